Context: an optimization exercise on an open-source flow, tuned for small area. The choices shown serve that exercise and are no tape-out recipe. RTL that was checked went through simulation tests only; none was proved equivalent to the original. The runs stand in the order in which they began. Some may have run side by side, so a run need not build on the results above it, and the first need not be the original design. The series may have gaps, and a smaller design here may also do less where the tests do not look. For runs 1 to 4 and 9, only the layout was checked, not whether the RTL still works.

--- design/flow/run.sh ---
#!/bin/bash
# synth_recipe.tcl (not shown) runs the flow's synth.tcl, then flattens the netlist and writes it again
# the make line also repeats each setting of config.mk as NAME=value (left out here)
make -C /OpenROAD-flow-scripts/flow DESIGN_CONFIG=/design/flow/config.mk WORK_HOME=/design/flow/orfs CLKGATE_MAP_FILE= SYNTH_SCRIPT=/design/flow/synth_recipe.tcl finish
--- design/flow/config.mk ---
export PLATFORM = sky130hd
export DESIGN_NAME = systolic_array_8x8
export DESIGN_NICKNAME = systolic_array_8x8
export VERILOG_FILES = /design/flow/design.v
export SDC_FILE = /design/flow/constraint.sdc
export NUM_CORES = 4
export LEC_CHECK = 0
export CAP_MARGIN = 20
export CORE_MARGIN = 2
export CORE_UTILIZATION = 40
export SLEW_MARGIN = 20
--- design/flow/constraint.sdc ---
create_clock -name core_clock -period 10.0 [get_ports {clk}]
set_input_delay 2.0000 -clock core_clock [delete_from_list [all_inputs] [get_ports {clk}]]
set_output_delay 2.0000 -clock core_clock [all_outputs]
set_load 0.01 [all_outputs]
--- design/flow/design.v ---
`timescale 1ns / 1ps
module integer_mac_pe #(parameter DATA_WIDTH=8)
(
    input clk, rstn,
    input signed [DATA_WIDTH-1:0] in_row,
    input signed [DATA_WIDTH-1:0] in_col,
    output reg signed [DATA_WIDTH-1:0] out_row,
    output reg signed [DATA_WIDTH-1:0] out_col,
    output reg signed [DATA_WIDTH-1:0] out_data
);
    always @ (posedge clk) begin
        if (! rstn) begin
            out_data <= 0;
            out_row <= 0;
            out_col <= 0;
        end
        else
            out_data <= out_data + (in_row * in_col);
            out_row <= in_row;
            out_col <= in_col;
    end
endmodule
`timescale 1ns / 1ps
module fifo #(parameter DEPTH=8, DATA_WIDTH=8) 
(
    input clk, rstn,
    input w_en, r_en,
    input signed [DATA_WIDTH-1:0] in_data,
    output reg signed [DATA_WIDTH-1:0] out_data,
    output full, empty
);
    reg [$clog2(DEPTH)-1:0] w_ptr, r_ptr;
    reg signed [DATA_WIDTH-1:0] fifo[DEPTH-1:0];
    always @ (posedge clk) begin
        if (! rstn) begin
            w_ptr <= 0;
        end
        else if (w_en & ! full) begin
            fifo[w_ptr] <= in_data;
            w_ptr <= w_ptr + 1;
        end
    end
    always @ (posedge clk) begin
        if (! rstn) begin
            out_data <= 0;
            r_ptr <= 0;
        end
        else if (r_en & ! empty) begin
            out_data <= fifo[r_ptr];
            r_ptr <= r_ptr + 1;
        end
    end
    assign full = ((w_ptr + 1'b1) == r_ptr);
    assign empty = (w_ptr == r_ptr);
endmodule
`timescale 1ns / 1ps
module demux_1_to_8 #(parameter SELECT_WIDTH=3, DATA_WIDTH=8) 
(
  input [SELECT_WIDTH-1:0] select,
	input signed [DATA_WIDTH-1:0] in_data,
	output reg signed [DATA_WIDTH-1:0] out_data_0,
	output reg signed [DATA_WIDTH-1:0] out_data_1,
	output reg signed [DATA_WIDTH-1:0] out_data_2,
	output reg signed [DATA_WIDTH-1:0] out_data_3,
	output reg signed [DATA_WIDTH-1:0] out_data_4,
	output reg signed [DATA_WIDTH-1:0] out_data_5,
	output reg signed [DATA_WIDTH-1:0] out_data_6,
	output reg signed [DATA_WIDTH-1:0] out_data_7
);
  always @* begin
    {out_data_0, out_data_1, out_data_2, out_data_3,
     out_data_4, out_data_5, out_data_6, out_data_7} = 0;
    case (select)
			3'b000 : out_data_0 = in_data;
			3'b001 : out_data_1 = in_data;
			3'b010 : out_data_2 = in_data;
			3'b011 : out_data_3 = in_data;
			3'b100 : out_data_4 = in_data;
			3'b101 : out_data_5 = in_data;
			3'b110 : out_data_6 = in_data;
			3'b111 : out_data_7 = in_data;
  endcase
end
endmodule
`timescale 1ns / 1ps
module mux_64_to_1 #(parameter SELECT_WIDTH=6, DATA_WIDTH=8) 
(
  input [SELECT_WIDTH-1:0] select,
	input signed [DATA_WIDTH-1:0] in_data_0_0,
	input signed [DATA_WIDTH-1:0] in_data_0_1,
	input signed [DATA_WIDTH-1:0] in_data_0_2,
	input signed [DATA_WIDTH-1:0] in_data_0_3,
	input signed [DATA_WIDTH-1:0] in_data_0_4,
	input signed [DATA_WIDTH-1:0] in_data_0_5,
	input signed [DATA_WIDTH-1:0] in_data_0_6,
	input signed [DATA_WIDTH-1:0] in_data_0_7,
	input signed [DATA_WIDTH-1:0] in_data_1_0,
	input signed [DATA_WIDTH-1:0] in_data_1_1,
	input signed [DATA_WIDTH-1:0] in_data_1_2,
	input signed [DATA_WIDTH-1:0] in_data_1_3,
	input signed [DATA_WIDTH-1:0] in_data_1_4,
	input signed [DATA_WIDTH-1:0] in_data_1_5,
	input signed [DATA_WIDTH-1:0] in_data_1_6,
	input signed [DATA_WIDTH-1:0] in_data_1_7,
	input signed [DATA_WIDTH-1:0] in_data_2_0,
	input signed [DATA_WIDTH-1:0] in_data_2_1,
	input signed [DATA_WIDTH-1:0] in_data_2_2,
	input signed [DATA_WIDTH-1:0] in_data_2_3,
	input signed [DATA_WIDTH-1:0] in_data_2_4,
	input signed [DATA_WIDTH-1:0] in_data_2_5,
	input signed [DATA_WIDTH-1:0] in_data_2_6,
	input signed [DATA_WIDTH-1:0] in_data_2_7,
	input signed [DATA_WIDTH-1:0] in_data_3_0,
	input signed [DATA_WIDTH-1:0] in_data_3_1,
	input signed [DATA_WIDTH-1:0] in_data_3_2,
	input signed [DATA_WIDTH-1:0] in_data_3_3,
	input signed [DATA_WIDTH-1:0] in_data_3_4,
	input signed [DATA_WIDTH-1:0] in_data_3_5,
	input signed [DATA_WIDTH-1:0] in_data_3_6,
	input signed [DATA_WIDTH-1:0] in_data_3_7,
	input signed [DATA_WIDTH-1:0] in_data_4_0,
	input signed [DATA_WIDTH-1:0] in_data_4_1,
	input signed [DATA_WIDTH-1:0] in_data_4_2,
	input signed [DATA_WIDTH-1:0] in_data_4_3,
	input signed [DATA_WIDTH-1:0] in_data_4_4,
	input signed [DATA_WIDTH-1:0] in_data_4_5,
	input signed [DATA_WIDTH-1:0] in_data_4_6,
	input signed [DATA_WIDTH-1:0] in_data_4_7,
	input signed [DATA_WIDTH-1:0] in_data_5_0,
	input signed [DATA_WIDTH-1:0] in_data_5_1,
	input signed [DATA_WIDTH-1:0] in_data_5_2,
	input signed [DATA_WIDTH-1:0] in_data_5_3,
	input signed [DATA_WIDTH-1:0] in_data_5_4,
	input signed [DATA_WIDTH-1:0] in_data_5_5,
	input signed [DATA_WIDTH-1:0] in_data_5_6,
	input signed [DATA_WIDTH-1:0] in_data_5_7,
	input signed [DATA_WIDTH-1:0] in_data_6_0,
	input signed [DATA_WIDTH-1:0] in_data_6_1,
	input signed [DATA_WIDTH-1:0] in_data_6_2,
	input signed [DATA_WIDTH-1:0] in_data_6_3,
	input signed [DATA_WIDTH-1:0] in_data_6_4,
	input signed [DATA_WIDTH-1:0] in_data_6_5,
	input signed [DATA_WIDTH-1:0] in_data_6_6,
	input signed [DATA_WIDTH-1:0] in_data_6_7,
	input signed [DATA_WIDTH-1:0] in_data_7_0,
	input signed [DATA_WIDTH-1:0] in_data_7_1,
	input signed [DATA_WIDTH-1:0] in_data_7_2,
	input signed [DATA_WIDTH-1:0] in_data_7_3,
	input signed [DATA_WIDTH-1:0] in_data_7_4,
	input signed [DATA_WIDTH-1:0] in_data_7_5,
	input signed [DATA_WIDTH-1:0] in_data_7_6,
	input signed [DATA_WIDTH-1:0] in_data_7_7,
	output reg signed [DATA_WIDTH-1:0] out_data
);
  always @* begin
    case (select)
			6'b000000 : out_data <= in_data_0_0;
			6'b000001 : out_data <= in_data_0_1;
			6'b000010 : out_data <= in_data_0_2;
			6'b000011 : out_data <= in_data_0_3;
			6'b000100 : out_data <= in_data_0_4;
			6'b000101 : out_data <= in_data_0_5;
			6'b000110 : out_data <= in_data_0_6;
			6'b000111 : out_data <= in_data_0_7;
			6'b001000 : out_data <= in_data_1_0;
			6'b001001 : out_data <= in_data_1_1;
			6'b001010 : out_data <= in_data_1_2;
			6'b001011 : out_data <= in_data_1_3;
			6'b001100 : out_data <= in_data_1_4;
			6'b001101 : out_data <= in_data_1_5;
			6'b001110 : out_data <= in_data_1_6;
			6'b001111 : out_data <= in_data_1_7;
			6'b010000 : out_data <= in_data_2_0;
			6'b010001 : out_data <= in_data_2_1;
			6'b010010 : out_data <= in_data_2_2;
			6'b010011 : out_data <= in_data_2_3;
			6'b010100 : out_data <= in_data_2_4;
			6'b010101 : out_data <= in_data_2_5;
			6'b010110 : out_data <= in_data_2_6;
			6'b010111 : out_data <= in_data_2_7;
			6'b011000 : out_data <= in_data_3_0;
			6'b011001 : out_data <= in_data_3_1;
			6'b011010 : out_data <= in_data_3_2;
			6'b011011 : out_data <= in_data_3_3;
			6'b011100 : out_data <= in_data_3_4;
			6'b011101 : out_data <= in_data_3_5;
			6'b011110 : out_data <= in_data_3_6;
			6'b011111 : out_data <= in_data_3_7;
			6'b100000 : out_data <= in_data_4_0;
			6'b100001 : out_data <= in_data_4_1;
			6'b100010 : out_data <= in_data_4_2;
			6'b100011 : out_data <= in_data_4_3;
			6'b100100 : out_data <= in_data_4_4;
			6'b100101 : out_data <= in_data_4_5;
			6'b100110 : out_data <= in_data_4_6;
			6'b100111 : out_data <= in_data_4_7;
			6'b101000 : out_data <= in_data_5_0;
			6'b101001 : out_data <= in_data_5_1;
			6'b101010 : out_data <= in_data_5_2;
			6'b101011 : out_data <= in_data_5_3;
			6'b101100 : out_data <= in_data_5_4;
			6'b101101 : out_data <= in_data_5_5;
			6'b101110 : out_data <= in_data_5_6;
			6'b101111 : out_data <= in_data_5_7;
			6'b110000 : out_data <= in_data_6_0;
			6'b110001 : out_data <= in_data_6_1;
			6'b110010 : out_data <= in_data_6_2;
			6'b110011 : out_data <= in_data_6_3;
			6'b110100 : out_data <= in_data_6_4;
			6'b110101 : out_data <= in_data_6_5;
			6'b110110 : out_data <= in_data_6_6;
			6'b110111 : out_data <= in_data_6_7;
			6'b111000 : out_data <= in_data_7_0;
			6'b111001 : out_data <= in_data_7_1;
			6'b111010 : out_data <= in_data_7_2;
			6'b111011 : out_data <= in_data_7_3;
			6'b111100 : out_data <= in_data_7_4;
			6'b111101 : out_data <= in_data_7_5;
			6'b111110 : out_data <= in_data_7_6;
			6'b111111 : out_data <= in_data_7_7;
  endcase
end
endmodule
`timescale 1ns / 1ps
module systolic_array_8x8 #(parameter DEPTH=8, DATA_WIDTH=8, OUT_SELECT_WIDTH=6) (
	input clk, rstn,
	input r_en, w_en,
	input [2:0] row_select,
	input [2:0] col_select,
	input [OUT_SELECT_WIDTH-1:0] out_select,
	input signed [DATA_WIDTH-1:0] in_row,
	input signed [DATA_WIDTH-1:0] in_col,
	output signed [DATA_WIDTH-1:0] mux_data_out,
	output row_fifo_0_full,
	output row_fifo_0_empty,
	output row_fifo_1_full,
	output row_fifo_1_empty,
	output row_fifo_2_full,
	output row_fifo_2_empty,
	output row_fifo_3_full,
	output row_fifo_3_empty,
	output row_fifo_4_full,
	output row_fifo_4_empty,
	output row_fifo_5_full,
	output row_fifo_5_empty,
	output row_fifo_6_full,
	output row_fifo_6_empty,
	output row_fifo_7_full,
	output row_fifo_7_empty,
	output col_fifo_0_full,
	output col_fifo_0_empty,
	output col_fifo_1_full,
	output col_fifo_1_empty,
	output col_fifo_2_full,
	output col_fifo_2_empty,
	output col_fifo_3_full,
	output col_fifo_3_empty,
	output col_fifo_4_full,
	output col_fifo_4_empty,
	output col_fifo_5_full,
	output col_fifo_5_empty,
	output col_fifo_6_full,
	output col_fifo_6_empty,
	output col_fifo_7_full,
	output col_fifo_7_empty
);
	wire [DATA_WIDTH-1:0] row_demux_out_data_0;
	wire [DATA_WIDTH-1:0] row_demux_out_data_1;
	wire [DATA_WIDTH-1:0] row_demux_out_data_2;
	wire [DATA_WIDTH-1:0] row_demux_out_data_3;
	wire [DATA_WIDTH-1:0] row_demux_out_data_4;
	wire [DATA_WIDTH-1:0] row_demux_out_data_5;
	wire [DATA_WIDTH-1:0] row_demux_out_data_6;
	wire [DATA_WIDTH-1:0] row_demux_out_data_7;
	demux_1_to_8  row_demux (
		.select (row_select),
		.in_data (in_row),
		.out_data_0 (row_demux_out_data_0),
		.out_data_1 (row_demux_out_data_1),
		.out_data_2 (row_demux_out_data_2),
		.out_data_3 (row_demux_out_data_3),
		.out_data_4 (row_demux_out_data_4),
		.out_data_5 (row_demux_out_data_5),
		.out_data_6 (row_demux_out_data_6),
		.out_data_7 (row_demux_out_data_7)
	);
	wire [DATA_WIDTH-1:0] col_demux_out_data_0;
	wire [DATA_WIDTH-1:0] col_demux_out_data_1;
	wire [DATA_WIDTH-1:0] col_demux_out_data_2;
	wire [DATA_WIDTH-1:0] col_demux_out_data_3;
	wire [DATA_WIDTH-1:0] col_demux_out_data_4;
	wire [DATA_WIDTH-1:0] col_demux_out_data_5;
	wire [DATA_WIDTH-1:0] col_demux_out_data_6;
	wire [DATA_WIDTH-1:0] col_demux_out_data_7;
	demux_1_to_8  col_demux (
		.select (col_select),
		.in_data (in_col),
		.out_data_0 (col_demux_out_data_0),
		.out_data_1 (col_demux_out_data_1),
		.out_data_2 (col_demux_out_data_2),
		.out_data_3 (col_demux_out_data_3),
		.out_data_4 (col_demux_out_data_4),
		.out_data_5 (col_demux_out_data_5),
		.out_data_6 (col_demux_out_data_6),
		.out_data_7 (col_demux_out_data_7)
	);
	wire signed [DATA_WIDTH-1:0] row_fifo_0_out;
	fifo  row_fifo_0 (
		.clk (clk),
		.rstn (rstn),
		.w_en (w_en & (row_select == 3'd0)),
		.r_en (r_en),
		.in_data (row_demux_out_data_0),
		.out_data (row_fifo_0_out),
		.full (row_fifo_0_full),
		.empty(row_fifo_0_empty)
	);
	wire signed [DATA_WIDTH-1:0] row_fifo_1_out;
	fifo  row_fifo_1 (
		.clk (clk),
		.rstn (rstn),
		.w_en (w_en & (row_select == 3'd1)),
		.r_en (r_en),
		.in_data (row_demux_out_data_1),
		.out_data (row_fifo_1_out),
		.full (row_fifo_1_full),
		.empty(row_fifo_1_empty)
	);
	wire signed [DATA_WIDTH-1:0] row_fifo_2_out;
	fifo  row_fifo_2 (
		.clk (clk),
		.rstn (rstn),
		.w_en (w_en & (row_select == 3'd2)),
		.r_en (r_en),
		.in_data (row_demux_out_data_2),
		.out_data (row_fifo_2_out),
		.full (row_fifo_2_full),
		.empty(row_fifo_2_empty)
	);
	wire signed [DATA_WIDTH-1:0] row_fifo_3_out;
	fifo  row_fifo_3 (
		.clk (clk),
		.rstn (rstn),
		.w_en (w_en & (row_select == 3'd3)),
		.r_en (r_en),
		.in_data (row_demux_out_data_3),
		.out_data (row_fifo_3_out),
		.full (row_fifo_3_full),
		.empty(row_fifo_3_empty)
	);
	wire signed [DATA_WIDTH-1:0] row_fifo_4_out;
	fifo  row_fifo_4 (
		.clk (clk),
		.rstn (rstn),
		.w_en (w_en & (row_select == 3'd4)),
		.r_en (r_en),
		.in_data (row_demux_out_data_4),
		.out_data (row_fifo_4_out),
		.full (row_fifo_4_full),
		.empty(row_fifo_4_empty)
	);
	wire signed [DATA_WIDTH-1:0] row_fifo_5_out;
	fifo  row_fifo_5 (
		.clk (clk),
		.rstn (rstn),
		.w_en (w_en & (row_select == 3'd5)),
		.r_en (r_en),
		.in_data (row_demux_out_data_5),
		.out_data (row_fifo_5_out),
		.full (row_fifo_5_full),
		.empty(row_fifo_5_empty)
	);
	wire signed [DATA_WIDTH-1:0] row_fifo_6_out;
	fifo  row_fifo_6 (
		.clk (clk),
		.rstn (rstn),
		.w_en (w_en & (row_select == 3'd6)),
		.r_en (r_en),
		.in_data (row_demux_out_data_6),
		.out_data (row_fifo_6_out),
		.full (row_fifo_6_full),
		.empty(row_fifo_6_empty)
	);
	wire signed [DATA_WIDTH-1:0] row_fifo_7_out;
	fifo  row_fifo_7 (
		.clk (clk),
		.rstn (rstn),
		.w_en (w_en & (row_select == 3'd7)),
		.r_en (r_en),
		.in_data (row_demux_out_data_7),
		.out_data (row_fifo_7_out),
		.full (row_fifo_7_full),
		.empty(row_fifo_7_empty)
	);
	wire signed [DATA_WIDTH-1:0] col_fifo_0_out;
	fifo  col_fifo_0 (
		.clk (clk),
		.rstn (rstn),
		.w_en (w_en & (col_select == 3'd0)),
		.r_en (r_en),
		.in_data (col_demux_out_data_0),
		.out_data (col_fifo_0_out),
		.full (col_fifo_0_full),
		.empty(col_fifo_0_empty)
	);
	wire signed [DATA_WIDTH-1:0] col_fifo_1_out;
	fifo  col_fifo_1 (
		.clk (clk),
		.rstn (rstn),
		.w_en (w_en & (col_select == 3'd1)),
		.r_en (r_en),
		.in_data (col_demux_out_data_1),
		.out_data (col_fifo_1_out),
		.full (col_fifo_1_full),
		.empty(col_fifo_1_empty)
	);
	wire signed [DATA_WIDTH-1:0] col_fifo_2_out;
	fifo  col_fifo_2 (
		.clk (clk),
		.rstn (rstn),
		.w_en (w_en & (col_select == 3'd2)),
		.r_en (r_en),
		.in_data (col_demux_out_data_2),
		.out_data (col_fifo_2_out),
		.full (col_fifo_2_full),
		.empty(col_fifo_2_empty)
	);
	wire signed [DATA_WIDTH-1:0] col_fifo_3_out;
	fifo  col_fifo_3 (
		.clk (clk),
		.rstn (rstn),
		.w_en (w_en & (col_select == 3'd3)),
		.r_en (r_en),
		.in_data (col_demux_out_data_3),
		.out_data (col_fifo_3_out),
		.full (col_fifo_3_full),
		.empty(col_fifo_3_empty)
	);
	wire signed [DATA_WIDTH-1:0] col_fifo_4_out;
	fifo  col_fifo_4 (
		.clk (clk),
		.rstn (rstn),
		.w_en (w_en & (col_select == 3'd4)),
		.r_en (r_en),
		.in_data (col_demux_out_data_4),
		.out_data (col_fifo_4_out),
		.full (col_fifo_4_full),
		.empty(col_fifo_4_empty)
	);
	wire signed [DATA_WIDTH-1:0] col_fifo_5_out;
	fifo  col_fifo_5 (
		.clk (clk),
		.rstn (rstn),
		.w_en (w_en & (col_select == 3'd5)),
		.r_en (r_en),
		.in_data (col_demux_out_data_5),
		.out_data (col_fifo_5_out),
		.full (col_fifo_5_full),
		.empty(col_fifo_5_empty)
	);
	wire signed [DATA_WIDTH-1:0] col_fifo_6_out;
	fifo  col_fifo_6 (
		.clk (clk),
		.rstn (rstn),
		.w_en (w_en & (col_select == 3'd6)),
		.r_en (r_en),
		.in_data (col_demux_out_data_6),
		.out_data (col_fifo_6_out),
		.full (col_fifo_6_full),
		.empty(col_fifo_6_empty)
	);
	wire signed [DATA_WIDTH-1:0] col_fifo_7_out;
	fifo  col_fifo_7 (
		.clk (clk),
		.rstn (rstn),
		.w_en (w_en & (col_select == 3'd7)),
		.r_en (r_en),
		.in_data (col_demux_out_data_7),
		.out_data (col_fifo_7_out),
		.full (col_fifo_7_full),
		.empty(col_fifo_7_empty)
	);
	wire signed [DATA_WIDTH-1:0] out_row_0_0;
	wire signed [DATA_WIDTH-1:0] out_col_0_0;
	wire signed [DATA_WIDTH-1:0] out_data_0_0;
	integer_mac_pe mac_pe_0_0 (
		.clk (clk),
		.rstn (rstn),
		.in_row (row_fifo_0_out),
		.in_col (col_fifo_0_out),
		.out_row (out_row_0_0),
		.out_col (out_col_0_0),
		.out_data (out_data_0_0)
	);
	wire signed [DATA_WIDTH-1:0] out_row_0_1;
	wire signed [DATA_WIDTH-1:0] out_col_0_1;
	wire signed [DATA_WIDTH-1:0] out_data_0_1;
	integer_mac_pe mac_pe_0_1 (
		.clk (clk),
		.rstn (rstn),
		.in_row (out_row_0_0),
		.in_col (col_fifo_1_out),
		.out_row (out_row_0_1),
		.out_col (out_col_0_1),
		.out_data (out_data_0_1)
	);
	wire signed [DATA_WIDTH-1:0] out_row_0_2;
	wire signed [DATA_WIDTH-1:0] out_col_0_2;
	wire signed [DATA_WIDTH-1:0] out_data_0_2;
	integer_mac_pe mac_pe_0_2 (
		.clk (clk),
		.rstn (rstn),
		.in_row (out_row_0_1),
		.in_col (col_fifo_2_out),
		.out_row (out_row_0_2),
		.out_col (out_col_0_2),
		.out_data (out_data_0_2)
	);
	wire signed [DATA_WIDTH-1:0] out_row_0_3;
	wire signed [DATA_WIDTH-1:0] out_col_0_3;
	wire signed [DATA_WIDTH-1:0] out_data_0_3;
	integer_mac_pe mac_pe_0_3 (
		.clk (clk),
		.rstn (rstn),
		.in_row (out_row_0_2),
		.in_col (col_fifo_3_out),
		.out_row (out_row_0_3),
		.out_col (out_col_0_3),
		.out_data (out_data_0_3)
	);
	wire signed [DATA_WIDTH-1:0] out_row_0_4;
	wire signed [DATA_WIDTH-1:0] out_col_0_4;
	wire signed [DATA_WIDTH-1:0] out_data_0_4;
	integer_mac_pe mac_pe_0_4 (
		.clk (clk),
		.rstn (rstn),
		.in_row (out_row_0_3),
		.in_col (col_fifo_4_out),
		.out_row (out_row_0_4),
		.out_col (out_col_0_4),
		.out_data (out_data_0_4)
	);
	wire signed [DATA_WIDTH-1:0] out_row_0_5;
	wire signed [DATA_WIDTH-1:0] out_col_0_5;
	wire signed [DATA_WIDTH-1:0] out_data_0_5;
	integer_mac_pe mac_pe_0_5 (
		.clk (clk),
		.rstn (rstn),
		.in_row (out_row_0_4),
		.in_col (col_fifo_5_out),
		.out_row (out_row_0_5),
		.out_col (out_col_0_5),
		.out_data (out_data_0_5)
	);
	wire signed [DATA_WIDTH-1:0] out_row_0_6;
	wire signed [DATA_WIDTH-1:0] out_col_0_6;
	wire signed [DATA_WIDTH-1:0] out_data_0_6;
	integer_mac_pe mac_pe_0_6 (
		.clk (clk),
		.rstn (rstn),
		.in_row (out_row_0_5),
		.in_col (col_fifo_6_out),
		.out_row (out_row_0_6),
		.out_col (out_col_0_6),
		.out_data (out_data_0_6)
	);
	wire signed [DATA_WIDTH-1:0] out_row_0_7;
	wire signed [DATA_WIDTH-1:0] out_col_0_7;
	wire signed [DATA_WIDTH-1:0] out_data_0_7;
	integer_mac_pe mac_pe_0_7 (
		.clk (clk),
		.rstn (rstn),
		.in_row (out_row_0_6),
		.in_col (col_fifo_7_out),
		.out_row (out_row_0_7),
		.out_col (out_col_0_7),
		.out_data (out_data_0_7)
	);
	wire signed [DATA_WIDTH-1:0] out_row_1_0;
	wire signed [DATA_WIDTH-1:0] out_col_1_0;
	wire signed [DATA_WIDTH-1:0] out_data_1_0;
	integer_mac_pe mac_pe_1_0 (
		.clk (clk),
		.rstn (rstn),
		.in_row (row_fifo_1_out),
		.in_col (out_col_0_0),
		.out_row (out_row_1_0),
		.out_col (out_col_1_0),
		.out_data (out_data_1_0)
	);
	wire signed [DATA_WIDTH-1:0] out_row_1_1;
	wire signed [DATA_WIDTH-1:0] out_col_1_1;
	wire signed [DATA_WIDTH-1:0] out_data_1_1;
	integer_mac_pe mac_pe_1_1 (
		.clk (clk),
		.rstn (rstn),
		.in_row (out_row_1_0),
		.in_col (out_col_0_1),
		.out_row (out_row_1_1),
		.out_col (out_col_1_1),
		.out_data (out_data_1_1)
	);
	wire signed [DATA_WIDTH-1:0] out_row_1_2;
	wire signed [DATA_WIDTH-1:0] out_col_1_2;
	wire signed [DATA_WIDTH-1:0] out_data_1_2;
	integer_mac_pe mac_pe_1_2 (
		.clk (clk),
		.rstn (rstn),
		.in_row (out_row_1_1),
		.in_col (out_col_0_2),
		.out_row (out_row_1_2),
		.out_col (out_col_1_2),
		.out_data (out_data_1_2)
	);
	wire signed [DATA_WIDTH-1:0] out_row_1_3;
	wire signed [DATA_WIDTH-1:0] out_col_1_3;
	wire signed [DATA_WIDTH-1:0] out_data_1_3;
	integer_mac_pe mac_pe_1_3 (
		.clk (clk),
		.rstn (rstn),
		.in_row (out_row_1_2),
		.in_col (out_col_0_3),
		.out_row (out_row_1_3),
		.out_col (out_col_1_3),
		.out_data (out_data_1_3)
	);
	wire signed [DATA_WIDTH-1:0] out_row_1_4;
	wire signed [DATA_WIDTH-1:0] out_col_1_4;
	wire signed [DATA_WIDTH-1:0] out_data_1_4;
	integer_mac_pe mac_pe_1_4 (
		.clk (clk),
		.rstn (rstn),
		.in_row (out_row_1_3),
		.in_col (out_col_0_4),
		.out_row (out_row_1_4),
		.out_col (out_col_1_4),
		.out_data (out_data_1_4)
	);
	wire signed [DATA_WIDTH-1:0] out_row_1_5;
	wire signed [DATA_WIDTH-1:0] out_col_1_5;
	wire signed [DATA_WIDTH-1:0] out_data_1_5;
	integer_mac_pe mac_pe_1_5 (
		.clk (clk),
		.rstn (rstn),
		.in_row (out_row_1_4),
		.in_col (out_col_0_5),
		.out_row (out_row_1_5),
		.out_col (out_col_1_5),
		.out_data (out_data_1_5)
	);
	wire signed [DATA_WIDTH-1:0] out_row_1_6;
	wire signed [DATA_WIDTH-1:0] out_col_1_6;
	wire signed [DATA_WIDTH-1:0] out_data_1_6;
	integer_mac_pe mac_pe_1_6 (
		.clk (clk),
		.rstn (rstn),
		.in_row (out_row_1_5),
		.in_col (out_col_0_6),
		.out_row (out_row_1_6),
		.out_col (out_col_1_6),
		.out_data (out_data_1_6)
	);
	wire signed [DATA_WIDTH-1:0] out_row_1_7;
	wire signed [DATA_WIDTH-1:0] out_col_1_7;
	wire signed [DATA_WIDTH-1:0] out_data_1_7;
	integer_mac_pe mac_pe_1_7 (
		.clk (clk),
		.rstn (rstn),
		.in_row (out_row_1_6),
		.in_col (out_col_0_7),
		.out_row (out_row_1_7),
		.out_col (out_col_1_7),
		.out_data (out_data_1_7)
	);
	wire signed [DATA_WIDTH-1:0] out_row_2_0;
	wire signed [DATA_WIDTH-1:0] out_col_2_0;
	wire signed [DATA_WIDTH-1:0] out_data_2_0;
	integer_mac_pe mac_pe_2_0 (
		.clk (clk),
		.rstn (rstn),
		.in_row (row_fifo_2_out),
		.in_col (out_col_1_0),
		.out_row (out_row_2_0),
		.out_col (out_col_2_0),
		.out_data (out_data_2_0)
	);
	wire signed [DATA_WIDTH-1:0] out_row_2_1;
	wire signed [DATA_WIDTH-1:0] out_col_2_1;
	wire signed [DATA_WIDTH-1:0] out_data_2_1;
	integer_mac_pe mac_pe_2_1 (
		.clk (clk),
		.rstn (rstn),
		.in_row (out_row_2_0),
		.in_col (out_col_1_1),
		.out_row (out_row_2_1),
		.out_col (out_col_2_1),
		.out_data (out_data_2_1)
	);
	wire signed [DATA_WIDTH-1:0] out_row_2_2;
	wire signed [DATA_WIDTH-1:0] out_col_2_2;
	wire signed [DATA_WIDTH-1:0] out_data_2_2;
	integer_mac_pe mac_pe_2_2 (
		.clk (clk),
		.rstn (rstn),
		.in_row (out_row_2_1),
		.in_col (out_col_1_2),
		.out_row (out_row_2_2),
		.out_col (out_col_2_2),
		.out_data (out_data_2_2)
	);
	wire signed [DATA_WIDTH-1:0] out_row_2_3;
	wire signed [DATA_WIDTH-1:0] out_col_2_3;
	wire signed [DATA_WIDTH-1:0] out_data_2_3;
	integer_mac_pe mac_pe_2_3 (
		.clk (clk),
		.rstn (rstn),
		.in_row (out_row_2_2),
		.in_col (out_col_1_3),
		.out_row (out_row_2_3),
		.out_col (out_col_2_3),
		.out_data (out_data_2_3)
	);
	wire signed [DATA_WIDTH-1:0] out_row_2_4;
	wire signed [DATA_WIDTH-1:0] out_col_2_4;
	wire signed [DATA_WIDTH-1:0] out_data_2_4;
	integer_mac_pe mac_pe_2_4 (
		.clk (clk),
		.rstn (rstn),
		.in_row (out_row_2_3),
		.in_col (out_col_1_4),
		.out_row (out_row_2_4),
		.out_col (out_col_2_4),
		.out_data (out_data_2_4)
	);
	wire signed [DATA_WIDTH-1:0] out_row_2_5;
	wire signed [DATA_WIDTH-1:0] out_col_2_5;
	wire signed [DATA_WIDTH-1:0] out_data_2_5;
	integer_mac_pe mac_pe_2_5 (
		.clk (clk),
		.rstn (rstn),
		.in_row (out_row_2_4),
		.in_col (out_col_1_5),
		.out_row (out_row_2_5),
		.out_col (out_col_2_5),
		.out_data (out_data_2_5)
	);
	wire signed [DATA_WIDTH-1:0] out_row_2_6;
	wire signed [DATA_WIDTH-1:0] out_col_2_6;
	wire signed [DATA_WIDTH-1:0] out_data_2_6;
	integer_mac_pe mac_pe_2_6 (
		.clk (clk),
		.rstn (rstn),
		.in_row (out_row_2_5),
		.in_col (out_col_1_6),
		.out_row (out_row_2_6),
		.out_col (out_col_2_6),
		.out_data (out_data_2_6)
	);
	wire signed [DATA_WIDTH-1:0] out_row_2_7;
	wire signed [DATA_WIDTH-1:0] out_col_2_7;
	wire signed [DATA_WIDTH-1:0] out_data_2_7;
	integer_mac_pe mac_pe_2_7 (
		.clk (clk),
		.rstn (rstn),
		.in_row (out_row_2_6),
		.in_col (out_col_1_7),
		.out_row (out_row_2_7),
		.out_col (out_col_2_7),
		.out_data (out_data_2_7)
	);
	wire signed [DATA_WIDTH-1:0] out_row_3_0;
	wire signed [DATA_WIDTH-1:0] out_col_3_0;
	wire signed [DATA_WIDTH-1:0] out_data_3_0;
	integer_mac_pe mac_pe_3_0 (
		.clk (clk),
		.rstn (rstn),
		.in_row (row_fifo_3_out),
		.in_col (out_col_2_0),
		.out_row (out_row_3_0),
		.out_col (out_col_3_0),
		.out_data (out_data_3_0)
	);
	wire signed [DATA_WIDTH-1:0] out_row_3_1;
	wire signed [DATA_WIDTH-1:0] out_col_3_1;
	wire signed [DATA_WIDTH-1:0] out_data_3_1;
	integer_mac_pe mac_pe_3_1 (
		.clk (clk),
		.rstn (rstn),
		.in_row (out_row_3_0),
		.in_col (out_col_2_1),
		.out_row (out_row_3_1),
		.out_col (out_col_3_1),
		.out_data (out_data_3_1)
	);
	wire signed [DATA_WIDTH-1:0] out_row_3_2;
	wire signed [DATA_WIDTH-1:0] out_col_3_2;
	wire signed [DATA_WIDTH-1:0] out_data_3_2;
	integer_mac_pe mac_pe_3_2 (
		.clk (clk),
		.rstn (rstn),
		.in_row (out_row_3_1),
		.in_col (out_col_2_2),
		.out_row (out_row_3_2),
		.out_col (out_col_3_2),
		.out_data (out_data_3_2)
	);
	wire signed [DATA_WIDTH-1:0] out_row_3_3;
	wire signed [DATA_WIDTH-1:0] out_col_3_3;
	wire signed [DATA_WIDTH-1:0] out_data_3_3;
	integer_mac_pe mac_pe_3_3 (
		.clk (clk),
		.rstn (rstn),
		.in_row (out_row_3_2),
		.in_col (out_col_2_3),
		.out_row (out_row_3_3),
		.out_col (out_col_3_3),
		.out_data (out_data_3_3)
	);
	wire signed [DATA_WIDTH-1:0] out_row_3_4;
	wire signed [DATA_WIDTH-1:0] out_col_3_4;
	wire signed [DATA_WIDTH-1:0] out_data_3_4;
	integer_mac_pe mac_pe_3_4 (
		.clk (clk),
		.rstn (rstn),
		.in_row (out_row_3_3),
		.in_col (out_col_2_4),
		.out_row (out_row_3_4),
		.out_col (out_col_3_4),
		.out_data (out_data_3_4)
	);
	wire signed [DATA_WIDTH-1:0] out_row_3_5;
	wire signed [DATA_WIDTH-1:0] out_col_3_5;
	wire signed [DATA_WIDTH-1:0] out_data_3_5;
	integer_mac_pe mac_pe_3_5 (
		.clk (clk),
		.rstn (rstn),
		.in_row (out_row_3_4),
		.in_col (out_col_2_5),
		.out_row (out_row_3_5),
		.out_col (out_col_3_5),
		.out_data (out_data_3_5)
	);
	wire signed [DATA_WIDTH-1:0] out_row_3_6;
	wire signed [DATA_WIDTH-1:0] out_col_3_6;
	wire signed [DATA_WIDTH-1:0] out_data_3_6;
	integer_mac_pe mac_pe_3_6 (
		.clk (clk),
		.rstn (rstn),
		.in_row (out_row_3_5),
		.in_col (out_col_2_6),
		.out_row (out_row_3_6),
		.out_col (out_col_3_6),
		.out_data (out_data_3_6)
	);
	wire signed [DATA_WIDTH-1:0] out_row_3_7;
	wire signed [DATA_WIDTH-1:0] out_col_3_7;
	wire signed [DATA_WIDTH-1:0] out_data_3_7;
	integer_mac_pe mac_pe_3_7 (
		.clk (clk),
		.rstn (rstn),
		.in_row (out_row_3_6),
		.in_col (out_col_2_7),
		.out_row (out_row_3_7),
		.out_col (out_col_3_7),
		.out_data (out_data_3_7)
	);
	wire signed [DATA_WIDTH-1:0] out_row_4_0;
	wire signed [DATA_WIDTH-1:0] out_col_4_0;
	wire signed [DATA_WIDTH-1:0] out_data_4_0;
	integer_mac_pe mac_pe_4_0 (
		.clk (clk),
		.rstn (rstn),
		.in_row (row_fifo_4_out),
		.in_col (out_col_3_0),
		.out_row (out_row_4_0),
		.out_col (out_col_4_0),
		.out_data (out_data_4_0)
	);
	wire signed [DATA_WIDTH-1:0] out_row_4_1;
	wire signed [DATA_WIDTH-1:0] out_col_4_1;
	wire signed [DATA_WIDTH-1:0] out_data_4_1;
	integer_mac_pe mac_pe_4_1 (
		.clk (clk),
		.rstn (rstn),
		.in_row (out_row_4_0),
		.in_col (out_col_3_1),
		.out_row (out_row_4_1),
		.out_col (out_col_4_1),
		.out_data (out_data_4_1)
	);
	wire signed [DATA_WIDTH-1:0] out_row_4_2;
	wire signed [DATA_WIDTH-1:0] out_col_4_2;
	wire signed [DATA_WIDTH-1:0] out_data_4_2;
	integer_mac_pe mac_pe_4_2 (
		.clk (clk),
		.rstn (rstn),
		.in_row (out_row_4_1),
		.in_col (out_col_3_2),
		.out_row (out_row_4_2),
		.out_col (out_col_4_2),
		.out_data (out_data_4_2)
	);
	wire signed [DATA_WIDTH-1:0] out_row_4_3;
	wire signed [DATA_WIDTH-1:0] out_col_4_3;
	wire signed [DATA_WIDTH-1:0] out_data_4_3;
	integer_mac_pe mac_pe_4_3 (
		.clk (clk),
		.rstn (rstn),
		.in_row (out_row_4_2),
		.in_col (out_col_3_3),
		.out_row (out_row_4_3),
		.out_col (out_col_4_3),
		.out_data (out_data_4_3)
	);
	wire signed [DATA_WIDTH-1:0] out_row_4_4;
	wire signed [DATA_WIDTH-1:0] out_col_4_4;
	wire signed [DATA_WIDTH-1:0] out_data_4_4;
	integer_mac_pe mac_pe_4_4 (
		.clk (clk),
		.rstn (rstn),
		.in_row (out_row_4_3),
		.in_col (out_col_3_4),
		.out_row (out_row_4_4),
		.out_col (out_col_4_4),
		.out_data (out_data_4_4)
	);
	wire signed [DATA_WIDTH-1:0] out_row_4_5;
	wire signed [DATA_WIDTH-1:0] out_col_4_5;
	wire signed [DATA_WIDTH-1:0] out_data_4_5;
	integer_mac_pe mac_pe_4_5 (
		.clk (clk),
		.rstn (rstn),
		.in_row (out_row_4_4),
		.in_col (out_col_3_5),
		.out_row (out_row_4_5),
		.out_col (out_col_4_5),
		.out_data (out_data_4_5)
	);
	wire signed [DATA_WIDTH-1:0] out_row_4_6;
	wire signed [DATA_WIDTH-1:0] out_col_4_6;
	wire signed [DATA_WIDTH-1:0] out_data_4_6;
	integer_mac_pe mac_pe_4_6 (
		.clk (clk),
		.rstn (rstn),
		.in_row (out_row_4_5),
		.in_col (out_col_3_6),
		.out_row (out_row_4_6),
		.out_col (out_col_4_6),
		.out_data (out_data_4_6)
	);
	wire signed [DATA_WIDTH-1:0] out_row_4_7;
	wire signed [DATA_WIDTH-1:0] out_col_4_7;
	wire signed [DATA_WIDTH-1:0] out_data_4_7;
	integer_mac_pe mac_pe_4_7 (
		.clk (clk),
		.rstn (rstn),
		.in_row (out_row_4_6),
		.in_col (out_col_3_7),
		.out_row (out_row_4_7),
		.out_col (out_col_4_7),
		.out_data (out_data_4_7)
	);
	wire signed [DATA_WIDTH-1:0] out_row_5_0;
	wire signed [DATA_WIDTH-1:0] out_col_5_0;
	wire signed [DATA_WIDTH-1:0] out_data_5_0;
	integer_mac_pe mac_pe_5_0 (
		.clk (clk),
		.rstn (rstn),
		.in_row (row_fifo_5_out),
		.in_col (out_col_4_0),
		.out_row (out_row_5_0),
		.out_col (out_col_5_0),
		.out_data (out_data_5_0)
	);
	wire signed [DATA_WIDTH-1:0] out_row_5_1;
	wire signed [DATA_WIDTH-1:0] out_col_5_1;
	wire signed [DATA_WIDTH-1:0] out_data_5_1;
	integer_mac_pe mac_pe_5_1 (
		.clk (clk),
		.rstn (rstn),
		.in_row (out_row_5_0),
		.in_col (out_col_4_1),
		.out_row (out_row_5_1),
		.out_col (out_col_5_1),
		.out_data (out_data_5_1)
	);
	wire signed [DATA_WIDTH-1:0] out_row_5_2;
	wire signed [DATA_WIDTH-1:0] out_col_5_2;
	wire signed [DATA_WIDTH-1:0] out_data_5_2;
	integer_mac_pe mac_pe_5_2 (
		.clk (clk),
		.rstn (rstn),
		.in_row (out_row_5_1),
		.in_col (out_col_4_2),
		.out_row (out_row_5_2),
		.out_col (out_col_5_2),
		.out_data (out_data_5_2)
	);
	wire signed [DATA_WIDTH-1:0] out_row_5_3;
	wire signed [DATA_WIDTH-1:0] out_col_5_3;
	wire signed [DATA_WIDTH-1:0] out_data_5_3;
	integer_mac_pe mac_pe_5_3 (
		.clk (clk),
		.rstn (rstn),
		.in_row (out_row_5_2),
		.in_col (out_col_4_3),
		.out_row (out_row_5_3),
		.out_col (out_col_5_3),
		.out_data (out_data_5_3)
	);
	wire signed [DATA_WIDTH-1:0] out_row_5_4;
	wire signed [DATA_WIDTH-1:0] out_col_5_4;
	wire signed [DATA_WIDTH-1:0] out_data_5_4;
	integer_mac_pe mac_pe_5_4 (
		.clk (clk),
		.rstn (rstn),
		.in_row (out_row_5_3),
		.in_col (out_col_4_4),
		.out_row (out_row_5_4),
		.out_col (out_col_5_4),
		.out_data (out_data_5_4)
	);
	wire signed [DATA_WIDTH-1:0] out_row_5_5;
	wire signed [DATA_WIDTH-1:0] out_col_5_5;
	wire signed [DATA_WIDTH-1:0] out_data_5_5;
	integer_mac_pe mac_pe_5_5 (
		.clk (clk),
		.rstn (rstn),
		.in_row (out_row_5_4),
		.in_col (out_col_4_5),
		.out_row (out_row_5_5),
		.out_col (out_col_5_5),
		.out_data (out_data_5_5)
	);
	wire signed [DATA_WIDTH-1:0] out_row_5_6;
	wire signed [DATA_WIDTH-1:0] out_col_5_6;
	wire signed [DATA_WIDTH-1:0] out_data_5_6;
	integer_mac_pe mac_pe_5_6 (
		.clk (clk),
		.rstn (rstn),
		.in_row (out_row_5_5),
		.in_col (out_col_4_6),
		.out_row (out_row_5_6),
		.out_col (out_col_5_6),
		.out_data (out_data_5_6)
	);
	wire signed [DATA_WIDTH-1:0] out_row_5_7;
	wire signed [DATA_WIDTH-1:0] out_col_5_7;
	wire signed [DATA_WIDTH-1:0] out_data_5_7;
	integer_mac_pe mac_pe_5_7 (
		.clk (clk),
		.rstn (rstn),
		.in_row (out_row_5_6),
		.in_col (out_col_4_7),
		.out_row (out_row_5_7),
		.out_col (out_col_5_7),
		.out_data (out_data_5_7)
	);
	wire signed [DATA_WIDTH-1:0] out_row_6_0;
	wire signed [DATA_WIDTH-1:0] out_col_6_0;
	wire signed [DATA_WIDTH-1:0] out_data_6_0;
	integer_mac_pe mac_pe_6_0 (
		.clk (clk),
		.rstn (rstn),
		.in_row (row_fifo_6_out),
		.in_col (out_col_5_0),
		.out_row (out_row_6_0),
		.out_col (out_col_6_0),
		.out_data (out_data_6_0)
	);
	wire signed [DATA_WIDTH-1:0] out_row_6_1;
	wire signed [DATA_WIDTH-1:0] out_col_6_1;
	wire signed [DATA_WIDTH-1:0] out_data_6_1;
	integer_mac_pe mac_pe_6_1 (
		.clk (clk),
		.rstn (rstn),
		.in_row (out_row_6_0),
		.in_col (out_col_5_1),
		.out_row (out_row_6_1),
		.out_col (out_col_6_1),
		.out_data (out_data_6_1)
	);
	wire signed [DATA_WIDTH-1:0] out_row_6_2;
	wire signed [DATA_WIDTH-1:0] out_col_6_2;
	wire signed [DATA_WIDTH-1:0] out_data_6_2;
	integer_mac_pe mac_pe_6_2 (
		.clk (clk),
		.rstn (rstn),
		.in_row (out_row_6_1),
		.in_col (out_col_5_2),
		.out_row (out_row_6_2),
		.out_col (out_col_6_2),
		.out_data (out_data_6_2)
	);
	wire signed [DATA_WIDTH-1:0] out_row_6_3;
	wire signed [DATA_WIDTH-1:0] out_col_6_3;
	wire signed [DATA_WIDTH-1:0] out_data_6_3;
	integer_mac_pe mac_pe_6_3 (
		.clk (clk),
		.rstn (rstn),
		.in_row (out_row_6_2),
		.in_col (out_col_5_3),
		.out_row (out_row_6_3),
		.out_col (out_col_6_3),
		.out_data (out_data_6_3)
	);
	wire signed [DATA_WIDTH-1:0] out_row_6_4;
	wire signed [DATA_WIDTH-1:0] out_col_6_4;
	wire signed [DATA_WIDTH-1:0] out_data_6_4;
	integer_mac_pe mac_pe_6_4 (
		.clk (clk),
		.rstn (rstn),
		.in_row (out_row_6_3),
		.in_col (out_col_5_4),
		.out_row (out_row_6_4),
		.out_col (out_col_6_4),
		.out_data (out_data_6_4)
	);
	wire signed [DATA_WIDTH-1:0] out_row_6_5;
	wire signed [DATA_WIDTH-1:0] out_col_6_5;
	wire signed [DATA_WIDTH-1:0] out_data_6_5;
	integer_mac_pe mac_pe_6_5 (
		.clk (clk),
		.rstn (rstn),
		.in_row (out_row_6_4),
		.in_col (out_col_5_5),
		.out_row (out_row_6_5),
		.out_col (out_col_6_5),
		.out_data (out_data_6_5)
	);
	wire signed [DATA_WIDTH-1:0] out_row_6_6;
	wire signed [DATA_WIDTH-1:0] out_col_6_6;
	wire signed [DATA_WIDTH-1:0] out_data_6_6;
	integer_mac_pe mac_pe_6_6 (
		.clk (clk),
		.rstn (rstn),
		.in_row (out_row_6_5),
		.in_col (out_col_5_6),
		.out_row (out_row_6_6),
		.out_col (out_col_6_6),
		.out_data (out_data_6_6)
	);
	wire signed [DATA_WIDTH-1:0] out_row_6_7;
	wire signed [DATA_WIDTH-1:0] out_col_6_7;
	wire signed [DATA_WIDTH-1:0] out_data_6_7;
	integer_mac_pe mac_pe_6_7 (
		.clk (clk),
		.rstn (rstn),
		.in_row (out_row_6_6),
		.in_col (out_col_5_7),
		.out_row (out_row_6_7),
		.out_col (out_col_6_7),
		.out_data (out_data_6_7)
	);
	wire signed [DATA_WIDTH-1:0] out_row_7_0;
	wire signed [DATA_WIDTH-1:0] out_col_7_0;
	wire signed [DATA_WIDTH-1:0] out_data_7_0;
	integer_mac_pe mac_pe_7_0 (
		.clk (clk),
		.rstn (rstn),
		.in_row (row_fifo_7_out),
		.in_col (out_col_6_0),
		.out_row (out_row_7_0),
		.out_col (out_col_7_0),
		.out_data (out_data_7_0)
	);
	wire signed [DATA_WIDTH-1:0] out_row_7_1;
	wire signed [DATA_WIDTH-1:0] out_col_7_1;
	wire signed [DATA_WIDTH-1:0] out_data_7_1;
	integer_mac_pe mac_pe_7_1 (
		.clk (clk),
		.rstn (rstn),
		.in_row (out_row_7_0),
		.in_col (out_col_6_1),
		.out_row (out_row_7_1),
		.out_col (out_col_7_1),
		.out_data (out_data_7_1)
	);
	wire signed [DATA_WIDTH-1:0] out_row_7_2;
	wire signed [DATA_WIDTH-1:0] out_col_7_2;
	wire signed [DATA_WIDTH-1:0] out_data_7_2;
	integer_mac_pe mac_pe_7_2 (
		.clk (clk),
		.rstn (rstn),
		.in_row (out_row_7_1),
		.in_col (out_col_6_2),
		.out_row (out_row_7_2),
		.out_col (out_col_7_2),
		.out_data (out_data_7_2)
	);
	wire signed [DATA_WIDTH-1:0] out_row_7_3;
	wire signed [DATA_WIDTH-1:0] out_col_7_3;
	wire signed [DATA_WIDTH-1:0] out_data_7_3;
	integer_mac_pe mac_pe_7_3 (
		.clk (clk),
		.rstn (rstn),
		.in_row (out_row_7_2),
		.in_col (out_col_6_3),
		.out_row (out_row_7_3),
		.out_col (out_col_7_3),
		.out_data (out_data_7_3)
	);
	wire signed [DATA_WIDTH-1:0] out_row_7_4;
	wire signed [DATA_WIDTH-1:0] out_col_7_4;
	wire signed [DATA_WIDTH-1:0] out_data_7_4;
	integer_mac_pe mac_pe_7_4 (
		.clk (clk),
		.rstn (rstn),
		.in_row (out_row_7_3),
		.in_col (out_col_6_4),
		.out_row (out_row_7_4),
		.out_col (out_col_7_4),
		.out_data (out_data_7_4)
	);
	wire signed [DATA_WIDTH-1:0] out_row_7_5;
	wire signed [DATA_WIDTH-1:0] out_col_7_5;
	wire signed [DATA_WIDTH-1:0] out_data_7_5;
	integer_mac_pe mac_pe_7_5 (
		.clk (clk),
		.rstn (rstn),
		.in_row (out_row_7_4),
		.in_col (out_col_6_5),
		.out_row (out_row_7_5),
		.out_col (out_col_7_5),
		.out_data (out_data_7_5)
	);
	wire signed [DATA_WIDTH-1:0] out_row_7_6;
	wire signed [DATA_WIDTH-1:0] out_col_7_6;
	wire signed [DATA_WIDTH-1:0] out_data_7_6;
	integer_mac_pe mac_pe_7_6 (
		.clk (clk),
		.rstn (rstn),
		.in_row (out_row_7_5),
		.in_col (out_col_6_6),
		.out_row (out_row_7_6),
		.out_col (out_col_7_6),
		.out_data (out_data_7_6)
	);
	wire signed [DATA_WIDTH-1:0] out_row_7_7;
	wire signed [DATA_WIDTH-1:0] out_col_7_7;
	wire signed [DATA_WIDTH-1:0] out_data_7_7;
	integer_mac_pe mac_pe_7_7 (
		.clk (clk),
		.rstn (rstn),
		.in_row (out_row_7_6),
		.in_col (out_col_6_7),
		.out_row (out_row_7_7),
		.out_col (out_col_7_7),
		.out_data (out_data_7_7)
	);
	mux_64_to_1  mux (
		.select (out_select),
		.in_data_0_0 (out_data_0_0),
		.in_data_0_1 (out_data_0_1),
		.in_data_0_2 (out_data_0_2),
		.in_data_0_3 (out_data_0_3),
		.in_data_0_4 (out_data_0_4),
		.in_data_0_5 (out_data_0_5),
		.in_data_0_6 (out_data_0_6),
		.in_data_0_7 (out_data_0_7),
		.in_data_1_0 (out_data_1_0),
		.in_data_1_1 (out_data_1_1),
		.in_data_1_2 (out_data_1_2),
		.in_data_1_3 (out_data_1_3),
		.in_data_1_4 (out_data_1_4),
		.in_data_1_5 (out_data_1_5),
		.in_data_1_6 (out_data_1_6),
		.in_data_1_7 (out_data_1_7),
		.in_data_2_0 (out_data_2_0),
		.in_data_2_1 (out_data_2_1),
		.in_data_2_2 (out_data_2_2),
		.in_data_2_3 (out_data_2_3),
		.in_data_2_4 (out_data_2_4),
		.in_data_2_5 (out_data_2_5),
		.in_data_2_6 (out_data_2_6),
		.in_data_2_7 (out_data_2_7),
		.in_data_3_0 (out_data_3_0),
		.in_data_3_1 (out_data_3_1),
		.in_data_3_2 (out_data_3_2),
		.in_data_3_3 (out_data_3_3),
		.in_data_3_4 (out_data_3_4),
		.in_data_3_5 (out_data_3_5),
		.in_data_3_6 (out_data_3_6),
		.in_data_3_7 (out_data_3_7),
		.in_data_4_0 (out_data_4_0),
		.in_data_4_1 (out_data_4_1),
		.in_data_4_2 (out_data_4_2),
		.in_data_4_3 (out_data_4_3),
		.in_data_4_4 (out_data_4_4),
		.in_data_4_5 (out_data_4_5),
		.in_data_4_6 (out_data_4_6),
		.in_data_4_7 (out_data_4_7),
		.in_data_5_0 (out_data_5_0),
		.in_data_5_1 (out_data_5_1),
		.in_data_5_2 (out_data_5_2),
		.in_data_5_3 (out_data_5_3),
		.in_data_5_4 (out_data_5_4),
		.in_data_5_5 (out_data_5_5),
		.in_data_5_6 (out_data_5_6),
		.in_data_5_7 (out_data_5_7),
		.in_data_6_0 (out_data_6_0),
		.in_data_6_1 (out_data_6_1),
		.in_data_6_2 (out_data_6_2),
		.in_data_6_3 (out_data_6_3),
		.in_data_6_4 (out_data_6_4),
		.in_data_6_5 (out_data_6_5),
		.in_data_6_6 (out_data_6_6),
		.in_data_6_7 (out_data_6_7),
		.in_data_7_0 (out_data_7_0),
		.in_data_7_1 (out_data_7_1),
		.in_data_7_2 (out_data_7_2),
		.in_data_7_3 (out_data_7_3),
		.in_data_7_4 (out_data_7_4),
		.in_data_7_5 (out_data_7_5),
		.in_data_7_6 (out_data_7_6),
		.in_data_7_7 (out_data_7_7),
		.out_data (mux_data_out)
	);
endmodule
==> flow_metrics.py, run 1 <==
metrics = {
    "timing": {
        "finalHoldViolations": 0,
        "max_freq_ghz": 0.1160,
        "setup_viol": 0,
        "rsz0062_at_grt": "no",
        "drv_slew": 0,
        "fin_setup_tns_ns": 0,
        "worst_pin_slew_ns": 1.208,
        "fin_skew_ns": 0.05867,
        "slew_headroom_pct": 19.38,
        "finalCritPeriodShare_pct": 86.22,
        "holdWs_ns": 0.3517,
        "min_period_ns": 8.622,
    },
    "min_path": {
        "hp-class": "reg2reg",
    },
    "cells_and_area": {
        "fin_area_sq_mm": 0.1710,
        "finalNonFillerCells": 18890,
        "drive_gt1_share_pct": 6.797,
        "syn2layout_area_growth_pct": 11.14,
        "mostFrequentLayoutCell": "inv_1",
        "nFillCells": 35210,
        "final_cell_mix": "1,924 x inv_1, 1,632 x dfxtp_1, 1,629 x nand2_1",
        "nNetsFinal": 16080,
    },
    "yosys": {
        "synth_ff_type": "dfxtp_1",
        "synth_nets": 15870,
        "synth_edf_count": 1024,
        "synth.avg_cell_area_sq_um": 11.50,
        "synth_top_cell_area_share_pct": 21.23,
        "yosys-top-cells-area": "dfxtp_1 21%, edfxtp_1 20%, fa_1 15%",
        "netlist_area_sq_mm": 0.1539,
        "synth_cell_type_count": 68,
        "netlist.top_cell.by_area": "dfxtp_1",
        "synth-seq-cells": 2656,
        "ys_seq_area_share_pct": 41.22,
        "yosysWarnings": 4,
        "async_flop_share_pct": 0,
        "synthCells": 13380,
    },
    "floorplan": {
        "die_x_um": 624.2,
        "die_area_sq_mm": 0.3896,
        "start_util_pct": 40.22,
        "die-height_um": 624.2,
        "num_rows": 227,
        "coreArea_sq_mm": 0.3826,
        "io-pin-count": 72,
    },
    "place": {
        "place_inst": 18320,
        "dpl_cell_area_sq_mm": 0.1609,
        "numPortBuffers": 71,
        "place_hpwl_um": 347900,
        "gp_congestion": 1.012,
    },
    "global_routing": {
        "grt_overflow_total": 0,
        "grt_pass1_wl_um": 663100,
        "grt_use_total_pct": 22.97,
        "antenna_found_initial": 48,
        "first_global_vias": 97030,
        "grt_max_degree": 127,
    },
    "critical_path": {
        "cp-start-kind": "input port",
        "critPathBufInv": 4,
        "cp_slowest_cell": "a32oi_1",
        "required_ns": 8.00,
        "path_class": "in2out",
        "endpoint_kind": "output port",
        "crit_path_max_fanout": 21,
        "cpPeakStageDelay_ns": 0.86,
        "arrival_ns": 6.62,
        "path_delay_family": "buffers and inverters",
        "path_cells": "buf_2 > buf_4 > nor2b_2 > buf_4 > and2_1 > a32oi_1 > nand4_1 > nor4_1 > a32oi_1 > clkdlybuf4s50_1",
    },
    "clock_network": {
        "clkTransAtPathRegs_ns": 0.06,
        "cts_tree": "done",
        "cts_resized": 0,
        "cts_max_level": 5,
        "cts_hold_buf": 0,
        "cts.sinks": 2656,
        "post_cts_buffers": 0,
        "clock_path_buffers": 4,
        "clockRootBuffer": "clkbuf_16",
        "clk_latency_ns": 0.93,
        "numCtsBuffers": 300,
    },
    "detailed_routing": {
        "drt-total-wl_um": 443700,
        "drtIter0Drc": 6145,
        "route.detailed.drc": 0,
        "dr_total_vias": 94650,
        "ant_nets": 0,
        "dr.pass1.iters": 5,
        "wl_per_cell_um": 23.49,
        "vias_per_cell": 5.011,
    },
    "flow_run": {
        "maxCapViolCount": 0,
    },
    "run_status": {
        "status": "no timing/DRC/antenna violations",
    },
}
[final timing paths]
check | from | end | slack (ns) | cells past startpoint
worst min register to register | mac_pe_0_1.out_row[7] | mac_pe_0_2.out_row[7] | 0.35 | 0
worst max register to register | mac_pe_0_7.out_data[6] | mac_pe_0_7.out_data[7] | 5.42 | 15
worst max-delay path | out_select[2] | mux_data_out[1] | 1.38 | 10
worst min-delay path | mac_pe_0_1.out_row[7] | mac_pe_0_2.out_row[7] | 0.35 | 0
[cells by family (layout without fill, tap and decap cells)]
| group | Yosys count | count (layout) | share of synthesized area (%) |
|---|---|---|---|
| buf+inv | 2251 | 2703 | 5.583 |
| xor+xnor | 1308 | 1308 | 7.455 |
| flops | 2656 | 2656 | 41.22 |
| simple gates | 3747 | 3747 | 12.39 |
| other cells | 0 | 20 | 0 |
| mux | 446 | 446 | 4.991 |
| fa+ha+maj | 2464 | 2464 | 25.66 |
| compound gates | 506 | 506 | 2.706 |
[cell usage after synthesis, drive strengths merged, types with 4 or more instances]
cell,n
nor4,15
a21o,64
ha,1312
nand3,94
clkbuf,221
xnor2,978
or4,6
a22o,11
a2111oi,7
and4b,4
a221oi,14
a32o,19
o22ai,11
mux2,9
and2,1565
o311a,15
or3,4
nand3b,10
nor2,99
edfxtp,1024
nor3,84
xor2,329
nand2,1629
o211a,128
nor4b,23
mux4,256
fa,1152
o32a,7
o21ai,10
nor3b,6
a32oi,81
and4,5
nand4,42
a31oi,12
nor4bb,7
buf,106
nor2b,95
nand2b,30
mux2i,181
a21oi,74
and3,20
a22oi,40
dfxtp,1632
inv,1924
[through the flow]
stage | worst slack, ns | util, %
3_5_place_dp | 1.545 | 42.05
6_report | 1.378 | 44.70
3_3_place_gp | 1.565 | 42.04
2_1_floorplan | 3.956 | -
5_1_grt | 1.489 | 44.69
4_1_cts | 1.553 | 44.68
[per-layer routing]
layer  global-route usage [%]  vias to the layer above  wire [um]
met5                        0                        -         89
met4                    9.728                       12      22290
met3                    4.197                      699      26130
met2                    36.33                     2216     199700
met1                    30.94                    48040     195600
li1                         -                    43690          -
[final cells by class]
cell class                 instances  area [sq um]  share of cell area [%]
antenna                           20         50.05                 0.02927
clock buffer                     387          8212                   4.802
clock inverter                   162          1879                   1.099
inverter                        1924          7222                   4.223
multi-input combinational       8471         82020                   47.97
sequential                      2656         63420                   37.09
tap                             5038          6304                   3.686
timing repair buffer             230          1894                   1.108
Power of run 1 is not shown: the default activity estimate is doubtful for this run.
==> run 2, diff against run 1 <==
==> design/flow/design.v (replaced) <==
module integer_mac_pe #(parameter DATA_WIDTH=8)
(
    input clk, rstn,
    input signed [DATA_WIDTH-1:0] in_row,
    input signed [DATA_WIDTH-1:0] in_col,
    output reg signed [DATA_WIDTH-1:0] out_row,
    output reg signed [DATA_WIDTH-1:0] out_col,
    output reg signed [DATA_WIDTH-1:0] out_data
);
  wire p1, p2, p3, p4, p5, p6, p7, p8, p9, p10, p11, p12, p13, p14, p15, p16, p17, p18, p19, p20, p21, p22, p23, p24, p25, p26, p27, p28, p29, p30, p31, p32, p33, p34, p35, p36, s37, c38, s39, c40, s41, c42, s43, c44, s45, c46, s47, c48, s49, c50, s51, c52, s53, c54, s55, c56, s57, c58, s59, c60, s61, c62, s63, c64, s65, c66, s67, c68, s69, c70, s71, c72, s73, c74, s75, c76, s77, c78, s79, c80, s81, c82, s83, c84, s85, c86, s87, c88, s89, c90, s91, c92, s93, s94, s95, s96, s97, s98, s99, s100;
  wire [7:0] sum;
  assign p1 = ~(in_row[0] & in_col[0]);
  assign p2 = ~(in_row[0] & in_col[1]);
  assign p3 = ~(in_row[0] & in_col[2]);
  assign p4 = ~(in_row[0] & in_col[3]);
  assign p5 = ~(in_row[0] & in_col[4]);
  assign p6 = ~(in_row[0] & in_col[5]);
  assign p7 = ~(in_row[0] & in_col[6]);
  assign p8 = ~(in_row[0] & in_col[7]);
  assign p9 = ~(in_row[1] & in_col[0]);
  assign p10 = ~(in_row[1] & in_col[1]);
  assign p11 = ~(in_row[1] & in_col[2]);
  assign p12 = ~(in_row[1] & in_col[3]);
  assign p13 = ~(in_row[1] & in_col[4]);
  assign p14 = ~(in_row[1] & in_col[5]);
  assign p15 = ~(in_row[1] & in_col[6]);
  assign p16 = ~(in_row[2] & in_col[0]);
  assign p17 = ~(in_row[2] & in_col[1]);
  assign p18 = ~(in_row[2] & in_col[2]);
  assign p19 = ~(in_row[2] & in_col[3]);
  assign p20 = ~(in_row[2] & in_col[4]);
  assign p21 = ~(in_row[2] & in_col[5]);
  assign p22 = ~(in_row[3] & in_col[0]);
  assign p23 = ~(in_row[3] & in_col[1]);
  assign p24 = ~(in_row[3] & in_col[2]);
  assign p25 = ~(in_row[3] & in_col[3]);
  assign p26 = ~(in_row[3] & in_col[4]);
  assign p27 = ~(in_row[4] & in_col[0]);
  assign p28 = ~(in_row[4] & in_col[1]);
  assign p29 = ~(in_row[4] & in_col[2]);
  assign p30 = ~(in_row[4] & in_col[3]);
  assign p31 = ~(in_row[5] & in_col[0]);
  assign p32 = ~(in_row[5] & in_col[1]);
  assign p33 = ~(in_row[5] & in_col[2]);
  assign p34 = ~(in_row[6] & in_col[0]);
  assign p35 = ~(in_row[6] & in_col[1]);
  assign p36 = ~(in_row[7] & in_col[0]);
  assign s37 = ~(p1 ^ out_data[0]);
  assign c38 = p1 | out_data[0];
  mac_fa u40 (.a(p2), .b(p9), .c(out_data[1]), .s(s39), .co(c40));
  assign s41 = ~(c38 ^ s39);
  assign c42 = c38 | s39;
  mac_fa u44 (.a(p3), .b(p10), .c(p16), .s(s43), .co(c44));
  mac_fa u46 (.a(out_data[2]), .b(c40), .c(s43), .s(s45), .co(c46));
  assign s47 = ~(c42 ^ s45);
  assign c48 = c42 | s45;
  mac_fa u50 (.a(p4), .b(p11), .c(p17), .s(s49), .co(c50));
  mac_fa u52 (.a(p22), .b(out_data[3]), .c(c44), .s(s51), .co(c52));
  mac_fa u54 (.a(s49), .b(c46), .c(s51), .s(s53), .co(c54));
  assign s55 = ~(c48 ^ s53);
  assign c56 = c48 | s53;
  mac_fa u58 (.a(p5), .b(p12), .c(p18), .s(s57), .co(c58));
  mac_fa u60 (.a(p23), .b(p27), .c(out_data[4]), .s(s59), .co(c60));
  mac_fa u62 (.a(c50), .b(s57), .c(s59), .s(s61), .co(c62));
  mac_fa u64 (.a(c52), .b(s61), .c(c54), .s(s63), .co(c64));
  assign s65 = ~(c56 ^ s63);
  assign c66 = c56 | s63;
  mac_fa u68 (.a(p6), .b(p13), .c(p19), .s(s67), .co(c68));
  mac_fa u70 (.a(p24), .b(p28), .c(p31), .s(s69), .co(c70));
  mac_fa u72 (.a(out_data[5]), .b(c58), .c(c60), .s(s71), .co(c72));
  mac_fa u74 (.a(s67), .b(s69), .c(c62), .s(s73), .co(c74));
  mac_fa u76 (.a(s71), .b(s73), .c(c64), .s(s75), .co(c76));
  assign s77 = ~(c66 ^ s75);
  assign c78 = c66 | s75;
  mac_fa u80 (.a(p7), .b(p14), .c(p20), .s(s79), .co(c80));
  mac_fa u82 (.a(p25), .b(p29), .c(p32), .s(s81), .co(c82));
  mac_fa u84 (.a(p34), .b(out_data[6]), .c(c68), .s(s83), .co(c84));
  mac_fa u86 (.a(c70), .b(s79), .c(s81), .s(s85), .co(c86));
  mac_fa u88 (.a(c72), .b(s83), .c(s85), .s(s87), .co(c88));
  mac_fa u90 (.a(c74), .b(s87), .c(c76), .s(s89), .co(c90));
  assign s91 = ~(c78 ^ s89);
  assign c92 = c78 | s89;
  assign s93 = p8 ^ p15 ^ p21;
  assign s94 = p26 ^ p30 ^ p33;
  assign s95 = p35 ^ p36 ^ out_data[7];
  assign s96 = c80 ^ c82 ^ s93;
  assign s97 = s94 ^ s95 ^ c84;
  assign s98 = c86 ^ s96 ^ c88;
  assign s99 = s97 ^ s98 ^ c90;
  assign s100 = ~(c92 ^ s99);
  assign sum = {s100, s91, s77, s65, s55, s47, s41, s37};
  always @(posedge clk) begin
    out_row <= in_row;
    out_col <= in_col;
    if (!rstn) out_data <= 8'hff;
    else out_data <= sum;
  end
endmodule
module mac_fa (input a, b, c, output s, co);
  assign s = a ^ b ^ c;
  assign co = (a & b) | (c & (a ^ b));
endmodule
module fifo (
    input clk, rstn,
    input w_en, r_en,
    input [7:0] in_data,
    input [7:0] in_data_z,
    output [7:0] out_data,
    output full, empty
);
    reg [2:0] wq, rq;
    reg [7:0] mem [0:7];
    wire [2:0] wn = {wq[1:0], wq[2] ^ (wq[1] | ~wq[0])};
    wire [2:0] rn = {rq[1:0], rq[2] ^ (rq[1] | ~rq[0])};
    assign full  = (wn == rq);
    assign empty = (wq == rq);
    assign out_data = mem[rq];
    wire wr = w_en & !full;
    always @(posedge clk) begin
        if (!rstn) begin
            wq <= 3'd7;
            rq <= 3'd7;
        end else begin
            if (wr) wq <= wn;
            if (r_en & !empty) rq <= rn;
        end
    end
    genvar k;
    generate
        for (k = 0; k < 7; k = k + 1) begin : slot
            always @(posedge clk)
                if (wr & (wn == k)) mem[k] <= in_data;
        end
    endgenerate
    always @(posedge clk)
        if (!rstn | (wr & (wn == 3'd7))) mem[7] <= in_data_z;
endmodule
`timescale 1ns / 1ps
module demux_1_to_8 #(parameter SELECT_WIDTH=3, DATA_WIDTH=8) 
(
  input [SELECT_WIDTH-1:0] select,
	input signed [DATA_WIDTH-1:0] in_data,
	output reg signed [DATA_WIDTH-1:0] out_data_0,
	output reg signed [DATA_WIDTH-1:0] out_data_1,
	output reg signed [DATA_WIDTH-1:0] out_data_2,
	output reg signed [DATA_WIDTH-1:0] out_data_3,
	output reg signed [DATA_WIDTH-1:0] out_data_4,
	output reg signed [DATA_WIDTH-1:0] out_data_5,
	output reg signed [DATA_WIDTH-1:0] out_data_6,
	output reg signed [DATA_WIDTH-1:0] out_data_7
);
  always @* begin
    {out_data_0, out_data_1, out_data_2, out_data_3,
     out_data_4, out_data_5, out_data_6, out_data_7} = 0;
    case (select)
			3'b000 : out_data_0 = in_data;
			3'b001 : out_data_1 = in_data;
			3'b010 : out_data_2 = in_data;
			3'b011 : out_data_3 = in_data;
			3'b100 : out_data_4 = in_data;
			3'b101 : out_data_5 = in_data;
			3'b110 : out_data_6 = in_data;
			3'b111 : out_data_7 = in_data;
  endcase
end
endmodule
module mux_64_to_1 #(parameter SELECT_WIDTH=6, DATA_WIDTH=8)
(
    input [SELECT_WIDTH-1:0] select,
    input [64*DATA_WIDTH-1:0] in_data,
    output [DATA_WIDTH-1:0] out_data
);
    assign out_data = ~in_data[select*DATA_WIDTH +: DATA_WIDTH];
endmodule
module systolic_array_8x8 #(parameter DEPTH=8, DATA_WIDTH=8, OUT_SELECT_WIDTH=6) (
	input clk, rstn,
	input r_en, w_en,
	input [2:0] row_select,
	input [2:0] col_select,
	input [OUT_SELECT_WIDTH-1:0] out_select,
	input signed [DATA_WIDTH-1:0] in_row,
	input signed [DATA_WIDTH-1:0] in_col,
	output signed [DATA_WIDTH-1:0] mux_data_out,
	output row_fifo_0_full,
	output row_fifo_0_empty,
	output row_fifo_1_full,
	output row_fifo_1_empty,
	output row_fifo_2_full,
	output row_fifo_2_empty,
	output row_fifo_3_full,
	output row_fifo_3_empty,
	output row_fifo_4_full,
	output row_fifo_4_empty,
	output row_fifo_5_full,
	output row_fifo_5_empty,
	output row_fifo_6_full,
	output row_fifo_6_empty,
	output row_fifo_7_full,
	output row_fifo_7_empty,
	output col_fifo_0_full,
	output col_fifo_0_empty,
	output col_fifo_1_full,
	output col_fifo_1_empty,
	output col_fifo_2_full,
	output col_fifo_2_empty,
	output col_fifo_3_full,
	output col_fifo_3_empty,
	output col_fifo_4_full,
	output col_fifo_4_empty,
	output col_fifo_5_full,
	output col_fifo_5_empty,
	output col_fifo_6_full,
	output col_fifo_6_empty,
	output col_fifo_7_full,
	output col_fifo_7_empty
);
	wire [7:0] row_full, row_empty, col_full, col_empty;
	assign row_fifo_0_full = row_full[0];
	assign row_fifo_0_empty = row_empty[0];
	assign row_fifo_1_full = row_full[1];
	assign row_fifo_1_empty = row_empty[1];
	assign row_fifo_2_full = row_full[2];
	assign row_fifo_2_empty = row_empty[2];
	assign row_fifo_3_full = row_full[3];
	assign row_fifo_3_empty = row_empty[3];
	assign row_fifo_4_full = row_full[4];
	assign row_fifo_4_empty = row_empty[4];
	assign row_fifo_5_full = row_full[5];
	assign row_fifo_5_empty = row_empty[5];
	assign row_fifo_6_full = row_full[6];
	assign row_fifo_6_empty = row_empty[6];
	assign row_fifo_7_full = row_full[7];
	assign row_fifo_7_empty = row_empty[7];
	assign col_fifo_0_full = col_full[0];
	assign col_fifo_0_empty = col_empty[0];
	assign col_fifo_1_full = col_full[1];
	assign col_fifo_1_empty = col_empty[1];
	assign col_fifo_2_full = col_full[2];
	assign col_fifo_2_empty = col_empty[2];
	assign col_fifo_3_full = col_full[3];
	assign col_fifo_3_empty = col_empty[3];
	assign col_fifo_4_full = col_full[4];
	assign col_fifo_4_empty = col_empty[4];
	assign col_fifo_5_full = col_full[5];
	assign col_fifo_5_empty = col_empty[5];
	assign col_fifo_6_full = col_full[6];
	assign col_fifo_6_empty = col_empty[6];
	assign col_fifo_7_full = col_full[7];
	assign col_fifo_7_empty = col_empty[7];
	wire [8*9*8-1:0] x;
	wire [9*8*8-1:0] y;
	wire [511:0] acc;
	wire [7:0] in_row_z = in_row & {8{rstn}};
	wire [7:0] in_col_z = in_col & {8{rstn}};
	genvar i, j;
	generate
		for (i = 0; i < 8; i = i + 1) begin : rf
			fifo row_fifo (
				.clk (clk), .rstn (rstn),
				.w_en (w_en & (row_select == i)), .r_en (r_en),
				.in_data (in_row), .in_data_z (in_row_z), .out_data (x[(i*9)*8 +: 8]),
				.full (row_full[i]), .empty (row_empty[i])
			);
		end
		for (j = 0; j < 8; j = j + 1) begin : cf
			fifo col_fifo (
				.clk (clk), .rstn (rstn),
				.w_en (w_en & (col_select == j)), .r_en (r_en),
				.in_data (in_col), .in_data_z (in_col_z), .out_data (y[j*8 +: 8]),
				.full (col_full[j]), .empty (col_empty[j])
			);
		end
		for (i = 0; i < 8; i = i + 1) begin : r
			for (j = 0; j < 8; j = j + 1) begin : c
				integer_mac_pe pe (
					.clk (clk), .rstn (rstn),
					.in_row (x[(i*9+j)*8 +: 8]), .in_col (y[(i*8+j)*8 +: 8]),
					.out_row (x[(i*9+j+1)*8 +: 8]), .out_col (y[((i+1)*8+j)*8 +: 8]),
					.out_data (acc[(8*i+j)*8 +: 8])
				);
			end
		end
	endgenerate
	mux_64_to_1 mux (.select (out_select), .in_data (acc), .out_data (mux_data_out));
endmodule
--- a/design/flow/config.mk
+++ b/design/flow/config.mk
@@ -11 +11,3 @@
 export SLEW_MARGIN = 20
+export SYNTH_HIERARCHICAL = 1
+export SYNTH_MINIMUM_KEEP_SIZE = 0
==> run 2 against run 1 <==
Core utilization is 0.24 points lower. Critical path type unchanged. Register-to-register slack worse by 2.3 ns. Sequential share of layout area is 3.6 points higher. Critical path depth down 2. Via count decreased by 14%. First-iteration DRC count is 6.4% higher. Worst setup slack better by 0.95 ns. Fmax is 12% higher. Flip-flop and latch count fell by 128. Still clean. Clock skew down 0.011 ns.
==> flow_metrics.py, run 2 <==
metrics = {
    "timing": {
        "setup_viol": 0,
        "fin_ws_ns": 2.331,
        "drv_slew": 0,
        "min_period_ns": 7.669,
        "rsz0062_at_grt": "no",
        "fin_setup_tns_ns": 0,
        "slew_headroom_pct": 24.00,
        "worst_pin_slew_ns": 1.125,
        "fin_skew_ns": 0.04772,
        "finalCritPeriodShare_pct": 76.69,
        "max_freq_ghz": 0.1304,
        "finalHoldViolations": 0,
    },
    "cells_and_area": {
        "drive_gt1_share_pct": 10.11,
        "syn2layout_area_growth_pct": 10.51,
        "nNetsFinal": 12830,
        "mostFrequentLayoutCell": "nand2_1",
        "reg_top3": "cf.col_fifo.mem x512, r.c.pe.out_data x512, rf.row_fifo.mem x512",
        "final_cell_mix": "2,915 x nand2_1, 1,504 x dfxtp_1, 1,344 x fa_1",
    },
    "run_status": {
        "status": "no timing/DRC/antenna violations",
    },
    "detailed_routing": {
        "route.detailed.drc": 0,
        "ant_nets": 0,
        "drt-total-wl_um": 333000,
        "wl_per_cell_um": 21.19,
        "drtIter0Drc": 6540,
        "vias_per_cell": 5.184,
        "dr.pass1.iters": 10,
        "dr_total_vias": 81460,
    },
    "critical_path": {
        "worstSetupStartpoint": "out_select[0]",
        "required_ns": 8.00,
        "arrival_ns": 5.67,
        "path_delay_family": "buffers and inverters",
        "reg2reg_from": "cf[7].col_fifo.rq[2]",
        "crit_path_max_fanout": 79,
        "path_cells": "clkbuf_8 > buf_12 > mux4_2 > mux2i_1 > o22ai_1 > o21a_1 > o21ai_1 > clkdlybuf4s50_1",
        "endpoint_kind": "output port",
        "reg2reg_slack_ns": 3.15,
        "worstReg2RegEnd": "r[0].c[7].pe.out_data[7]",
        "worst-path-stages": 8,
        "critPathBufInv": 3,
        "reg2reg_depth": 18,
        "cp-start-kind": "input port",
        "cp_slowest_cell": "clkdlybuf4s50_1",
        "cp-endpoint": "mux_data_out[7]",
        "cpPeakStageDelay_ns": 0.67,
        "path_class": "in2out",
    },
    "clock_network": {
        "cts_tree": "done",
        "clk_latency_ns": 0.91,
        "clkTransAtPathRegs_ns": 0.06,
        "clock_path_buffers": 4,
        "cts_hold_buf": 0,
        "post_cts_buffers": 0,
        "numCtsBuffers": 281,
        "cts.sinks": 2528,
        "clockRootBuffer": "clkbuf_16",
        "cts_resized": 0,
        "cts_max_level": 5,
    },
    "floorplan": {
        "io-pin-count": 72,
        "start_util_pct": 40.23,
        "num_rows": 213,
        "coreArea_sq_mm": 0.3369,
        "die-height_um": 586.0,
        "die_area_sq_mm": 0.3434,
        "die_x_um": 586.0,
    },
    "global_routing": {
        "antenna_found_initial": 9,
        "first_global_vias": 86580,
        "grt_overflow_total": 0,
        "grt_max_degree": 159,
        "grt_use_total_pct": 19.61,
        "grt_pass1_wl_um": 520700,
    },
    "yosys": {
        "yosysWarnings": 9,
        "synth.avg_cell_area_sq_um": 12.47,
        "netlist_area_sq_mm": 0.1355,
        "synth_nets": 12720,
        "synthCells": 10870,
    },
    "flow_run": {
        "maxCapViolCount": 0,
    },
    "place": {
        "gp_congestion": 0.9065,
        "place_hpwl_um": 249600,
        "pre_cts_ws_ns": 2.394,
        "numPortBuffers": 71,
    },
    "min_path": {
        "hp-class": "reg2reg",
    },
}
==> run 2: cell count changes in the layout (fill, tap and decap cells not counted), sizes merged, moves of 78 or more <==
cell	change
o21ai	+104
a222oi	+127
dfxtp	-128
a32oi	-81
a31oi	+180
fa	+192
ha	-832
o211a	-128
xnor2	-306
and2	-1485
inv	-1426
nor2	+110
nand2	+1350
nand3	-78
==> run 2: how the worst min path moves through the flow <==
stage / start / to / slack (ns) / cells after the start
after floorplan: r[0].c[0].pe.out_col[7] / r[1].c[0].pe.out_col[7] / 0.33 / 0
after detailed placement: r[5].c[7].pe.out_col[7] / r[6].c[7].pe.out_col[7] / 0.35 / 0
final: r[5].c[1].pe.out_row[7] / r[5].c[2].pe.out_row[7] / 0.35 / 0
after global routing: r[5].c[1].pe.out_row[7] / r[5].c[2].pe.out_row[7] / 0.36 / 0
after CTS: r[5].c[1].pe.out_row[7] / r[5].c[2].pe.out_row[7] / 0.35 / 0
after global placement: r[5].c[2].pe.out_col[7] / r[6].c[2].pe.out_col[7] / 0.34 / 0
==> run 2: layer usage <==
layer  global-route usage (%)  vias to the layer above  share of wire, %
met1                    24.66                    41650                40
li1                         -                    36680                 -
met4                    8.666                        2               4.9
met5                        0                        -            0.0054
met2                    34.01                     2513                50
met3                    2.241                      618               5.1
==> run 2: area by class of cell <==
type	count	area (sq um)
timing repair buffer	187	1553
inverter	496	1862
sequential	2528	60860
tap	4515	5649
clock buffer	367	7834
multi-input combinational	7475	70270
clock inverter	140	1715
antenna	5	12.51
fill	30490	187100
==> run 2: metrics by stage <==
stage,std cells,util [%],instance area [sq um],hold slack [ns]
after global placement,15200,41.49,139800,0.3414
after CTS,15710,44.38,149500,0.3486
after floorplan,10870,-,135500,0.3311
after detailed placement,15200,41.55,140000,0.3537
final,15710,44.46,149800,0.3461
after global routing,15710,44.45,149700,0.3644
Power of run 2 is not shown: the default activity estimate is doubtful for this run.
==> run 3, diff against run 2 <==
--- a/design/flow/design.v
+++ b/design/flow/design.v
@@ -116,4 +116,15 @@
     assign empty = (wq == rq);
-    assign out_data = mem[rq];
     wire wr = w_en & !full;
+    wire [7:0] rs = 8'd1 << rq;
+    wire [7:0] ws = 8'd1 << wn;
+    genvar b;
+    generate
+        for (b = 0; b < 8; b = b + 1) begin : rd
+            wire g0, g1, g2;
+            aoi222 u0 (.a0(mem[0][b]), .s0(rs[0]), .a1(mem[1][b]), .s1(rs[1]), .a2(mem[2][b]), .s2(rs[2]), .y(g0));
+            aoi222 u1 (.a0(mem[3][b]), .s0(rs[3]), .a1(mem[4][b]), .s1(rs[4]), .a2(mem[5][b]), .s2(rs[5]), .y(g1));
+            assign g2 = ~((mem[6][b] & rs[6]) | (mem[7][b] & rs[7]));
+            assign out_data[b] = ~(g0 & g1 & g2);
+        end
+    endgenerate
     always @(posedge clk) begin
@@ -131,3 +142,3 @@
             always @(posedge clk)
-                if (wr & (wn == k)) mem[k] <= in_data;
+                if (wr & ws[k]) mem[k] <= in_data;
         end
@@ -135,3 +146,3 @@
     always @(posedge clk)
-        if (!rstn | (wr & (wn == 3'd7))) mem[7] <= in_data_z;
+        if (!rstn | (wr & ws[7])) mem[7] <= in_data_z;
 endmodule
@@ -172,3 +183,24 @@
 );
-    assign out_data = ~in_data[select*DATA_WIDTH +: DATA_WIDTH];
+    wire [7:0] hi = 8'd1 << select[5:3];
+    wire [7:0] lo = 8'd1 << select[2:0];
+    wire [63:0] oh;
+    genvar k, b;
+    generate
+        for (k = 0; k < 64; k = k + 1) begin : dec
+            assign oh[k] = hi[k/8] & lo[k%8];
+        end
+        for (b = 0; b < 8; b = b + 1) begin : bit_
+            wire [21:0] g;
+            for (k = 0; k < 21; k = k + 1) begin : grp
+                aoi222 u (.a0(in_data[(3*k)*8+b]), .s0(oh[3*k]),
+                              .a1(in_data[(3*k+1)*8+b]), .s1(oh[3*k+1]),
+                              .a2(in_data[(3*k+2)*8+b]), .s2(oh[3*k+2]), .y(g[k]));
+            end
+            assign g[21] = ~(in_data[63*8+b] & oh[63]);
+            assign out_data[b] = &g;
+        end
+    endgenerate
+endmodule
+module aoi222 (input a0, s0, a1, s1, a2, s2, output y);
+    assign y = ~((a0 & s0) | (a1 & s1) | (a2 & s2));
 endmodule
--- a/design/flow/config.mk
+++ b/design/flow/config.mk
@@ -9,3 +9,6 @@
 export CORE_MARGIN = 2
-export CORE_UTILIZATION = 40
+export CORE_UTILIZATION = 60
+export CTS_BUF_LIST = sky130_fd_sc_hd__clkbuf_16
+export CTS_CLUSTER_DIAMETER = 100
+export CTS_CLUSTER_SIZE = 30
 export SLEW_MARGIN = 20
==> run 3 against run 2 <==
Still clean on timing, DRC and antenna. Hold slack better by 0.0018 ns. Routed wire length rose by 7.3%. Fmax is 5.7% lower. Largest cell class unchanged.
==> flow_metrics.py, run 3 <==
metrics = {
    "run_status": {
        "status": "no timing/DRC/antenna violations",
    },
    "cells_and_area": {
        "nNetsFinal": 12550,
        "syn2layout_area_growth_pct": 5.620,
        "drive_gt1_share_pct": 5.225,
        "mostFrequentLayoutCell": "nand2_1",
        "finalNonFillerCells": 13640,
        "final_cell_mix": "2,826 x nand2_1, 1,504 x dfxtp_1, 1,344 x fa_1",
        "reg_top3": "cf.col_fifo.mem x512, r.c.pe.out_data x512, rf.row_fifo.mem x512",
        "fin_area_sq_mm": 0.1390,
        "fin_util_pct": 63.89,
        "nFillCells": 16820,
    },
    "critical_path": {
        "cpPeakStageDelay_ns": 0.70,
        "worstSetupStartpoint": "out_select[1]",
        "reg2reg_from": "rf[3].row_fifo.rq[0]",
        "arrival_ns": 6.13,
        "critPathBufInv": 2,
        "path_common_cell": "clkdlybuf4s50_1",
        "endpoint_kind": "output port",
        "path_class": "in2out",
        "path_delay_family": "simple AND/OR/NAND/NOR gates",
        "worstReg2RegEnd": "r[3].c[0].pe.out_data[7]",
        "required_ns": 8.00,
        "cp_slowest_cell": "a2111oi_2",
        "cp-start-kind": "input port",
        "path_cells": "clkdlybuf4s50_1 > or3b_1 > nor2_1 > a222oi_1 > nand4_1 > or4_1 > a2111oi_2 > clkdlybuf4s50_1",
        "crit_path_max_fanout": 8,
        "reg2reg_depth": 18,
        "reg2reg_slack_ns": 3.36,
    },
    "clock_network": {
        "clockRootBuffer": "clkbuf_16",
        "cts_tree": "done",
        "cts_hold_buf": 0,
        "numCtsBuffers": 108,
        "cts.sinks": 2528,
        "cts_resized": 0,
        "cts_max_level": 3,
        "clk_latency_ns": 0.84,
        "post_cts_buffers": 0,
        "clkTransAtPathRegs_ns": 0.11,
        "clock_path_buffers": 3,
    },
    "yosys": {
        "synth.avg_cell_area_sq_um": 12.38,
        "yosysWarnings": 10,
        "synthCells": 10630,
        "netlist_area_sq_mm": 0.1316,
        "synth_nets": 12490,
    },
    "detailed_routing": {
        "wl_per_cell_um": 26.21,
        "drt-total-wl_um": 357400,
        "routed-wl-met3_um": 24220,
        "wl_met1_um": 143400,
        "vias_per_cell": 6.068,
        "dr_total_vias": 82770,
        "drtIter0Drc": 9652,
        "dr.max_layer_used": "met5",
        "route.detailed.drc": 0,
        "dr.pass1.iters": 15,
        "ant_nets": 0,
        "wl_met2_um": 170600,
    },
    "place": {
        "place_hpwl_um": 277700,
        "numPortBuffers": 71,
        "gp_congestion": 0.9648,
        "place_inst": 13440,
        "dpl_cell_area_sq_mm": 0.1353,
    },
    "timing": {
        "slew_headroom_pct": 19.76,
        "drv_slew": 0,
        "setup_viol": 0,
        "fin_setup_tns_ns": 0,
        "max_freq_ghz": 0.1229,
        "min_period_ns": 8.134,
        "finalCritPeriodShare_pct": 81.34,
        "finalHoldViolations": 0,
        "worst_pin_slew_ns": 1.194,
        "rsz0062_at_grt": "no",
        "fin_skew_ns": 0.03705,
    },
    "floorplan": {
        "num_rows": 171,
        "die_x_um": 472.4,
        "die_area_sq_mm": 0.2231,
        "start_util_pct": 60.49,
        "coreArea_sq_mm": 0.2176,
        "die-height_um": 472.4,
        "io-pin-count": 72,
    },
    "global_routing": {
        "grt_overflow_total": 0,
        "grt_pass1_wl_um": 544400,
        "grt_max_degree": 159,
        "first_global_vias": 85320,
        "grt_use_total_pct": 32.59,
        "antenna_found_initial": 12,
    },
    "min_path": {
        "hold_end": "r[1].c[6].pe.out_row[7]",
        "hp-class": "reg2reg",
        "hold_depth": 0,
        "worstHoldStart": "r[1].c[5].pe.out_row[7]",
    },
    "flow_run": {
        "maxCapViolCount": 0,
    },
}
run 3: cell count changes in the layout (fill, tap and decap cells not counted), sizes merged, moves of 73 or more:
cell    before   now
a222oi     128   424
a31oi      192    16
clkbuf     368   110
mux4       210     0
nand2     2979  2906
o211ai      32   128
o221ai       5    80
run 3: layer usage:
layer	track usage [%]	vias to the layer above
li1	-	36300
met1	43.52	42600
met2	53.21	3249
met3	4.713	614
met4	14.71	10
met5	0	-
run 3: how the worst max path moves through the flow:
stage / endpoint / slack (ns) / cells past startpoint
final: mux_data_out[2] / 1.87 / 8
after floorplan: mux_data_out[1] / 3.93 / 8
after CTS: mux_data_out[5] / 1.98 / 8
after detailed placement: mux_data_out[5] / 2.00 / 8
after global placement: mux_data_out[2] / 2.11 / 8
after global routing: mux_data_out[1] / 1.80 / 8
run 3: area by class of cell:
class | instances | area [sq um] | area share, %
multi-input cells | 7354 | 67540 | 48.58
flip-flops and latches | 2528 | 60860 | 43.78
well taps | 2854 | 3571 | 2.569
clock buffers | 109 | 2728 | 1.962
inverters | 528 | 1982 | 1.426
repair buffers | 175 | 1426 | 1.026
clock inverters | 81 | 884.6 | 0.6364
diodes | 10 | 25.02 | 0.01800
run 3: worst register-to-register path: cells and delay by family, from the launching register on:
family / cells / cell delay, ns
flip-flops: 1 / 1.03
buffers and inverters: 2 / 0.20
AO/OA/AOI/OAI: 2 / 0.85
XOR/XNOR: 4 / 0.74
adder cells (fa/ha/maj): 7 / 2.84
AND/OR/NAND/NOR: 3 / 0.88
run 3: through the flow:
step / worst slack [ns] / hold WS, ns
final: 1.866 / 0.3479
after global routing: 1.797 / 0.3653
after CTS: 1.978 / 0.3608
after floorplan: 3.935 / 0.3311
after global placement: 2.109 / 0.3433
after detailed placement: 1.996 / 0.3447
Power of run 3 is not shown: the default activity estimate is doubtful for this run.
==> run 4, diff against run 3 <==
--- a/design/flow/config.mk
+++ b/design/flow/config.mk
@@ -10,5 +10,5 @@
 export CORE_UTILIZATION = 60
-export CTS_BUF_LIST = sky130_fd_sc_hd__clkbuf_16
-export CTS_CLUSTER_DIAMETER = 100
-export CTS_CLUSTER_SIZE = 30
+export CTS_BUF_LIST = sky130_fd_sc_hd__clkbuf_8
+export CTS_CLUSTER_DIAMETER = 60
+export CTS_CLUSTER_SIZE = 16
 export SLEW_MARGIN = 20
==> run 4 against run 3 <==
Hold slack gained 0.013 ns. Flip-flop and latch count is the same. Cell area grew 0.38%. Fmax shrank 0.30%. Critical path depth is the same. Sequential share of layout area shrank 0.17 points. Routed wire length grew 0.49%. Final cell count grew 1.3%. Register-to-register slack gained 0.05 ns. Synthesized cell count is the same. Clock-buffer cell count grew 103.
==> flow_metrics.py, run 4 <==
metrics = {
    "place": {
        "dpl_cell_area_sq_mm": 0.1353,
        "place_hpwl_um": 277700,
        "gp_congestion": 0.9648,
        "numPortBuffers": 71,
        "place_inst": 13440,
    },
    "timing": {
        "fin_setup_tns_ns": 0,
        "setup_viol": 0,
        "drv_slew": 0,
        "max_freq_ghz": 0.1226,
        "finalHoldViolations": 0,
        "finalCritPeriodShare_pct": 81.58,
        "fin_skew_ns": 0.04501,
        "worst_pin_slew_ns": 1.144,
        "min_period_ns": 8.158,
        "slew_headroom_pct": 23.12,
        "rsz0062_at_grt": "no",
    },
    "detailed_routing": {
        "route.detailed.drc": 0,
        "dr_total_vias": 83170,
        "drtIter0Drc": 9091,
        "ant_nets": 0,
        "drt-total-wl_um": 359200,
        "dr.pass1.iters": 17,
        "vias_per_cell": 6.020,
        "wl_per_cell_um": 26.00,
    },
    "flow_run": {
        "maxCapViolCount": 0,
    },
    "clock_network": {
        "cts_max_level": 4,
        "clkTransAtPathRegs_ns": 0.09,
        "cts.sinks": 2528,
        "clock_path_buffers": 3,
        "clk_latency_ns": 1.03,
        "cts_resized": 0,
        "numCtsBuffers": 205,
        "cts_tree": "done",
        "clockRootBuffer": "clkbuf_8",
        "cts_hold_buf": 0,
        "post_cts_buffers": 0,
    },
    "global_routing": {
        "antenna_found_initial": 13,
        "grt_overflow_total": 0,
        "first_global_vias": 86210,
        "grt_max_degree": 159,
        "grt_pass1_wl_um": 547200,
        "grt_use_total_pct": 32.79,
    },
    "floorplan": {
        "coreArea_sq_mm": 0.2176,
        "die-height_um": 472.4,
        "start_util_pct": 60.49,
        "io-pin-count": 72,
        "die_area_sq_mm": 0.2231,
        "num_rows": 171,
        "die_x_um": 472.4,
    },
    "cells_and_area": {
        "drive_gt1_share_pct": 6.458,
        "nNetsFinal": 12650,
        "mostFrequentLayoutCell": "nand2_1",
        "fin_area_sq_mm": 0.1395,
        "nFillCells": 16840,
        "finalNonFillerCells": 13820,
        "fin_util_pct": 64.13,
        "final_cell_mix": "2,826 x nand2_1, 1,504 x dfxtp_1, 1,344 x fa_1",
        "reg_top3": "cf.col_fifo.mem x512, r.c.pe.out_data x512, rf.row_fifo.mem x512",
        "syn2layout_area_growth_pct": 6.025,
    },
    "yosys": {
        "synth.avg_cell_area_sq_um": 12.38,
        "synth_nets": 12490,
        "synthCells": 10630,
        "yosysWarnings": 10,
        "netlist_area_sq_mm": 0.1316,
    },
    "critical_path": {
        "arrival_ns": 6.16,
        "reg2reg_slack_ns": 3.41,
        "required_ns": 8.00,
        "path_cells": "clkdlybuf4s50_1 > or3b_1 > nor2_1 > a222oi_1 > nand3_1 > or4_1 > a2111oi_2 > clkdlybuf4s50_1",
        "path_delay_family": "simple AND/OR/NAND/NOR gates",
        "cp-start-kind": "input port",
        "endpoint_kind": "output port",
        "path_class": "in2out",
        "crit_path_max_fanout": 8,
        "cpPeakStageDelay_ns": 0.70,
        "path_common_cell": "clkdlybuf4s50_1",
        "cp_slowest_cell": "a2111oi_2",
        "critPathBufInv": 2,
    },
    "run_status": {
        "status": "no timing/DRC/antenna violations",
    },
    "min_path": {
        "hp-class": "reg2reg",
    },
}
run 4: final timing paths:
check	from	end	cells past startpoint
worst max register to register	rf[3].row_fifo.rq[0]	r[3].c[0].pe.out_data[7]	18
worst min-delay path	r[3].c[0].pe.out_col[7]	r[4].c[0].pe.out_col[7]	0
worst min register to register	r[3].c[0].pe.out_col[7]	r[4].c[0].pe.out_col[7]	0
worst max-delay path	out_select[1]	mux_data_out[7]	8
run 4: area by class of cell:
cell class	instances	area [sq um]	area share, %
Inverter	528	1982	1.420
Timing Repair Buffer	176	1431	1.026
Clock inverter	150	1220	0.8742
Sequential cell	2528	60860	43.61
Clock buffer	212	2918	2.091
Antenna cell	13	32.53	0.02331
Multi-Input combinational cell	7354	67530	48.39
Tap cell	2854	3571	2.559
run 4: stage by stage:
stage | setup slack [ns] | hold WS, ns
final | 1.842 | 0.3611
after global routing | 1.798 | 0.3628
after CTS | 1.978 | 0.3615
after detailed placement | 1.996 | 0.3447
after global placement | 2.109 | 0.3433
after floorplan | 3.935 | 0.3311
run 4: metal layers:
layer / wire length [um] / track usage [%] / vias up
li1: - / - / 36550
met5: 52 / 0 / -
met3: 25530 / 5.044 / 698
met1: 143400 / 43.65 / 42620
met4: 20300 / 15.79 / 8
met2: 169900 / 53.00 / 3292
Power of run 4 is not shown: the default activity estimate is doubtful for this run.
==> run 5, diff against run 4 <==
--- a/design/flow/design.v
+++ b/design/flow/design.v
@@ -105,4 +105,5 @@
     input w_en, r_en,
+    input z,                         
     input [7:0] in_data,
-    input [7:0] in_data_z,
+    input [7:0] last_out,            
     output [7:0] out_data,
@@ -111,8 +112,12 @@
     reg [2:0] wq, rq;
-    reg [7:0] mem [0:7];
-    wire [2:0] wn = {wq[1:0], wq[2] ^ (wq[1] | ~wq[0])};
-    wire [2:0] rn = {rq[1:0], rq[2] ^ (rq[1] | ~rq[0])};
-    assign full  = (wn == rq);
-    assign empty = (wq == rq);
+    reg wx, rx;
+    reg popped;
+    reg [7:0] mem [1:7];
+    wire [2:0] wn = {wq[1:0], wq[2] ^ wq[1]};
+    wire [2:0] rn = {rq[1:0], rq[2] ^ rq[1]};
+    wire same = (wq == rq);
+    assign empty = same & (wx == rx);
+    assign full  = same & (wx != rx);
     wire wr = w_en & !full;
+    wire rd = r_en & !empty;
     wire [7:0] rs = 8'd1 << rq;
@@ -121,8 +126,8 @@
     generate
-        for (b = 0; b < 8; b = b + 1) begin : rd
+        for (b = 0; b < 8; b = b + 1) begin : rdm
             wire g0, g1, g2;
-            aoi222 u0 (.a0(mem[0][b]), .s0(rs[0]), .a1(mem[1][b]), .s1(rs[1]), .a2(mem[2][b]), .s2(rs[2]), .y(g0));
-            aoi222 u1 (.a0(mem[3][b]), .s0(rs[3]), .a1(mem[4][b]), .s1(rs[4]), .a2(mem[5][b]), .s2(rs[5]), .y(g1));
-            assign g2 = ~((mem[6][b] & rs[6]) | (mem[7][b] & rs[7]));
-            assign out_data[b] = ~(g0 & g1 & g2);
+            aoi222 u0 (.a0(mem[1][b]), .s0(rs[1]), .a1(mem[2][b]), .s1(rs[2]), .a2(mem[3][b]), .s2(rs[3]), .y(g0));
+            aoi222 u1 (.a0(mem[4][b]), .s0(rs[4]), .a1(mem[5][b]), .s1(rs[5]), .a2(mem[6][b]), .s2(rs[6]), .y(g1));
+            assign g2 = ~(mem[7][b] & rs[7]);
+            assign out_data[b] = popped ? ~(g0 & g1 & g2) : (last_out[b] & ~z);
         end
@@ -131,7 +136,9 @@
         if (!rstn) begin
-            wq <= 3'd7;
-            rq <= 3'd7;
+            wq <= 3'd1; rq <= 3'd1;
+            wx <= 1'b0; rx <= 1'b0;
+            popped <= 1'b0;
         end else begin
-            if (wr) wq <= wn;
-            if (r_en & !empty) rq <= rn;
+            if (wr) begin wq <= wn; if (wq == 3'd4) wx <= ~wx; end
+            if (rd) begin rq <= rn; if (rq == 3'd4) rx <= ~rx; end
+            popped <= rd;
         end
@@ -140,3 +147,3 @@
     generate
-        for (k = 0; k < 7; k = k + 1) begin : slot
+        for (k = 1; k < 8; k = k + 1) begin : slot
             always @(posedge clk)
@@ -145,4 +152,2 @@
     endgenerate
-    always @(posedge clk)
-        if (!rstn | (wr & ws[7])) mem[7] <= in_data_z;
 endmodule
@@ -284,4 +289,4 @@
 	wire [511:0] acc;
-	wire [7:0] in_row_z = in_row & {8{rstn}};
-	wire [7:0] in_col_z = in_col & {8{rstn}};
+	reg z;
+	always @(posedge clk) z <= !rstn;
 	genvar i, j;
@@ -292,3 +297,3 @@
 				.w_en (w_en & (row_select == i)), .r_en (r_en),
-				.in_data (in_row), .in_data_z (in_row_z), .out_data (x[(i*9)*8 +: 8]),
+				.z (z), .in_data (in_row), .last_out (x[(i*9+1)*8 +: 8]), .out_data (x[(i*9)*8 +: 8]),
 				.full (row_full[i]), .empty (row_empty[i])
@@ -300,3 +305,3 @@
 				.w_en (w_en & (col_select == j)), .r_en (r_en),
-				.in_data (in_col), .in_data_z (in_col_z), .out_data (y[j*8 +: 8]),
+				.z (z), .in_data (in_col), .last_out (y[(8+j)*8 +: 8]), .out_data (y[j*8 +: 8]),
 				.full (col_full[j]), .empty (col_empty[j])
==> design/flow/flow/run.sh (new file) <==
#!/bin/bash
# The standard layout, with power recovery (downsizing of gates off the
# critical paths) after global routing. ORFS's logs stay under orfs/logs.
set -euo pipefail
bash standard.sh RECOVER_POWER=100 finish > standard.log 2>&1
==> design/flow/standard.sh (new file) <==
#!/bin/bash
# synth_recipe.tcl (not shown) runs the flow's synth.tcl, then flattens the netlist and writes it again
# the make line also repeats each setting of config.mk as NAME=value (left out here)
make -C /OpenROAD-flow-scripts/flow DESIGN_CONFIG=/design/flow/config.mk WORK_HOME=/design/flow/orfs CLKGATE_MAP_FILE= SYNTH_SCRIPT=/design/flow/synth_recipe.tcl "${@:-finish}"
--- a/design/flow/config.mk
+++ b/design/flow/config.mk
@@ -10,5 +10,5 @@
 export CORE_UTILIZATION = 60
-export CTS_BUF_LIST = sky130_fd_sc_hd__clkbuf_8
-export CTS_CLUSTER_DIAMETER = 60
-export CTS_CLUSTER_SIZE = 16
+export CTS_BUF_LIST = sky130_fd_sc_hd__clkbuf_16
+export CTS_CLUSTER_DIAMETER = 80
+export CTS_CLUSTER_SIZE = 24
 export SLEW_MARGIN = 20
removed: design/flow/run.sh
==> run 5 against run 4 <==
Now fails the layout checks on max-capacitance violations, max-slew violations. Worst setup slack worse by 1.2 ns. Flip-flop and latch count shrank 79. Routed wire length decreased by 5.6%. Non-clock buffer count is 28 higher. Critical endpoint unchanged.
==> flow_metrics.py, run 5 <==
metrics = {
    "critical_path": {
        "path_class": "in2out",
        "endpoint_kind": "output port",
        "required_ns": 8.00,
        "arrival_ns": 7.39,
        "cpPeakStageDelay_ns": 1.60,
        "path_cells": "clkdlybuf4s50_1 > nand3b_1 > nor2_1 > a222oi_1 > nand4_1 > or4_1 > a2111oi_1 > clkdlybuf4s50_1",
        "cp-start-kind": "input port",
        "cp_slowest_cell": "a2111oi_1",
        "path_common_cell": "clkdlybuf4s50_1",
        "crit_path_max_fanout": 8,
    },
    "timing": {
        "setup_viol": 0,
        "max_freq_ghz": 0.1065,
        "fin_setup_tns_ns": 0,
        "drv_slew": 1586,
        "fin_ws_ns": 0.6063,
        "worst_pin_slew_ns": 4.318,
        "rsz0062_at_grt": "no",
        "finalHoldViolations": 0,
        "min_period_ns": 9.394,
        "holdWs_ns": 0.3528,
        "finalCritPeriodShare_pct": 93.94,
        "fin_skew_ns": 0.02435,
        "slew_headroom_pct": -187.8,
    },
    "place": {
        "pre_cts_ws_ns": 1.392,
        "gp_congestion": 0.9735,
        "place_hpwl_um": 265400,
        "numPortBuffers": 71,
    },
    "clock_network": {
        "clock_path_buffers": 3,
        "clockRootBuffer": "clkbuf_16",
        "cts_resized": 0,
        "numCtsBuffers": 141,
        "clk_latency_ns": 0.83,
        "clkTransAtPathRegs_ns": 0.09,
        "cts.sinks": 2449,
        "cts_hold_buf": 0,
        "cts_max_level": 4,
        "cts_tree": "done",
        "post_cts_buffers": 0,
    },
    "detailed_routing": {
        "ant_nets": 0,
        "route.detailed.drc": 0,
        "wl_per_cell_um": 24.72,
        "dr.pass1.iters": 17,
        "vias_per_cell": 5.958,
        "dr_total_vias": 81750,
        "drt-total-wl_um": 339200,
        "drtIter0Drc": 8634,
    },
    "cells_and_area": {
        "multiInputGateArea_sq_mm": 0.06888,
        "fin_util_pct": 63.70,
        "final_cell_mix": "2,858 x nand2_1, 1,552 x dfxtp_1, 1,344 x fa_1",
        "largest_reg_flops": 512,
        "mostFrequentLayoutCell": "nand2_1",
        "syn2layout_area_growth_pct": 5.643,
        "nNetsFinal": 12570,
        "register_area_sq_mm": 0.05800,
        "regMostFlops": "r.c.pe.out_data",
        "drive_gt1_share_pct": 4.845,
        "nFillCells": 16910,
    },
    "yosys": {
        "netlist_area_sq_mm": 0.1308,
        "yosysWarnings": 11,
        "synth.avg_cell_area_sq_um": 12.27,
        "synth_nets": 12490,
        "synthCells": 10670,
    },
    "global_routing": {
        "grt_max_degree": 158,
        "first_global_vias": 84760,
        "grt_overflow_total": 0,
        "grt_use_total_pct": 31.11,
        "grt_pass1_wl_um": 522600,
        "antenna_found_initial": 19,
    },
    "run_status": {
        "so.violations": "max-capacitance violations, max-slew violations",
        "status": "complete, but fails checks",
    },
    "floorplan": {
        "die_area_sq_mm": 0.2218,
        "num_rows": 171,
        "coreArea_sq_mm": 0.2170,
        "io-pin-count": 72,
        "die-height_um": 470.9,
        "start_util_pct": 60.29,
        "die_x_um": 470.9,
    },
    "flow_run": {
        "maxCapViolCount": 28,
    },
    "min_path": {
        "hp-class": "reg2reg",
    },
}
## run 5: worst max-delay path: cells and delay by family
kind | cells | cell delay [ns]
and+or+nand+nor | 4 | 1.84
buffers and inverters | 2 | 1.37
AOI/OAI and AO/OA | 2 | 2.16
## run 5: metrics by stage
step / cell area, sq um / cells
after floorplan: 130800 / 10670
after global placement: 134500 / 13450
after detailed placement: 134500 / 13450
after CTS: 139200 / 13710
after global routing: 138200 / 13720
final: 138200 / 13720
## run 5: worst paths after layout
check	start	to	slack, ns	cells past startpoint
max	out_select[2]	mux_data_out[7]	0.61	8
min	r[1].c[5].pe.out_col[7]	r[2].c[5].pe.out_col[7]	0.35	0
max reg2reg	cf[5].col_fifo.rq[0]	r[0].c[5].pe.out_data[7]	3.18	17
min reg2reg	r[1].c[5].pe.out_col[7]	r[2].c[5].pe.out_col[7]	0.35	0
## run 5: routing by layer
layer / global-route usage [%] / wire length, um
met1: 40.16 / 132700
met2: 51.58 / 166500
met3: 3.835 / 18950
met4: 16.68 / 20920
met5: 0 / 87
## run 5: area by class of cell
cell class	instances	area share [%]
antenna	12	0.02173
tap	2854	2.584
clock inverter	111	0.7859
clock buffer	145	2.626
timing repair buffer	204	0.8610
multi-input combinational	7466	49.85
inverter	481	1.307
sequential	2449	41.97
Power of run 5 is not shown: the default activity estimate is doubtful for this run.
==> run 6, diff against run 5 <==
==> design/flow/run.sh (new file) <==
#!/bin/bash
# synth_recipe.tcl (not shown) runs the flow's synth.tcl, then flattens the netlist and writes it again
# the make line also repeats each setting of config.mk as NAME=value (left out here)
make -C /OpenROAD-flow-scripts/flow DESIGN_CONFIG=/design/flow/config.mk WORK_HOME=/design/flow/orfs CLKGATE_MAP_FILE= SYNTH_SCRIPT=/design/flow/synth_recipe.tcl finish
removed: design/flow/flow/run.sh
removed: design/flow/standard.sh
==> run 6 against run 5 <==
Now clean on timing, DRC and antenna. Critical path depth unchanged. Die area stayed put. Hold slack about the same. Flip-flop and latch count stayed put. Critical endpoint unchanged.
==> flow_metrics.py, run 6 <==
metrics = {
    "global_routing": {
        "antenna_found_initial": 18,
        "grt_overflow_total": 0,
        "grt_use_total_pct": 31.11,
        "grt_pass1_wl_um": 522600,
        "first_global_vias": 84760,
        "grt_max_degree": 158,
    },
    "detailed_routing": {
        "dr.pass1.iters": 15,
        "drtIter0Drc": 8734,
        "drt-total-wl_um": 338800,
        "route.detailed.drc": 0,
        "wl_per_cell_um": 24.70,
        "dr_total_vias": 81540,
        "ant_nets": 0,
        "vias_per_cell": 5.944,
    },
    "critical_path": {
        "worst-path-stages": 8,
        "path_class": "in2out",
        "cpPeakStageDelay_ns": 1.03,
        "path_delay_family": "simple AND/OR/NAND/NOR gates",
        "reg2reg_from": "cf[5].col_fifo.rq[0]",
        "endpoint_kind": "output port",
        "cp_slowest_cell": "a2111oi_2",
        "required_ns": 8.00,
        "path_common_cell": "clkdlybuf4s50_1",
        "cp-start-kind": "input port",
        "worstSetupStartpoint": "out_select[2]",
        "path_cells": "clkdlybuf4s50_1 > nand3b_1 > nor2_1 > a222oi_1 > nand4_1 > or4_1 > a2111oi_2 > clkdlybuf4s50_1",
        "reg2reg_depth": 17,
        "arrival_ns": 6.69,
        "reg2reg_slack_ns": 3.29,
        "critPathBufInv": 2,
        "crit_path_max_fanout": 8,
    },
    "run_status": {
        "status": "no timing/DRC/antenna violations",
    },
    "clock_network": {
        "numCtsBuffers": 141,
        "clockRootBuffer": "clkbuf_16",
        "clk_latency_ns": 0.82,
        "cts.sinks": 2449,
        "cts_tree": "done",
        "cts_resized": 0,
        "clkTransAtPathRegs_ns": 0.09,
        "cts_max_level": 4,
        "cts_hold_buf": 0,
        "post_cts_buffers": 0,
        "clock_path_buffers": 3,
    },
    "floorplan": {
        "die-height_um": 470.9,
        "coreArea_sq_mm": 0.2170,
        "io-pin-count": 72,
        "die_area_sq_mm": 0.2218,
        "start_util_pct": 60.29,
        "die_x_um": 470.9,
        "num_rows": 171,
    },
    "cells_and_area": {
        "final_cell_mix": "2,858 x nand2_1, 1,552 x dfxtp_1, 1,344 x fa_1",
        "regMostFlops": "r.c.pe.out_data",
        "mostFrequentLayoutCell": "nand2_1",
        "syn2layout_area_growth_pct": 6.444,
        "nNetsFinal": 12570,
        "largest_reg_flops": 512,
        "nFillCells": 16710,
        "drive_gt1_share_pct": 6.402,
    },
    "flow_run": {
        "maxCapViolCount": 0,
    },
    "timing": {
        "max_freq_ghz": 0.1151,
        "worst_pin_slew_ns": 1.214,
        "fin_skew_ns": 0.02159,
        "setup_viol": 0,
        "finalHoldViolations": 0,
        "fin_setup_tns_ns": 0,
        "rsz0062_at_grt": "no",
        "slew_headroom_pct": 18.91,
        "min_period_ns": 8.690,
        "drv_slew": 0,
        "finalCritPeriodShare_pct": 86.90,
    },
    "yosys": {
        "synth_nets": 12490,
        "synth.avg_cell_area_sq_um": 12.27,
        "netlist_area_sq_mm": 0.1308,
        "synthCells": 10670,
        "yosysWarnings": 11,
    },
    "place": {
        "place_hpwl_um": 265400,
        "gp_congestion": 0.9735,
        "numPortBuffers": 71,
    },
    "min_path": {
        "hold_depth": 0,
        "hp-class": "reg2reg",
        "worstHoldStart": "r[1].c[5].pe.out_col[7]",
    },
}
-- run 6: final cells by class --
type | instances | area, sq um | share of cell area, %
diodes | 9 | 22.52 | 0.01617
multi-input cells | 7466 | 69450 | 49.88
repair buffers | 204 | 1677 | 1.204
inverters | 481 | 1805 | 1.297
clock buffers | 145 | 3628 | 2.606
flip-flops and latches | 2449 | 58000 | 41.65
well taps | 2854 | 3571 | 2.565
clock inverters | 111 | 1086 | 0.7800
-- run 6: final timing paths --
check,to
worst max-delay path,mux_data_out[7]
worst min-delay path,r[2].c[5].pe.out_col[7]
worst max register to register,r[0].c[5].pe.out_data[7]
worst min register to register,r[2].c[5].pe.out_col[7]
-- run 6: per-stage QoR --
stage	hold slack (ns)	setup slack (ns)	utilization (%)	area (sq um)	cells
6_report	0.3530	1.310	64.18	139200	13720
5_1_grt	0.3680	1.367	64.18	139200	13720
4_1_cts	0.3554	1.384	64.16	139200	13710
3_5_place_dp	0.3377	1.392	61.98	134500	13450
3_3_place_gp	0.3382	1.362	61.98	134500	13450
2_1_floorplan	0.3311	3.935	-	130800	10670
-- run 6: per-layer routing --
metal,part of all wire [%],global-route usage [%],vias up
li1,-,-,36600
met1,39,40.16,41620
met2,49,51.58,2647
met3,5.3,3.835,661
met4,6.2,16.68,14
met5,0.030,0,-
Power of run 6 is not shown: the default activity estimate is doubtful for this run.
==> run 7, diff against run 6 <==
==> design/flow/flow/run.sh (new file) <==
#!/bin/bash
# The standard layout, except that synthesis maps the logic with
# flow/abc.script: synth_recipe.tcl with an abc wrapper (flow/abc_proc.tcl)
# inserted after its first line. Everything else, registers included, is
# the standard synthesis and layout. make's output goes to standard.log,
# each ORFS step's log to orfs/logs/.
set -euo pipefail
export FLOW_ABC_SCRIPT="$PWD/flow/abc.script"
{ head -n 1 synth_recipe.tcl; cat flow/abc_proc.tcl; tail -n +2 synth_recipe.tcl; } > synth_abc.tcl
bash standard.sh SYNTH_SCRIPT="$PWD/synth_abc.tcl" finish > standard.log 2>&1
==> design/flow/flow/abc.script (new file) <==
&get -n
&st
&dch
&nf -R 1000
&st
&syn2
&if -g -K 6
&synch2
&nf -R 1000
&st
&syn2
&if -g -K 6
&synch2
&nf -R 1000
&st
&syn2
&if -g -K 6
&synch2
&nf -R 1000
&st
&syn2
&if -g -K 6
&synch2
&nf -R 1000
&st
&syn2
&if -g -K 6
&synch2
&nf -R 1000
&put
==> design/flow/flow/abc_proc.tcl (new file) <==
# Use this flow's ABC script (ORFS's speed script without its final buffering
# and gate upsizing, with more area recovery) for the technology mapping.
proc abc {args} {
  set i [lsearch -exact $args -script]
  if { $i >= 0 } {
    set args [lreplace $args [expr {$i + 1}] [expr {$i + 1}] $::env(FLOW_ABC_SCRIPT)]
  }
  yosys abc {*}$args
}
==> design/flow/standard.sh (new file) <==
#!/bin/bash
# synth_recipe.tcl (not shown) runs the flow's synth.tcl, then flattens the netlist and writes it again
# the make line also repeats each setting of config.mk as NAME=value (left out here)
make -C /OpenROAD-flow-scripts/flow DESIGN_CONFIG=/design/flow/config.mk WORK_HOME=/design/flow/orfs CLKGATE_MAP_FILE= SYNTH_SCRIPT=/design/flow/synth_recipe.tcl "${@:-finish}"
removed: design/flow/run.sh
==> run 7 against run 6 <==
Still clean. Non-clock buffer count shrank 45. Synthesized area is 5.0% lower. Routed wire length decreased by 2.4%. Synthesized cell count fell by 2.3%. Die area decreased by 4.9%. Register-to-register slack gained 0.38 ns. Fmax rose by 2.3%. Critical path type unchanged. Largest cell class unchanged. Highest routed layer unchanged.
==> flow_metrics.py, run 7 <==
metrics = {
    "place": {
        "place_hpwl_um": 260500,
        "numPortBuffers": 71,
        "gp_congestion": 0.9872,
    },
    "clock_network": {
        "cts_max_level": 4,
        "cts_resized": 0,
        "cts_hold_buf": 0,
        "numCtsBuffers": 142,
        "post_cts_buffers": 0,
        "clock_path_buffers": 3,
        "clkTransAtPathRegs_ns": 0.09,
        "clockRootBuffer": "clkbuf_16",
        "clk_latency_ns": 0.84,
        "cts_tree": "done",
        "cts.sinks": 2449,
    },
    "critical_path": {
        "path_cells": "clkdlybuf4s50_1 > nand3b_1 > nor2_1 > a222oi_1 > nand4_1 > or4_1 > a2111oi_2 > clkdlybuf4s50_1",
        "arrival_ns": 6.49,
        "path_common_cell": "clkdlybuf4s50_1",
        "cpPeakStageDelay_ns": 0.88,
        "crit_path_max_fanout": 8,
        "path_delay_family": "simple AND/OR/NAND/NOR gates",
        "worstReg2RegEnd": "r[0].c[3].pe.out_data[7]",
        "reg2reg_depth": 17,
        "required_ns": 8.00,
        "cp-start-kind": "input port",
        "cp_slowest_cell": "a2111oi_2",
        "endpoint_kind": "output port",
        "reg2reg_from": "cf[3].col_fifo.rq[0]",
        "reg2reg_slack_ns": 3.67,
        "path_class": "in2out",
        "critPathBufInv": 2,
    },
    "timing": {
        "finalHoldViolations": 0,
        "setup_viol": 0,
        "min_period_ns": 8.492,
        "max_freq_ghz": 0.1178,
        "rsz0062_at_grt": "no",
        "worst_pin_slew_ns": 1.086,
        "drv_slew": 0,
        "fin_skew_ns": 0.02792,
        "fin_setup_tns_ns": 0,
        "finalCritPeriodShare_pct": 84.92,
        "slew_headroom_pct": 27.49,
    },
    "cells_and_area": {
        "regMostFlops": "r.c.pe.out_data",
        "nFillCells": 15840,
        "final_cell_mix": "3,070 x nand2_1, 1,552 x dfxtp_1, 1,344 x fa_1",
        "fin_util_pct": 64.95,
        "syn2layout_area_growth_pct": 7.848,
        "largest_reg_flops": 512,
        "register_area_sq_mm": 0.05800,
        "mostFrequentLayoutCell": "nand2_1",
        "nNetsFinal": 12550,
        "drive_gt1_share_pct": 3.339,
        "multiInputGateArea_sq_mm": 0.06468,
    },
    "global_routing": {
        "grt_overflow_total": 0,
        "grt_max_degree": 163,
        "grt_use_total_pct": 32.01,
        "antenna_found_initial": 13,
        "grt_pass1_wl_um": 507600,
        "first_global_vias": 82240,
    },
    "detailed_routing": {
        "dr.pass1.iters": 15,
        "dr_total_vias": 80040,
        "wl_per_cell_um": 24.41,
        "drt-total-wl_um": 330800,
        "drtIter0Drc": 8621,
        "route.detailed.drc": 0,
        "vias_per_cell": 5.906,
        "ant_nets": 0,
    },
    "yosys": {
        "synthCells": 10420,
        "synth.avg_cell_area_sq_um": 11.93,
        "synth_nets": 12250,
        "netlist_area_sq_mm": 0.1243,
        "yosysWarnings": 11,
    },
    "floorplan": {
        "die-height_um": 459.2,
        "coreArea_sq_mm": 0.2064,
        "io-pin-count": 72,
        "die_x_um": 459.2,
        "start_util_pct": 60.22,
        "num_rows": 167,
        "die_area_sq_mm": 0.2109,
    },
    "flow_run": {
        "maxCapViolCount": 0,
    },
    "min_path": {
        "hold_end": "r[5].c[2].pe.out_row[7]",
        "hold_depth": 0,
        "hp-class": "reg2reg",
        "worstHoldStart": "r[5].c[1].pe.out_row[7]",
    },
    "run_status": {
        "status": "no timing/DRC/antenna violations",
    },
}
==> run 7: changes by cell type in the layout (fill, tap and decap cells not counted), moves of 80 or more <==
cell and delta:
and2_0 +80, clkinv_1 +478, nand4_1 -105, inv_1 -480
xnor2_2 -80, xnor2_1 +256, nand2_1 +212
==> run 7: worst max-delay path by stage <==
stage | cells past startpoint | to | startpoint
2_1_floorplan | 6 | mux_data_out[1] | out_select[1]
3_3_place_gp | 8 | mux_data_out[1] | out_select[2]
3_5_place_dp | 8 | mux_data_out[5] | out_select[2]
4_1_cts | 8 | mux_data_out[5] | out_select[2]
5_1_grt | 8 | mux_data_out[1] | out_select[2]
6_report | 8 | mux_data_out[5] | out_select[2]
==> run 7: metal layers <==
metal	share of wire (%)	vias up	wire length (um)	track usage, %
li1	-	35910	-	-
met1	39	40500	127800	40.92
met2	48	2981	160400	52.63
met3	6.3	641	20680	4.367
met4	6.6	6	21990	18.44
met5	0.012	-	39	0
==> run 7: area by class of cell <==
type | instances | area share (%)
Timing Repair Buffer | 159 | 1.000
Multi-Input combinational cell | 7492 | 48.24
Clock buffer | 145 | 2.706
Tap cell | 2704 | 2.523
Inverter | 481 | 1.347
Clock inverter | 116 | 0.9117
Sequential cell | 2449 | 43.26
Antenna cell | 6 | 0.01120
==> run 7: stage by stage <==
stage	setup WS (ns)	instances	area [sq um]	hold WS (ns)
after global routing	1.556	13550	134100	0.3640
after global placement	1.713	13280	129100	0.3369
after CTS	1.666	13550	134000	0.3518
after detailed placement	1.674	13290	129100	0.3356
after floorplan	3.998	10420	124300	0.3311
final	1.508	13550	134100	0.3472
Power of run 7 is not shown: the default activity estimate is doubtful for this run.
==> run 8, diff against run 7 <==
==> design/flow/flow/run.sh (replaced) <==
#!/bin/bash
# The standard layout (standard.sh) with three changes:
# - synthesis maps the logic with flow/abc.script: synth_recipe.tcl with an
#   abc wrapper (flow/abc_proc.tcl) inserted after its first line; the rest,
#   registers included, is the standard synthesis;
# - port buffers are buf_1 cells;
# - clock tree synthesis without dummy loads (same clustering as config.mk).
# make's output goes to standard.log, each ORFS step's log to orfs/logs/.
set -euo pipefail
export FLOW_ABC_SCRIPT="$PWD/flow/abc.script"
{ head -n 1 synth_recipe.tcl; cat flow/abc_proc.tcl; tail -n +2 synth_recipe.tcl; } > synth_abc.tcl
bash standard.sh SYNTH_SCRIPT="$PWD/synth_abc.tcl" \
  BUFFER_PORTS_ARGS="-buffer_cell sky130_fd_sc_hd__buf_1" \
  CTS_ARGS="-sink_clustering_enable -repair_clock_nets -sink_clustering_size 24 -sink_clustering_max_diameter 100 -buf_list sky130_fd_sc_hd__clkbuf_16 -dont_use_dummy_load" \
  finish > standard.log 2>&1
--- a/design/flow/config.mk
+++ b/design/flow/config.mk
@@ -9,5 +9,5 @@
 export CORE_MARGIN = 2
-export CORE_UTILIZATION = 60
+export CORE_UTILIZATION = 70
 export CTS_BUF_LIST = sky130_fd_sc_hd__clkbuf_16
-export CTS_CLUSTER_DIAMETER = 80
+export CTS_CLUSTER_DIAMETER = 100
 export CTS_CLUSTER_SIZE = 24
==> run 8 against run 7 <==
Hold slack lost 0.018 ns. Clock skew up 0.037 ns. Final cell count shrank 3.7%. Clock-buffer cell count decreased by 33. Register-to-register slack worse by 0.05 ns. Worst setup slack improved by 0.80 ns. Core utilization increased by 9.5 points. Via count grew 1.1%. First-iteration DRC count is 1.5% lower. Non-clock buffer count grew 8. Still clean. Routed wire length decreased by 3.4%. Flip-flop and latch count unchanged.
==> flow_metrics.py, run 8 <==
metrics = {
    "min_path": {
        "hp-class": "reg2reg",
    },
    "floorplan": {
        "coreArea_sq_mm": 0.1763,
        "start_util_pct": 70.51,
        "num_rows": 154,
        "die_area_sq_mm": 0.1810,
        "die_x_um": 425.4,
        "io-pin-count": 72,
        "die-height_um": 425.4,
    },
    "critical_path": {
        "path_delay_family": "simple AND/OR/NAND/NOR gates",
        "required_ns": 8.00,
        "cpPeakStageDelay_ns": 0.96,
        "path_common_cell": "buf_1",
        "arrival_ns": 5.69,
        "cp_slowest_cell": "a2111oi_2",
        "path_class": "in2out",
        "path_cells": "buf_1 > or3_1 > nor2_1 > a222oi_1 > nand4_1 > or4_1 > a2111oi_2 > buf_1",
        "crit_path_max_fanout": 8,
        "cp-start-kind": "input port",
        "critPathBufInv": 2,
        "endpoint_kind": "output port",
    },
    "global_routing": {
        "grt_overflow_total": 0,
        "grt_max_degree": 137,
        "antenna_found_initial": 21,
        "grt_pass1_wl_um": 493300,
        "first_global_vias": 83380,
        "grt_use_total_pct": 36.17,
    },
    "yosys": {
        "synthCells": 10420,
        "synth_nets": 12250,
        "netlist_area_sq_mm": 0.1243,
        "yosysWarnings": 11,
        "synth.avg_cell_area_sq_um": 11.93,
    },
    "timing": {
        "fin_skew_ns": 0.06518,
        "finalHoldViolations": 0,
        "fin_setup_tns_ns": 0,
        "worst_pin_slew_ns": 1.091,
        "slew_headroom_pct": 26.69,
        "rsz0062_at_grt": "no",
        "drv_slew": 0,
        "finalCritPeriodShare_pct": 76.94,
        "min_period_ns": 7.694,
        "max_freq_ghz": 0.1300,
        "setup_viol": 0,
    },
    "clock_network": {
        "cts_tree": "done",
        "clk_latency_ns": 0.80,
        "cts_max_level": 3,
        "clockRootBuffer": "clkbuf_16",
        "cts_hold_buf": 0,
        "numCtsBuffers": 112,
        "cts.sinks": 2449,
        "post_cts_buffers": 0,
        "clock_path_buffers": 3,
        "cts_resized": 0,
        "clkTransAtPathRegs_ns": 0.09,
    },
    "run_status": {
        "status": "no timing/DRC/antenna violations",
    },
    "detailed_routing": {
        "drt-total-wl_um": 319700,
        "dr_total_vias": 80880,
        "drtIter0Drc": 8492,
        "route.detailed.drc": 0,
        "vias_per_cell": 6.198,
        "wl_per_cell_um": 24.50,
        "ant_nets": 0,
        "dr.pass1.iters": 14,
    },
    "cells_and_area": {
        "nNetsFinal": 12530,
        "largest_reg_flops": 512,
        "regMostFlops": "r.c.pe.out_data",
        "syn2layout_area_growth_pct": 5.565,
        "drive_gt1_share_pct": 2.355,
        "mostFrequentLayoutCell": "nand2_1",
        "final_cell_mix": "3,070 x nand2_1, 1,552 x dfxtp_1, 1,344 x fa_1",
    },
    "place": {
        "place_hpwl_um": 249900,
        "numPortBuffers": 71,
        "gp_congestion": 1.026,
    },
    "flow_run": {
        "maxCapViolCount": 0,
    },
}
==> run 8: cell count changes in the layout (fill, tap and decap cells not counted), sizes merged <==
cell,previous run,this run
inv,72,0
clkbuf,145,130
clkdlybuf4s50,53,0
diode,6,10
clkinv,511,481
bufinv,10,0
clkinvlp,4,0
buf,106,149
==> run 8: final timing paths <==
| check | from | end | slack (ns) | depth (start not counted) |
|---|---|---|---|---|
| max | out_select[2] | mux_data_out[1] | 2.31 | 8 |
| min | r[1].c[5].pe.out_row[7] | r[1].c[6].pe.out_row[7] | 0.33 | 0 |
| max reg2reg | cf[6].col_fifo.rq[1] | r[0].c[6].pe.out_data[7] | 3.62 | 17 |
| min reg2reg | r[1].c[5].pe.out_row[7] | r[1].c[6].pe.out_row[7] | 0.33 | 0 |
==> run 8: metal layers <==
layer / wire, um / vias up / track usage (%)
li1: - / 35720 / -
met1: 116100 / 40450 / 45.38
met2: 153200 / 3808 / 58.45
met3: 23140 / 897 / 5.170
met4: 27260 / 4 / 25.19
met5: 24 / - / 0
==> run 8: final cells by class <==
cell class / count / area [sq um]
well taps: 2340 / 2928
clock buffers: 112 / 2803
flip-flops and latches: 2449 / 58000
diodes: 10 / 25.02
fillers: 11620 / 45070
repair buffers: 167 / 1032
inverters: 481 / 1805
multi-input cells: 7492 / 64650
==> run 8: worst reg2reg max path: stages, from the launching register on <==
cell,delay [ns]
dfxtp_1,0.57
nor3b_1,0.86
a222oi_1,0.25
a41oi_1,0.83
nand2_1,0.17
fa_1,0.45
fa_1,0.44
fa_1,0.42
fa_1,0.38
fa_1,0.38
fa_1,0.49
clkinv_1,0.06
ha_1,0.19
xnor2_1,0.21
xnor2_1,0.17
xnor2_1,0.16
xnor2_1,0.14
nand2_1,0.06
==> run 8: metrics by stage <==
| stage | instances | cell area, sq um | util, % | setup slack [ns] | hold slack [ns] |
|---|---|---|---|---|---|
| final | 13050 | 131200 | 74.44 | 2.306 | 0.3288 |
| after global routing | 13050 | 131200 | 74.43 | 2.457 | 0.3430 |
| after CTS | 13040 | 131100 | 74.37 | 2.543 | 0.3249 |
| after detailed placement | 12930 | 128300 | 72.78 | 2.555 | 0.3382 |
| after global placement | 12930 | 128300 | 72.76 | 2.556 | 0.3394 |
| after floorplan | 10420 | 124300 | - | 3.998 | 0.3311 |
Power of run 8 is not shown: the default activity estimate is doubtful for this run.
==> run 9, diff against run 8 <==
--- a/design/flow/design.v
+++ b/design/flow/design.v
@@ -122,3 +122,4 @@
     wire rd = r_en & !empty;
-    wire [7:0] rs = 8'd1 << rq;
+    wire [7:0] rs = popped ? (8'd1 << rq) : 8'd0;
+    wire keep = ~popped & ~z;
     wire [7:0] ws = 8'd1 << wn;
@@ -130,4 +131,4 @@
             aoi222 u1 (.a0(mem[4][b]), .s0(rs[4]), .a1(mem[5][b]), .s1(rs[5]), .a2(mem[6][b]), .s2(rs[6]), .y(g1));
-            assign g2 = ~(mem[7][b] & rs[7]);
-            assign out_data[b] = popped ? ~(g0 & g1 & g2) : (last_out[b] & ~z);
+            assign g2 = ~((mem[7][b] & rs[7]) | (last_out[b] & keep));
+            assign out_data[b] = ~(g0 & g1 & g2);
         end
==> run 9 against run 8 <==
First-iteration DRC count increased by 6.3%. Highest routed layer unchanged. Clock-buffer cell count increased by 1. Final cell count decreased by 0.64%. Synthesized cell count decreased by 0.15%. Still clean.
==> flow_metrics.py, run 9 <==
metrics = {
    "run_status": {
        "status": "no timing/DRC/antenna violations",
    },
    "min_path": {
        "worstHoldStart": "r[4].c[5].pe.out_row[7]",
        "hp-class": "reg2reg",
    },
    "floorplan": {
        "die_x_um": 424.6,
        "die_area_sq_mm": 0.1803,
        "die-height_um": 424.6,
        "start_util_pct": 70.38,
        "coreArea_sq_mm": 0.1759,
        "io-pin-count": 72,
        "num_rows": 154,
    },
    "clock_network": {
        "cts.sinks": 2449,
        "cts_resized": 0,
        "cts_hold_buf": 0,
        "clockRootBuffer": "clkbuf_16",
        "cts_tree": "done",
        "cts_max_level": 3,
        "clk_latency_ns": 0.80,
        "post_cts_buffers": 0,
        "clkTransAtPathRegs_ns": 0.09,
        "numCtsBuffers": 113,
        "clock_path_buffers": 3,
    },
    "timing": {
        "fin_setup_tns_ns": 0,
        "drv_slew": 0,
        "finalHoldViolations": 0,
        "rsz0062_at_grt": "no",
        "slew_headroom_pct": 26.11,
        "min_period_ns": 7.583,
        "fin_skew_ns": 0.05708,
        "finalCritPeriodShare_pct": 75.83,
        "setup_viol": 0,
        "worst_pin_slew_ns": 1.108,
        "max_freq_ghz": 0.1319,
    },
    "critical_path": {
        "path_cells": "buf_1 > nand3b_1 > nor2_1 > a222oi_1 > nand3_1 > or4_1 > a2111oi_2 > buf_1",
        "endpoint_kind": "output port",
        "cp-start-kind": "input port",
        "reg2reg_from": "rf[4].row_fifo.rq[2]",
        "path_class": "in2out",
        "path_common_cell": "buf_1",
        "arrival_ns": 5.58,
        "worstSetupStartpoint": "out_select[0]",
        "required_ns": 8.00,
        "cpPeakStageDelay_ns": 0.91,
        "cp_slowest_cell": "a2111oi_2",
        "crit_path_max_fanout": 8,
    },
    "place": {
        "place_hpwl_um": 249700,
        "numPortBuffers": 71,
        "gp_congestion": 0.9843,
    },
    "detailed_routing": {
        "drtIter0Drc": 9027,
        "dr_total_vias": 80340,
        "route.detailed.drc": 0,
        "drt-total-wl_um": 320000,
        "ant_nets": 0,
        "wl_per_cell_um": 24.68,
        "vias_per_cell": 6.196,
        "dr.pass1.iters": 15,
    },
    "cells_and_area": {
        "final_cell_mix": "3,102 x nand2_1, 1,553 x dfxtp_1, 1,344 x fa_1",
        "mostFrequentLayoutCell": "nand2_1",
        "drive_gt1_share_pct": 1.799,
        "nNetsFinal": 12440,
        "largest_reg_flops": 512,
        "nFillCells": 11600,
        "syn2layout_area_growth_pct": 5.232,
        "regMostFlops": "r.c.pe.out_data",
    },
    "flow_run": {
        "maxCapViolCount": 0,
    },
    "global_routing": {
        "grt_pass1_wl_um": 494600,
        "first_global_vias": 83830,
        "grt_max_degree": 200,
        "grt_overflow_total": 0,
        "grt_use_total_pct": 36.41,
        "antenna_found_initial": 18,
    },
    "yosys": {
        "synthCells": 10410,
        "synth.avg_cell_area_sq_um": 11.90,
        "yosysWarnings": 11,
        "netlist_area_sq_mm": 0.1238,
        "synth_nets": 12230,
    },
}
## run 9: final timing paths
kind                         endpoint  slack (ns)  depth (start not counted)
max reg2reg  r[4].c[0].pe.out_data[7]        3.85                         19
min reg2reg   r[4].c[6].pe.out_row[7]        0.35                          0
max                   mux_data_out[3]        2.42                          8
min           r[4].c[6].pe.out_row[7]        0.35                          0
## run 9: cell type report
| cell class | instances | area, sq um | share of cell area [%] |
|---|---|---|---|
| Clock buffer | 113 | 2828 | 2.170 |
| Tap cell | 2340 | 2928 | 2.247 |
| Timing Repair Buffer | 99 | 536.8 | 0.4120 |
| Antenna cell | 9 | 22.52 | 0.01728 |
| Inverter | 497 | 1866 | 1.432 |
| Multi-Input combinational cell | 7460 | 64120 | 49.21 |
| Sequential cell | 2449 | 58000 | 44.51 |
## run 9: critical path: cells and delay by family
kind	cells	cell delay [ns]
buffers and inverters	2	0.43
AOI/OAI and AO/OA	2	1.32
and+or+nand+nor	4	1.81
## run 9: through the flow
step | area (sq um) | util (%) | setup slack, ns | hold slack [ns] | std cells
final | 130300 | 74.07 | 2.417 | 0.3507 | 12970
after global routing | 130300 | 74.06 | 2.447 | 0.3593 | 12960
after CTS | 130200 | 73.99 | 2.521 | 0.3569 | 12960
after detailed placement | 127300 | 72.38 | 2.547 | 0.3397 | 12850
after global placement | 127300 | 72.35 | 2.606 | 0.3396 | 12840
after floorplan | 123800 | - | 3.998 | 0.3311 | 10410
## run 9: per-layer routing
metal  share of wire [%]  GRT usage (%)  up-vias
li1                    -              -    35440
met1                  36          44.96    40300
met2                  49          60.04     3728
met3                 7.6          5.469      864
met4                 8.1          24.16       14
met5               0.032              0        -
Power of run 9 is not shown: the default activity estimate is doubtful for this run.
==> run 10, diff against run 9 <==
--- a/design/flow/design.v
+++ b/design/flow/design.v
@@ -149,4 +149,6 @@
         for (k = 1; k < 8; k = k + 1) begin : slot
-            always @(posedge clk)
-                if (wr & ws[k]) mem[k] <= in_data;
+            wire load = wr & ws[k];
+            wire [7:0] d;
+            hold_mux8 hm (.a(in_data), .sa(load), .b(mem[k]), .sb(~load), .y(d));
+            always @(posedge clk) mem[k] <= d;
         end
@@ -154,2 +156,5 @@
 endmodule
+module hold_mux8 (input [7:0] a, input sa, input [7:0] b, input sb, output [7:0] y);
+    assign y = (a & {8{sa}}) | (b & {8{sb}});
+endmodule
 `timescale 1ns / 1ps
==> design/flow/flow/abc.script (replaced) <==
&get -n
&st
&dch
&nf -R 1000
&st
&syn2
&dch
&nf -R 1000
&st
&synch2
&nf -R 1000
&put
==> design/flow/flow/abc_proc.tcl (replaced) <==
# Use this flow's ABC script (area-recovering mapping rounds, without the final
# buffering and gate upsizing of ORFS's speed script) for the technology mapping.
proc abc {args} {
  set i [lsearch -exact $args -script]
  if { $i >= 0 } {
    set args [lreplace $args [expr {$i + 1}] [expr {$i + 1}] $::env(FLOW_ABC_SCRIPT)]
  }
  yosys abc {*}$args
}
==> run 10 against run 9 <==
Clock skew up 0.019 ns. Critical endpoint is now mux_data_out[2]. Final cell count is 6.8% higher. Via count increased by 9.1%. Routed wire length grew 3.7%. Highest routed layer unchanged. Largest cell class unchanged. Sequential share of layout area shrank 6.6 points. Global-route usage increased by 0.97 points.
==> flow_metrics.py, run 10 <==
metrics = {
    "run_status": {
        "status": "no timing/DRC/antenna violations",
    },
    "floorplan": {
        "start_util_pct": 70.48,
        "die_area_sq_mm": 0.1786,
        "die_x_um": 422.6,
        "coreArea_sq_mm": 0.1740,
        "die-height_um": 422.6,
        "io-pin-count": 72,
        "num_rows": 153,
    },
    "timing": {
        "fin_setup_tns_ns": 0,
        "fin_skew_ns": 0.07632,
        "worst_pin_slew_ns": 1.131,
        "slew_headroom_pct": 23.59,
        "setup_viol": 0,
        "finalHoldViolations": 0,
        "rsz0062_at_grt": "no",
        "drv_slew": 0,
        "max_freq_ghz": 0.1276,
        "min_period_ns": 7.839,
        "finalCritPeriodShare_pct": 78.39,
        "holdWs_ns": 0.3072,
    },
    "flow_run": {
        "maxCapViolCount": 0,
    },
    "detailed_routing": {
        "routed-wl-met3_um": 25370,
        "drt-total-wl_um": 331900,
        "route.detailed.drc": 0,
        "wl_met2_um": 156400,
        "wl_per_cell_um": 23.96,
        "wl_met1_um": 125500,
        "dr.pass1.iters": 15,
        "dr_total_vias": 87630,
        "drtIter0Drc": 9577,
        "ant_nets": 0,
        "vias_per_cell": 6.326,
        "dr.max_layer_used": "met5",
    },
    "global_routing": {
        "grt_use_total_pct": 37.39,
        "antenna_found_initial": 13,
        "first_global_vias": 89300,
        "grt_overflow_total": 0,
        "grt_max_degree": 188,
        "grt_pass1_wl_um": 518000,
    },
    "place": {
        "place_inst": 13730,
        "place_hpwl_um": 257800,
        "numPortBuffers": 71,
        "dpl_cell_area_sq_mm": 0.1263,
        "gp_congestion": 1.001,
    },
    "min_path": {
        "hp-class": "reg2reg",
    },
    "cells_and_area": {
        "regMostFlops": "r.c.pe.out_data",
        "drive_gt1_share_pct": 1.667,
        "register_area_sq_mm": 0.04903,
        "finalNonFillerCells": 13850,
        "multiInputGateArea_sq_mm": 0.07134,
        "final_cell_mix": "3,086 x nand2_1, 2,449 x dfxtp_1, 1,344 x fa_1",
        "largest_reg_flops": 512,
        "nFillCells": 11930,
        "fin_area_sq_mm": 0.1292,
        "nNetsFinal": 13350,
        "syn2layout_area_growth_pct": 5.318,
        "mostFrequentLayoutCell": "nand2_1",
    },
    "clock_network": {
        "cts.sinks": 2449,
        "cts_resized": 0,
        "clockRootBuffer": "clkbuf_16",
        "clk_latency_ns": 0.80,
        "post_cts_buffers": 0,
        "cts_hold_buf": 0,
        "cts_tree": "done",
        "clkTransAtPathRegs_ns": 0.10,
        "clock_path_buffers": 3,
        "cts_max_level": 3,
        "numCtsBuffers": 113,
    },
    "yosys": {
        "synth.avg_cell_area_sq_um": 10.87,
        "synth_nets": 13110,
        "synthCells": 11290,
        "yosysWarnings": 11,
        "netlist_area_sq_mm": 0.1226,
    },
    "critical_path": {
        "cp-start-kind": "input port",
        "path_class": "in2out",
        "arrival_ns": 5.84,
        "endpoint_kind": "output port",
        "crit_path_max_fanout": 8,
        "required_ns": 8.00,
    },
}
-- run 10: path summary, 6_finish.rpt --
kind	from	to	slack [ns]	depth (start not counted)
max	out_select[2]	mux_data_out[2]	2.16	9
min	r[1].c[5].pe.out_row[7]	r[1].c[6].pe.out_row[7]	0.31	0
max reg2reg	rf[7].row_fifo.rq[2]	r[7].c[0].pe.out_data[7]	3.88	18
min reg2reg	r[1].c[5].pe.out_row[7]	r[1].c[6].pe.out_row[7]	0.31	0
-- run 10: layout make-up --
class,count,area share (%)
Multi-Input combinational cell,8212,55.24
Sequential cell,2449,37.96
Tap cell,2325,2.252
Clock buffer,113,2.189
Inverter,625,1.816
Timing Repair Buffer,120,0.5299
Antenna cell,8,0.01550
-- run 10: worst max-delay path, cell delays in order --
cell       delay (ns)
buf_1            0.22
or3b_1           0.51
nor2_1           0.25
a222oi_1         0.64
nand4_1          0.32
or4_1            0.67
a2111oi_1        0.82
buf_4            0.26
buf_1            0.15
-- run 10: routing by layer --
metal  global-route usage (%)  vias up
li1                         -    38910
met1                    47.32    43740
met2                    60.35     4043
met3                    5.536      930
met4                    24.18        6
met5                        0        -
-- run 10: stage by stage --
step	utilization [%]	setup WS [ns]
5_1_grt	74.22	2.280
2_1_floorplan	-	3.998
3_5_place_dp	72.56	2.474
4_1_cts	74.18	2.469
6_report	74.22	2.161
3_3_place_gp	72.55	2.456
Power of run 10 is not shown: the default activity estimate is doubtful for this run.
==> run 11, diff against run 10 <==
--- a/design/flow/design.v
+++ b/design/flow/design.v
@@ -111,16 +111,21 @@
 );
-    reg [2:0] wq, rq;
-    reg wx, rx;
-    reg popped;
-    reg [7:0] mem [1:7];
-    wire [2:0] wn = {wq[1:0], wq[2] ^ wq[1]};
-    wire [2:0] rn = {rq[1:0], rq[2] ^ rq[1]};
-    wire same = (wq == rq);
-    assign empty = same & (wx == rx);
-    assign full  = same & (wx != rx);
+    reg [2:0] n;                     
+    reg popped;                      
+    reg [7:0] mem [0:6];
+    assign full  = (n == 3'd7);
+    assign empty = (n == 3'd0);
     wire wr = w_en & !full;
     wire rd = r_en & !empty;
-    wire [7:0] rs = popped ? (8'd1 << rq) : 8'd0;
+    always @(posedge clk) begin
+        if (!rstn) begin
+            n <= 3'd0;
+            popped <= 1'b0;
+        end else begin
+            if (wr & !rd) n <= n + 3'd1;
+            else if (rd & !wr) n <= n - 3'd1;
+            popped <= rd;
+        end
+    end
+    wire [7:0] rs = popped ? (8'd1 << n) : 8'd0;
     wire keep = ~popped & ~z;
-    wire [7:0] ws = 8'd1 << wn;
     genvar b;
@@ -129,5 +134,5 @@
             wire g0, g1, g2;
-            aoi222 u0 (.a0(mem[1][b]), .s0(rs[1]), .a1(mem[2][b]), .s1(rs[2]), .a2(mem[3][b]), .s2(rs[3]), .y(g0));
-            aoi222 u1 (.a0(mem[4][b]), .s0(rs[4]), .a1(mem[5][b]), .s1(rs[5]), .a2(mem[6][b]), .s2(rs[6]), .y(g1));
-            assign g2 = ~((mem[7][b] & rs[7]) | (last_out[b] & keep));
+            aoi222 u0 (.a0(mem[0][b]), .s0(rs[0]), .a1(mem[1][b]), .s1(rs[1]), .a2(mem[2][b]), .s2(rs[2]), .y(g0));
+            aoi222 u1 (.a0(mem[3][b]), .s0(rs[3]), .a1(mem[4][b]), .s1(rs[4]), .a2(mem[5][b]), .s2(rs[5]), .y(g1));
+            assign g2 = ~((mem[6][b] & rs[6]) | (last_out[b] & keep));
             assign out_data[b] = ~(g0 & g1 & g2);
@@ -135,19 +140,11 @@
     endgenerate
-    always @(posedge clk) begin
-        if (!rstn) begin
-            wq <= 3'd1; rq <= 3'd1;
-            wx <= 1'b0; rx <= 1'b0;
-            popped <= 1'b0;
-        end else begin
-            if (wr) begin wq <= wn; if (wq == 3'd4) wx <= ~wx; end
-            if (rd) begin rq <= rn; if (rq == 3'd4) rx <= ~rx; end
-            popped <= rd;
-        end
-    end
     genvar k;
     generate
-        for (k = 1; k < 8; k = k + 1) begin : slot
-            wire load = wr & ws[k];
+        for (k = 0; k < 7; k = k + 1) begin : slot
             wire [7:0] d;
-            hold_mux8 hm (.a(in_data), .sa(load), .b(mem[k]), .sb(~load), .y(d));
+            if (k == 0) begin : first
+                hold_mux8 hm (.a(in_data), .sa(wr), .b(mem[0]), .sb(~wr), .y(d));
+            end else begin : next
+                hold_mux8 hm (.a(mem[k-1]), .sa(wr), .b(mem[k]), .sb(~wr), .y(d));
+            end
             always @(posedge clk) mem[k] <= d;
==> run 11 against run 10 <==
Synthesized area is 3.5% lower. Clock-buffer cell count fell by 4. Global-route usage decreased by 0.41 points. Synthesized cell count shrank 5.4%. Cell area shrank 3.5%. First-iteration DRC count rose by 6.3%. Register-to-register slack improved by 0.10 ns. Critical path type unchanged. Critical endpoint is now mux_data_out[1].
==> flow_metrics.py, run 11 <==
metrics = {
    "place": {
        "place_inst": 13010,
        "dpl_cell_area_sq_mm": 0.1218,
        "place_hpwl_um": 247000,
        "numPortBuffers": 71,
        "gp_congestion": 0.9815,
    },
    "run_status": {
        "status": "no timing/DRC/antenna violations",
    },
    "critical_path": {
        "path_cells": "buf_1 > or3b_1 > nor2_1 > a222oi_1 > nand4_1 > or4_1 > a2111oi_2 > buf_1",
        "crit_path_max_fanout": 8,
        "critPathBufInv": 2,
        "endpoint_kind": "output port",
        "path_common_cell": "buf_1",
        "path_class": "in2out",
        "arrival_ns": 5.53,
        "path_delay_family": "simple AND/OR/NAND/NOR gates",
        "required_ns": 8.00,
        "cp-start-kind": "input port",
        "cpPeakStageDelay_ns": 0.86,
        "cp_slowest_cell": "a2111oi_2",
    },
    "cells_and_area": {
        "finalNonFillerCells": 13130,
        "regMostFlops": "r.c.pe.out_data",
        "fin_area_sq_mm": 0.1246,
        "final_cell_mix": "2,973 x nand2_1, 2,369 x dfxtp_1, 1,360 x fa_1",
        "largest_reg_flops": 512,
        "mostFrequentLayoutCell": "nand2_1",
        "drive_gt1_share_pct": 1.558,
        "nNetsFinal": 12770,
        "syn2layout_area_growth_pct": 5.267,
    },
    "yosys": {
        "synth.avg_cell_area_sq_um": 11.09,
        "netlist_area_sq_mm": 0.1184,
        "yosysWarnings": 11,
        "synthCells": 10680,
        "synth_nets": 12530,
    },
    "clock_network": {
        "cts_max_level": 3,
        "cts_tree": "done",
        "clock_path_buffers": 3,
        "post_cts_buffers": 0,
        "cts_hold_buf": 0,
        "cts.sinks": 2369,
        "clk_latency_ns": 0.80,
        "clkTransAtPathRegs_ns": 0.09,
        "cts_resized": 0,
        "clockRootBuffer": "clkbuf_16",
        "numCtsBuffers": 109,
    },
    "timing": {
        "drv_slew": 0,
        "min_period_ns": 7.530,
        "slew_headroom_pct": 21.64,
        "worst_pin_slew_ns": 1.175,
        "max_freq_ghz": 0.1328,
        "finalHoldViolations": 0,
        "fin_skew_ns": 0.07799,
        "fin_setup_tns_ns": 0,
        "setup_viol": 0,
        "rsz0062_at_grt": "no",
        "finalCritPeriodShare_pct": 75.30,
    },
    "detailed_routing": {
        "route.detailed.drc": 0,
        "ant_nets": 0,
        "drt-total-wl_um": 316300,
        "dr.pass1.iters": 14,
        "dr_total_vias": 83330,
        "vias_per_cell": 6.345,
        "wl_per_cell_um": 24.08,
        "drtIter0Drc": 10180,
    },
    "global_routing": {
        "grt_use_total_pct": 36.98,
        "grt_overflow_total": 0,
        "antenna_found_initial": 17,
        "grt_max_degree": 86,
        "first_global_vias": 84440,
        "grt_pass1_wl_um": 493000,
    },
    "floorplan": {
        "start_util_pct": 70.63,
        "die_area_sq_mm": 0.1724,
        "coreArea_sq_mm": 0.1676,
        "num_rows": 150,
        "die_x_um": 415.2,
        "io-pin-count": 72,
        "die-height_um": 415.2,
    },
    "flow_run": {
        "maxCapViolCount": 0,
    },
    "min_path": {
        "hp-class": "reg2reg",
    },
}
==> run 11: stage by stage <==
stage	setup slack [ns]	utilization, %	hold slack, ns
4_1_cts	2.601	74.33	0.3593
3_3_place_gp	2.645	72.70	0.3405
5_1_grt	2.468	74.34	0.3615
2_1_floorplan	3.998	-	0.3311
3_5_place_dp	2.607	72.70	0.3400
6_report	2.470	74.35	0.3563
==> run 11: routing by layer <==
metal | up-vias | wire length (um) | track usage [%]
met5 | - | 54 | 0
met2 | 3820 | 148700 | 59.25
met3 | 870 | 23120 | 5.467
met1 | 41730 | 118900 | 46.96
met4 | 8 | 25530 | 24.62
li1 | 36890 | - | -
==> run 11: final cells by class <==
class / instances / area (sq um)
diodes: 14 / 35.03
clock buffers: 109 / 2728
fillers: 11340 / 42990
inverters: 545 / 2046
multi-input cells: 7764 / 68920
flip-flops and latches: 2369 / 47430
well taps: 2204 / 2758
repair buffers: 127 / 691.9
==> run 11: worst register-to-register path, delay by kind of cell, from the launching register on <==
kind	cells	cell delay, ns
fa+ha+maj	7	2.75
simple gates	5	0.86
compound gates	2	0.83
xor+xnor	4	0.69
flops	1	0.50
buf+inv	2	0.17
==> run 11: path summary, 6_finish.rpt <==
kind                                start  slack (ns)                       end  depth (start not counted)
hold reg to reg   r[4].c[5].pe.out_row[7]        0.36   r[4].c[6].pe.out_row[7]                          0
setup / recovery            out_select[0]        2.47           mux_data_out[1]                          8
setup reg to reg      cf[5].col_fifo.n[0]        3.98  r[0].c[5].pe.out_data[7]                         20
hold / removal    r[4].c[5].pe.out_row[7]        0.36   r[4].c[6].pe.out_row[7]                          0
Power of run 11 is not shown: the default activity estimate is doubtful for this run.
==> run 12, diff against run 11 <==
--- a/design/flow/design.v
+++ b/design/flow/design.v
@@ -47,6 +47,6 @@
   assign p36 = ~(in_row[7] & in_col[0]);
-  assign s37 = ~(p1 ^ out_data[0]);
+  mac_x u38 (.a(p1), .b(out_data[0]), .y(s37));
   assign c38 = p1 | out_data[0];
   mac_fa u40 (.a(p2), .b(p9), .c(out_data[1]), .s(s39), .co(c40));
-  assign s41 = ~(c38 ^ s39);
+  mac_x u42 (.a(c38), .b(s39), .y(s41));
   assign c42 = c38 | s39;
@@ -54,3 +54,3 @@
   mac_fa u46 (.a(out_data[2]), .b(c40), .c(s43), .s(s45), .co(c46));
-  assign s47 = ~(c42 ^ s45);
+  mac_x u48 (.a(c42), .b(s45), .y(s47));
   assign c48 = c42 | s45;
@@ -59,3 +59,3 @@
   mac_fa u54 (.a(s49), .b(c46), .c(s51), .s(s53), .co(c54));
-  assign s55 = ~(c48 ^ s53);
+  mac_x u56 (.a(c48), .b(s53), .y(s55));
   assign c56 = c48 | s53;
@@ -65,3 +65,3 @@
   mac_fa u64 (.a(c52), .b(s61), .c(c54), .s(s63), .co(c64));
-  assign s65 = ~(c56 ^ s63);
+  mac_x u66 (.a(c56), .b(s63), .y(s65));
   assign c66 = c56 | s63;
@@ -72,3 +72,3 @@
   mac_fa u76 (.a(s71), .b(s73), .c(c64), .s(s75), .co(c76));
-  assign s77 = ~(c66 ^ s75);
+  mac_x u78 (.a(c66), .b(s75), .y(s77));
   assign c78 = c66 | s75;
@@ -80,3 +80,3 @@
   mac_fa u90 (.a(c74), .b(s87), .c(c76), .s(s89), .co(c90));
-  assign s91 = ~(c78 ^ s89);
+  mac_x u92 (.a(c78), .b(s89), .y(s91));
   assign c92 = c78 | s89;
@@ -95,3 +95,3 @@
     if (!rstn) out_data <= 8'hff;
-    else out_data <= sum;
+    else out_data <= sum ^ 8'h7f;   
   end
@@ -102,2 +102,5 @@
 endmodule
+module mac_x (input a, b, output y);
+  assign y = a ^ b;
+endmodule
 module fifo (
==> run 12 against run 11 <==
Fmax shrank 6.7%. Critical path depth grew 1. Die area shrank 0.74%. Via count grew 1.5%. Non-clock buffer count shrank 4. Synthesized area shrank 0.74%. First-iteration DRC count is essentially flat. Synthesized cell count is the same. Global-route usage grew 0.96 points. Register-to-register slack gained 0.19 ns. Critical path type unchanged.
==> flow_metrics.py, run 12 <==
metrics = {
    "timing": {
        "min_period_ns": 8.071,
        "drv_slew": 0,
        "setup_viol": 0,
        "fin_skew_ns": 0.08238,
        "rsz0062_at_grt": "no",
        "fin_setup_tns_ns": 0,
        "slew_headroom_pct": 17.65,
        "finalCritPeriodShare_pct": 80.71,
        "max_freq_ghz": 0.1239,
        "worst_pin_slew_ns": 1.232,
        "finalHoldViolations": 0,
    },
    "cells_and_area": {
        "nNetsFinal": 12320,
        "mostFrequentLayoutCell": "nand2_1",
        "drive_gt1_share_pct": 1.503,
        "syn2layout_area_growth_pct": 5.279,
        "largest_reg_flops": 512,
        "fin_area_sq_mm": 0.1237,
        "nFillCells": 11320,
        "regMostFlops": "r.c.pe.out_data",
        "final_cell_mix": "3,038 x nand2_1, 2,369 x dfxtp_1, 1,360 x fa_1",
    },
    "global_routing": {
        "grt_use_total_pct": 37.94,
        "grt_pass1_wl_um": 498000,
        "first_global_vias": 85320,
        "antenna_found_initial": 16,
        "grt_overflow_total": 0,
        "grt_max_degree": 161,
    },
    "critical_path": {
        "cp-start-kind": "input port",
        "worstReg2RegEnd": "r[4].c[0].pe.out_data[7]",
        "cp_slowest_cell": "a2111oi_1",
        "reg2reg_from": "rf[4].row_fifo.n[2]",
        "path_common_cell": "buf_1",
        "critPathBufInv": 3,
        "endpoint_kind": "output port",
        "arrival_ns": 6.07,
        "reg2reg_slack_ns": 4.17,
        "path_cells": "buf_1 > or3b_1 > nor2_1 > a222oi_1 > nand4_1 > or4_1 > a2111oi_1 > buf_4 > buf_1",
        "reg2reg_depth": 18,
        "cpPeakStageDelay_ns": 1.09,
        "path_delay_family": "simple AND/OR/NAND/NOR gates",
        "path_class": "in2out",
        "required_ns": 8.00,
        "crit_path_max_fanout": 8,
    },
    "clock_network": {
        "clkTransAtPathRegs_ns": 0.09,
        "cts_resized": 0,
        "post_cts_buffers": 0,
        "clockRootBuffer": "clkbuf_16",
        "clk_latency_ns": 0.82,
        "cts_max_level": 3,
        "numCtsBuffers": 109,
        "cts_tree": "done",
        "cts.sinks": 2369,
        "cts_hold_buf": 0,
        "clock_path_buffers": 3,
    },
    "detailed_routing": {
        "wl_per_cell_um": 24.61,
        "drtIter0Drc": 10180,
        "dr.pass1.iters": 17,
        "ant_nets": 0,
        "drt-total-wl_um": 322900,
        "vias_per_cell": 6.446,
        "route.detailed.drc": 0,
        "dr_total_vias": 84570,
    },
    "yosys": {
        "yosysWarnings": 11,
        "synthCells": 10680,
        "synth.avg_cell_area_sq_um": 11.00,
        "synth_nets": 12090,
        "netlist_area_sq_mm": 0.1175,
    },
    "floorplan": {
        "io-pin-count": 72,
        "start_util_pct": 70.42,
        "die-height_um": 413.7,
        "die_x_um": 413.7,
        "num_rows": 150,
        "coreArea_sq_mm": 0.1668,
        "die_area_sq_mm": 0.1711,
    },
    "place": {
        "dpl_cell_area_sq_mm": 0.1209,
        "gp_congestion": 0.9945,
        "place_hpwl_um": 249400,
        "numPortBuffers": 71,
    },
    "run_status": {
        "status": "no timing/DRC/antenna violations",
    },
    "min_path": {
        "hold_end": "r[5].c[2].pe.out_row[7]",
        "worstHoldStart": "r[5].c[1].pe.out_row[7]",
        "hold_depth": 0,
        "hp-class": "reg2reg",
    },
    "flow_run": {
        "maxCapViolCount": 0,
    },
}
-- run 12: cell types whose count changed in the layout (fill, tap and decap cells not counted), sizes merged, moves of 128 or more --
cell and change:
clkinv -448, or3 +256, ha -448, xor2 +576, xnor2 -128, or2 +128
-- run 12: layout make-up --
type | count | area [sq um] | area share, %
inverter | 97 | 364.1 | 0.2944
tap | 2204 | 2758 | 2.229
antenna | 6 | 15.01 | 0.01214
clock buffer | 109 | 2728 | 2.205
multi-input combinational | 8212 | 69720 | 56.36
sequential | 2369 | 47430 | 38.34
timing repair buffer | 123 | 686.9 | 0.5553
-- run 12: how the worst max path moves through the flow --
| stage | startpoint | endpoint | slack, ns | cells past startpoint |
|---|---|---|---|---|
| 6_report | out_select[2] | mux_data_out[3] | 1.93 | 9 |
| 5_1_grt | out_select[2] | mux_data_out[3] | 2.05 | 9 |
| 4_1_cts | out_select[0] | mux_data_out[3] | 2.11 | 9 |
| 3_5_place_dp | out_select[0] | mux_data_out[3] | 2.12 | 9 |
| 3_3_place_gp | out_select[1] | mux_data_out[3] | 2.10 | 9 |
| 2_1_floorplan | out_select[1] | mux_data_out[1] | 4.00 | 6 |
-- run 12: stage by stage --
step	cells	setup slack, ns	hold WS, ns	utilization (%)
5_1_grt	13120	2.050	0.3422	74.13
2_1_floorplan	10680	3.998	0.3311	-
4_1_cts	13110	2.111	0.3320	74.12
3_3_place_gp	13010	2.100	0.3390	72.49
6_report	13120	1.929	0.3227	74.14
3_5_place_dp	13010	2.118	0.3384	72.49
-- run 12: layer usage --
layer | up-vias | wire, um | global-route usage, %
met5 | - | 172 | 0
met4 | 10 | 26850 | 26.21
met3 | 906 | 23600 | 5.472
met2 | 3903 | 152500 | 60.93
met1 | 42550 | 119800 | 47.71
li1 | 37200 | - | -
Power of run 12 is not shown: the default activity estimate is doubtful for this run.

-- port drivers added, routing unchanged --
In the flow no input, the clock included, has a driving cell. The finished layouts below were timed again as built, in two steps.
Step 1 sets driving cells, clkbuf_16 on the clock port and buf_2 on the other inputs (assumed; they add their load-dependent delay and slew).
Step 2, shift: input delay + t, output delay - t, t = (earliest + latest rising clock arrival at the registers) / 2. This alone moves slack from input paths to output paths.
Slacks: no drivers / after step 1 / after step 2; pairs: no drivers / after step 1.
| run | shift t [ns] | setup WS [ns] | worst slew at a driven data input, ns |
|---|---|---|---|
| run 1 | 0.996 | 1.378 / 1.351 / 1.351 | 0.18 |
| run 2 | 0.972 | 2.331 / 2.178 / 2.178 | 0.18 |
| run 3 | 0.911 | 1.866 / 1.772 / 1.772 | 0.10 |
| run 4 | 1.103 | 1.842 / 1.754 / 1.754 | 0.11 |
| run 5 | 0.901 | 0.606 / 0.391 / 0.391 | 0.21 |
| run 6 | 0.901 | 1.310 / 1.099 / 1.099 | 0.21 |
| run 7 | 0.925 | 1.508 / 1.344 / 1.344 | 0.19 |
| run 8 | 0.866 | 2.306 / 2.122 / 2.122 | 0.19 |
| run 9 | 0.867 | 2.417 / 2.248 / 2.248 | 0.19 |
| run 10 | 0.860 | 2.161 / 2.008 / 2.008 | 0.16 |
| run 11 | 0.857 | 2.470 / 2.313 / 2.313 | 0.19 |
| run 12 | 0.859 | 1.929 / 1.779 / 1.779 | 0.15 |
The setup slack of run 5, which loses most, moves by -0.215 ns with the drivers and by -0.215 ns with both steps.
